This design comes from an exercise in tuning for small area on the open sky130 flow, not from production work.
In this exercise RTL edits were held to simulation tests only and were not proved equivalent to the original.
Runs are listed by start time; runs that overlapped did not see each other's results, and the first one shown may already differ from the original design.
Some runs may be left out. An edit can pass the tests and still lose a function that they never use.
Power is estimated from default activity; no workload was simulated.

===== flow/config.mk =====
export PLATFORM = sky130hd
export DESIGN_NAME = spell
export DESIGN_NICKNAME = spell
export VERILOG_FILES = /design/flow/design.v
export SDC_FILE = /design/flow/constraint.sdc
export NUM_CORES = 4
export LEC_CHECK = 0
export CAP_MARGIN = 20
export CORE_MARGIN = 2
export CORE_UTILIZATION = 40
export SLEW_MARGIN = 20

===== flow/constraint.sdc =====
create_clock -name core_clock -period 10.0 [get_ports {clock}]
set_input_delay 2.0000 -clock core_clock [delete_from_list [all_inputs] [get_ports {clock}]]
set_output_delay 2.0000 -clock core_clock [all_outputs]
set_load 0.01 [all_outputs]

===== flow/design.v =====
`default_nettype none
`timescale 1ns / 1ps
module spell_execute (
    input wire [7:0] opcode,
    input wire [7:0] pc,
    input wire [4:0] sp,
    input wire [7:0] stack_top,
    input wire [7:0] stack_belowtop,
    input wire [7:0] memory_input,
    input wire out_of_order_exec,
    output reg [7:0] next_pc,
    output reg [4:0] next_sp,
    output reg [1:0] stack_write_count,
    output reg [7:0] set_stack_top,
    output reg [7:0] set_stack_belowtop,
    output reg memory_write_en,
    output reg memory_write_type_data,
    output reg [7:0] memory_write_data,
    output reg [7:0] memory_write_addr,
    output reg [7:0] delay_amount,
    output reg sleep,
    output reg stop
);
  always @(*) begin
    next_pc = out_of_order_exec ? pc : pc + 8'd1;
    next_sp = sp;
    stack_write_count = 2'd0;
    set_stack_top = 8'd0;
    set_stack_belowtop = 8'd0;
    memory_write_en = 1'b0;
    memory_write_type_data = 1'b0;
    memory_write_addr = 8'd0;
    memory_write_data = 8'd0;
    sleep = 0;
    stop = 0;
    delay_amount = 0;
    case (opcode)
      "+": begin
        set_stack_top = stack_belowtop + stack_top;
        stack_write_count = 1;
        next_sp = sp - 1;
      end
      "-": begin
        set_stack_top = stack_belowtop - stack_top;
        stack_write_count = 1;
        next_sp = sp - 1;
      end
      "&": begin
        set_stack_top = stack_belowtop & stack_top;
        stack_write_count = 1;
        next_sp = sp - 1;
      end
      "^": begin
        set_stack_top = stack_belowtop ^ stack_top;
        stack_write_count = 1;
        next_sp = sp - 1;
      end
      "|": begin
        set_stack_top = stack_belowtop | stack_top;
        stack_write_count = 1;
        next_sp = sp - 1;
      end
      ">": begin
        set_stack_top = {1'b0, stack_top[7:1]};
        stack_write_count = 1;
      end
      "<": begin
        set_stack_top = {stack_top[6:0], 1'b0};
        stack_write_count = 1;
      end
      "=": begin
        next_pc = stack_top;
        next_sp = sp - 1;
      end
      "@": begin
        if (stack_belowtop != 8'd0) begin
          next_pc = stack_top;
          next_sp = sp - 1;
          set_stack_top = stack_belowtop - 1;
          stack_write_count = 1;
        end else begin
          next_sp = sp - 2;
        end
      end
      ",": begin
        delay_amount = stack_top;
        next_sp = sp - 1;
      end
      "2": begin
        set_stack_top = stack_top;
        stack_write_count = 1;
        next_sp = sp + 1;
      end
      "!": begin
        memory_write_en = 1'b1;
        memory_write_type_data = 1'b0;
        memory_write_addr = stack_top;
        memory_write_data = stack_belowtop;
        next_sp = sp - 2;
      end
      "?", "r": begin
        set_stack_top = memory_input;
        stack_write_count = 1;
      end
      "w": begin
        memory_write_en = 1'b1;
        memory_write_type_data = 1'b1;
        memory_write_addr = stack_top;
        memory_write_data = stack_belowtop;
        next_sp = sp - 2;
      end
      "x": begin
        set_stack_top = stack_belowtop;
        set_stack_belowtop = stack_top;
        stack_write_count = 2;
      end
      "z":   sleep = 1'b1;
      8'hff: stop = 1'b1;
      default: begin
        set_stack_top = opcode;
        stack_write_count = 1;
        next_sp = sp + 1;
      end
    endcase
  end
endmodule
`default_nettype none
`timescale 1ns / 1ps
module spell_mem_io (
    input wire reset,
    input wire clock,
    input wire select,
    input wire [7:0] addr,
    input wire [7:0] data_in,
    input wire write,
    output reg [7:0] data_out,
    output reg data_ready,
    input  wire [7:0] io_in,
    output reg  [7:0] io_out,
    output reg  [7:0] io_oeb    
);
  localparam REG_PIN = 8'h36;
  localparam REG_DDR = 8'h37;
  localparam REG_PORT = 8'h38;
  reg past_write;
  always @(posedge clock) begin
    if (reset) begin
      io_out <= 8'b00000000;
      io_oeb <= 8'b11111111;
      data_out <= 8'b0;
      data_ready <= 1'b0;
      past_write <= 1'b0;
    end else begin
      past_write <= select & write;
      if (select) begin
        data_out   <= 8'b0;
        data_ready <= 1'b1;
        case (addr)
          REG_PIN: begin
            if (write) begin
              if (!past_write) io_out <= io_out ^ data_in;
            end else begin
              data_out <= io_in;
            end
          end
          REG_DDR: begin
            if (write) begin
              io_oeb <= ~data_in;
            end else begin
              data_out <= ~io_oeb;
            end
          end
          REG_PORT: begin
            if (write) begin
              io_out <= data_in;
            end else begin
              data_out <= io_out;
            end
          end
        endcase
      end else data_ready <= 1'b0;
    end
  end
endmodule
`default_nettype none
`timescale 1ns / 1ps
module spell_mem_dff (
    input wire reset,
    input wire clock,
    input wire select,
    input wire [7:0] addr,
    input wire [7:0] data_in,
    input wire memory_type_data,
    input wire write,
    output reg [7:0] data_out,
    output reg data_ready
);
  localparam code_size = 32;
  localparam data_size = 8;
  reg [7:0] code_mem[code_size-1:0];
  reg [7:0] data_mem[data_size-1:0];
  reg [1:0] cycles;
  integer i;
  always @(posedge clock) begin
    if (reset) begin
      cycles <= 0;
      data_ready <= 0;
      for (i = 0; i < code_size; i++) code_mem[i] = 0;
      for (i = 0; i < data_size; i++) data_mem[i] = 0;
    end else begin
      if (!select) begin
        data_ready <= 1'b0;
      end else if (cycles > 0) begin
        cycles <= cycles - 1;
      end else begin
        data_ready <= 1'b1;
        if (write) begin
          if (memory_type_data && addr < data_size) begin
            data_mem[addr] <= data_in;
          end else if (!memory_type_data && addr < code_size) begin
            code_mem[addr] <= data_in;
          end
        end else begin
          data_out <= 8'b0;
          if (memory_type_data && addr < data_size) begin
            data_out <= data_mem[addr];
          end else if (!memory_type_data && addr < code_size) begin
            data_out <= code_mem[addr];
          end
        end
      end
    end
  end
endmodule
`default_nettype none
`timescale 1ns / 1ps
module spell_mem (
    input wire reset,
    input wire clock,
    input wire sram_enable,
    input wire select,
    input wire [7:0] addr,
    input wire [7:0] data_in,
    input wire memory_type_data,
    input wire write,
    output reg [7:0] data_out,
    output wire data_ready,
    input  wire [7:0] io_in,
    output wire [7:0] io_out,
    output wire [7:0] io_oeb,   
    input wire [31:0] sram_dat_i,
    input wire sram_ack_i,
    output wire sram_cyc_o,
    output wire sram_stb_o,
    output wire sram_we_o,
    output wire [3:0] sram_sel_o,
    output wire [9:0] sram_addr_o,
    output wire [31:0] sram_dat_o
);
  wire code_select = select && !memory_type_data;
  wire data_select = select && memory_type_data;
  wire data_mem_select = data_select && (addr < 8'h20 || addr >= 8'h60);
  wire data_io_select = data_select && (addr >= 8'h20 && addr < 8'h60);
  wire mem_select = code_select || data_mem_select;
  wire sram_select = mem_select && sram_enable;
  wire [1:0] sram_byte_index = addr[1:0];
  assign sram_cyc_o  = sram_select;
  assign sram_stb_o  = sram_select;
  assign sram_we_o   = write;
  assign sram_sel_o  = 1 << sram_byte_index;
  assign sram_addr_o = {1'b0, data_select, addr[7:2], 2'b00};
  assign sram_dat_o  = {data_in, data_in, data_in, data_in};
  wire io_data_ready;
  wire dff_data_ready;
  assign data_ready = io_data_ready | dff_data_ready | (sram_select && sram_ack_i);
  wire [7:0] io_data_out;
  wire [7:0] dff_data_out;
  wire [7:0] sram_data_out;
  spell_mem_io mem_io (
      .reset(reset),
      .clock(clock),
      .select(data_io_select),
      .addr(addr),
      .data_in(data_in),
      .write(write),
      .data_out(io_data_out),
      .data_ready(io_data_ready),
      .io_in (io_in),
      .io_out(io_out),
      .io_oeb(io_oeb)
  );
  spell_mem_dff mem_dff (
      .reset(reset),
      .clock(clock),
      .select(!sram_select && mem_select),
      .addr(addr),
      .data_in(data_in),
      .memory_type_data(memory_type_data),
      .write(write),
      .data_out(dff_data_out),
      .data_ready(dff_data_ready)
  );
  always @(*) begin
    if (data_io_select) begin
      data_out = io_data_out;
    end else if (sram_enable) begin
      case (sram_byte_index)
        0: data_out = sram_dat_i[7:0];
        1: data_out = sram_dat_i[15:8];
        2: data_out = sram_dat_i[23:16];
        3: data_out = sram_dat_i[31:24];
      endcase
    end else begin
      data_out = dff_data_out;
    end
  end
endmodule
`default_nettype none
`timescale 1ns / 1ps
module spell (
    input wire reset,
    input wire clock,
    input wire i_la_write,
    input wire [6:0] i_la_addr,
    input wire [7:0] i_la_data,
    input wire i_la_wb_disable,
    output wire [31:0] la_data_out,
    input  wire        i_wb_cyc,    
    input  wire        i_wb_stb,    
    input  wire        i_wb_we,     
    input  wire [31:0] i_wb_addr,   
    input  wire [31:0] i_wb_data,   
    output wire        o_wb_ack,    
    output reg  [31:0] o_wb_data,   
    input  wire [7:0] io_in,
    output wire [7:0] io_out,
    output wire [7:0] io_oeb,   
    output wire        rambus_wb_rst_o,    
    output wire        rambus_wb_stb_o,    
    output wire        rambus_wb_cyc_o,    
    output wire        rambus_wb_we_o,     
    output wire [ 3:0] rambus_wb_sel_o,    
    output wire [31:0] rambus_wb_dat_o,    
    output wire [ 9:0] rambus_wb_addr_o,   
    input  wire        rambus_wb_ack_i,    
    input  wire [31:0] rambus_wb_dat_i,    
    output wire interrupt
);
  localparam StateFetch = 3'd0;
  localparam StateFetchData = 3'd1;
  localparam StateExecute = 3'd2;
  localparam StateStore = 3'd3;
  localparam StateDelay = 3'd4;
  localparam StateSleep = 3'd5;
  localparam REG_PC = 24'h000;
  localparam REG_SP = 24'h004;
  localparam REG_EXEC = 24'h008;
  localparam REG_CTRL = 24'h00c;
  localparam REG_CYCLES_PER_MS = 24'h010;
  localparam REG_STACK_TOP = 24'h014;
  localparam REG_STACK_PUSH = 24'h018;
  localparam REG_INT_ENABLE = 24'h20;
  localparam REG_INT = 24'h24;
  localparam INTR_SLEEP = 0;
  localparam INTR_STOP = 1;
  localparam INTR_COUNT = 2;
  reg [2:0] state;
  reg [7:0] pc;
  reg [4:0] sp;
  reg [7:0] opcode;
  reg [7:0] memory_input;
  reg [7:0] stack[31:0];
  wire [7:0] next_pc;
  wire [4:0] next_sp;
  wire [1:0] stack_write_count;
  wire [7:0] set_stack_top;
  wire [7:0] set_stack_belowtop;
  wire memory_write_en;
  wire memory_write_type_data;
  wire [7:0] memory_write_addr;
  wire [7:0] memory_write_data;
  wire [7:0] delay_amount;
  wire sleep;
  wire stop;
  reg [INTR_COUNT-1:0] intr;
  reg [INTR_COUNT-1:0] intr_enable;
  reg edge_interrupts;
  wire level_interrupt = |(intr & intr_enable);
  reg prev_level_interrupt;
  assign interrupt = edge_interrupts ? (!prev_level_interrupt && level_interrupt) : level_interrupt;
  reg single_step;
  reg out_of_order_exec;
  wire [4:0] stack_top_index = sp - 1;
  wire [4:0] stack_belowtop_index = sp - 2;
  wire [4:0] next_stack_top_index = next_sp - 1;
  wire [4:0] next_stack_belowtop_index = next_sp - 2;
  wire [7:0] stack_top = stack[stack_top_index];
  reg sram_enable;
  reg mem_select;
  reg mem_type_data;
  reg [7:0] mem_addr;
  reg [7:0] mem_write_value;
  reg mem_write_en;
  wire [7:0] mem_read_value;
  wire mem_data_ready;
  reg [23:0] cycles_per_ms;
  reg [23:0] delay_cycles;
  reg [7:0] delay_counter;
  reg wb_read_ack;
  reg wb_write_ack;
  assign o_wb_ack = wb_read_ack | wb_write_ack;
  wire wb_read = i_wb_stb && i_wb_cyc && !i_wb_we;
  wire wb_write = i_wb_stb && i_wb_cyc && i_wb_we && !i_la_wb_disable;
  wire [23:0] wb_addr = i_wb_addr[23:0];
  reg prev_reg_write;
  wire reg_write = wb_write | i_la_write;
  wire [6:0] reg_write_addr = i_la_write ? i_la_addr : i_wb_addr[6:0];
  wire [31:0] reg_write_data = i_la_write ? {24'b0, i_la_data} : i_wb_data;
  assign rambus_wb_rst_o = reset;
  assign la_data_out = {stack_top, state, sp, opcode, pc};
  reg [63:0] state_name;
  always @(*) begin
    case (state)
      StateFetch: state_name <= "Fetch";
      StateFetchData: state_name <= "FetchDat";
      StateExecute: state_name <= "Execute";
      StateStore: state_name <= "Store";
      StateDelay: state_name <= "Delay";
      StateSleep: state_name <= "Sleep";
      default: state_name <= "Invalid";
    endcase
  end
  spell_execute exec (
      .opcode(opcode),
      .pc(pc),
      .sp(sp),
      .stack_top(stack_top),
      .stack_belowtop(stack[stack_belowtop_index]),
      .memory_input(memory_input),
      .next_pc(next_pc),
      .next_sp(next_sp),
      .out_of_order_exec(out_of_order_exec),
      .stack_write_count(stack_write_count),
      .set_stack_top(set_stack_top),
      .set_stack_belowtop(set_stack_belowtop),
      .memory_write_en(memory_write_en),
      .memory_write_type_data(memory_write_type_data),
      .memory_write_addr(memory_write_addr),
      .memory_write_data(memory_write_data),
      .delay_amount(delay_amount),
      .sleep(sleep),
      .stop(stop)
  );
  spell_mem mem (
      .reset(reset),
      .clock(clock),
      .sram_enable(sram_enable),
      .select(mem_select),
      .addr(mem_addr),
      .data_in(mem_write_value),
      .memory_type_data(mem_type_data),
      .write(mem_write_en),
      .data_out(mem_read_value),
      .data_ready(mem_data_ready),
      .io_in(io_in),
      .io_out(io_out),
      .io_oeb(io_oeb),
      .sram_stb_o(rambus_wb_stb_o),
      .sram_cyc_o(rambus_wb_cyc_o),
      .sram_we_o(rambus_wb_we_o),
      .sram_sel_o(rambus_wb_sel_o),
      .sram_dat_o(rambus_wb_dat_o),
      .sram_addr_o(rambus_wb_addr_o),
      .sram_ack_i(rambus_wb_ack_i),
      .sram_dat_i(rambus_wb_dat_i)
  );
  function is_data_opcode(input [7:0] opcode);
    is_data_opcode = (opcode == "?" || opcode == "r");
  endfunction
  always @(posedge clock) begin
    if (reset) begin
      o_wb_data   <= 0;
      wb_read_ack <= 0;
    end else if (wb_read) begin
      o_wb_data <= 0;
      case (wb_addr)
        REG_PC: o_wb_data <= {24'b0, pc};
        REG_SP: o_wb_data <= {27'b0, sp};
        REG_EXEC: o_wb_data <= {24'b0, opcode};
        REG_CTRL: begin
          o_wb_data <= {28'b0, edge_interrupts, sram_enable, single_step, state != StateSleep};
        end
        REG_CYCLES_PER_MS: o_wb_data <= {8'b0, cycles_per_ms};
        REG_STACK_TOP: o_wb_data <= {24'b0, stack_top};
        REG_INT_ENABLE: o_wb_data[INTR_COUNT-1:0] <= intr_enable;
        REG_INT: o_wb_data[INTR_COUNT-1:0] <= intr;
        default: begin
          o_wb_data <= 32'b0;
        end
      endcase
      wb_read_ack <= 1;
    end else begin
      wb_read_ack <= 0;
    end
  end
  integer j;
  always @(posedge clock) begin
    if (reset) begin
      state <= StateSleep;
      pc    <= 0;
      sp    <= 0;
      for (j = 0; j < 32; j++) stack[j] = 0;
      opcode <= 0;
      mem_select <= 0;
      mem_write_en <= 0;
      single_step <= 0;
      out_of_order_exec <= 0;
      wb_write_ack <= 0;
      prev_reg_write <= 0;
      sram_enable <= 0;
      intr <= 0;
      intr_enable <= 0;
      edge_interrupts <= 0;
      prev_level_interrupt <= 0;
      cycles_per_ms <= 24'd10000;   
      delay_cycles <= 0;
    end else begin
      prev_reg_write <= reg_write;
      prev_level_interrupt <= level_interrupt;
      if (reg_write) begin
        case (reg_write_addr)
          REG_PC: pc <= reg_write_data[7:0];
          REG_SP: sp <= reg_write_data[4:0];
          REG_EXEC: begin
            if (state == StateSleep) begin
              opcode = reg_write_data[7:0];
              state <= is_data_opcode(opcode) ? StateFetchData : StateExecute;
              single_step <= 1;
              out_of_order_exec <= 1;
            end
          end
          REG_CTRL: begin
            if (reg_write_data[0] && state == StateSleep) begin
              out_of_order_exec <= 0;
              state <= StateFetch;
            end
            single_step <= reg_write_data[1];
            sram_enable <= reg_write_data[2];
            edge_interrupts <= reg_write_data[3];
          end
          REG_CYCLES_PER_MS: cycles_per_ms <= reg_write_data[23:0];
          REG_STACK_TOP: stack[stack_top_index] <= reg_write_data[7:0];
          REG_STACK_PUSH:
          if (!prev_reg_write) begin
            stack[sp] <= reg_write_data[7:0];
            sp <= sp + 1;
          end
          REG_INT_ENABLE: intr_enable <= reg_write_data[INTR_COUNT-1:0];
          REG_INT: intr <= intr & ~reg_write_data[INTR_COUNT-1:0];
        endcase
        if (wb_write) wb_write_ack <= 1;
      end else begin
        wb_write_ack <= 0;
        case (state)
          StateFetch: begin
            mem_select <= 1;
            mem_type_data <= 0;
            mem_addr <= pc;
            mem_write_en <= 0;
            if (mem_select && mem_data_ready) begin
              mem_select <= 0;
              opcode = mem_read_value;
              state <= is_data_opcode(opcode) ? StateFetchData : StateExecute;
            end
          end
          StateFetchData: begin
            mem_select <= 1;
            mem_type_data <= (opcode == "r") ? 1'b1 : 1'b0;
            mem_addr <= stack_top;
            mem_write_en <= 0;
            if (mem_select && mem_data_ready) begin
              mem_select <= 0;
              memory_input <= mem_read_value;
              state <= StateExecute;
            end
          end
          StateExecute: begin
            pc <= next_pc;
            sp <= next_sp;
            mem_type_data <= memory_write_type_data;
            mem_addr <= memory_write_addr;
            mem_write_value <= memory_write_data;
            if (sleep) intr[INTR_SLEEP] = 1'b1;
            if (stop) intr[INTR_STOP] = 1'b1;
            if (stack_write_count == 1 || stack_write_count == 2) begin
              stack[next_stack_top_index] = set_stack_top;
            end
            if (stack_write_count == 2) begin
              stack[next_stack_belowtop_index] = set_stack_belowtop;
            end
            if (memory_write_en) begin
              state <= StateStore;
            end else if (sleep || stop || single_step) begin
              state <= StateSleep;
            end else if (delay_amount != 8'b0 && cycles_per_ms != 24'b0) begin
              delay_counter <= delay_amount - 1;
              delay_cycles <= 0;
              state <= StateDelay;
            end else begin
              state <= StateFetch;
            end
          end
          StateStore: begin
            mem_select   <= 1;
            mem_write_en <= 1;
            if (mem_data_ready) begin
              mem_select <= 0;
              mem_write_en <= 0;
              state <= single_step ? StateSleep : StateFetch;
            end
          end
          StateSleep: begin
          end
          StateDelay: begin
            if (delay_cycles + 1 >= cycles_per_ms) begin
              delay_counter <= delay_counter - 1;
              delay_cycles  <= 0;
              if (delay_counter == 0) begin
                state <= single_step ? StateSleep : StateFetch;
              end
            end else begin
              delay_cycles = delay_cycles + 1;
            end
          end
          default: state <= StateSleep;
        endcase
      end
    end
  end
endmodule

===== flow/run.sh =====
#!/bin/bash
# synth_recipe.tcl (not shown) runs the flow's synth.tcl, then flattens the netlist and writes it again
# the make line also repeats each setting of config.mk as NAME=value (left out here)
make -C /OpenROAD-flow-scripts/flow DESIGN_CONFIG=/design/flow/config.mk WORK_HOME=/design/flow/orfs CLKGATE_MAP_FILE= SYNTH_SCRIPT=/design/flow/synth_recipe.tcl finish

==> impl_metrics.env, run 1 <==
export IMPL_synth_cell_area_mm2=0.0436
export IMPL_powerDensity_mw_per_mm2=141
export IMPL_coreArea_mm2=0.108
export IMPL_period_needed_ns=8.20
export IMPL_dp_hpwl_um=113000
export IMPL_ys_top_cells_by_count="nand2_1, dfxtp_1, a21oi_1"
export IMPL_grt_pass1_wl_um=250000
export IMPL_drtAntennaViolNets=0
export IMPL_worstMarginPinSlew_ns=1.17
export IMPL_fmax_mhz=122
export IMPL_p_leak_nw=16.7
export IMPL_gp_congestion=0.962
export IMPL_post_route_period_util_pct=82.0
export IMPL_drtPass1Iterations=8
export IMPL_diodes=0
export IMPL_clock_skew_ns=0.0472
export IMPL_synth_seq_area_share_pct=41.6
export IMPL_p_total_mw=7.04
export IMPL_startpoint_type="flip-flop"
export IMPL_antenna_found_initial=4
export IMPL_worst_path_largest_cell_delay_ns=0.79
export IMPL_clk_transition_reported_paths_ns=0.06
export IMPL_viasPerCell=6.49
export IMPL_ys_ff_latch=756
export IMPL_ys_flop_type="dfxtp_1"
export IMPL_cts_hold_buf=0
export IMPL_wl_per_cell_um=27.3
export IMPL_cts_sinks=756
export IMPL_slowest_stage="ha_1"
export IMPL_relSlewSlack_pct=21.8
export IMPL_area_growth_pct=14.5
export IMPL_layout_drive_gt1_share_pct=12.1
export IMPL_final_hold_viol_count=0
export IMPL_drtIter0Drc=5569
export IMPL_die_area_mm2=0.112
export IMPL_port_buffers=231
export IMPL_cp_end_kind="flip-flop"
export IMPL_ys_warnings_count=7
export IMPL_rsz0062_at_grt="no"
export IMPL_synth_edff_count=297
export IMPL_die_width_um=334
export IMPL_hold_path_class="reg -> reg"
export IMPL_cp_common_cell="nor2_1"
export IMPL_post_cts_buffers=0
export IMPL_synth_largest_area_cell="dfxtp_1"
export IMPL_numCtsBuffers=88
export IMPL_fill_cells=10400
export IMPL_vias=40800
export IMPL_path_max_fanout=28
export IMPL_core_rowCount=121
export IMPL_critPathKind="reg -> reg"
export IMPL_post_route_drc_count=0
export IMPL_grt_remaining_overflow=0
export IMPL_clk_latency_ns=0.70
export IMPL_worstPathArrival_ns=8.69
export IMPL_layout_nets=4997
export IMPL_setup_viol_count_final=0
export IMPL_cp_required_ns=10.49
export IMPL_path_cells="inv_1 -> ha_1 -> nor2b_2 -> a22oi_1 -> o221ai_1 -> a22oi_1 -> nand2_1 -> and3_1 -> a21oi_2 -> nor2_1 -> ha_1 -> or3_1 -> a211oi_1 -> nor2_1 -> nor2_1 -> buf_4 -> nand2_1 -> o31ai_1"
export IMPL_cts_root_buf="clkbuf_16"
export IMPL_avgSynthCellArea_um2=9.07
export IMPL_start_util_pct=40.2
export IMPL_fp_dieH_um=334
export IMPL_cts_resized=0
export IMPL_slew_violations=0
export IMPL_netlist_instances=4806
export IMPL_synth_area_leaders="dfxtp_1, edfxtp_1, mux4_2"
export IMPL_ctsLongestPathBuffers=3
export IMPL_routed_wl_um=171000
export IMPL_ioPinCount=259
export IMPL_fin_tns_setup_ns=0
export IMPL_ys_types=95
export IMPL_synthMostInstantiatedCell="nand2_1"
export IMPL_grtUsageTotal_pct=29.5
export IMPL_ir_drop_mv=0.114
export IMPL_grt_pass1_vias=37500
export IMPL_grt_max_degree=164
export IMPL_htree_levels=3
export IMPL_cap_violations=0
export IMPL_synth_top_area_share_pct=21.1
export IMPL_cts_tree="yes"
export IMPL_status="no timing/DRC/antenna violations"
export IMPL_synth_async_reset_ratio_pct=0
## final cells by class
cell class	count	area, um2	share of cell area [%]
Multi-Input combinational cell	3464	23100	46.3
Sequential cell	756	18100	36.3
Timing Repair Buffer	409	3710	7.44
Clock buffer	119	2530	5.07
Tap cell	1414	1770	3.55
Clock inverter	41	372	0.745
Inverter	84	315	0.632
## placed cells by master (no fill, tap or decap), types with 40 or more instances in the layout
cell	netlist	routed
edfxtp_1	297	297
nand4_1	181	181
inv_1	82	82
ha_1	66	64
mux4_2	125	125
clkbuf_16	0	92
dfxtp_1	459	457
buf_4	54	172
xnor2_1	51	48
mux2i_1	123	121
clkdlybuf4s50_1	0	229
nand3_1	346	346
a22oi_1	125	125
mux2_2	40	40
a221oi_1	43	43
o31ai_1	224	224
a21oi_1	418	417
nand2_1	649	649
nor3_1	50	43
nor2_1	273	257
o21ai_0	119	119
## flip-flops by register name, summed over array words and instances (netlist names), 2 cells and up
register / count
intr: 2
sp: 5
mem.mem_dff.cycles: 2
intr_enable: 2
mem.mem_io.io_out: 8
opcode: 8
mem.mem_dff.data_mem: 64
mem.mem_dff.data_out: 8
cycles_per_ms: 24
delay_cycles: 24
mem.mem_dff.code_mem: 256
mem_addr: 8
stack: 256
o_wb_data: 24
state: 3
memory_input: 8
mem.mem_io.io_oeb: 8
mem.mem_io.data_out: 8
delay_counter: 8
mem_write_value: 8
pc: 8
## final timing paths
path	startpoint	endpoint	slack, ns	cells past startpoint
hold / removal	mem.mem_dff.code_mem[0][6]	mem.mem_dff.code_mem[0][6]	0.45	2
setup reg to reg	sp[1]	stack[1][2]	1.80	18
setup / recovery	sp[1]	stack[1][2]	1.80	18
hold reg to reg	mem.mem_dff.code_mem[0][6]	mem.mem_dff.code_mem[0][6]	0.45	2
## stage by stage
step	setup slack, ns	instance area [um2]	hold slack, ns	instances	util (%)
2_1_floorplan	2.83	43600	0.433	4816	-
3_3_place_gp	2.02	47000	0.439	6127	43.3
3_5_place_dp	1.87	47000	0.445	6127	43.3
4_1_cts	1.82	49900	0.453	6287	46.0
5_1_grt	1.48	49900	0.469	6287	46.0
6_report	1.80	49900	0.452	6287	46.0
## cell families after synthesis
| logic type | Yosys count | synth area share, % |
|---|---|---|
| AND/OR/NAND/NOR | 1740 | 18.9 |
| AO/OA/AOI/OAI | 1286 | 19.9 |
| flip-flops | 756 | 41.6 |
| buffers and inverters | 596 | 5.97 |
| multiplexers | 288 | 10.3 |
| XOR/XNOR | 72 | 1.45 |
| adder cells (fa/ha/maj) | 67 | 1.94 |
| other | 1 | 0.00861 |
## per-layer routing
metal	part of all wire (%)	global-route usage (%)	wire (um)
met1	39	39.2	67600
met2	43	44.3	74300
met4	4.9	13.5	8350
met5	0.0058	0	10
met3	12	8.36	21200
## report_power, final
part	total (mW)	internal (mW)	leakage (nW)	switching, mW
Combinational	0.505	0.185	8.57	0.320
Sequential	3.27	3.23	6.69	0.0326
Clock	3.27	1.88	1.43	1.38
## worst max-delay path: cells and delay by family (launching register included)
family / cells / cell delay, ns
buffers and inverters: 2 / 0.63
adders and majority gates: 2 / 1.13
and+or+nand+nor: 8 / 2.84
DFF: 1 / 0.66
AOI/OAI and AO/OA: 6 / 2.72
==> run 2: changes to the inputs <==
--- a/flow/design.v
+++ b/flow/design.v
@@ -12,9 +12,8 @@
     output reg [4:0] next_sp,
-    output reg [1:0] stack_write_count,
-    output reg [7:0] set_stack_top,
-    output reg [7:0] set_stack_belowtop,
+    output reg wr_sp,
+    output reg wr_sp1,
+    output reg wr_sp2,
+    output reg swap,
+    output reg [7:0] value,
     output reg memory_write_en,
-    output reg memory_write_type_data,
-    output reg [7:0] memory_write_data,
-    output reg [7:0] memory_write_addr,
     output reg [7:0] delay_amount,
@@ -23,2 +22,8 @@
 );
+  wire op_add = opcode == "+";
+  wire op_sub = opcode == "-";
+  wire op_loop = opcode == "@";
+  wire below_nz = stack_belowtop != 8'd0;
+  wire [7:0] add_b = op_sub ? ~stack_top : (op_loop ? 8'hff : stack_top);
+  wire [7:0] sum = stack_belowtop + add_b + {7'd0, op_sub};
   always @(*) begin
@@ -26,9 +31,8 @@
     next_sp = sp;
-    stack_write_count = 2'd0;
-    set_stack_top = 8'd0;
-    set_stack_belowtop = 8'd0;
+    wr_sp = 1'b0;
+    wr_sp1 = 1'b0;
+    wr_sp2 = 1'b0;
+    swap = 1'b0;
+    value = opcode;
     memory_write_en = 1'b0;
-    memory_write_type_data = 1'b0;
-    memory_write_addr = 8'd0;
-    memory_write_data = 8'd0;
     sleep = 0;
@@ -37,10 +41,5 @@
     case (opcode)
-      "+": begin
-        set_stack_top = stack_belowtop + stack_top;
-        stack_write_count = 1;
-        next_sp = sp - 1;
-      end
-      "-": begin
-        set_stack_top = stack_belowtop - stack_top;
-        stack_write_count = 1;
+      "+", "-": begin
+        value = sum;
+        wr_sp2 = 1'b1;
         next_sp = sp - 1;
@@ -48,4 +47,4 @@
       "&": begin
-        set_stack_top = stack_belowtop & stack_top;
-        stack_write_count = 1;
+        value = stack_belowtop & stack_top;
+        wr_sp2 = 1'b1;
         next_sp = sp - 1;
@@ -53,4 +52,4 @@
       "^": begin
-        set_stack_top = stack_belowtop ^ stack_top;
-        stack_write_count = 1;
+        value = stack_belowtop ^ stack_top;
+        wr_sp2 = 1'b1;
         next_sp = sp - 1;
@@ -58,4 +57,4 @@
       "|": begin
-        set_stack_top = stack_belowtop | stack_top;
-        stack_write_count = 1;
+        value = stack_belowtop | stack_top;
+        wr_sp2 = 1'b1;
         next_sp = sp - 1;
@@ -63,8 +62,8 @@
       ">": begin
-        set_stack_top = {1'b0, stack_top[7:1]};
-        stack_write_count = 1;
+        value = {1'b0, stack_top[7:1]};
+        wr_sp1 = 1'b1;
       end
       "<": begin
-        set_stack_top = {stack_top[6:0], 1'b0};
-        stack_write_count = 1;
+        value = {stack_top[6:0], 1'b0};
+        wr_sp1 = 1'b1;
       end
@@ -75,7 +74,7 @@
       "@": begin
-        if (stack_belowtop != 8'd0) begin
+        value = sum;
+        if (below_nz) begin
           next_pc = stack_top;
           next_sp = sp - 1;
-          set_stack_top = stack_belowtop - 1;
-          stack_write_count = 1;
+          wr_sp2 = 1'b1;
         end else begin
@@ -89,11 +88,8 @@
       "2": begin
-        set_stack_top = stack_top;
-        stack_write_count = 1;
+        value = stack_top;
+        wr_sp = 1'b1;
         next_sp = sp + 1;
       end
-      "!": begin
+      "!", "w": begin
         memory_write_en = 1'b1;
-        memory_write_type_data = 1'b0;
-        memory_write_addr = stack_top;
-        memory_write_data = stack_belowtop;
         next_sp = sp - 2;
@@ -101,16 +97,10 @@
       "?", "r": begin
-        set_stack_top = memory_input;
-        stack_write_count = 1;
-      end
-      "w": begin
-        memory_write_en = 1'b1;
-        memory_write_type_data = 1'b1;
-        memory_write_addr = stack_top;
-        memory_write_data = stack_belowtop;
-        next_sp = sp - 2;
+        value = memory_input;
+        wr_sp1 = 1'b1;
       end
       "x": begin
-        set_stack_top = stack_belowtop;
-        set_stack_belowtop = stack_top;
-        stack_write_count = 2;
+        value = stack_belowtop;
+        wr_sp1 = 1'b1;
+        wr_sp2 = 1'b1;
+        swap = 1'b1;
       end
@@ -119,4 +109,4 @@
       default: begin
-        set_stack_top = opcode;
-        stack_write_count = 1;
+        value = opcode;
+        wr_sp = 1'b1;
         next_sp = sp + 1;
@@ -197,36 +187,41 @@
 );
-  localparam code_size = 32;
-  localparam data_size = 8;
-  reg [7:0] code_mem[code_size-1:0];
-  reg [7:0] data_mem[data_size-1:0];
-  reg [1:0] cycles;
+  wire code_hit = !memory_type_data && addr[7:5] == 3'd0;
+  wire data_hit = memory_type_data && addr[7:3] == 5'd0;
+  wire do_write = select && write;
+  wire [31:0] dec = 32'd1 << addr[4:0];
+  wire [7:0] wd = reset ? 8'd0 : data_in;
+  reg [7:0] rd;
   integer i;
+  reg [255:0] code_q;
+  reg [63:0] data_q;
+  genvar g;
+  generate
+    for (g = 0; g < 32; g = g + 1) begin : code
+      always @(posedge clock) if (reset || (do_write && code_hit && dec[g])) code_q[g*8+:8] <= wd;
+    end
+    for (g = 0; g < 8; g = g + 1) begin : data
+      always @(posedge clock) if (reset || (do_write && data_hit && dec[g])) data_q[g*8+:8] <= wd;
+    end
+  endgenerate
+  wire [7:0] code_rd[0:31];
+  wire [7:0] data_rd[0:7];
+  generate
+    for (g = 0; g < 32; g = g + 1) begin : crd
+      assign code_rd[g] = (code_hit && dec[g]) ? code_q[g*8+:8] : 8'd0;
+    end
+    for (g = 0; g < 8; g = g + 1) begin : drd
+      assign data_rd[g] = (data_hit && dec[g]) ? data_q[g*8+:8] : 8'd0;
+    end
+  endgenerate
+  always @(*) begin
+    rd = 8'd0;
+    for (i = 0; i < 32; i = i + 1) rd = rd | code_rd[i];
+    for (i = 0; i < 8; i = i + 1) rd = rd | data_rd[i];
+  end
   always @(posedge clock) begin
     if (reset) begin
-      cycles <= 0;
       data_ready <= 0;
-      for (i = 0; i < code_size; i++) code_mem[i] = 0;
-      for (i = 0; i < data_size; i++) data_mem[i] = 0;
     end else begin
-      if (!select) begin
-        data_ready <= 1'b0;
-      end else if (cycles > 0) begin
-        cycles <= cycles - 1;
-      end else begin
-        data_ready <= 1'b1;
-        if (write) begin
-          if (memory_type_data && addr < data_size) begin
-            data_mem[addr] <= data_in;
-          end else if (!memory_type_data && addr < code_size) begin
-            code_mem[addr] <= data_in;
-          end
-        end else begin
-          data_out <= 8'b0;
-          if (memory_type_data && addr < data_size) begin
-            data_out <= data_mem[addr];
-          end else if (!memory_type_data && addr < code_size) begin
-            data_out <= code_mem[addr];
-          end
-        end
-      end
+      data_ready <= select;
+      if (select && !write) data_out <= rd;
     end
@@ -371,12 +366,7 @@
   reg [7:0] memory_input;
-  reg [7:0] stack[31:0];
   wire [7:0] next_pc;
   wire [4:0] next_sp;
-  wire [1:0] stack_write_count;
-  wire [7:0] set_stack_top;
-  wire [7:0] set_stack_belowtop;
+  wire ex_wr_sp, ex_wr_sp1, ex_wr_sp2, ex_swap;
+  wire [7:0] ex_value;
   wire memory_write_en;
-  wire memory_write_type_data;
-  wire [7:0] memory_write_addr;
-  wire [7:0] memory_write_data;
   wire [7:0] delay_amount;
@@ -392,7 +382,2 @@
   reg out_of_order_exec;
-  wire [4:0] stack_top_index = sp - 1;
-  wire [4:0] stack_belowtop_index = sp - 2;
-  wire [4:0] next_stack_top_index = next_sp - 1;
-  wire [4:0] next_stack_belowtop_index = next_sp - 2;
-  wire [7:0] stack_top = stack[stack_top_index];
   reg sram_enable;
@@ -418,16 +403,61 @@
   wire [31:0] reg_write_data = i_la_write ? {24'b0, i_la_data} : i_wb_data;
+  wire wa_pc = reg_write_addr == REG_PC[6:0];
+  wire wa_sp = reg_write_addr == REG_SP[6:0];
+  wire wa_exec = reg_write_addr == REG_EXEC[6:0];
+  wire wa_ctrl = reg_write_addr == REG_CTRL[6:0];
+  wire wa_cpm = reg_write_addr == REG_CYCLES_PER_MS[6:0];
+  wire wa_top = reg_write_addr == REG_STACK_TOP[6:0];
+  wire wa_push = reg_write_addr == REG_STACK_PUSH[6:0];
+  wire wa_ien = reg_write_addr == REG_INT_ENABLE[6:0];
+  wire wa_int = reg_write_addr == REG_INT[6:0];
   assign rambus_wb_rst_o = reset;
-  assign la_data_out = {stack_top, state, sp, opcode, pc};
-  reg [63:0] state_name;
+  wire [3:0] h = sp[4:1];
+  wire [15:0] dh = 16'd1 << h;
+  wire [15:0] dm = {dh[0], dh[15:1]};   
+  wire [15:0] de = sp[0] ? dh : dm;
+  reg [7:0] even_out, odd_out;
+  wire [7:0] stack_top = sp[0] ? even_out : odd_out;
+  wire [7:0] stack_belowtop = sp[0] ? odd_out : even_out;
+  wire exec_cycle = !reset && !reg_write && state == StateExecute;
+  wire host_top = !reset && reg_write && wa_top;
+  wire host_push = !reset && reg_write && wa_push && !prev_reg_write;
+  wire wr_sp = host_push || (exec_cycle && ex_wr_sp);
+  wire wr_sp1 = host_top || (exec_cycle && ex_wr_sp1);
+  wire wr_sp2 = exec_cycle && ex_wr_sp2;
+  wire [7:0] dd = reg_write ? reg_write_data[7:0] : ex_value;
+  wire [7:0] d2 = ex_swap ? stack_top : ex_value;
+  wire even_en_h = sp[0] ? wr_sp1 : wr_sp;
+  wire even_en_m = !sp[0] && wr_sp2;
+  wire odd_en_h = sp[0] && wr_sp;
+  wire odd_en_m = sp[0] ? wr_sp2 : wr_sp1;
+  wire [7:0] even_wd = reset ? 8'd0 : ((sp[0] || wr_sp) ? dd : d2);
+  wire [7:0] odd_wd = reset ? 8'd0 : ((!sp[0] || wr_sp) ? dd : d2);
+  reg [127:0] stk_e, stk_o;
+  genvar g;
+  generate
+    for (g = 0; g < 16; g = g + 1) begin : stk
+      always @(posedge clock) begin
+        if (reset || (even_en_h && dh[g]) || (even_en_m && dm[g])) stk_e[g*8+:8] <= even_wd;
+        if (reset || (odd_en_h && dh[g]) || (odd_en_m && dm[g])) stk_o[g*8+:8] <= odd_wd;
+      end
+    end
+  endgenerate
+  wire [7:0] e_rd[0:15];
+  wire [7:0] o_rd[0:15];
+  generate
+    for (g = 0; g < 16; g = g + 1) begin : srd
+      assign e_rd[g] = de[g] ? stk_e[g*8+:8] : 8'd0;
+      assign o_rd[g] = dm[g] ? stk_o[g*8+:8] : 8'd0;
+    end
+  endgenerate
+  integer i;
   always @(*) begin
-    case (state)
-      StateFetch: state_name <= "Fetch";
-      StateFetchData: state_name <= "FetchDat";
-      StateExecute: state_name <= "Execute";
-      StateStore: state_name <= "Store";
-      StateDelay: state_name <= "Delay";
-      StateSleep: state_name <= "Sleep";
-      default: state_name <= "Invalid";
-    endcase
+    even_out = 8'd0;
+    odd_out = 8'd0;
+    for (i = 0; i < 16; i = i + 1) begin
+      even_out = even_out | e_rd[i];
+      odd_out = odd_out | o_rd[i];
+    end
   end
+  assign la_data_out = {stack_top, state, sp, opcode, pc};
   spell_execute exec (
@@ -437,14 +467,13 @@
       .stack_top(stack_top),
-      .stack_belowtop(stack[stack_belowtop_index]),
+      .stack_belowtop(stack_belowtop),
       .memory_input(memory_input),
+      .out_of_order_exec(out_of_order_exec),
       .next_pc(next_pc),
       .next_sp(next_sp),
-      .out_of_order_exec(out_of_order_exec),
-      .stack_write_count(stack_write_count),
-      .set_stack_top(set_stack_top),
-      .set_stack_belowtop(set_stack_belowtop),
+      .wr_sp(ex_wr_sp),
+      .wr_sp1(ex_wr_sp1),
+      .wr_sp2(ex_wr_sp2),
+      .swap(ex_swap),
+      .value(ex_value),
       .memory_write_en(memory_write_en),
-      .memory_write_type_data(memory_write_type_data),
-      .memory_write_addr(memory_write_addr),
-      .memory_write_data(memory_write_data),
       .delay_amount(delay_amount),
@@ -505,3 +534,2 @@
   end
-  integer j;
   always @(posedge clock) begin
@@ -511,3 +539,2 @@
       sp    <= 0;
-      for (j = 0; j < 32; j++) stack[j] = 0;
       opcode <= 0;
@@ -525,3 +552,2 @@
       cycles_per_ms <= 24'd10000;   
-      delay_cycles <= 0;
     end else begin
@@ -530,32 +556,23 @@
       if (reg_write) begin
-        case (reg_write_addr)
-          REG_PC: pc <= reg_write_data[7:0];
-          REG_SP: sp <= reg_write_data[4:0];
-          REG_EXEC: begin
-            if (state == StateSleep) begin
-              opcode = reg_write_data[7:0];
-              state <= is_data_opcode(opcode) ? StateFetchData : StateExecute;
-              single_step <= 1;
-              out_of_order_exec <= 1;
-            end
-          end
-          REG_CTRL: begin
-            if (reg_write_data[0] && state == StateSleep) begin
-              out_of_order_exec <= 0;
-              state <= StateFetch;
-            end
-            single_step <= reg_write_data[1];
-            sram_enable <= reg_write_data[2];
-            edge_interrupts <= reg_write_data[3];
-          end
-          REG_CYCLES_PER_MS: cycles_per_ms <= reg_write_data[23:0];
-          REG_STACK_TOP: stack[stack_top_index] <= reg_write_data[7:0];
-          REG_STACK_PUSH:
-          if (!prev_reg_write) begin
-            stack[sp] <= reg_write_data[7:0];
-            sp <= sp + 1;
-          end
-          REG_INT_ENABLE: intr_enable <= reg_write_data[INTR_COUNT-1:0];
-          REG_INT: intr <= intr & ~reg_write_data[INTR_COUNT-1:0];
-        endcase
+        if (wa_pc) pc <= reg_write_data[7:0];
+        if (wa_sp) sp <= reg_write_data[4:0];
+        if (wa_exec && state == StateSleep) begin
+          opcode <= reg_write_data[7:0];
+          state <= is_data_opcode(reg_write_data[7:0]) ? StateFetchData : StateExecute;
+          single_step <= 1;
+          out_of_order_exec <= 1;
+        end
+        if (wa_ctrl) begin
+          if (reg_write_data[0] && state == StateSleep) begin
+            out_of_order_exec <= 0;
+            state <= StateFetch;
+          end
+          single_step <= reg_write_data[1];
+          sram_enable <= reg_write_data[2];
+          edge_interrupts <= reg_write_data[3];
+        end
+        if (wa_cpm) cycles_per_ms <= reg_write_data[23:0];
+        if (wa_push && !prev_reg_write) sp <= sp + 1;
+        if (wa_ien) intr_enable <= reg_write_data[INTR_COUNT-1:0];
+        if (wa_int) intr <= intr & ~reg_write_data[INTR_COUNT-1:0];
         if (wb_write) wb_write_ack <= 1;
@@ -571,4 +588,4 @@
               mem_select <= 0;
-              opcode = mem_read_value;
-              state <= is_data_opcode(opcode) ? StateFetchData : StateExecute;
+              opcode <= mem_read_value;
+              state <= is_data_opcode(mem_read_value) ? StateFetchData : StateExecute;
             end
@@ -589,13 +606,7 @@
             sp <= next_sp;
-            mem_type_data <= memory_write_type_data;
-            mem_addr <= memory_write_addr;
-            mem_write_value <= memory_write_data;
-            if (sleep) intr[INTR_SLEEP] = 1'b1;
-            if (stop) intr[INTR_STOP] = 1'b1;
-            if (stack_write_count == 1 || stack_write_count == 2) begin
-              stack[next_stack_top_index] = set_stack_top;
-            end
-            if (stack_write_count == 2) begin
-              stack[next_stack_belowtop_index] = set_stack_belowtop;
-            end
+            mem_type_data <= opcode[6];
+            mem_addr <= stack_top;
+            mem_write_value <= stack_belowtop;
+            if (sleep) intr[INTR_SLEEP] <= 1'b1;
+            if (stop) intr[INTR_STOP] <= 1'b1;
             if (memory_write_en) begin
@@ -631,3 +642,3 @@
             end else begin
-              delay_cycles = delay_cycles + 1;
+              delay_cycles <= delay_cycles + 1;
             end
==> impl_metrics.env, run 2 <==
export IMPL_synth_top_area_share_pct=55.3
export IMPL_cts_sinks=754
export IMPL_htree_levels=3
export IMPL_setup_viol_count_final=0
export IMPL_ys_types=88
export IMPL_port_buffers=231
export IMPL_synth_area_leaders="edfxtp_1, dfxtp_1, nand2_1"
export IMPL_ctsLongestPathBuffers=3
export IMPL_final_hold_viol_count=0
export IMPL_wl_met3_um=11100
export IMPL_layout_commonest_cell="edfxtp_1"
export IMPL_status="no timing/DRC/antenna violations"
export IMPL_critPathLaunch="sp[1]"
export IMPL_path_cells="inv_1 -> ha_1 -> buf_4 -> mux2i_1 -> o32ai_1 -> a22oi_1 -> nand4_1 -> mux2_2 -> inv_1 -> nand2_1 -> and2_1 -> ha_1 -> a21o_1 -> a21oi_1 -> o21bai_1 -> a2111oi_0 -> nor3_1 -> xnor2_1 -> o21bai_1 -> a211oi_1 -> o221ai_1 -> a21oi_2"
export IMPL_min_path_cells=2
export IMPL_die_width_um=299
export IMPL_synth_seq_area_share_pct=61.8
export IMPL_wl_met2_um=55200
export IMPL_synth_compound_area_share_pct=14.7
export IMPL_largest_reg_flops=256
export IMPL_cp_end_kind="flip-flop"
export IMPL_ys_warnings_count=5
export IMPL_synth_xor_area_share_pct=1.33
export IMPL_grt_pass1_wl_um=172000
export IMPL_slew_violations=0
export IMPL_ff2ff_path_depth=22
export IMPL_synth_top_family_by_area="compound AO/OA/AOI/OAI gates"
export IMPL_die_area_mm2=0.0893
export IMPL_fill_cells=7699
export IMPL_seqCellArea_mm2=0.0215
export IMPL_post_place_ws_ns=2.24
export IMPL_coreArea_mm2=0.0865
export IMPL_cts_tree="yes"
export IMPL_p_clk_share_pct=43.6
export IMPL_period_needed_ns=7.54
export IMPL_numCtsBuffers=81
export IMPL_antenna_found_initial=4
export IMPL_hold_ws_ns=0.453
export IMPL_min_from="o_wb_data[18]"
export IMPL_post_cts_buffers=0
export IMPL_synthMostInstantiatedCell="edfxtp_1"
export IMPL_combPwrFrac_pct=5.5
export IMPL_ys_flop_type="edfxtp_1"
export IMPL_clk_transition_reported_paths_ns=0.07
export IMPL_synthMuxAreaShare_pct=4.09
export IMPL_drtAntennaViolNets=0
export IMPL_drtPass1Iterations=8
export IMPL_ys_ff_latch=754
export IMPL_layout_nets=3236
export IMPL_cts_hold_buf=0
export IMPL_wl_per_cell_um=27.8
export IMPL_path_max_fanout=37
export IMPL_cap_violations=0
export IMPL_cts_resized=0
export IMPL_fin_tns_setup_ns=0
export IMPL_top_layer="met4"
export IMPL_synth_edff_count=641
export IMPL_wirelength_met1_um=48900
export IMPL_slowest_stage="mux2i_1"
export IMPL_worstMarginPinSlew_ns=1.15
export IMPL_rsz0062_at_grt="no"
export IMPL_gp_congestion=0.921
export IMPL_layout_drive_gt1_share_pct=9.74
export IMPL_cp_required_ns=10.32
export IMPL_grt_remaining_overflow=0
export IMPL_cts_root_buf="clkbuf_16"
export IMPL_powerDensity_mw_per_mm2=170
export IMPL_worst_path_largest_cell_delay_ns=0.90
export IMPL_hold_path_class="reg -> reg"
export IMPL_fp_dieH_um=299
export IMPL_multi_input_area_mm2=0.0122
export IMPL_ys_top_cells_by_count="edfxtp_1, nand2_1, nor2_1"
export IMPL_r2r_start="sp[1]"
export IMPL_p_sw_mw=1.62
export IMPL_p_int_mw=5.37
export IMPL_viasPerCell=6.10
export IMPL_p_seq_share_pct=50.9
export IMPL_p_leak_nw=14.2
export IMPL_grtUsageTotal_pct=25.9
export IMPL_drtIter0Drc=3555
export IMPL_final_cell_mix="edfxtp_1, nand2_1, clkdlybuf4s50_1"
export IMPL_utilization_pct=47.5
export IMPL_top_register="mem.mem_dff.code_q"
export IMPL_r2r_end="stk_o[103]"
export IMPL_avgSynthCellArea_um2=12.2
export IMPL_synth_cell_area_mm2=0.0348
export IMPL_synthSimpleGateAreaFrac_pct=12.3
export IMPL_synth_largest_area_cell="edfxtp_1"
export IMPL_worstPathArrival_ns=7.86
export IMPL_routed_wl_um=119000
export IMPL_startpoint_type="flip-flop"
export IMPL_post_route_drc_count=0
export IMPL_netlist_instances=2848
export IMPL_clock_skew_ns=0.0497
export IMPL_vias=26100
export IMPL_relSlewSlack_pct=22.7
export IMPL_fin_ws_ns=2.46
export IMPL_fmax_mhz=133
export IMPL_dp_hpwl_um=81100
export IMPL_start_util_pct=40.2
export IMPL_grt_pass1_vias=25300
export IMPL_largestRegisters="mem.mem_dff.code_q (256), stk_e (128), stk_o (128)"
export IMPL_sw_frac_of_total_pct=23.1
export IMPL_ir_drop_mv=0.111
export IMPL_whs_endpoint="o_wb_data[18]"
export IMPL_ioPinCount=259
export IMPL_rrSetupSlack_ns=2.46
export IMPL_synth_async_reset_ratio_pct=0
export IMPL_area_growth_pct=18.2
export IMPL_synth_fa_ha_area_share_pct=2.13
export IMPL_critPathKind="reg -> reg"
export IMPL_post_route_period_util_pct=75.4
export IMPL_clk_latency_ns=0.66
export IMPL_core_rowCount=108
export IMPL_grt_max_degree=87
-- run 2: kinds of logic after synthesis --
group,after synthesis
compound gates,705
xor+xnor,53
fa+ha+maj,58
buf+inv,285
flops,754
mux,122
other cells,1
simple gates,870
-- run 2: per-stage QoR --
step | power, mW | cells | cell area [um2]
after global placement | 3.99 | 4122 | 38300
after detailed placement | 4.00 | 4122 | 38300
final | 6.99 | 4278 | 41100
after global routing | 7.17 | 4277 | 41100
after CTS | 7.02 | 4274 | 41100
after floorplan | 3.81 | 2858 | 34800
-- run 2: power groups by stage --
stage / Sequential [mW] / Clock [mW] / Combinational [mW]
after global placement: 3.62 / 0 / 0.375
final: 3.55 / 3.05 / 0.387
after global routing: 3.56 / 3.20 / 0.409
after floorplan: 3.61 / 0 / 0.198
after detailed placement: 3.62 / 0 / 0.381
after CTS: 3.55 / 3.08 / 0.383
-- run 2: critical path, delay by kind of cell (launching register included) --
family,cells,cell delay [ns]
AO/OA/AOI/OAI,10,2.77
XOR/XNOR,1,0.31
adder cells (fa/ha/maj),2,0.55
buffers and inverters,3,0.81
flip-flops,1,0.61
multiplexers,2,1.45
AND/OR/NAND/NOR,4,0.68
-- run 2: worst max path at each step --
stage | depth (start not counted) | to | slack [ns]
6_report | 22 | stk_o[103] | 2.46
3_5_place_dp | 22 | stk_o[103] | 2.24
5_1_grt | 22 | stk_o[119] | 2.10
4_1_cts | 22 | stk_o[103] | 2.19
3_3_place_gp | 22 | stk_o[103] | 2.40
2_1_floorplan | 24 | stk_e[101] | 3.59
-- run 2: cell type report --
cell class	count	area share, %
antenna	3	0.0183
clock buffer	100	5.18
clock inverter	52	1.41
inverter	82	0.749
multi-input combinational	1819	29.7
sequential	754	52.4
tap	1155	3.52
timing repair buffer	313	7.11
-- run 2: metal layers --
layer	GRT usage, %	up-vias
li1	-	11400
met1	36.1	13000
met2	41.2	1457
met3	4.32	224
met4	8.79	0
met5	0	-
==> run 3: changes to the inputs <==
--- a/flow/config.mk
+++ b/flow/config.mk
@@ -10,2 +10,3 @@
 export CORE_UTILIZATION = 40
+export CTS_BUF_LIST = sky130_fd_sc_hd__clkbuf_4
 export SLEW_MARGIN = 20
==> impl_metrics.env, run 3 <==
export IMPL_grtUsageTotal_pct=26.3
export IMPL_area_growth_pct=17.7
export IMPL_coreArea_mm2=0.0865
export IMPL_clk_transition_reported_paths_ns=0.06
export IMPL_synth_edff_count=641
export IMPL_ff2ff_path_depth=22
export IMPL_vias=26800
export IMPL_antenna_found_initial=6
export IMPL_die_area_mm2=0.0893
export IMPL_drtPass1Iterations=8
export IMPL_ys_flop_type="edfxtp_1"
export IMPL_post_route_period_util_pct=76.5
export IMPL_viasPerCell=5.99
export IMPL_relSlewSlack_pct=18.8
export IMPL_port_buffers=231
export IMPL_cts_tree="yes"
export IMPL_sw_frac_of_total_pct=23.8
export IMPL_r2r_start="sp[1]"
export IMPL_synth_area_leaders="edfxtp_1, dfxtp_1, nand2_1"
export IMPL_slew_violations=0
export IMPL_ir_drop_mv=0.0998
export IMPL_rrSetupSlack_ns=2.57
export IMPL_drtAntennaViolNets=0
export IMPL_post_cts_buffers=0
export IMPL_ys_warnings_count=5
export IMPL_wl_met3_um=11600
export IMPL_cts_resized=0
export IMPL_cts_root_buf="clkbuf_4"
export IMPL_final_cell_mix="edfxtp_1, clkbuf_4, nand2_1"
export IMPL_p_leak_nw=14.4
export IMPL_routed_wl_um=120000
export IMPL_startpoint_type="flip-flop"
export IMPL_clock_skew_ns=0.0789
export IMPL_netlist_instances=2848
export IMPL_ys_types=88
export IMPL_worst_path_largest_cell_delay_ns=0.86
export IMPL_p_seq_share_pct=53.4
export IMPL_largestRegisters="mem.mem_dff.code_q (256), stk_e (128), stk_o (128)"
export IMPL_p_clk_share_pct=40.8
export IMPL_worstPathArrival_ns=5.65
export IMPL_setup_viol_count_final=0
export IMPL_fin_tns_setup_ns=0
export IMPL_cap_violations=0
export IMPL_grt_remaining_overflow=0
export IMPL_min_from="o_wb_data[12]"
export IMPL_avgSynthCellArea_um2=12.2
export IMPL_critPathKind="reg -> out"
export IMPL_p_sw_mw=1.58
export IMPL_gp_congestion=0.921
export IMPL_top_register="mem.mem_dff.code_q"
export IMPL_wirelength_met1_um=49000
export IMPL_min_path_cells=2
export IMPL_whs_endpoint="o_wb_data[12]"
export IMPL_top_layer="met4"
export IMPL_critPathLaunch="sp[1]"
export IMPL_htree_levels=4
export IMPL_numCtsBuffers=194
export IMPL_wl_per_cell_um=26.8
export IMPL_worstMarginPinSlew_ns=1.21
export IMPL_fin_area_mm2=0.0409
export IMPL_r2r_end="stk_o[71]"
export IMPL_drtIter0Drc=3549
export IMPL_synth_seq_area_share_pct=61.8
export IMPL_synth_async_reset_ratio_pct=0
export IMPL_ioPinCount=259
export IMPL_layout_drive_gt1_share_pct=14.7
export IMPL_die_width_um=299
export IMPL_rsz0062_at_grt="no"
export IMPL_post_route_drc_count=0
export IMPL_cts_hold_buf=0
export IMPL_ys_ff_latch=754
export IMPL_synth_largest_area_cell="edfxtp_1"
export IMPL_path_cells="inv_1 -> ha_1 -> buf_4 -> mux2i_1 -> nor2_1 -> a221o_1 -> a2111oi_1 -> mux2i_1 -> buf_4 -> clkdlybuf4s50_1"
export IMPL_synth_cell_area_mm2=0.0348
export IMPL_clk_latency_ns=1.09
export IMPL_fill_cells=7832
export IMPL_grt_max_degree=87
export IMPL_largest_reg_flops=256
export IMPL_slowest_stage="mux2i_1"
export IMPL_cp_required_ns=8.00
export IMPL_wl_met2_um=55100
export IMPL_synthMostInstantiatedCell="edfxtp_1"
export IMPL_dp_hpwl_um=81100
export IMPL_p_int_mw=5.07
export IMPL_cp_end_kind="output pin"
export IMPL_path_max_fanout=37
export IMPL_fmax_mhz=131
export IMPL_final_hold_viol_count=0
export IMPL_grt_pass1_wl_um=174000
export IMPL_ctsLongestPathBuffers=3
export IMPL_combPwrFrac_pct=5.8
export IMPL_core_rowCount=108
export IMPL_hold_path_class="reg -> reg"
export IMPL_fp_dieH_um=299
export IMPL_synth_top_area_share_pct=55.3
export IMPL_layout_nets=3348
export IMPL_cts_sinks=754
export IMPL_ys_top_cells_by_count="edfxtp_1, nand2_1, nor2_1"
export IMPL_dpl_cell_area_mm2=0.0383
export IMPL_period_needed_ns=7.65
export IMPL_layout_commonest_cell="edfxtp_1"
export IMPL_powerDensity_mw_per_mm2=163
export IMPL_grt_pass1_vias=26100
export IMPL_status="no timing/DRC/antenna violations"
export IMPL_start_util_pct=40.2
run 3: critical path: cells and delay by family (launching register included):
family	cells	cell delay, ns
AOI/OAI and AO/OA	2	1.17
adders and majority gates	1	0.26
buffers and inverters	4	1.30
DFF	1	0.61
muxes	2	1.02
and+or+nand+nor	1	0.19
run 3: final cells by class:
cell class                      instances  area (um2)  area share (%)
Sequential cell                       754       21500            52.6
Multi-Input combinational cell       1819       12200            29.8
Timing Repair Buffer                  312        2920            7.12
Clock buffer                          289        2170            5.30
Tap cell                             1155        1450            3.53
Clock inverter                         58         370           0.905
Inverter                               82         308           0.752
Antenna cell                            8        20.0          0.0489
run 3: per-layer routing:
metal	GRT usage, %	vias up
li1	-	11800
met1	35.5	13300
met2	41.0	1538
met3	6.28	249
met4	10.4	0
met5	0	-
run 3: how the worst max path moves through the flow:
stage / endpoint / slack [ns] / depth (start not counted)
detailed placement: stk_o[103] / 2.24 / 22
CTS: stk_o[95] / 2.17 / 22
global route: stk_o[95] / 2.12 / 22
floorplan: stk_e[101] / 3.59 / 24
global placement: stk_o[103] / 2.40 / 22
finish: la_data_out[28] / 2.35 / 10
run 3: cell families after synthesis:
| kind of cell | share of synthesized area, % |
|---|---|
| mux | 4.09 |
| buf+inv | 3.61 |
| fa+ha+maj | 2.13 |
| xor+xnor | 1.33 |
| other cells | 0.0108 |
| simple gates | 12.3 |
| compound gates | 14.7 |
| flops | 61.8 |
run 3: through the flow:
step	hold WS [ns]	worst slack, ns	cells	total power, mW	util [%]
floorplan	0.433	3.59	2858	3.81	-
global placement	0.442	2.40	4122	3.99	44.3
detailed placement	0.449	2.24	4122	4.00	44.3
CTS	0.457	2.17	4469	6.70	47.3
global route	0.472	2.12	4476	6.91	47.3
finish	0.454	2.35	4477	6.66	47.3
run 3: power groups by stage:
stage	Sequential, mW	Clock (mW)	Combinational [mW]
3_5_place_dp	3.62	0	0.381
3_3_place_gp	3.62	0	0.375
6_report	3.55	2.72	0.388
4_1_cts	3.55	2.77	0.383
5_1_grt	3.56	2.94	0.409
2_1_floorplan	3.61	0	0.198
==> run 4: changes to the inputs <==
--- a/flow/config.mk
+++ b/flow/config.mk
@@ -10,3 +10,3 @@
 export CORE_UTILIZATION = 40
-export CTS_BUF_LIST = sky130_fd_sc_hd__clkbuf_4
+export CTS_BUF_LIST = sky130_fd_sc_hd__clkbuf_8
 export SLEW_MARGIN = 20
==> impl_metrics.env, run 4 <==
export IMPL_path_max_fanout=37
export IMPL_critPathLaunch="sp[1]"
export IMPL_rsz0062_at_grt="no"
export IMPL_synth_edff_count=641
export IMPL_hold_path_class="reg -> reg"
export IMPL_startpoint_type="flip-flop"
export IMPL_grt_max_degree=87
export IMPL_grt_pass1_vias=25700
export IMPL_cp_endpoint="stk_o[103]"
export IMPL_synthSimpleGateAreaFrac_pct=12.3
export IMPL_critPathKind="reg -> reg"
export IMPL_crit_buf_inv=3
export IMPL_avgSynthCellArea_um2=12.2
export IMPL_period_needed_ns=7.48
export IMPL_cp_required_ns=10.47
export IMPL_numCtsBuffers=131
export IMPL_cts_resized=0
export IMPL_drtPass1Iterations=6
export IMPL_synthMuxAreaShare_pct=4.09
export IMPL_synth_seq_area_share_pct=61.8
export IMPL_worstPathArrival_ns=7.95
export IMPL_grt_pass1_wl_um=173000
export IMPL_ys_types=88
export IMPL_netlist_instances=2848
export IMPL_synthMostInstantiatedCell="edfxtp_1"
export IMPL_worstMarginPinSlew_ns=1.18
export IMPL_dp_hpwl_um=81100
export IMPL_routed_wl_um=119000
export IMPL_ys_ff_latch=754
export IMPL_fin_tns_setup_ns=0
export IMPL_grtUsageTotal_pct=26.1
export IMPL_coreArea_mm2=0.0865
export IMPL_start_util_pct=40.2
export IMPL_post_route_drc_count=0
export IMPL_cp_num_cells=22
export IMPL_min_from="o_wb_data[12]"
export IMPL_ys_flop_type="edfxtp_1"
export IMPL_largest_reg_flops=256
export IMPL_synth_cell_area_mm2=0.0348
export IMPL_synth_compound_area_share_pct=14.7
export IMPL_clk_latency_ns=0.83
export IMPL_slowest_stage="mux2i_1"
export IMPL_synth_fa_ha_area_share_pct=2.13
export IMPL_antenna_found_initial=5
export IMPL_synth_largest_area_cell="edfxtp_1"
export IMPL_grt_remaining_overflow=0
export IMPL_utilization_pct=47.3
export IMPL_hold_ws_ns=0.453
export IMPL_min_path_cells=2
export IMPL_ctsLongestPathBuffers=3
export IMPL_slew_violations=0
export IMPL_area_growth_pct=17.6
export IMPL_htree_levels=4
export IMPL_setup_viol_count_final=0
export IMPL_final_hold_viol_count=0
export IMPL_layout_nets=3285
export IMPL_largestRegisters="mem.mem_dff.code_q (256), stk_e (128), stk_o (128)"
export IMPL_layout_commonest_cell="edfxtp_1"
export IMPL_viasPerCell=6.05
export IMPL_fmax_mhz=134
export IMPL_relSlewSlack_pct=21.2
export IMPL_synth_top_family_by_area="compound AO/OA/AOI/OAI gates"
export IMPL_die_width_um=299
export IMPL_ys_top_cells_by_count="edfxtp_1, nand2_1, nor2_1"
export IMPL_fp_dieH_um=299
export IMPL_clk_transition_reported_paths_ns=0.06
export IMPL_synth_async_reset_ratio_pct=0
export IMPL_cp_end_kind="flip-flop"
export IMPL_post_route_period_util_pct=74.8
export IMPL_final_cell_mix="edfxtp_1, nand2_1, clkdlybuf4s50_1"
export IMPL_rrSetupSlack_ns=2.52
export IMPL_r2r_end="stk_o[103]"
export IMPL_ioPinCount=259
export IMPL_status="no timing/DRC/antenna violations"
export IMPL_vias=26300
export IMPL_dpl_cell_area_mm2=0.0383
export IMPL_powerDensity_mw_per_mm2=164
export IMPL_cap_violations=0
export IMPL_drtIter0Drc=3307
export IMPL_clock_skew_ns=0.0778
export IMPL_worst_path_largest_cell_delay_ns=0.90
export IMPL_path_cells="inv_1 -> ha_1 -> buf_4 -> mux2i_1 -> o32ai_1 -> a22oi_1 -> nand4_1 -> mux2_2 -> inv_1 -> nand2_1 -> and2_1 -> ha_1 -> a21o_1 -> a21oi_1 -> o21bai_1 -> a2111oi_0 -> nor3_1 -> xnor2_1 -> o21bai_1 -> a211oi_1 -> o221ai_1 -> a21oi_2"
export IMPL_gp_congestion=0.921
export IMPL_r2r_start="sp[1]"
export IMPL_p_leak_nw=14.3
export IMPL_ir_drop_mv=0.102
export IMPL_ff2ff_path_depth=22
export IMPL_port_buffers=231
export IMPL_wl_per_cell_um=27.4
export IMPL_layout_drive_gt1_share_pct=10.9
export IMPL_cts_sinks=754
export IMPL_synth_area_leaders="edfxtp_1, dfxtp_1, nand2_1"
export IMPL_die_area_mm2=0.0893
export IMPL_post_cts_buffers=0
export IMPL_top_register="mem.mem_dff.code_q"
export IMPL_cp_top_family="compound AO/OA/AOI/OAI gates"
export IMPL_ys_warnings_count=5
export IMPL_core_rowCount=108
export IMPL_p_total_mw=6.70
export IMPL_synth_xor_area_share_pct=1.33
export IMPL_drtAntennaViolNets=0
export IMPL_cts_hold_buf=0
export IMPL_cts_tree="yes"
export IMPL_synth_top_area_share_pct=55.3
export IMPL_fin_area_mm2=0.0409
export IMPL_cts_root_buf="clkbuf_8"
## run 4: cell counts after synthesis
No cell type changed its count.
## run 4: worst min-delay path by stage
| stage | slack, ns | endpoint |
|---|---|---|
| after floorplan | 0.43 | wb_write_ack |
| after global placement | 0.44 | o_wb_data[18] |
| after detailed placement | 0.45 | o_wb_data[14] |
| after CTS | 0.46 | o_wb_data[18] |
| final | 0.45 | o_wb_data[12] |
| after global routing | 0.47 | o_wb_data[22] |
## run 4: cells by family after synthesis
family,after synthesis
simple gates,870
xor+xnor,53
buf+inv,285
compound gates,705
other cells,1
mux,122
flops,754
fa+ha+maj,58
## run 4: cell type report
| cell class | instances | area [um2] |
|---|---|---|
| fill | 7744 | 45600 |
| sequential | 754 | 21500 |
| multi-input combinational | 1819 | 12200 |
| timing repair buffer | 312 | 2920 |
| clock buffer | 139 | 1910 |
| tap | 1155 | 1450 |
| clock inverter | 88 | 614 |
| inverter | 82 | 308 |
| antenna | 4 | 10.0 |
## run 4: report_power, final
part	total [mW]	switching, mW	internal [mW]	leakage [nW]
Combinational	0.387	0.261	0.126	5.55
Sequential	3.56	0.0331	3.52	7.33
Clock	2.75	1.35	1.40	1.44
## run 4: tightest hold or removal path, delay by kind of cell (launching register included)
| kind | cells | cell delay (ns) |
|---|---|---|
| AND/OR/NAND/NOR | 1 | 0.05 |
| AO/OA/AOI/OAI | 1 | 0.05 |
| flip-flops | 1 | 0.31 |
## run 4: metal layers
| metal | track usage (%) | wire length [um] |
|---|---|---|
| met1 | 35.6 | 48800 |
| met2 | 40.6 | 54500 |
| met3 | 5.55 | 11300 |
| met4 | 10.6 | 4660 |
| met5 | 0 | 0 |
## run 4: through the flow
stage / instances / setup WS (ns)
6_report: 4353 / 2.52
3_3_place_gp: 4122 / 2.40
5_1_grt: 4352 / 2.09
3_5_place_dp: 4122 / 2.24
4_1_cts: 4349 / 2.18
2_1_floorplan: 2858 / 3.59
==> run 5: changes to the inputs <==
--- a/flow/design.v
+++ b/flow/design.v
@@ -125,4 +125,3 @@
     input wire write,
-    output reg [7:0] data_out,
-    output reg data_ready,
+    output reg [7:0] rd,
     input  wire [7:0] io_in,
@@ -135,3 +134,15 @@
   reg past_write;
+  always @(*) begin
+    rd = 8'b0;
+    if (!write) begin
+      case (addr)
+        REG_PIN: rd = io_in;
+        REG_DDR: rd = ~io_oeb;
+        REG_PORT: rd = io_out;
+        default: rd = 8'b0;
+      endcase
+    end
+  end
   always @(posedge clock) begin
+    past_write <= select & write;
     if (reset) begin
@@ -139,34 +150,8 @@
       io_oeb <= 8'b11111111;
-      data_out <= 8'b0;
-      data_ready <= 1'b0;
-      past_write <= 1'b0;
-    end else begin
-      past_write <= select & write;
-      if (select) begin
-        data_out   <= 8'b0;
-        data_ready <= 1'b1;
-        case (addr)
-          REG_PIN: begin
-            if (write) begin
-              if (!past_write) io_out <= io_out ^ data_in;
-            end else begin
-              data_out <= io_in;
-            end
-          end
-          REG_DDR: begin
-            if (write) begin
-              io_oeb <= ~data_in;
-            end else begin
-              data_out <= ~io_oeb;
-            end
-          end
-          REG_PORT: begin
-            if (write) begin
-              io_out <= data_in;
-            end else begin
-              data_out <= io_out;
-            end
-          end
-        endcase
-      end else data_ready <= 1'b0;
+    end else if (select && write) begin
+      case (addr)
+        REG_PIN: if (!past_write) io_out <= io_out ^ data_in;
+        REG_DDR: io_oeb <= ~data_in;
+        REG_PORT: io_out <= data_in;
+      endcase
     end
@@ -179,3 +164,2 @@
     input wire clock,
-    input wire select,
     input wire [7:0] addr,
@@ -183,5 +167,4 @@
     input wire memory_type_data,
-    input wire write,
-    output reg [7:0] data_out,
-    output reg data_ready
+    input wire write_en,
+    output reg [7:0] rd
 );
@@ -189,9 +172,7 @@
   wire data_hit = memory_type_data && addr[7:3] == 5'd0;
-  wire do_write = select && write;
   wire [31:0] dec = 32'd1 << addr[4:0];
   wire [7:0] wd = reset ? 8'd0 : data_in;
-  reg [7:0] rd;
-  integer i;
   reg [255:0] code_q;
   reg [63:0] data_q;
+  integer i;
   genvar g;
@@ -199,6 +180,6 @@
     for (g = 0; g < 32; g = g + 1) begin : code
-      always @(posedge clock) if (reset || (do_write && code_hit && dec[g])) code_q[g*8+:8] <= wd;
+      always @(posedge clock) if (reset || (write_en && code_hit && dec[g])) code_q[g*8+:8] <= wd;
     end
     for (g = 0; g < 8; g = g + 1) begin : data
-      always @(posedge clock) if (reset || (do_write && data_hit && dec[g])) data_q[g*8+:8] <= wd;
+      always @(posedge clock) if (reset || (write_en && data_hit && dec[g])) data_q[g*8+:8] <= wd;
     end
@@ -220,10 +201,2 @@
   end
-  always @(posedge clock) begin
-    if (reset) begin
-      data_ready <= 0;
-    end else begin
-      data_ready <= select;
-      if (select && !write) data_out <= rd;
-    end
-  end
 endmodule
@@ -240,4 +213,6 @@
     input wire write,
-    output reg [7:0] data_out,
+    input wire capture,
+    output wire [7:0] data_out,
     output wire data_ready,
+    output reg [7:0] rdata,
     input  wire [7:0] io_in,
@@ -254,8 +229,7 @@
 );
-  wire code_select = select && !memory_type_data;
-  wire data_select = select && memory_type_data;
-  wire data_mem_select = data_select && (addr < 8'h20 || addr >= 8'h60);
-  wire data_io_select = data_select && (addr >= 8'h20 && addr < 8'h60);
-  wire mem_select = code_select || data_mem_select;
-  wire sram_select = mem_select && sram_enable;
+  wire io_range = addr >= 8'h20 && addr < 8'h60;
+  wire io_hit = memory_type_data && io_range;
+  wire data_io_select = select && io_hit;
+  wire sram_select = select && !io_hit && sram_enable;
+  wire dff_select = select && !io_hit && !sram_enable;
   wire [1:0] sram_byte_index = addr[1:0];
@@ -265,10 +239,9 @@
   assign sram_sel_o  = 1 << sram_byte_index;
-  assign sram_addr_o = {1'b0, data_select, addr[7:2], 2'b00};
+  assign sram_addr_o = {1'b0, memory_type_data, addr[7:2], 2'b00};
   assign sram_dat_o  = {data_in, data_in, data_in, data_in};
-  wire io_data_ready;
-  wire dff_data_ready;
-  assign data_ready = io_data_ready | dff_data_ready | (sram_select && sram_ack_i);
-  wire [7:0] io_data_out;
-  wire [7:0] dff_data_out;
-  wire [7:0] sram_data_out;
+  reg ready_r;
+  assign data_ready = ready_r | (sram_select && sram_ack_i);
+  wire [7:0] io_rd;
+  wire [7:0] dff_rd;
+  reg [7:0] sram_byte;
   spell_mem_io mem_io (
@@ -280,4 +253,3 @@
       .write(write),
-      .data_out(io_data_out),
-      .data_ready(io_data_ready),
+      .rd(io_rd),
       .io_in (io_in),
@@ -289,3 +261,2 @@
       .clock(clock),
-      .select(!sram_select && mem_select),
       .addr(addr),
@@ -293,19 +264,19 @@
       .memory_type_data(memory_type_data),
-      .write(write),
-      .data_out(dff_data_out),
-      .data_ready(dff_data_ready)
+      .write_en(dff_select && write),
+      .rd(dff_rd)
   );
   always @(*) begin
-    if (data_io_select) begin
-      data_out = io_data_out;
-    end else if (sram_enable) begin
-      case (sram_byte_index)
-        0: data_out = sram_dat_i[7:0];
-        1: data_out = sram_dat_i[15:8];
-        2: data_out = sram_dat_i[23:16];
-        3: data_out = sram_dat_i[31:24];
-      endcase
-    end else begin
-      data_out = dff_data_out;
-    end
+    case (sram_byte_index)
+      0: sram_byte = sram_dat_i[7:0];
+      1: sram_byte = sram_dat_i[15:8];
+      2: sram_byte = sram_dat_i[23:16];
+      3: sram_byte = sram_dat_i[31:24];
+    endcase
+  end
+  assign data_out = (!data_io_select && sram_enable) ? sram_byte : rdata;
+  always @(posedge clock) begin
+    ready_r <= data_io_select || dff_select;
+    if (capture) rdata <= data_out;
+    else if (data_io_select) rdata <= io_rd;
+    else if (dff_select && !write) rdata <= dff_rd;
   end
@@ -365,3 +336,3 @@
   reg [7:0] opcode;
-  reg [7:0] memory_input;
+  wire [7:0] memory_input;
   wire [7:0] next_pc;
@@ -384,6 +355,6 @@
   reg mem_select;
-  reg mem_type_data;
   reg [7:0] mem_addr;
   reg [7:0] mem_write_value;
-  reg mem_write_en;
+  wire mem_type_data = opcode[6] && state[0];
+  wire mem_write_en = state == StateStore;
   wire [7:0] mem_read_value;
@@ -403,2 +374,4 @@
   wire [31:0] reg_write_data = i_la_write ? {24'b0, i_la_data} : i_wb_data;
+  wire mem_capture = !reg_write && mem_select && mem_data_ready &&
+                     (state == StateFetch || state == StateFetchData);
   wire wa_pc = reg_write_addr == REG_PC[6:0];
@@ -491,4 +464,6 @@
       .write(mem_write_en),
+      .capture(mem_capture),
       .data_out(mem_read_value),
       .data_ready(mem_data_ready),
+      .rdata(memory_input),
       .io_in(io_in),
@@ -541,3 +516,2 @@
       mem_select <= 0;
-      mem_write_en <= 0;
       single_step <= 0;
@@ -583,5 +557,3 @@
             mem_select <= 1;
-            mem_type_data <= 0;
             mem_addr <= pc;
-            mem_write_en <= 0;
             if (mem_select && mem_data_ready) begin
@@ -594,8 +566,5 @@
             mem_select <= 1;
-            mem_type_data <= (opcode == "r") ? 1'b1 : 1'b0;
             mem_addr <= stack_top;
-            mem_write_en <= 0;
             if (mem_select && mem_data_ready) begin
               mem_select <= 0;
-              memory_input <= mem_read_value;
               state <= StateExecute;
@@ -606,3 +575,2 @@
             sp <= next_sp;
-            mem_type_data <= opcode[6];
             mem_addr <= stack_top;
@@ -625,6 +593,4 @@
             mem_select   <= 1;
-            mem_write_en <= 1;
             if (mem_data_ready) begin
               mem_select <= 0;
-              mem_write_en <= 0;
               state <= single_step ? StateSleep : StateFetch;
==> flow/flow/run.sh (new file) <==
#!/bin/bash
# Own layout flow: the standard ORFS flow, with two changes to how cells are chosen:
#  - port buffers use the smallest buffer (buf_1) instead of ORFS's default choice;
#  - clock tree synthesis uses clkbuf_8 and inserts no dummy loads.
# Everything else (synthesis, floorplan, power grid, tap cells, placement, routing) is the
# standard flow, run through standard.sh. Its full output goes to standard.log here, and
# ORFS's own per-step logs stay under orfs/logs/.
set -euo pipefail
export BUFFER_PORTS_ARGS="-buffer_cell sky130_fd_sc_hd__buf_1"
export CTS_ARGS="-sink_clustering_enable -repair_clock_nets -dont_use_dummy_load -buf_list sky130_fd_sc_hd__clkbuf_8"
bash standard.sh > standard.log 2>&1
==> flow/standard.sh (new file) <==
#!/bin/bash
# synth_recipe.tcl (not shown) runs the flow's synth.tcl, then flattens the netlist and writes it again
# the make line also repeats each setting of config.mk as NAME=value (left out here)
make -C /OpenROAD-flow-scripts/flow DESIGN_CONFIG=/design/flow/config.mk WORK_HOME=/design/flow/orfs CLKGATE_MAP_FILE= SYNTH_SCRIPT=/design/flow/synth_recipe.tcl "${@:-finish}"
--- a/flow/config.mk
+++ b/flow/config.mk
@@ -10,3 +10,2 @@
 export CORE_UTILIZATION = 40
-export CTS_BUF_LIST = sky130_fd_sc_hd__clkbuf_8
 export SLEW_MARGIN = 20
removed: flow/run.sh
==> impl_metrics.env, run 5 <==
export IMPL_hold_path_class="reg -> reg"
export IMPL_path_max_fanout=42
export IMPL_cp_common_cell="inv_1"
export IMPL_drtIter0Drc=3456
export IMPL_p_int_mw=4.60
export IMPL_synth_top_area_share_pct=55.4
export IMPL_setup_viol_count_final=0
export IMPL_ys_types=101
export IMPL_ctsLongestPathBuffers=3
export IMPL_synth_largest_area_cell="edfxtp_1"
export IMPL_cp_required_ns=10.39
export IMPL_cts_resized=0
export IMPL_combPwrFrac_pct=6.4
export IMPL_layout_nets=3184
export IMPL_ys_ff_latch=735
export IMPL_layout_commonest_cell="edfxtp_1"
export IMPL_cp_end_kind="flip-flop"
export IMPL_grt_pass1_vias=24500
export IMPL_drtPass1Iterations=6
export IMPL_worstPathArrival_ns=7.14
export IMPL_post_cts_buffers=0
export IMPL_vias=25600
export IMPL_clk_transition_reported_paths_ns=0.06
export IMPL_utilization_pct=44.6
export IMPL_routed_wl_um=113000
export IMPL_netlist_instances=2763
export IMPL_ioPinCount=259
export IMPL_dp_hpwl_um=77300
export IMPL_synth_seq_area_share_pct=61.4
export IMPL_relSlewSlack_pct=23.1
export IMPL_grt_max_degree=75
export IMPL_critPathLaunch="sp[2]"
export IMPL_viasPerCell=6.19
export IMPL_die_area_mm2=0.0880
export IMPL_cap_violations=0
export IMPL_worstMarginPinSlew_ns=1.15
export IMPL_wl_per_cell_um=27.2
export IMPL_p_sw_mw=1.39
export IMPL_layout_drive_gt1_share_pct=10.2
export IMPL_clk_latency_ns=0.78
export IMPL_antenna_found_initial=2
export IMPL_top_register="mem.mem_dff.code_q"
export IMPL_period_needed_ns=6.76
export IMPL_synth_edff_count=632
export IMPL_r2r_start="sp[2]"
export IMPL_cts_sinks=735
export IMPL_sw_frac_of_total_pct=23.2
export IMPL_slew_violations=0
export IMPL_fin_ws_ns=3.24
export IMPL_avgSynthCellArea_um2=12.4
export IMPL_fmax_mhz=148
export IMPL_critPathKind="reg -> reg"
export IMPL_cts_tree="yes"
export IMPL_crit_buf_inv=6
export IMPL_core_rowCount=107
export IMPL_ys_warnings_count=5
export IMPL_die_width_um=297
export IMPL_coreArea_mm2=0.0850
export IMPL_p_total_mw=5.99
export IMPL_synth_area_leaders="edfxtp_1, dfxtp_1, a22oi_1"
export IMPL_synth_cell_area_mm2=0.0343
export IMPL_clock_skew_ns=0.118
export IMPL_fp_dieH_um=297
export IMPL_drtAntennaViolNets=0
export IMPL_post_route_drc_count=0
export IMPL_area_growth_pct=10.6
export IMPL_cp_top_family="compound AO/OA/AOI/OAI gates"
export IMPL_rsz0062_at_grt="no"
export IMPL_powerDensity_mw_per_mm2=158
export IMPL_grtUsageTotal_pct=25.0
export IMPL_ir_drop_mv=0.124
export IMPL_synth_async_reset_ratio_pct=0
export IMPL_port_buffers=231
export IMPL_fin_area_mm2=0.0379
export IMPL_numCtsBuffers=118
export IMPL_grt_pass1_wl_um=163000
export IMPL_post_place_ws_ns=2.92
export IMPL_largestRegisters="mem.mem_dff.code_q (256), stk_e (128), stk_o (128)"
export IMPL_slowest_stage="o32ai_2"
export IMPL_cts_hold_buf=0
export IMPL_largest_reg_flops=256
export IMPL_grt_remaining_overflow=0
export IMPL_min_from="o_wb_data[19]"
export IMPL_final_cell_mix="edfxtp_1, buf_1, nand2_1"
export IMPL_start_util_pct=40.3
export IMPL_worst_path_largest_cell_delay_ns=0.73
export IMPL_p_clk_share_pct=35.0
export IMPL_status="no timing/DRC/antenna violations"
export IMPL_post_route_period_util_pct=67.6
export IMPL_startpoint_type="flip-flop"
export IMPL_p_seq_share_pct=58.6
export IMPL_fin_tns_setup_ns=0
export IMPL_p_leak_nw=12.9
export IMPL_dpl_cell_area_mm2=0.0362
export IMPL_gp_congestion=0.912
export IMPL_final_hold_viol_count=0
export IMPL_ys_flop_type="edfxtp_1"
export IMPL_synthMostInstantiatedCell="edfxtp_1"
export IMPL_htree_levels=3
export IMPL_cts_root_buf="clkbuf_8"
export IMPL_ys_top_cells_by_count="edfxtp_1, nand2_1, nor2_1"
[run 5: cell count changes after synthesis, moves of 17 or more]
cell | before | now
o21ai_0 | 86 | 121
a221o_1 | 7 | 32
clkbuf_1 | 129 | 98
a22o_1 | 59 | 30
nand2_1 | 234 | 193
a221oi_1 | 55 | 38
nor3_1 | 57 | 39
mux2i_1 | 82 | 63
a22oi_1 | 116 | 171
[run 5: power groups by stage]
stage                     combinational, mW  sequential (mW)  clock, mW
after floorplan                       0.225             3.55          0
after global placement                0.368             3.56          0
after detailed placement              0.378             3.57          0
after CTS                             0.379             3.51       2.13
after global routing                  0.409             3.52       2.25
final                                 0.384             3.51       2.09
[run 5: cell type report]
| class | instances | area, um2 |
|---|---|---|
| Fill cell | 7777 | 47100 |
| Sequential cell | 735 | 21000 |
| Multi-Input combinational cell | 1769 | 12100 |
| Clock buffer | 118 | 1620 |
| Tap cell | 1144 | 1430 |
| Timing Repair Buffer | 301 | 1400 |
| Inverter | 74 | 278 |
| Antenna cell | 2 | 5.00 |
[run 5: metal layers]
metal / track usage (%) / routed length (um)
met5: 0 / 16
met4: 9.67 / 4640
met3: 5.01 / 11000
met2: 40.2 / 52800
met1: 33.3 / 44400
[run 5: tightest hold or removal path, cell delays in order (launching register included)]
cell	delay [ns]
dfxtp_1	0.31
nand2_1	0.05
a21oi_1	0.05
[run 5: kinds of logic (layout without fill, tap and decap cells)]
kind of cell    count (synthesis)  in the layout  synth area share (%)
mux                           110            110                  3.90
flops                         735            735                  61.4
other cells                     1             13                0.0109
fa+ha+maj                      58             58                  2.16
xor+xnor                       46             46                  1.18
simple gates                  778            778                  11.3
buf+inv                       269            493                  3.70
compound gates                766            766                  16.3
[run 5: stage by stage]
stage | hold WS (ns) | std cells
6_report | 0.453 | 4143
5_1_grt | 0.464 | 4142
4_1_cts | 0.451 | 4141
3_5_place_dp | 0.445 | 4023
3_3_place_gp | 0.442 | 4022
2_1_floorplan | 0.433 | 2773
[run 5: worst paths after layout]
kind	slack [ns]	to	cells after the start
max	3.24	stk_o[62]	25
min	0.45	o_wb_data[19]	2
max reg2reg	3.24	stk_o[62]	25
min reg2reg	0.45	o_wb_data[19]	2
==> run 6: changes to the inputs <==
==> flow/run.sh (new file) <==
#!/bin/bash
# synth_recipe.tcl (not shown) runs the flow's synth.tcl, then flattens the netlist and writes it again
# the make line also repeats each setting of config.mk as NAME=value (left out here)
make -C /OpenROAD-flow-scripts/flow DESIGN_CONFIG=/design/flow/config.mk WORK_HOME=/design/flow/orfs CLKGATE_MAP_FILE= SYNTH_SCRIPT=/design/flow/synth_recipe.tcl finish
removed: flow/flow/run.sh
removed: flow/standard.sh
==> impl_metrics.env, run 6 <==
export IMPL_ctsLongestPathBuffers=3
export IMPL_cp_required_ns=8.00
export IMPL_grt_remaining_overflow=0
export IMPL_clock_skew_ns=0.0482
export IMPL_ys_ff_latch=735
export IMPL_viasPerCell=6.10
export IMPL_die_width_um=297
export IMPL_layout_drive_gt1_share_pct=10.3
export IMPL_grt_pass1_wl_um=164000
export IMPL_synth_top_area_share_pct=55.4
export IMPL_p_seq_share_pct=50.5
export IMPL_numCtsBuffers=79
export IMPL_largestRegisters="mem.mem_dff.code_q (256), stk_e (128), stk_o (128)"
export IMPL_layout_commonest_cell="edfxtp_1"
export IMPL_fmax_mhz=143
export IMPL_hold_ws_ns=0.454
export IMPL_cp_endpoint="la_data_out[28]"
export IMPL_vias=25500
export IMPL_clk_transition_reported_paths_ns=0.06
export IMPL_critPathLaunch="sp[2]"
export IMPL_combPwrFrac_pct=6.0
export IMPL_synth_async_reset_ratio_pct=0
export IMPL_worstPathArrival_ns=4.99
export IMPL_antenna_found_initial=0
export IMPL_htree_levels=3
export IMPL_cts_resized=0
export IMPL_period_needed_ns=6.99
export IMPL_critPathKind="reg -> out"
export IMPL_path_max_fanout=29
export IMPL_r2r_end="stk_o[42]"
export IMPL_ys_types=101
export IMPL_hold_path_class="reg -> reg"
export IMPL_cts_tree="yes"
export IMPL_grtUsageMet1_pct=33.8
export IMPL_synth_area_leaders="edfxtp_1, dfxtp_1, a22oi_1"
export IMPL_grtUsageTotal_pct=25.1
export IMPL_synth_seq_area_share_pct=61.4
export IMPL_cp_end_kind="output pin"
export IMPL_grt_max_degree=82
export IMPL_dp_hpwl_um=77500
export IMPL_core_rowCount=107
export IMPL_area_growth_pct=17.9
export IMPL_p_int_mw=5.34
export IMPL_gr_usage_met2_pct=40.7
export IMPL_powerDensity_mw_per_mm2=172
export IMPL_grt_pass1_vias=24500
export IMPL_synth_cell_area_mm2=0.0343
export IMPL_synth_largest_area_cell="edfxtp_1"
export IMPL_synth_edff_count=632
export IMPL_layout_nets=3146
export IMPL_cts_sinks=735
export IMPL_final_hold_viol_count=0
export IMPL_p_sw_mw=1.60
export IMPL_netlist_instances=2763
export IMPL_relSlewSlack_pct=21.1
export IMPL_final_cell_mix="edfxtp_1, clkdlybuf4s50_1, nand2_1"
export IMPL_post_cts_buffers=0
export IMPL_cap_violations=0
export IMPL_rsz0062_at_grt="no"
export IMPL_synthMostInstantiatedCell="edfxtp_1"
export IMPL_worstMarginPinSlew_ns=1.18
export IMPL_start_util_pct=40.3
export IMPL_ir_drop_mv=0.130
export IMPL_ys_top_cells_by_count="edfxtp_1, nand2_1, nor2_1"
export IMPL_startpoint_type="flip-flop"
export IMPL_cts_root_buf="clkbuf_16"
export IMPL_drtPass1Iterations=7
export IMPL_clk_latency_ns=0.66
export IMPL_port_buffers=231
export IMPL_fin_tns_setup_ns=0
export IMPL_r2r_start="sp[2]"
export IMPL_status="no timing/DRC/antenna violations"
export IMPL_rrSetupSlack_ns=3.22
export IMPL_slew_violations=0
export IMPL_dpl_cell_area_mm2=0.0377
export IMPL_top_register="mem.mem_dff.code_q"
export IMPL_cts_hold_buf=0
export IMPL_largest_reg_flops=256
export IMPL_ff2ff_path_depth=21
export IMPL_p_clk_share_pct=43.5
export IMPL_die_area_mm2=0.0880
export IMPL_routed_wl_um=113000
export IMPL_wl_per_cell_um=27.0
export IMPL_grt_use_met3_pct=4.74
export IMPL_ioPinCount=259
export IMPL_drtIter0Drc=3011
export IMPL_p_leak_nw=13.9
export IMPL_post_route_drc_count=0
export IMPL_avgSynthCellArea_um2=12.4
export IMPL_busiest_layer="met2"
export IMPL_sw_frac_of_total_pct=23.0
export IMPL_drtAntennaViolNets=0
export IMPL_fp_dieH_um=297
export IMPL_gp_congestion=0.912
export IMPL_ys_warnings_count=5
export IMPL_coreArea_mm2=0.0850
export IMPL_setup_viol_count_final=0
export IMPL_post_route_period_util_pct=69.9
export IMPL_ys_flop_type="edfxtp_1"
export IMPL_fin_area_mm2=0.0404
run 6: cell counts after synthesis:
No cell type changed its count.
run 6: layout make-up:
type | count | area, um2
clock buffers | 94 | 2070
fillers | 7564 | 44600
repair buffers | 302 | 2840
multi-input cells | 1769 | 12100
clock inverters | 53 | 613
well taps | 1144 | 1430
diodes | 1 | 2.50
flip-flops and latches | 735 | 21000
inverters | 74 | 278
run 6: cells by family after synthesis:
family | after synthesis | synth area share [%]
xor gates and xnor gates | 46 | 1.18
and+or+nand+nor | 778 | 11.3
other | 1 | 0.0109
AOI/OAI and AO/OA | 766 | 16.3
adders and majority gates | 58 | 2.16
muxes | 110 | 3.90
buffers and inverters | 269 | 3.70
DFF | 735 | 61.4
run 6: routing by layer:
layer	part of all wire [%]	wire (um)	up-vias
met3	9.1	10200	213
li1	-	-	11200
met4	3.5	3940	0
met5	0	0	-
met1	40	45300	12600
met2	47	53100	1365
run 6: power by group through the flow:
stage	clock, mW	combinational (mW)	sequential [mW]
5_1_grt	3.16	0.443	3.51
2_1_floorplan	0	0.225	3.55
3_3_place_gp	0	0.402	3.56
4_1_cts	3.04	0.413	3.50
3_5_place_dp	0	0.411	3.57
6_report	3.01	0.418	3.50
run 6: metrics by stage:
step	std cells	utilization [%]	power [mW]	setup WS [ns]
3_5_place_dp	4023	44.3	3.98	3.08
6_report	4172	47.5	6.94	3.01
4_1_cts	4170	47.5	6.96	3.15
3_3_place_gp	4022	44.3	3.96	3.08
5_1_grt	4171	47.5	7.11	2.88
2_1_floorplan	2773	-	3.77	3.29
run 6: worst min-delay path by stage:
stage / end / from / slack (ns) / cells past startpoint
2_1_floorplan: wb_write_ack / wb_write_ack / 0.43 / 2
3_3_place_gp: o_wb_data[11] / o_wb_data[11] / 0.44 / 2
3_5_place_dp: o_wb_data[10] / o_wb_data[10] / 0.45 / 2
4_1_cts: o_wb_data[10] / o_wb_data[10] / 0.46 / 2
5_1_grt: o_wb_data[8] / o_wb_data[8] / 0.48 / 2
6_report: o_wb_data[2] / o_wb_data[2] / 0.45 / 2
run 6: critical path, cell delays in order (launching register included):
cell,delay (ns)
dfxtp_1,0.64
inv_1,0.18
ha_1,0.48
buf_4,0.38
a221oi_1,0.30
a21oi_1,0.06
a2111oi_0,0.91
nor2_1,0.30
mux2_2,0.53
clkdlybuf4s50_1,0.56
==> run 7: changes to the inputs <==
--- a/flow/design.v
+++ b/flow/design.v
@@ -18,3 +18,3 @@
     output reg memory_write_en,
-    output reg [7:0] delay_amount,
+    output reg is_delay,
     output reg sleep,
@@ -28,5 +28,11 @@
   wire [7:0] sum = stack_belowtop + add_b + {7'd0, op_sub};
+  reg sp_inc, sp_dec1, sp_dec2;
+  always @(*) begin
+    next_sp = sp + (sp_inc ? 5'd1 : sp_dec1 ? 5'd31 : sp_dec2 ? 5'd30 : 5'd0);
+  end
   always @(*) begin
     next_pc = out_of_order_exec ? pc : pc + 8'd1;
-    next_sp = sp;
+    sp_inc = 1'b0;
+    sp_dec1 = 1'b0;
+    sp_dec2 = 1'b0;
     wr_sp = 1'b0;
@@ -39,3 +45,3 @@
     stop = 0;
-    delay_amount = 0;
+    is_delay = 1'b0;
     case (opcode)
@@ -44,3 +50,3 @@
         wr_sp2 = 1'b1;
-        next_sp = sp - 1;
+        sp_dec1 = 1'b1;
       end
@@ -49,3 +55,3 @@
         wr_sp2 = 1'b1;
-        next_sp = sp - 1;
+        sp_dec1 = 1'b1;
       end
@@ -54,3 +60,3 @@
         wr_sp2 = 1'b1;
-        next_sp = sp - 1;
+        sp_dec1 = 1'b1;
       end
@@ -59,3 +65,3 @@
         wr_sp2 = 1'b1;
-        next_sp = sp - 1;
+        sp_dec1 = 1'b1;
       end
@@ -71,3 +77,3 @@
         next_pc = stack_top;
-        next_sp = sp - 1;
+        sp_dec1 = 1'b1;
       end
@@ -77,6 +83,6 @@
           next_pc = stack_top;
-          next_sp = sp - 1;
+          sp_dec1 = 1'b1;
           wr_sp2 = 1'b1;
         end else begin
-          next_sp = sp - 2;
+          sp_dec2 = 1'b1;
         end
@@ -84,4 +90,4 @@
       ",": begin
-        delay_amount = stack_top;
-        next_sp = sp - 1;
+        is_delay = 1'b1;
+        sp_dec1 = 1'b1;
       end
@@ -90,3 +96,3 @@
         wr_sp = 1'b1;
-        next_sp = sp + 1;
+        sp_inc = 1'b1;
       end
@@ -94,3 +100,3 @@
         memory_write_en = 1'b1;
-        next_sp = sp - 2;
+        sp_dec2 = 1'b1;
       end
@@ -101,3 +107,2 @@
       "x": begin
-        value = stack_belowtop;
         wr_sp1 = 1'b1;
@@ -111,3 +116,3 @@
         wr_sp = 1'b1;
-        next_sp = sp + 1;
+        sp_inc = 1'b1;
       end
@@ -342,3 +347,3 @@
   wire memory_write_en;
-  wire [7:0] delay_amount;
+  wire is_delay;
   wire sleep;
@@ -400,3 +405,3 @@
   wire [7:0] dd = reg_write ? reg_write_data[7:0] : ex_value;
-  wire [7:0] d2 = ex_swap ? stack_top : ex_value;
+  wire xswap = exec_cycle && ex_swap;
   wire even_en_h = sp[0] ? wr_sp1 : wr_sp;
@@ -405,4 +410,4 @@
   wire odd_en_m = sp[0] ? wr_sp2 : wr_sp1;
-  wire [7:0] even_wd = reset ? 8'd0 : ((sp[0] || wr_sp) ? dd : d2);
-  wire [7:0] odd_wd = reset ? 8'd0 : ((!sp[0] || wr_sp) ? dd : d2);
+  wire [7:0] even_wd = reset ? 8'd0 : (xswap ? odd_out : dd);
+  wire [7:0] odd_wd = reset ? 8'd0 : (xswap ? even_out : dd);
   reg [127:0] stk_e, stk_o;
@@ -451,3 +456,3 @@
       .memory_write_en(memory_write_en),
-      .delay_amount(delay_amount),
+      .is_delay(is_delay),
       .sleep(sleep),
@@ -510,2 +515,6 @@
   always @(posedge clock) begin
+    if (state != StateDelay) delay_cycles <= 0;
+    else if (!reg_write) delay_cycles <= (delay_cycles + 1 >= cycles_per_ms) ? 24'd0 : delay_cycles + 1;
+  end
+  always @(posedge clock) begin
     if (reset) begin
@@ -577,2 +586,3 @@
             mem_write_value <= stack_belowtop;
+            delay_counter <= stack_top;
             if (sleep) intr[INTR_SLEEP] <= 1'b1;
@@ -583,5 +593,3 @@
               state <= StateSleep;
-            end else if (delay_amount != 8'b0 && cycles_per_ms != 24'b0) begin
-              delay_counter <= delay_amount - 1;
-              delay_cycles <= 0;
+            end else if (is_delay && stack_top != 8'b0 && cycles_per_ms != 24'b0) begin
               state <= StateDelay;
@@ -603,8 +611,5 @@
               delay_counter <= delay_counter - 1;
-              delay_cycles  <= 0;
-              if (delay_counter == 0) begin
+              if (delay_counter == 8'd1) begin
                 state <= single_step ? StateSleep : StateFetch;
               end
-            end else begin
-              delay_cycles <= delay_cycles + 1;
             end
==> flow/flow/run.sh (new file) <==
#!/bin/bash
# Own layout flow: the standard ORFS flow (standard.sh), with three changes to how cells
# are chosen; the floorplan, power grid, tap cells, placement and routing are the standard ones.
#  - synthesis: the same synthesis script, but ABC maps the combinational logic for area
#    (no delay-driven mapping, buffering or gate upsizing; timing has ample slack at 10 ns),
#    and adders are left to ABC instead of being mapped to half/full-adder cells first.
#    Registers are mapped before ABC runs, so they are exactly the standard synthesis's.
#  - port buffers use the smallest buffer (buf_1) instead of ORFS's default choice;
#  - clock tree synthesis uses larger sink clusters and inserts no dummy loads.
# Each tool's full output goes to a log file here (synth.log, standard.log), and ORFS's
# per-step logs stay under orfs/logs/.
set -euo pipefail
rm -rf scripts_area
cp -r "$FLOW_HOME/scripts" scripts_area
printf '&get -n\n&st\n&dc2\n&dch\n&nf -R 1000 -p\n&put\n' > scripts_area/abc_speed.script
bash standard.sh SCRIPTS_DIR="$PWD/scripts_area" ADDER_MAP_FILE= synth > synth.log 2>&1
export BUFFER_PORTS_ARGS="-buffer_cell sky130_fd_sc_hd__buf_1"
export CTS_ARGS="-sink_clustering_enable -repair_clock_nets -dont_use_dummy_load -buf_list sky130_fd_sc_hd__clkbuf_16 -sink_clustering_size 30 -sink_clustering_max_diameter 100"
bash standard.sh > standard.log 2>&1
==> flow/standard.sh (new file) <==
#!/bin/bash
# synth_recipe.tcl (not shown) runs the flow's synth.tcl, then flattens the netlist and writes it again
# the make line also repeats each setting of config.mk as NAME=value (left out here)
make -C /OpenROAD-flow-scripts/flow DESIGN_CONFIG=/design/flow/config.mk WORK_HOME=/design/flow/orfs CLKGATE_MAP_FILE= SYNTH_SCRIPT=/design/flow/synth_recipe.tcl "${@:-finish}"
removed: flow/run.sh
==> impl_metrics.env, run 7 <==
export IMPL_crit_buf_inv=1
export IMPL_clk_latency_ns=0.64
export IMPL_wl_per_cell_um=26.5
export IMPL_utilization_pct=45.0
export IMPL_largestRegisters="mem.mem_dff.code_q (256), stk_e (128), stk_o (128)"
export IMPL_worstMarginPinSlew_ns=1.17
export IMPL_cp_end_kind="flip-flop"
export IMPL_cap_violations=0
export IMPL_post_place_ws_ns=2.46
export IMPL_worst_path_largest_cell_delay_ns=0.89
export IMPL_layout_nets=2917
export IMPL_cts_sinks=735
export IMPL_die_area_mm2=0.0807
export IMPL_synth_seq_area_share_pct=66.3
export IMPL_fin_tns_setup_ns=0
export IMPL_diodes=0
export IMPL_synth_edff_count=608
export IMPL_layout_commonest_cell="edfxtp_1"
export IMPL_synth_largest_area_cell="edfxtp_1"
export IMPL_post_cts_buffers=0
export IMPL_post_route_drc_count=0
export IMPL_ctsLongestPathBuffers=3
export IMPL_synth_area_leaders="edfxtp_1, dfxtp_1, a222oi_1"
export IMPL_drtAntennaViolNets=0
export IMPL_sw_frac_of_total_pct=25.3
export IMPL_relSlewSlack_pct=22.0
export IMPL_gp_congestion=0.903
export IMPL_path_cells="nor3_1 -> and2_0 -> a21o_1 -> a222oi_1 -> nand3_1 -> nor2_1 -> mux2i_1 -> or4_1 -> nor4_1 -> or2_0 -> nand2_1 -> nor3_1 -> clkinv_1 -> maj3_1 -> maj3_1 -> o21ai_0 -> o21ai_0 -> a21oi_1 -> o21ai_0 -> a311oi_1"
export IMPL_grt_remaining_overflow=0
export IMPL_final_cell_mix="edfxtp_1, nor2_1, buf_1"
export IMPL_routed_wl_um=102000
export IMPL_ys_types=60
export IMPL_fill_cells=7176
export IMPL_path_max_fanout=19
export IMPL_p_seq_share_pct=63.2
export IMPL_antenna_found_initial=2
export IMPL_cts_resized=0
export IMPL_start_util_pct=40.4
export IMPL_ioPinCount=259
export IMPL_cts_hold_buf=0
export IMPL_grtUsageTotal_pct=24.1
export IMPL_coreArea_mm2=0.0776
export IMPL_avgSynthCellArea_um2=12.7
export IMPL_hold_ws_ns=0.475
export IMPL_cts_root_buf="clkbuf_16"
export IMPL_powerDensity_mw_per_mm2=160
export IMPL_p_int_mw=4.18
export IMPL_clock_skew_ns=0.0569
export IMPL_netlist_instances=2460
export IMPL_viasPerCell=6.28
export IMPL_drtPass1Iterations=8
export IMPL_area_growth_pct=11.4
export IMPL_port_buffers=231
export IMPL_htree_levels=1
export IMPL_fp_dieH_um=284
export IMPL_setup_viol_count_final=0
export IMPL_cts_tree="yes"
export IMPL_cp_required_ns=10.53
export IMPL_slew_violations=0
export IMPL_period_needed_ns=7.66
export IMPL_die_width_um=284
export IMPL_grt_pass1_vias=22800
export IMPL_numCtsBuffers=30
export IMPL_dp_hpwl_um=70900
export IMPL_top_register="mem.mem_dff.code_q"
export IMPL_fmax_mhz=131
export IMPL_cp_top_family="simple AND/OR/NAND/NOR gates"
export IMPL_ir_drop_mv=0.117
export IMPL_ys_top_cells_by_count="edfxtp_1, nor2_1, nand2_1"
export IMPL_ys_warnings_count=5
export IMPL_vias=24000
export IMPL_synth_cell_area_mm2=0.0314
export IMPL_status="no timing/DRC/antenna violations"
export IMPL_seqCellArea_mm2=0.0208
export IMPL_p_leak_nw=11.6
export IMPL_grt_pass1_wl_um=149000
export IMPL_combPwrFrac_pct=11.4
export IMPL_layout_drive_gt1_share_pct=6.21
export IMPL_ys_ff_latch=735
export IMPL_fin_ws_ns=2.34
export IMPL_p_clk_share_pct=25.4
export IMPL_critPathKind="reg -> reg"
export IMPL_startpoint_type="flip-flop"
export IMPL_largest_reg_flops=256
export IMPL_core_rowCount=102
export IMPL_grt_max_degree=76
export IMPL_cp_common_cell="o21ai_0"
export IMPL_ys_flop_type="edfxtp_1"
export IMPL_synthMostInstantiatedCell="edfxtp_1"
export IMPL_synth_async_reset_ratio_pct=0
export IMPL_clk_transition_reported_paths_ns=0.11
export IMPL_slowest_stage="dfxtp_1"
export IMPL_worstPathArrival_ns=8.19
export IMPL_rsz0062_at_grt="no"
export IMPL_drtIter0Drc=3963
export IMPL_multi_input_area_mm2=0.0104
export IMPL_post_route_period_util_pct=76.6
export IMPL_p_sw_mw=1.41
export IMPL_final_hold_viol_count=0
export IMPL_hold_path_class="reg -> reg"
export IMPL_synth_top_area_share_pct=58.2
## run 7: worst min-delay path: stages, from the launching register on
cell and delay [ns]:
dfxtp_1 0.33, nand2_1 0.05, a21oi_1 0.05
## run 7: final cells by class
type                       instances  share of cell area, %
clock buffer                      30                   2.15
sequential                       735                   59.6
inverter                          15                  0.161
timing repair buffer             332                   4.66
multi-input combinational       1676                   29.7
tap                             1040                   3.73
## run 7: worst paths after layout
kind	start	endpoint	slack, ns	cells past startpoint
min reg2reg	o_wb_data[7]	o_wb_data[7]	0.47	2
max	sp[1]	sp[4]	2.34	20
max reg2reg	sp[1]	sp[4]	2.34	20
min	o_wb_data[7]	o_wb_data[7]	0.47	2
## run 7: metrics by stage
step | instances | instance area, um2 | power, mW
final | 3828 | 34900 | 5.59
after floorplan | 2470 | 31400 | 3.93
after CTS | 3827 | 34800 | 5.60
after global placement | 3797 | 34100 | 4.21
after detailed placement | 3797 | 34100 | 4.23
after global routing | 3828 | 34900 | 5.77
## run 7: cell families after synthesis
group | synth area share, %
other | 0.0120
xor gates and xnor gates | 1.33
AOI/OAI and AO/OA | 17.3
buffers and inverters | 1.23
and+or+nand+nor | 12.5
DFF | 66.3
adders and majority gates | 0.160
muxes | 1.14
## run 7: power groups by stage
stage               registers [mW]  clock network (mW)  logic, mW
finish                        3.54                1.42      0.640
global route                  3.55                1.53      0.685
detailed placement            3.60                   0      0.628
global placement              3.60                   0      0.615
CTS                           3.53                1.44      0.629
floorplan                     3.59                   0      0.344
## run 7: metal layers
metal,track usage (%),routed length (um),vias to the layer above
met5,0,13,-
li1,-,-,10600
met2,39.8,48600,1231
met4,7.26,3230,2
met3,3.91,8970,178
met1,32.8,40700,12000
==> run 8: changes to the inputs <==
--- a/flow/flow/run.sh
+++ b/flow/flow/run.sh
@@ -17,3 +17,3 @@
 export BUFFER_PORTS_ARGS="-buffer_cell sky130_fd_sc_hd__buf_1"
-export CTS_ARGS="-sink_clustering_enable -repair_clock_nets -dont_use_dummy_load -buf_list sky130_fd_sc_hd__clkbuf_16 -sink_clustering_size 30 -sink_clustering_max_diameter 100"
+export CTS_ARGS="-sink_clustering_enable -repair_clock_nets -dont_use_dummy_load -buf_list sky130_fd_sc_hd__clkbuf_8 -sink_clustering_size 16 -sink_clustering_max_diameter 60"
 bash standard.sh > standard.log 2>&1
==> impl_metrics.env, run 8 <==
export IMPL_die_area_mm2=0.0807
export IMPL_port_buffers=231
export IMPL_grt_remaining_overflow=0
export IMPL_cap_violations=0
export IMPL_htree_levels=2
export IMPL_dp_hpwl_um=70900
export IMPL_avgSynthCellArea_um2=12.7
export IMPL_slowest_stage="nor3_1"
export IMPL_grt_pass1_wl_um=150000
export IMPL_ioPinCount=259
export IMPL_grt_max_degree=76
export IMPL_synth_top_area_share_pct=58.2
export IMPL_path_cells="nor3_1 -> and2_0 -> a21o_1 -> a222oi_1 -> nand3_1 -> nor2_1 -> mux2i_1 -> or4_1 -> nor4_1 -> or2_0 -> nand2_1 -> nor3_1 -> clkinv_1 -> maj3_1 -> maj3_1 -> o21ai_0 -> o21ai_0 -> a21oi_1 -> o21ai_0 -> a311oi_1"
export IMPL_fin_ws_ns=2.36
export IMPL_netlist_instances=2460
export IMPL_fill_cells=7172
export IMPL_cp_required_ns=10.62
export IMPL_min_path_cells=2
export IMPL_ff2ff_path_depth=20
export IMPL_die_width_um=284
export IMPL_grt_pass1_vias=23000
export IMPL_worstPathArrival_ns=8.25
export IMPL_cts_hold_buf=0
export IMPL_fp_dieH_um=284
export IMPL_min_from="o_wb_data[7]"
export IMPL_worst_path_largest_cell_delay_ns=0.90
export IMPL_cp_end_kind="flip-flop"
export IMPL_drtPass1Iterations=12
export IMPL_ir_drop_mv=0.0964
export IMPL_clk_transition_reported_paths_ns=0.10
export IMPL_gp_congestion=0.903
export IMPL_r2r_end="sp[4]"
export IMPL_synth_seq_area_share_pct=66.3
export IMPL_viasPerCell=6.27
export IMPL_post_route_drc_count=0
export IMPL_wl_per_cell_um=26.5
export IMPL_largestRegisters="mem.mem_dff.code_q (256), stk_e (128), stk_o (128)"
export IMPL_startpoint_type="flip-flop"
export IMPL_rsz0062_at_grt="no"
export IMPL_whs_endpoint="o_wb_data[7]"
export IMPL_hold_path_class="reg -> reg"
export IMPL_layout_drive_gt1_share_pct=7.07
export IMPL_coreArea_mm2=0.0776
export IMPL_grtUsageTotal_pct=24.4
export IMPL_fin_tns_setup_ns=0
export IMPL_cts_tree="yes"
export IMPL_clk_latency_ns=0.74
export IMPL_synth_cell_area_mm2=0.0314
export IMPL_clock_skew_ns=0.122
export IMPL_synth_area_leaders="edfxtp_1, dfxtp_1, a222oi_1"
export IMPL_vias=24200
export IMPL_synth_edff_count=608
export IMPL_ys_top_cells_by_count="edfxtp_1, nor2_1, nand2_1"
export IMPL_synthMostInstantiatedCell="edfxtp_1"
export IMPL_ys_types=60
export IMPL_setup_viol_count_final=0
export IMPL_rrSetupSlack_ns=2.36
export IMPL_layout_nets=2943
export IMPL_layout_commonest_cell="edfxtp_1"
export IMPL_ys_flop_type="edfxtp_1"
export IMPL_cts_root_buf="clkbuf_8"
export IMPL_routed_wl_um=102000
export IMPL_post_cts_buffers=0
export IMPL_final_hold_viol_count=0
export IMPL_largest_reg_flops=256
export IMPL_ys_ff_latch=735
export IMPL_ctsLongestPathBuffers=3
export IMPL_cts_sinks=735
export IMPL_worstMarginPinSlew_ns=1.19
export IMPL_p_leak_nw=11.6
export IMPL_cp_num_cells=20
export IMPL_cts_resized=0
export IMPL_drtAntennaViolNets=0
export IMPL_relSlewSlack_pct=20.3
export IMPL_cp_common_cell="o21ai_0"
export IMPL_cp_top_family="simple AND/OR/NAND/NOR gates"
export IMPL_post_route_period_util_pct=76.4
export IMPL_path_max_fanout=18
export IMPL_status="no timing/DRC/antenna violations"
export IMPL_top_register="mem.mem_dff.code_q"
export IMPL_post_place_ws_ns=2.46
export IMPL_synth_async_reset_ratio_pct=0
export IMPL_r2r_start="sp[2]"
export IMPL_antenna_found_initial=3
export IMPL_multi_input_area_mm2=0.0104
export IMPL_core_rowCount=102
export IMPL_drtIter0Drc=3816
export IMPL_critPathKind="reg -> reg"
export IMPL_slew_violations=0
export IMPL_area_growth_pct=11.5
export IMPL_final_cell_mix="edfxtp_1, nor2_1, buf_1"
export IMPL_start_util_pct=40.4
export IMPL_numCtsBuffers=56
export IMPL_seqCellArea_mm2=0.0208
export IMPL_fmax_mhz=131
export IMPL_ys_warnings_count=5
export IMPL_utilization_pct=45.0
export IMPL_period_needed_ns=7.64
export IMPL_synth_largest_area_cell="edfxtp_1"
export IMPL_crit_buf_inv=1
export IMPL_powerDensity_mw_per_mm2=160
[run 8: changes by cell type in the layout (fill, tap and decap cells not counted), sizes merged]
| cell | change |
|---|---|
| diode | +3 |
| clkbuf | +26 |
[run 8: kinds of logic after synthesis]
family	after synthesis	synth area share, %
DFF	735	66.3
and+or+nand+nor	845	12.5
buffers and inverters	59	1.23
muxes	34	1.14
adders and majority gates	5	0.160
AOI/OAI and AO/OA	735	17.3
xor gates and xnor gates	46	1.33
other	1	0.0120
[run 8: cell type report]
type / count / share of cell area (%)
sequential: 735 / 59.5
inverter: 15 / 0.161
clock buffer: 56 / 2.21
timing repair buffer: 332 / 4.66
tap: 1040 / 3.72
antenna: 3 / 0.0215
multi-input combinational: 1676 / 29.7
[run 8: worst max-delay path by stage]
stage             to  slack [ns]   from
3_3_place_gp   sp[4]        2.64  sp[1]
5_1_grt        sp[4]        1.81  sp[2]
2_1_floorplan  sp[4]        3.51  sp[0]
3_5_place_dp   sp[4]        2.46  sp[1]
4_1_cts        sp[4]        2.49  sp[2]
6_report       sp[4]        2.36  sp[2]
[run 8: metrics by stage]
stage,total power [mW],area (um2),std cells,hold WS [ns]
4_1_cts,5.60,34900,3853,0.473
3_3_place_gp,4.21,34100,3797,0.445
5_1_grt,5.77,35000,3856,0.507
2_1_floorplan,3.93,31400,2470,0.434
6_report,5.59,35000,3857,0.473
3_5_place_dp,4.23,34100,3797,0.459
[run 8: worst register-to-register path, stage by stage (launching register included)]
cell	delay [ns]
dfxtp_1	0.85
nor3_1	0.18
and2_0	0.57
a21o_1	0.47
a222oi_1	0.29
nand3_1	0.22
nor2_1	0.36
mux2i_1	0.23
or4_1	0.52
nor4_1	0.57
or2_0	0.22
nand2_1	0.37
nor3_1	0.90
clkinv_1	0.26
maj3_1	0.43
maj3_1	0.40
o21ai_0	0.10
o21ai_0	0.14
a21oi_1	0.18
o21ai_0	0.11
a311oi_1	0.21
[run 8: routing by layer]
metal	wire [um]	global-route usage [%]	up-vias	part of all wire [%]
li1	-	-	10600	-
met1	40900	32.8	12000	40
met2	48700	40.0	1335	48
met3	9200	4.14	211	9.0
met4	3500	8.00	2	3.4
met5	13	0	-	0.013
[run 8: where the power goes]
group	switching (mW)	internal, mW
registers	0.0688	3.47
clock network	0.916	0.499
logic	0.465	0.177
==> run 9: changes to the inputs <==
--- a/flow/config.mk
+++ b/flow/config.mk
@@ -7,5 +7,6 @@
 export LEC_CHECK = 0
-export CAP_MARGIN = 20
+export CAP_MARGIN = 0
 export CORE_MARGIN = 2
-export CORE_UTILIZATION = 40
-export SLEW_MARGIN = 20
+export CORE_UTILIZATION = 60
+export PLACE_DENSITY = 0.7
+export SLEW_MARGIN = 0
==> impl_metrics.env, run 9 <==
export IMPL_cts_root_buf="clkbuf_8"
export IMPL_startpoint_type="flip-flop"
export IMPL_path_cells="nand3_1 -> nor2_1 -> nand2_1 -> o21ai_1 -> buf_4 -> a22o_1 -> a221oi_1 -> nand3_1 -> nor2_1 -> a21oi_1 -> buf_4 -> mux2i_1 -> xnor2_1 -> nor2_1 -> o21bai_1 -> maj3_1 -> a311oi_1 -> o21ai_0 -> xnor2_1 -> a221oi_1 -> nor2_1 -> nor2_1 -> a21oi_1"
export IMPL_clk_latency_ns=0.70
export IMPL_ioPinCount=259
export IMPL_p_leak_nw=11.7
export IMPL_whs_endpoint="wb_write_ack"
export IMPL_diodes=0
export IMPL_post_route_drc_count=0
export IMPL_area_growth_pct=9.85
export IMPL_post_route_period_util_pct=75.0
export IMPL_fp_dieH_um=233
export IMPL_cp_end_kind="flip-flop"
export IMPL_status="no timing/DRC/antenna violations"
export IMPL_die_width_um=233
export IMPL_grt_max_degree=74
export IMPL_relSlewSlack_pct=7.69
export IMPL_ctsLongestPathBuffers=3
export IMPL_clk_transition_reported_paths_ns=0.08
export IMPL_worstMarginPinSlew_ns=1.38
export IMPL_combPwrFrac_pct=11.4
export IMPL_slew_violations=0
export IMPL_cp_required_ns=10.29
export IMPL_htree_levels=2
export IMPL_vias=24400
export IMPL_synth_async_reset_ratio_pct=0
export IMPL_ys_warnings_count=5
export IMPL_min_from="wb_write_ack"
export IMPL_ys_ff_latch=735
export IMPL_cts_tree="yes"
export IMPL_cap_violations=0
export IMPL_p_clk_share_pct=25.4
export IMPL_routed_wl_um=97400
export IMPL_synth_largest_area_cell="edfxtp_1"
export IMPL_synth_top_area_share_pct=58.2
export IMPL_cp_common_cell="nor2_1"
export IMPL_cts_resized=0
export IMPL_crit_buf_inv=2
export IMPL_antenna_found_initial=0
export IMPL_synth_cell_area_mm2=0.0314
export IMPL_hold_path_class="reg -> reg"
export IMPL_netlist_instances=2460
export IMPL_ff2ff_path_depth=23
export IMPL_synth_area_leaders="edfxtp_1, dfxtp_1, a222oi_1"
export IMPL_top_register="mem.mem_dff.code_q"
export IMPL_drtPass1Iterations=7
export IMPL_cts_sinks=735
export IMPL_start_util_pct=60.9
export IMPL_worstPathArrival_ns=7.79
export IMPL_worst_path_largest_cell_delay_ns=1.01
export IMPL_synth_edff_count=608
export IMPL_r2r_start="sp[2]"
export IMPL_ir_drop_mv=0.164
export IMPL_p_sw_mw=1.43
export IMPL_clock_skew_ns=0.0801
export IMPL_synth_seq_area_share_pct=66.3
export IMPL_core_rowCount=83
export IMPL_final_cell_mix="edfxtp_1, nor2_1, buf_1"
export IMPL_cts_hold_buf=0
export IMPL_setup_viol_count_final=0
export IMPL_coreArea_mm2=0.0515
export IMPL_drtIter0Drc=4117
export IMPL_layout_drive_gt1_share_pct=6.52
export IMPL_fin_tns_setup_ns=0
export IMPL_synthMostInstantiatedCell="edfxtp_1"
export IMPL_sw_frac_of_total_pct=25.6
export IMPL_rsz0062_at_grt="no"
export IMPL_largestRegisters="mem.mem_dff.code_q (256), stk_e (128), stk_o (128)"
export IMPL_p_seq_share_pct=63.3
export IMPL_dp_cells=3445
export IMPL_die_area_mm2=0.0541
export IMPL_grt_remaining_overflow=0
export IMPL_drtAntennaViolNets=0
export IMPL_post_cts_buffers=0
export IMPL_cp_top_family="compound AO/OA/AOI/OAI gates"
export IMPL_layout_commonest_cell="edfxtp_1"
export IMPL_r2r_end="stk_o[55]"
export IMPL_slowest_stage="a21oi_1"
export IMPL_period_needed_ns=7.50
export IMPL_ys_flop_type="edfxtp_1"
export IMPL_powerDensity_mw_per_mm2=162
export IMPL_dp_hpwl_um=67100
export IMPL_grt_pass1_vias=22600
export IMPL_rrSetupSlack_ns=2.50
export IMPL_fin_cells=3502
export IMPL_avgSynthCellArea_um2=12.7
export IMPL_ys_top_cells_by_count="edfxtp_1, nor2_1, nand2_1"
export IMPL_largest_reg_flops=256
export IMPL_wl_per_cell_um=27.8
export IMPL_grt_pass1_wl_um=142000
export IMPL_fmax_mhz=133
export IMPL_viasPerCell=6.98
export IMPL_layout_nets=2951
export IMPL_min_path_cells=1
export IMPL_grtUsageTotal_pct=35.4
export IMPL_final_hold_viol_count=0
export IMPL_numCtsBuffers=57
export IMPL_p_int_mw=4.15
export IMPL_critPathKind="reg -> reg"
export IMPL_path_max_fanout=18
export IMPL_ys_types=60
export IMPL_port_buffers=231
export IMPL_gp_congestion=0.914
## run 9: cell counts after synthesis
Identical to the previous run, type by type.
## run 9: how the worst max path moves through the flow
stage | depth (start not counted) | endpoint | start | slack [ns]
floorplan | 18 | sp[4] | sp[0] | 3.51
global placement | 20 | sp[4] | sp[2] | 2.88
detailed placement | 20 | sp[4] | sp[2] | 2.71
CTS | 23 | stk_o[55] | sp[2] | 2.67
global route | 23 | stk_o[55] | sp[2] | 2.00
finish | 23 | stk_o[55] | sp[2] | 2.50
## run 9: metrics by stage
step | power, mW | area (um2) | worst slack (ns) | utilization (%) | hold WS [ns]
after floorplan | 3.93 | 31400 | 3.51 | - | 0.434
after global placement | 4.20 | 33700 | 2.88 | 65.4 | 0.446
final | 5.58 | 34400 | 2.50 | 66.9 | 0.470
after detailed placement | 4.22 | 33700 | 2.71 | 65.4 | 0.451
after global routing | 5.75 | 34400 | 2.00 | 66.9 | 0.479
after CTS | 5.57 | 34400 | 2.67 | 66.9 | 0.470
## run 9: power by group through the flow
stage | Sequential, mW | Combinational [mW] | Clock, mW
global route | 3.54 | 0.675 | 1.53
global placement | 3.59 | 0.605 | 0
detailed placement | 3.60 | 0.616 | 0
CTS | 3.53 | 0.619 | 1.43
finish | 3.53 | 0.634 | 1.42
floorplan | 3.59 | 0.344 | 0
## run 9: layer usage
metal	track usage [%]	wire length (um)	up-vias
li1	-	-	10700
met1	50.2	36900	11900
met2	54.7	44700	1646
met3	7.46	12400	227
met4	12.3	3360	0
met5	0	0	-
## run 9: cell families (layout without fill, tap and decap cells)
| family | after synthesis | in the layout | synth area share [%] |
|---|---|---|---|
| compound gates | 735 | 735 | 17.3 |
| xor+xnor | 46 | 46 | 1.33 |
| fa+ha+maj | 5 | 5 | 0.160 |
| buf+inv | 59 | 411 | 1.23 |
| flops | 735 | 735 | 66.3 |
| mux | 34 | 34 | 1.14 |
| other cells | 1 | 11 | 0.0120 |
| simple gates | 845 | 845 | 12.5 |
## run 9: final cells by class
type	count	area (um2)
inverter	15	56.3
sequential	735	20800
tap	680	851
multi-input combinational	1676	10300
fill	3965	17100
clock buffer	57	785
timing repair buffer	339	1680
==> run 10: changes to the inputs <==
--- a/flow/flow/run.sh
+++ b/flow/flow/run.sh
@@ -5,3 +5,4 @@
 #    (no delay-driven mapping, buffering or gate upsizing; timing has ample slack at 10 ns),
-#    and adders are left to ABC instead of being mapped to half/full-adder cells first.
+#    adders are left to ABC instead of being mapped to half/full-adder cells first, and
+#    no buffers are added for pass-through wires (every port gets its buffer later anyway).
 #    Registers are mapped before ABC runs, so they are exactly the standard synthesis's.
@@ -15,3 +16,3 @@
 printf '&get -n\n&st\n&dc2\n&dch\n&nf -R 1000 -p\n&put\n' > scripts_area/abc_speed.script
-bash standard.sh SCRIPTS_DIR="$PWD/scripts_area" ADDER_MAP_FILE= synth > synth.log 2>&1
+bash standard.sh SCRIPTS_DIR="$PWD/scripts_area" ADDER_MAP_FILE= SYNTH_INSBUF=0 synth > synth.log 2>&1
 export BUFFER_PORTS_ARGS="-buffer_cell sky130_fd_sc_hd__buf_1"
--- a/flow/config.mk
+++ b/flow/config.mk
@@ -7,6 +7,6 @@
 export LEC_CHECK = 0
-export CAP_MARGIN = 0
+export CAP_MARGIN = 20
 export CORE_MARGIN = 2
-export CORE_UTILIZATION = 60
-export PLACE_DENSITY = 0.7
-export SLEW_MARGIN = 0
+export CORE_UTILIZATION = 40
+export GPL_TIMING_DRIVEN = 0
+export SLEW_MARGIN = 20
==> impl_metrics.env, run 10 <==
export IMPL_cts_sinks=735
export IMPL_p_total_mw=5.63
export IMPL_synth_xor_area_share_pct=1.35
export IMPL_cts_root_buf="clkbuf_8"
export IMPL_clk_transition_reported_paths_ns=0.09
export IMPL_ys_flop_type="edfxtp_1"
export IMPL_routed_wl_um=102000
export IMPL_slew_violations=0
export IMPL_synth_top_family_by_area="compound AO/OA/AOI/OAI gates"
export IMPL_ctsLongestPathBuffers=3
export IMPL_netlist_instances=2416
export IMPL_synthSimpleGateAreaFrac_pct=12.7
export IMPL_critPathKind="reg -> reg"
export IMPL_ys_ff_latch=735
export IMPL_p_leak_nw=11.6
export IMPL_synth_compound_area_share_pct=17.4
export IMPL_cts_tree="yes"
export IMPL_avgSynthCellArea_um2=12.8
export IMPL_dp_hpwl_um=72600
export IMPL_r2r_start="sp[3]"
export IMPL_layout_nets=2916
export IMPL_min_path_cells=1
export IMPL_start_util_pct=40.3
export IMPL_post_route_period_util_pct=86.7
export IMPL_area_growth_pct=13.7
export IMPL_synth_largest_area_cell="edfxtp_1"
export IMPL_synth_fa_ha_area_share_pct=0.161
export IMPL_grt_pass1_wl_um=147000
export IMPL_die_width_um=283
export IMPL_grt_pass1_vias=22400
export IMPL_synth_seq_area_share_pct=67.0
export IMPL_ff2ff_path_depth=20
export IMPL_drtPass1Iterations=8
export IMPL_grt_max_degree=70
export IMPL_post_cts_buffers=0
export IMPL_startpoint_type="flip-flop"
export IMPL_core_rowCount=102
export IMPL_vias=24000
export IMPL_ys_types=59
export IMPL_layout_commonest_cell="edfxtp_1"
export IMPL_fin_ws_ns=1.33
export IMPL_synth_async_reset_ratio_pct=0
export IMPL_cp_required_ns=10.53
export IMPL_viasPerCell=6.28
export IMPL_rrSetupSlack_ns=1.33
export IMPL_final_cell_mix="edfxtp_1, nor2_1, buf_1"
export IMPL_largestRegisters="mem.mem_dff.code_q (256), stk_e (128), stk_o (128)"
export IMPL_period_needed_ns=8.67
export IMPL_setup_viol_count_final=0
export IMPL_min_from="wb_write_ack"
export IMPL_numCtsBuffers=57
export IMPL_cp_end_kind="flip-flop"
export IMPL_fin_area_mm2=0.0353
export IMPL_post_route_drc_count=0
export IMPL_synthMostInstantiatedCell="edfxtp_1"
export IMPL_dp_cells=3770
export IMPL_ir_drop_mv=0.122
export IMPL_antenna_found_initial=2
export IMPL_synthMuxAreaShare_pct=1.15
export IMPL_hold_path_class="reg -> reg"
export IMPL_clock_skew_ns=0.171
export IMPL_post_place_ws_ns=1.52
export IMPL_synth_edff_count=608
export IMPL_cts_resized=0
export IMPL_htree_levels=2
export IMPL_synth_cell_area_mm2=0.0310
export IMPL_grt_remaining_overflow=0
export IMPL_cap_violations=0
export IMPL_clk_latency_ns=0.77
export IMPL_worstPathArrival_ns=9.20
export IMPL_coreArea_mm2=0.0771
export IMPL_final_hold_viol_count=0
export IMPL_ys_top_cells_by_count="edfxtp_1, nor2_1, nand2_1"
export IMPL_synth_top_area_share_pct=58.8
export IMPL_fmax_mhz=115
export IMPL_dpl_cell_area_mm2=0.0344
export IMPL_drtIter0Drc=3332
export IMPL_whs_endpoint="wb_write_ack"
export IMPL_cts_hold_buf=0
export IMPL_rsz0062_at_grt="no"
export IMPL_relSlewSlack_pct=22.4
export IMPL_die_area_mm2=0.0798
export IMPL_wl_per_cell_um=26.6
export IMPL_fp_dieH_um=283
export IMPL_r2r_end="sp[4]"
export IMPL_port_buffers=231
export IMPL_layout_drive_gt1_share_pct=7.68
export IMPL_drtAntennaViolNets=0
export IMPL_ys_warnings_count=5
export IMPL_path_max_fanout=25
export IMPL_synth_area_leaders="edfxtp_1, dfxtp_1, a222oi_1"
export IMPL_ioPinCount=259
export IMPL_largest_reg_flops=256
export IMPL_top_register="mem.mem_dff.code_q"
export IMPL_worstMarginPinSlew_ns=1.16
export IMPL_utilization_pct=45.8
export IMPL_fill_cells=7035
export IMPL_fin_cells=3828
export IMPL_grtUsageTotal_pct=24.7
export IMPL_status="no timing/DRC/antenna violations"
export IMPL_gp_congestion=0.893
export IMPL_powerDensity_mw_per_mm2=160
==> run 10: cell count changes in the layout (fill, tap and decap cells not counted), moves of 9 or more <==
cell / change
o21ai_0: -24
a21oi_2: +20
nor3_1: -13
buf_12: +9
buf_4: -68
nor3_2: +13
a21oi_1: -20
buf_6: +11
o21ai_1: +16
==> run 10: layer usage <==
layer	vias up	wire length, um	part of all wire, %	track usage (%)
li1	10600	-	-	-
met1	12000	39500	39	32.5
met2	1253	50000	49	41.7
met3	164	9800	9.6	4.74
met4	0	2690	2.6	6.54
met5	-	0	0	0
==> run 10: how the worst max path moves through the flow <==
stage | to | cells after the start | startpoint
3_5_place_dp | sp[4] | 20 | sp[3]
5_1_grt | sp[4] | 20 | sp[3]
4_1_cts | sp[4] | 20 | sp[3]
3_3_place_gp | stk_o[13] | 7 | reset
6_report | sp[4] | 20 | sp[3]
2_1_floorplan | sp[4] | 18 | sp[0]
==> run 10: kinds of logic (layout without fill, tap and decap cells) <==
kind of cell	Yosys count	after routing
compound gates	735	735
xor+xnor	46	46
fa+ha+maj	5	5
buf+inv	15	376
flops	735	735
mux	34	34
other cells	1	12
simple gates	845	845
==> run 10: area by class of cell <==
class | instances | area (um2) | area share, %
Antenna cell | 1 | 2.50 | 0.00709
Clock buffer | 57 | 785 | 2.22
Multi-Input combinational cell | 1676 | 10600 | 30.1
Sequential cell | 735 | 20800 | 59.0
Tap cell | 1040 | 1300 | 3.69
Timing Repair Buffer | 304 | 1720 | 4.87
Inverter | 15 | 57.6 | 0.163
==> run 10: where the power goes <==
group	internal (mW)	total (mW)	switching (mW)	leakage, nW
logic	0.191	0.653	0.463	4.01
clock network	0.507	1.44	0.929	0.410
registers	3.47	3.54	0.0737	7.23
==> run 10: through the flow <==
stage	hold slack (ns)	setup TNS, ns
2_1_floorplan	0.434	0
3_3_place_gp	0.448	-3125.14
3_5_place_dp	0.459	0
4_1_cts	0.476	0
5_1_grt	0.494	0
6_report	0.470	0
==> run 10: critical path, stage by stage (launching register included) <==
cell and delay, ns:
dfxtp_1 1.05, clkinv_1 0.69, and3_1 0.56, a21o_1 0.41
a222oi_1 0.54, nand3_1 0.21, nor2_1 0.45, mux2i_1 0.28
or4_1 0.60, nor4_1 0.44, or2_0 0.23, nand2_1 0.39
nor3_1 0.88, clkinv_1 0.25, maj3_1 0.42, maj3_1 0.40
o21ai_0 0.09, o21ai_0 0.13, a21oi_1 0.15, o21ai_0 0.10
a311oi_1 0.24
==> run 11: changes to the inputs <==
--- a/flow/design.v
+++ b/flow/design.v
@@ -215,3 +215,4 @@
     input wire [7:0] addr,
-    input wire [7:0] data_in,
+    input wire load,
+    input wire [7:0] load_value,
     input wire memory_type_data,
@@ -234,2 +235,3 @@
 );
+  wire [7:0] data_in = rdata;
   wire io_range = addr >= 8'h20 && addr < 8'h60;
@@ -284,3 +286,4 @@
     if (capture) rdata <= data_out;
-    else if (data_io_select) rdata <= io_rd;
+    else if (load) rdata <= load_value;
+    else if (data_io_select && !write) rdata <= io_rd;
     else if (dff_select && !write) rdata <= dff_rd;
@@ -361,3 +364,2 @@
   reg [7:0] mem_addr;
-  reg [7:0] mem_write_value;
   wire mem_type_data = opcode[6] && state[0];
@@ -368,3 +370,2 @@
   reg [23:0] delay_cycles;
-  reg [7:0] delay_counter;
   reg wb_read_ack;
@@ -466,3 +467,4 @@
       .addr(mem_addr),
-      .data_in(mem_write_value),
+      .load(exec_cycle),
+      .load_value(stack_belowtop),
       .memory_type_data(mem_type_data),
@@ -585,4 +587,2 @@
             mem_addr <= stack_top;
-            mem_write_value <= stack_belowtop;
-            delay_counter <= stack_top;
             if (sleep) intr[INTR_SLEEP] <= 1'b1;
@@ -610,4 +610,4 @@
             if (delay_cycles + 1 >= cycles_per_ms) begin
-              delay_counter <= delay_counter - 1;
-              if (delay_counter == 8'd1) begin
+              mem_addr <= mem_addr - 1;
+              if (mem_addr == 8'd1) begin
                 state <= single_step ? StateSleep : StateFetch;
--- a/flow/flow/run.sh
+++ b/flow/flow/run.sh
@@ -5,4 +5,3 @@
 #    (no delay-driven mapping, buffering or gate upsizing; timing has ample slack at 10 ns),
-#    adders are left to ABC instead of being mapped to half/full-adder cells first, and
-#    no buffers are added for pass-through wires (every port gets its buffer later anyway).
+#    and adders are left to ABC instead of being mapped to half/full-adder cells first.
 #    Registers are mapped before ABC runs, so they are exactly the standard synthesis's.
@@ -16,3 +15,3 @@
 printf '&get -n\n&st\n&dc2\n&dch\n&nf -R 1000 -p\n&put\n' > scripts_area/abc_speed.script
-bash standard.sh SCRIPTS_DIR="$PWD/scripts_area" ADDER_MAP_FILE= SYNTH_INSBUF=0 synth > synth.log 2>&1
+bash standard.sh SCRIPTS_DIR="$PWD/scripts_area" ADDER_MAP_FILE= synth > synth.log 2>&1
 export BUFFER_PORTS_ARGS="-buffer_cell sky130_fd_sc_hd__buf_1"
--- a/flow/config.mk
+++ b/flow/config.mk
@@ -10,3 +10,2 @@
 export CORE_UTILIZATION = 40
-export GPL_TIMING_DRIVEN = 0
 export SLEW_MARGIN = 20
==> impl_metrics.env, run 11 <==
export IMPL_synth_seq_area_share_pct=65.8
export IMPL_drtIter0Drc=3903
export IMPL_p_leak_nw=11.6
export IMPL_final_hold_viol_count=0
export IMPL_synth_top_area_share_pct=57.5
export IMPL_netlist_instances=2448
export IMPL_critPathKind="reg -> reg"
export IMPL_routed_wl_um=108000
export IMPL_synthMostInstantiatedCell="edfxtp_1"
export IMPL_ir_drop_mv=0.0855
export IMPL_synth_area_leaders="edfxtp_1, dfxtp_1, a222oi_1"
export IMPL_start_util_pct=40.5
export IMPL_synth_async_reset_ratio_pct=0
export IMPL_fp_dieH_um=282
export IMPL_worstMarginPinSlew_ns=1.16
export IMPL_largest_reg_flops=256
export IMPL_cp_required_ns=10.63
export IMPL_final_cell_mix="edfxtp_1, nor2_1, buf_1"
export IMPL_relSlewSlack_pct=22.2
export IMPL_powerDensity_mw_per_mm2=159
export IMPL_ys_top_cells_by_count="edfxtp_1, nor2_1, nand2_1"
export IMPL_port_buffers=231
export IMPL_fin_cells=3846
export IMPL_ys_ff_latch=719
export IMPL_clock_skew_ns=0.130
export IMPL_post_cts_buffers=0
export IMPL_cts_hold_buf=0
export IMPL_ys_types=60
export IMPL_die_area_mm2=0.0795
export IMPL_wl_per_cell_um=28.0
export IMPL_slew_violations=0
export IMPL_coreArea_mm2=0.0762
export IMPL_utilization_pct=45.4
export IMPL_drtAntennaViolNets=0
export IMPL_hold_path_class="reg -> reg"
export IMPL_core_rowCount=101
export IMPL_grt_max_degree=79
export IMPL_antenna_found_initial=3
export IMPL_synth_largest_area_cell="edfxtp_1"
export IMPL_worstPathArrival_ns=8.29
export IMPL_synth_cell_area_mm2=0.0309
export IMPL_layout_commonest_cell="edfxtp_1"
export IMPL_fmax_mhz=131
export IMPL_numCtsBuffers=59
export IMPL_avgSynthCellArea_um2=12.6
export IMPL_setup_viol_count_final=0
export IMPL_post_route_period_util_pct=76.6
export IMPL_largestRegisters="mem.mem_dff.code_q (256), stk_e (128), stk_o (128)"
export IMPL_cap_violations=0
export IMPL_fin_tns_setup_ns=0
export IMPL_die_width_um=282
export IMPL_cts_sinks=719
export IMPL_area_growth_pct=11.9
export IMPL_clk_transition_reported_paths_ns=0.09
export IMPL_rsz0062_at_grt="no"
export IMPL_fin_area_mm2=0.0346
export IMPL_vias=24500
export IMPL_grt_pass1_wl_um=154000
export IMPL_dp_hpwl_um=74300
export IMPL_hold_ws_ns=0.487
export IMPL_layout_drive_gt1_share_pct=7.50
export IMPL_dp_cells=3785
export IMPL_layout_nets=2943
export IMPL_cts_resized=0
export IMPL_ys_warnings_count=5
export IMPL_htree_levels=2
export IMPL_top_register="mem.mem_dff.code_q"
export IMPL_status="no timing/DRC/antenna violations"
export IMPL_grt_remaining_overflow=0
export IMPL_path_max_fanout=18
export IMPL_synth_edff_count=592
export IMPL_dpl_cell_area_mm2=0.0337
export IMPL_gp_congestion=0.909
export IMPL_cp_end_kind="flip-flop"
export IMPL_startpoint_type="flip-flop"
export IMPL_cts_root_buf="clkbuf_8"
export IMPL_drtPass1Iterations=9
export IMPL_grtUsageTotal_pct=26.3
export IMPL_post_route_drc_count=0
export IMPL_ys_flop_type="edfxtp_1"
export IMPL_viasPerCell=6.36
export IMPL_ctsLongestPathBuffers=3
export IMPL_ioPinCount=259
export IMPL_cts_tree="yes"
export IMPL_period_needed_ns=7.66
export IMPL_clk_latency_ns=0.73
export IMPL_grt_pass1_vias=22600
run 11: cell types whose count changed after synthesis, sizes merged, moves of 16 or more:
cell,delta
a221oi,+17
o21ai,+23
a211oi,-21
buf,+44
edfxtp,-16
run 11: area by class of cell:
cell class / count / area (um2)
fill: 6988 / 41600
sequential: 719 / 20300
multi-input combinational: 1676 / 10400
timing repair buffer: 341 / 1700
tap: 1030 / 1290
clock buffer: 59 / 812
inverter: 19 / 71.3
antenna: 2 / 5.00
run 11: critical path: stages (launching register included):
cell and delay (ns):
dfxtp_1 0.58, nand2_1 0.21, nor2_1 0.07, and2_0 0.51, a21o_1 0.45, a22o_1 0.29, a221oi_1 0.34, nand4_1 0.25
o31ai_1 0.86, nand3b_1 0.23, nor4_1 0.53, nor2_1 0.43, or2_0 0.35, nor3_1 0.74, xnor2_1 0.23, nand2_1 0.08
o21ai_0 0.13, clkinv_1 0.11, maj3_1 0.40, maj3_1 0.38, a21oi_1 0.12, o21ai_0 0.10, a31oi_1 0.16
run 11: worst paths after layout:
check | startpoint | cells past startpoint | end | slack, ns
max | sp[1] | 22 | sp[4] | 2.34
min | wb_write_ack | 1 | wb_write_ack | 0.49
max reg2reg | sp[1] | 22 | sp[4] | 2.34
min reg2reg | wb_write_ack | 1 | wb_write_ack | 0.49
run 11: per-stage QoR:
| step | setup slack (ns) | power (mW) |
|---|---|---|
| 2_1_floorplan | 3.67 | 3.84 |
| 3_3_place_gp | 2.59 | 4.09 |
| 3_5_place_dp | 2.53 | 4.11 |
| 4_1_cts | 2.51 | 5.50 |
| 5_1_grt | 1.80 | 5.67 |
| 6_report | 2.34 | 5.49 |
run 11: logic make-up after synthesis:
kind of cell,Yosys count,synth area share [%]
flops,719,65.8
buf+inv,63,1.30
compound gates,755,17.9
other cells,1,0.0121
xor+xnor,42,1.19
simple gates,834,12.7
fa+ha+maj,6,0.194
mux,28,0.919
run 11: routing by layer:
layer / wire length [um] / part of all wire, % / vias up / GRT usage, %
met4: 3340 / 3.1 / 2 / 8.22
li1: - / - / 10700 / -
met3: 10300 / 9.6 / 214 / 5.25
met2: 49700 / 46 / 1367 / 41.7
met5: 13 / 0.012 / - / 0
met1: 44200 / 41 / 12200 / 36.4
run 11: report_power, final:
| group | internal [mW] | leakage (nW) | switching [mW] |
|---|---|---|---|
| combinational | 0.140 | 4.04 | 0.397 |
| sequential | 3.43 | 7.09 | 0.0871 |
| clock | 0.523 | 0.424 | 0.920 |
| total | 4.09 | 11.6 | 1.40 |
==> run 12: changes to the inputs <==
--- a/flow/flow/run.sh
+++ b/flow/flow/run.sh
@@ -3,4 +3,6 @@
 # are chosen; the floorplan, power grid, tap cells, placement and routing are the standard ones.
-#  - synthesis: the same synthesis script, but ABC maps the combinational logic for area
-#    (no delay-driven mapping, buffering or gate upsizing; timing has ample slack at 10 ns),
+#  - synthesis: the same synthesis script, but ABC restructures the combinational logic for
+#    area (&deepsyn, bounded by steps without improvement, so the result is deterministic)
+#    and maps it for area (no delay-driven mapping, buffering or gate upsizing; timing has
+#    ample slack at 10 ns),
 #    and adders are left to ABC instead of being mapped to half/full-adder cells first.
@@ -14,3 +16,3 @@
 cp -r "$FLOW_HOME/scripts" scripts_area
-printf '&get -n\n&st\n&dc2\n&dch\n&nf -R 1000 -p\n&put\n' > scripts_area/abc_speed.script
+printf '&get -n\n&st\n&deepsyn -J 50\n&dch\n&nf -R 1000 -p\n&put\n' > scripts_area/abc_speed.script
 bash standard.sh SCRIPTS_DIR="$PWD/scripts_area" ADDER_MAP_FILE= synth > synth.log 2>&1
==> impl_metrics.env, run 12 <==
export IMPL_worstPathArrival_ns=8.67
export IMPL_fin_tns_setup_ns=0
export IMPL_ys_warnings_count=5
export IMPL_r2r_start="sp[3]"
export IMPL_ys_flop_type="edfxtp_1"
export IMPL_viasPerCell=6.27
export IMPL_coreArea_mm2=0.0742
export IMPL_relSlewSlack_pct=23.5
export IMPL_post_cts_buffers=0
export IMPL_wl_per_cell_um=28.1
export IMPL_status="no timing/DRC/antenna violations"
export IMPL_die_width_um=278
export IMPL_ir_drop_mv=0.0888
export IMPL_synth_seq_area_share_pct=67.9
export IMPL_drtIter0Drc=3691
export IMPL_start_util_pct=40.3
export IMPL_largestRegisters="mem.mem_dff.code_q (256), stk_e (128), stk_o (128)"
export IMPL_vias=22700
export IMPL_top_register="mem.mem_dff.code_q"
export IMPL_fin_ws_ns=1.59
export IMPL_layout_drive_gt1_share_pct=6.76
export IMPL_synth_edff_count=592
export IMPL_fp_dieH_um=278
export IMPL_synth_area_leaders="edfxtp_1, dfxtp_1, nand2_1"
export IMPL_layout_nets=2776
export IMPL_clk_latency_ns=0.73
export IMPL_grt_max_degree=59
export IMPL_cp_required_ns=10.27
export IMPL_antenna_found_initial=3
export IMPL_cts_hold_buf=0
export IMPL_grt_pass1_vias=21300
export IMPL_drtAntennaViolNets=0
export IMPL_fill_cells=6777
export IMPL_cp_endpoint="stk_o[43]"
export IMPL_critPathKind="reg -> reg"
export IMPL_cts_resized=0
export IMPL_dp_cells=3557
export IMPL_synth_largest_area_cell="edfxtp_1"
export IMPL_ys_top_cells_by_count="edfxtp_1, nand2_1, nor2_1"
export IMPL_post_route_drc_count=0
export IMPL_synth_top_area_share_pct=59.4
export IMPL_p_leak_nw=11.2
export IMPL_die_area_mm2=0.0770
export IMPL_dp_hpwl_um=70700
export IMPL_grt_remaining_overflow=0
export IMPL_path_max_fanout=16
export IMPL_numCtsBuffers=59
export IMPL_fmax_mhz=119
export IMPL_period_needed_ns=8.41
export IMPL_ys_types=63
export IMPL_synth_async_reset_ratio_pct=0
export IMPL_routed_wl_um=102000
export IMPL_startpoint_type="flip-flop"
export IMPL_drtPass1Iterations=9
export IMPL_setup_viol_count_final=0
export IMPL_p_sw_mw=1.49
export IMPL_avgSynthCellArea_um2=13.0
export IMPL_slew_violations=0
export IMPL_grtUsageTotal_pct=25.7
export IMPL_core_rowCount=100
export IMPL_ff2ff_path_depth=24
export IMPL_layout_commonest_cell="edfxtp_1"
export IMPL_post_place_ws_ns=1.85
export IMPL_area_growth_pct=11.4
export IMPL_rsz0062_at_grt="no"
export IMPL_ctsLongestPathBuffers=3
export IMPL_critPathLaunch="sp[3]"
export IMPL_worstMarginPinSlew_ns=1.14
export IMPL_netlist_instances=2296
export IMPL_p_seq_share_pct=62.8
export IMPL_cap_violations=0
export IMPL_cts_tree="yes"
export IMPL_ys_ff_latch=719
export IMPL_sw_frac_of_total_pct=26.4
export IMPL_synth_cell_area_mm2=0.0299
export IMPL_htree_levels=2
export IMPL_final_hold_viol_count=0
export IMPL_final_cell_mix="edfxtp_1, nand2_1, buf_1"
export IMPL_p_clk_share_pct=25.5
export IMPL_cp_end_kind="flip-flop"
export IMPL_r2r_end="stk_o[43]"
export IMPL_combPwrFrac_pct=11.7
export IMPL_gp_congestion=0.915
export IMPL_ioPinCount=259
export IMPL_powerDensity_mw_per_mm2=170
export IMPL_clock_skew_ns=0.128
export IMPL_largest_reg_flops=256
export IMPL_clk_transition_reported_paths_ns=0.09
export IMPL_hold_path_class="reg -> reg"
export IMPL_fin_cells=3622
export IMPL_rrSetupSlack_ns=1.59
export IMPL_cts_root_buf="clkbuf_8"
export IMPL_synthMostInstantiatedCell="edfxtp_1"
export IMPL_post_route_period_util_pct=84.1
export IMPL_p_int_mw=4.16
export IMPL_port_buffers=231
export IMPL_grt_pass1_wl_um=148000
export IMPL_cts_sinks=719
## run 12: how the worst min path moves through the flow
stage / startpoint / endpoint / slack [ns] / depth (start not counted)
3_3_place_gp: wb_write_ack / wb_write_ack / 0.45 / 1
3_5_place_dp: o_wb_data[17] / o_wb_data[17] / 0.45 / 1
2_1_floorplan: wb_write_ack / wb_write_ack / 0.43 / 1
4_1_cts: wb_write_ack / wb_write_ack / 0.48 / 1
6_report: wb_write_ack / wb_write_ack / 0.48 / 1
5_1_grt: wb_write_ack / wb_write_ack / 0.50 / 1
## run 12: cell families (layout without fill, tap and decap cells)
group	count (synthesis)	count (layout)	synth area share (%)
compound gates	637	637	15.9
fa+ha+maj	7	7	0.234
other cells	1	17	0.0125
flops	719	719	67.9
xor+xnor	52	52	1.52
mux	24	24	0.878
buf+inv	63	404	1.34
simple gates	793	793	12.2
## run 12: final cells by class
type / count / area (um2) / area share [%]
repair buffers: 326 / 1580 / 4.75
inverters: 19 / 71.3 / 0.214
diodes: 6 / 15.0 / 0.0450
clock buffers: 59 / 812 / 2.44
well taps: 969 / 1210 / 3.64
multi-input cells: 1524 / 9330 / 28.0
flip-flops and latches: 719 / 20300 / 60.9
## run 12: routing by layer
metal  wire (um)  track usage (%)  vias up
met5           0                0        -
met4        2930             7.17        0
met3       11400             4.58      153
met2       46200             40.3     1452
met1       41300             36.8    11200
li1            -                -     9882
## run 12: through the flow
step | utilization, % | power, mW | hold WS [ns] | cell area, um2
floorplan | - | 3.95 | 0.434 | 30000
global placement | 43.8 | 4.25 | 0.449 | 32500
detailed placement | 43.8 | 4.27 | 0.455 | 32500
CTS | 44.9 | 5.66 | 0.478 | 33300
global route | 44.9 | 5.83 | 0.497 | 33300
finish | 44.9 | 5.66 | 0.479 | 33300
## run 12: critical path, cell delays in order, from the launching register on
cell and delay [ns]:
dfxtp_1 0.60, or2_0 0.64, nor3_1 0.13, nor2_1 0.16, nor2_1 0.05, buf_4 0.18
a22oi_1 0.28, nand4_1 0.15, nand4b_1 0.47, mux2_1 0.49, buf_4 0.21, a21oi_1 0.22
clkinv_1 0.09, maj3_1 0.37, maj3_1 0.40, maj3_1 0.41, maj3_1 0.41, maj3_1 0.40
maj3_1 0.40, o21bai_1 0.33, nand2_1 0.13, o21ai_0 0.40, a21oi_1 0.16, buf_4 0.24
a221o_1 0.60
## run 12: power by group through the flow
stage / Combinational (mW) / Sequential (mW) / Clock, mW
after detailed placement: 0.652 / 3.62 / 0
final: 0.662 / 3.55 / 1.44
after CTS: 0.656 / 3.55 / 1.46
after floorplan: 0.370 / 3.58 / 0
after global routing: 0.707 / 3.57 / 1.55
after global placement: 0.645 / 3.61 / 0
==> run 13: changes to the inputs <==
--- a/flow/flow/run.sh
+++ b/flow/flow/run.sh
@@ -19,3 +19,3 @@
 export BUFFER_PORTS_ARGS="-buffer_cell sky130_fd_sc_hd__buf_1"
-export CTS_ARGS="-sink_clustering_enable -repair_clock_nets -dont_use_dummy_load -buf_list sky130_fd_sc_hd__clkbuf_8 -sink_clustering_size 16 -sink_clustering_max_diameter 60"
+export CTS_ARGS="-sink_clustering_enable -repair_clock_nets -dont_use_dummy_load -buf_list sky130_fd_sc_hd__clkbuf_4 -sink_clustering_size 10 -sink_clustering_max_diameter 50"
 bash standard.sh > standard.log 2>&1
==> impl_metrics.env, run 13 <==
export IMPL_drtPass1Iterations=6
export IMPL_status="no timing/DRC/antenna violations"
export IMPL_rrSetupSlack_ns=1.59
export IMPL_netlist_instances=2296
export IMPL_worstMarginPinSlew_ns=1.14
export IMPL_clk_transition_reported_paths_ns=0.10
export IMPL_grt_pass1_wl_um=148000
export IMPL_relSlewSlack_pct=23.8
export IMPL_setup_viol_count_final=0
export IMPL_fill_cells=6811
export IMPL_fp_dieH_um=278
export IMPL_ioPinCount=259
export IMPL_worst_path_largest_cell_delay_ns=0.70
export IMPL_drtAntennaViolNets=0
export IMPL_path_cells="or2_0 -> nor3_1 -> nor2_1 -> nor2_1 -> buf_4 -> a22oi_1 -> nand4_1 -> nand4b_1 -> mux2_1 -> buf_4 -> a21oi_1 -> clkinv_1 -> maj3_1 -> maj3_1 -> maj3_1 -> maj3_1 -> maj3_1 -> maj3_1 -> o21bai_1 -> nand2_1 -> o21ai_0 -> a21oi_1 -> buf_4 -> a221o_1"
export IMPL_period_needed_ns=8.41
export IMPL_synth_edff_count=592
export IMPL_dp_hpwl_um=70700
export IMPL_wl_per_cell_um=27.9
export IMPL_cp_end_kind="flip-flop"
export IMPL_rsz0062_at_grt="no"
export IMPL_path_max_fanout=16
export IMPL_grtUsageTotal_pct=25.9
export IMPL_slowest_stage="or2_0"
export IMPL_ir_drop_mv=0.0862
export IMPL_cts_root_buf="clkbuf_4"
export IMPL_die_width_um=278
export IMPL_critPathKind="reg -> reg"
export IMPL_grt_pass1_vias=21600
export IMPL_die_area_mm2=0.0770
export IMPL_cp_required_ns=10.42
export IMPL_grt_max_degree=59
export IMPL_cts_hold_buf=0
export IMPL_worstPathArrival_ns=8.83
export IMPL_ys_types=63
export IMPL_slew_violations=0
export IMPL_cts_tree="yes"
export IMPL_layout_commonest_cell="edfxtp_1"
export IMPL_port_buffers=231
export IMPL_drtIter0Drc=3453
export IMPL_area_growth_pct=11.0
export IMPL_numCtsBuffers=91
export IMPL_vias=23000
export IMPL_synth_area_leaders="edfxtp_1, dfxtp_1, nand2_1"
export IMPL_cap_violations=0
export IMPL_clock_skew_ns=0.160
export IMPL_largestRegisters="mem.mem_dff.code_q (256), stk_e (128), stk_o (128)"
export IMPL_synth_seq_area_share_pct=67.9
export IMPL_hold_path_class="reg -> reg"
export IMPL_post_route_drc_count=0
export IMPL_viasPerCell=6.30
export IMPL_p_leak_nw=11.2
export IMPL_startpoint_type="flip-flop"
export IMPL_ys_top_cells_by_count="edfxtp_1, nand2_1, nor2_1"
export IMPL_fmax_mhz=119
export IMPL_ctsLongestPathBuffers=3
export IMPL_post_route_period_util_pct=84.1
export IMPL_powerDensity_mw_per_mm2=167
export IMPL_layout_drive_gt1_share_pct=7.88
export IMPL_top_register="mem.mem_dff.code_q"
export IMPL_final_hold_viol_count=0
export IMPL_grt_remaining_overflow=0
export IMPL_cts_sinks=719
export IMPL_post_cts_buffers=0
export IMPL_synth_async_reset_ratio_pct=0
export IMPL_start_util_pct=40.3
export IMPL_ys_ff_latch=719
export IMPL_coreArea_mm2=0.0742
export IMPL_avgSynthCellArea_um2=13.0
export IMPL_ys_warnings_count=5
export IMPL_antenna_found_initial=2
export IMPL_largest_reg_flops=256
export IMPL_synth_cell_area_mm2=0.0299
export IMPL_ys_flop_type="edfxtp_1"
export IMPL_clk_latency_ns=0.90
export IMPL_cts_resized=0
export IMPL_core_rowCount=100
export IMPL_synth_largest_area_cell="edfxtp_1"
export IMPL_synth_top_area_share_pct=59.4
export IMPL_htree_levels=3
export IMPL_final_cell_mix="edfxtp_1, nand2_1, buf_1"
export IMPL_fin_area_mm2=0.0332
export IMPL_layout_nets=2808
export IMPL_gp_congestion=0.915
export IMPL_cp_common_cell="maj3_1"
export IMPL_fin_tns_setup_ns=0
export IMPL_synthMostInstantiatedCell="edfxtp_1"
export IMPL_routed_wl_um=102000
export IMPL_dpl_cell_area_mm2=0.0325
## run 13: cell counts after synthesis
No cell type changed its count.
## run 13: critical path: cells and delay by family (launching register included)
family                     cells  cell delay [ns]
muxes                          1             0.49
AOI/OAI and AO/OA              6             1.94
and+or+nand+nor                7             1.78
buffers and inverters          4             0.74
adders and majority gates      6             2.41
DFF                            1             0.61
## run 13: path summary, 6_finish.rpt
kind	from	end	cells past startpoint
setup / recovery	sp[3]	stk_o[61]	24
hold / removal	o_wb_data[14]	o_wb_data[14]	1
setup reg to reg	sp[3]	stk_o[61]	24
hold reg to reg	o_wb_data[14]	o_wb_data[14]	1
## run 13: report_power, final
group | switching, mW | internal, mW | total (mW)
registers | 0.0987 | 3.45 | 3.55
logic | 0.474 | 0.188 | 0.662
clock network | 0.930 | 0.417 | 1.35
## run 13: final cells by class
cell class / count / area, um2 / area share, %
multi-input cells: 1524 / 9330 / 28.1
diodes: 5 / 12.5 / 0.0377
well taps: 969 / 1210 / 3.65
clock buffers: 91 / 683 / 2.06
repair buffers: 326 / 1580 / 4.77
flip-flops and latches: 719 / 20300 / 61.2
inverters: 19 / 71.3 / 0.215
## run 13: through the flow
stage                     worst slack [ns]  cells  hold slack [ns]  util (%)  power (mW)
after floorplan                       2.79   2306            0.434         -        3.95
after global placement                1.79   3556            0.449      43.8        4.25
after detailed placement              1.85   3557            0.455      43.8        4.27
after CTS                             1.76   3648            0.477      44.7        5.57
after global routing                  1.36   3653            0.500      44.8        5.75
final                                 1.59   3653            0.480      44.8        5.56
## run 13: layer usage
| layer | global-route usage (%) | up-vias | wire (um) |
|---|---|---|---|
| met5 | 0 | - | 0 |
| met4 | 7.83 | 0 | 2790 |
| met3 | 5.63 | 147 | 11700 |
| met2 | 40.4 | 1478 | 46300 |
| met1 | 36.3 | 11400 | 41100 |
| li1 | - | 9992 | - |
## run 13: kinds of logic (layout without fill, tap and decap cells)
logic type                 after synthesis  in the layout  share of synthesized area (%)
muxes                                   24             24                          0.878
other                                    1             16                         0.0125
buffers and inverters                   63            436                           1.34
DFF                                    719            719                           67.9
and+or+nand+nor                        793            793                           12.2
AOI/OAI and AO/OA                      637            637                           15.9
xor gates and xnor gates                52             52                           1.52
adders and majority gates                7              7                          0.234
==> run 14: changes to the inputs <==
--- a/flow/flow/run.sh
+++ b/flow/flow/run.sh
@@ -19,3 +19,3 @@
 export BUFFER_PORTS_ARGS="-buffer_cell sky130_fd_sc_hd__buf_1"
-export CTS_ARGS="-sink_clustering_enable -repair_clock_nets -dont_use_dummy_load -buf_list sky130_fd_sc_hd__clkbuf_4 -sink_clustering_size 10 -sink_clustering_max_diameter 50"
+export CTS_ARGS="-sink_clustering_enable -repair_clock_nets -dont_use_dummy_load -buf_list sky130_fd_sc_hd__clkbuf_8 -sink_clustering_size 18 -sink_clustering_max_diameter 60"
 bash standard.sh > standard.log 2>&1
==> impl_metrics.env, run 14 <==
export IMPL_die_area_mm2=0.0770
export IMPL_cts_hold_buf=0
export IMPL_cts_resized=0
export IMPL_coreArea_mm2=0.0742
export IMPL_port_buffers=231
export IMPL_synth_area_leaders="edfxtp_1, dfxtp_1, nand2_1"
export IMPL_worstMarginPinSlew_ns=1.17
export IMPL_sw_frac_of_total_pct=26.4
export IMPL_powerDensity_mw_per_mm2=169
export IMPL_top_register="mem.mem_dff.code_q"
export IMPL_p_seq_share_pct=63.1
export IMPL_fin_ws_ns=1.64
export IMPL_fill_cells=6775
export IMPL_ctsLongestPathBuffers=3
export IMPL_viasPerCell=6.31
export IMPL_grt_pass1_vias=21300
export IMPL_p_int_mw=4.14
export IMPL_htree_levels=2
export IMPL_synthMostInstantiatedCell="edfxtp_1"
export IMPL_layout_nets=2773
export IMPL_layout_commonest_cell="edfxtp_1"
export IMPL_final_hold_viol_count=0
export IMPL_dp_hpwl_um=70700
export IMPL_cts_tree="yes"
export IMPL_vias=22800
export IMPL_wl_per_cell_um=28.2
export IMPL_netlist_instances=2296
export IMPL_area_growth_pct=11.2
export IMPL_fp_dieH_um=278
export IMPL_synth_cell_area_mm2=0.0299
export IMPL_dpl_cell_area_mm2=0.0325
export IMPL_gr_usage_met2_pct=40.5
export IMPL_worstPathArrival_ns=8.64
export IMPL_grt_remaining_overflow=0
export IMPL_antenna_found_initial=3
export IMPL_fmax_mhz=120
export IMPL_post_route_drc_count=0
export IMPL_post_cts_buffers=0
export IMPL_cts_sinks=719
export IMPL_drtPass1Iterations=10
export IMPL_hold_path_class="reg -> reg"
export IMPL_period_needed_ns=8.36
export IMPL_synth_async_reset_ratio_pct=0
export IMPL_slew_violations=0
export IMPL_ioPinCount=259
export IMPL_final_cell_mix="edfxtp_1, nand2_1, buf_1"
export IMPL_p_leak_nw=11.2
export IMPL_synth_largest_area_cell="edfxtp_1"
export IMPL_p_clk_share_pct=25.1
export IMPL_critPathKind="reg -> reg"
export IMPL_post_route_period_util_pct=83.6
export IMPL_p_sw_mw=1.49
export IMPL_setup_viol_count_final=0
export IMPL_drtIter0Drc=3575
export IMPL_grt_max_degree=59
export IMPL_synth_top_area_share_pct=59.4
export IMPL_grtUsageMet1_pct=36.4
export IMPL_ys_ff_latch=719
export IMPL_largest_reg_flops=256
export IMPL_layout_drive_gt1_share_pct=6.66
export IMPL_fin_area_mm2=0.0333
export IMPL_relSlewSlack_pct=21.7
export IMPL_drtAntennaViolNets=0
export IMPL_grt_use_met3_pct=4.91
export IMPL_cts_root_buf="clkbuf_8"
export IMPL_start_util_pct=40.3
export IMPL_grt_pass1_wl_um=147000
export IMPL_ir_drop_mv=0.0837
export IMPL_synth_edff_count=592
export IMPL_path_max_fanout=16
export IMPL_startpoint_type="flip-flop"
export IMPL_core_rowCount=100
export IMPL_gp_congestion=0.915
export IMPL_cp_required_ns=10.28
export IMPL_die_width_um=278
export IMPL_cp_end_kind="flip-flop"
export IMPL_busiest_layer="met2"
export IMPL_numCtsBuffers=56
export IMPL_ys_warnings_count=5
export IMPL_clk_transition_reported_paths_ns=0.08
export IMPL_cap_violations=0
export IMPL_combPwrFrac_pct=11.8
export IMPL_largestRegisters="mem.mem_dff.code_q (256), stk_e (128), stk_o (128)"
export IMPL_ys_types=63
export IMPL_fin_tns_setup_ns=0
export IMPL_grtUsageTotal_pct=25.7
export IMPL_ys_flop_type="edfxtp_1"
export IMPL_clock_skew_ns=0.113
export IMPL_clk_latency_ns=0.71
export IMPL_status="no timing/DRC/antenna violations"
export IMPL_ys_top_cells_by_count="edfxtp_1, nand2_1, nor2_1"
export IMPL_avgSynthCellArea_um2=13.0
export IMPL_rsz0062_at_grt="no"
export IMPL_post_place_ws_ns=1.85
export IMPL_synth_seq_area_share_pct=67.9
export IMPL_routed_wl_um=102000
==> run 14: worst paths after layout <==
| path | startpoint | end | slack (ns) | depth (start not counted) |
|---|---|---|---|---|
| setup / recovery | sp[4] | stk_o[61] | 1.64 | 23 |
| hold / removal | o_wb_data[14] | o_wb_data[14] | 0.48 | 1 |
| setup reg to reg | sp[4] | stk_o[61] | 1.64 | 23 |
| hold reg to reg | o_wb_data[14] | o_wb_data[14] | 0.48 | 1 |
==> run 14: per-layer routing <==
metal | part of all wire [%] | vias up | wire [um]
li1 | - | 9879 | -
met1 | 41 | 11300 | 41600
met2 | 45 | 1450 | 46300
met3 | 11 | 143 | 11300
met4 | 2.6 | 0 | 2690
met5 | 0 | - | 0
==> run 14: cell type report <==
| class | instances | area, um2 | area share (%) |
|---|---|---|---|
| Sequential cell | 719 | 20300 | 61.0 |
| Tap cell | 969 | 1210 | 3.64 |
| Multi-Input combinational cell | 1524 | 9330 | 28.0 |
| Timing Repair Buffer | 326 | 1580 | 4.76 |
| Clock buffer | 56 | 771 | 2.32 |
| Inverter | 19 | 71.3 | 0.214 |
| Antenna cell | 1 | 2.50 | 0.00752 |
==> run 14: power groups by stage <==
stage	Sequential, mW	Combinational, mW	Clock, mW
final	3.55	0.663	1.41
after global routing	3.57	0.707	1.52
after CTS	3.55	0.656	1.43
after detailed placement	3.62	0.652	0
after global placement	3.61	0.645	0
after floorplan	3.58	0.370	0
==> run 14: critical path: stages (launching register included) <==
cell	delay [ns]
dfxtp_1	0.59
or2_0	0.68
nor2_1	0.11
buf_4	0.23
nor2_1	0.13
nor2_1	0.19
a222oi_1	0.66
nand4_1	0.49
nor2_1	0.20
a21oi_1	0.12
a21oi_1	0.20
nor2_1	0.10
maj3_1	0.40
maj3_1	0.41
maj3_1	0.41
maj3_1	0.41
maj3_1	0.40
maj3_1	0.40
o21bai_1	0.34
nand2_1	0.13
o21ai_0	0.38
a21oi_1	0.15
buf_4	0.23
a221o_1	0.58
==> run 14: metrics by stage <==
| step | power, mW | cells | hold slack, ns | utilization (%) |
|---|---|---|---|---|
| floorplan | 3.95 | 2306 | 0.434 | - |
| global placement | 4.25 | 3556 | 0.449 | 43.8 |
| detailed placement | 4.27 | 3557 | 0.455 | 43.8 |
| CTS | 5.63 | 3613 | 0.476 | 44.9 |
| global route | 5.79 | 3614 | 0.499 | 44.9 |
| finish | 5.63 | 3614 | 0.475 | 44.9 |
==> run 14: cell families after synthesis <==
| kind of cell | after synthesis | synth area share [%] |
|---|---|---|
| multiplexers | 24 | 0.878 |
| AND/OR/NAND/NOR | 793 | 12.2 |
| adder cells (fa/ha/maj) | 7 | 0.234 |
| AO/OA/AOI/OAI | 637 | 15.9 |
| buffers and inverters | 63 | 1.34 |
| flip-flops | 719 | 67.9 |
| other | 1 | 0.0125 |
| XOR/XNOR | 52 | 1.52 |
==> run 15: changes to the inputs <==
--- a/flow/flow/run.sh
+++ b/flow/flow/run.sh
@@ -19,3 +19,3 @@
 export BUFFER_PORTS_ARGS="-buffer_cell sky130_fd_sc_hd__buf_1"
-export CTS_ARGS="-sink_clustering_enable -repair_clock_nets -dont_use_dummy_load -buf_list sky130_fd_sc_hd__clkbuf_8 -sink_clustering_size 18 -sink_clustering_max_diameter 60"
+export CTS_ARGS="-sink_clustering_enable -repair_clock_nets -dont_use_dummy_load -buf_list sky130_fd_sc_hd__clkbuf_4 -sink_clustering_size 8 -sink_clustering_max_diameter 50"
 bash standard.sh > standard.log 2>&1
==> impl_metrics.env, run 15 <==
export IMPL_drtPass1Iterations=8
export IMPL_final_hold_viol_count=0
export IMPL_dp_hpwl_um=70700
export IMPL_path_max_fanout=16
export IMPL_r2r_start="sp[2]"
export IMPL_synth_largest_area_cell="edfxtp_1"
export IMPL_fmax_mhz=120
export IMPL_whs_endpoint="o_wb_data[12]"
export IMPL_cp_end_kind="flip-flop"
export IMPL_largest_reg_flops=256
export IMPL_min_path_cells=1
export IMPL_grt_max_degree=59
export IMPL_die_width_um=278
export IMPL_core_rowCount=100
export IMPL_wl_per_cell_um=27.9
export IMPL_ys_types=63
export IMPL_routed_wl_um=102000
export IMPL_setup_viol_count_final=0
export IMPL_avgSynthCellArea_um2=13.0
export IMPL_ys_flop_type="edfxtp_1"
export IMPL_status="no timing/DRC/antenna violations"
export IMPL_dpl_cell_area_mm2=0.0325
export IMPL_p_total_mw=5.64
export IMPL_area_growth_pct=11.3
export IMPL_synth_cell_area_mm2=0.0299
export IMPL_grt_pass1_wl_um=149000
export IMPL_cts_hold_buf=0
export IMPL_die_area_mm2=0.0770
export IMPL_hold_path_class="reg -> reg"
export IMPL_synth_seq_area_share_pct=67.9
export IMPL_synth_edff_count=592
export IMPL_coreArea_mm2=0.0742
export IMPL_synth_top_area_share_pct=59.4
export IMPL_ys_warnings_count=5
export IMPL_p_leak_nw=11.3
export IMPL_netlist_instances=2296
export IMPL_critPathKind="reg -> reg"
export IMPL_rsz0062_at_grt="no"
export IMPL_drtAntennaViolNets=0
export IMPL_post_route_drc_count=0
export IMPL_drtIter0Drc=3618
export IMPL_fp_dieH_um=278
export IMPL_relSlewSlack_pct=22.7
export IMPL_htree_levels=3
export IMPL_antenna_found_initial=3
export IMPL_ys_ff_latch=719
export IMPL_cts_sinks=719
export IMPL_start_util_pct=40.3
export IMPL_numCtsBuffers=106
export IMPL_viasPerCell=6.29
export IMPL_top_register="mem.mem_dff.code_q"
export IMPL_clock_skew_ns=0.208
export IMPL_gp_congestion=0.915
export IMPL_synthMostInstantiatedCell="edfxtp_1"
export IMPL_fin_cells=3665
export IMPL_rrSetupSlack_ns=1.67
export IMPL_synth_async_reset_ratio_pct=0
export IMPL_grt_pass1_vias=21700
export IMPL_grt_remaining_overflow=0
export IMPL_r2r_end="stk_o[46]"
export IMPL_ys_top_cells_by_count="edfxtp_1, nand2_1, nor2_1"
export IMPL_layout_nets=2823
export IMPL_min_from="o_wb_data[12]"
export IMPL_largestRegisters="mem.mem_dff.code_q (256), stk_e (128), stk_o (128)"
export IMPL_startpoint_type="flip-flop"
export IMPL_cts_root_buf="clkbuf_4"
export IMPL_worstPathArrival_ns=8.77
export IMPL_post_route_period_util_pct=83.3
export IMPL_post_cts_buffers=0
export IMPL_powerDensity_mw_per_mm2=169
export IMPL_slew_violations=0
export IMPL_synth_area_leaders="edfxtp_1, dfxtp_1, nand2_1"
export IMPL_dp_cells=3557
export IMPL_vias=23100
export IMPL_fin_area_mm2=0.0333
export IMPL_worstMarginPinSlew_ns=1.15
export IMPL_ff2ff_path_depth=22
export IMPL_final_cell_mix="edfxtp_1, nand2_1, buf_1"
export IMPL_port_buffers=231
export IMPL_ioPinCount=259
export IMPL_ctsLongestPathBuffers=3
export IMPL_cts_tree="yes"
export IMPL_cp_required_ns=10.44
export IMPL_grtUsageTotal_pct=25.9
export IMPL_clk_transition_reported_paths_ns=0.09
export IMPL_ir_drop_mv=0.0745
export IMPL_cap_violations=0
export IMPL_cts_resized=0
export IMPL_layout_drive_gt1_share_pct=8.39
export IMPL_period_needed_ns=8.33
export IMPL_fin_tns_setup_ns=0
export IMPL_clk_latency_ns=0.94
export IMPL_layout_commonest_cell="edfxtp_1"
[run 15: cell counts after synthesis]
Identical to the previous run, type by type.
[run 15: worst max-delay path, cell delays in order (launching register included)]
cell,delay (ns)
dfxtp_1,0.85
xnor2_1,0.21
or2_0,0.35
nor2_1,0.29
a22o_1,0.35
a221oi_1,0.25
nand4b_1,0.41
mux2_1,0.49
buf_4,0.21
a21oi_1,0.22
clkinv_1,0.09
maj3_1,0.38
maj3_1,0.40
maj3_1,0.41
maj3_1,0.41
maj3_1,0.40
maj3_1,0.40
o21bai_1,0.32
nand2_1,0.12
o21ai_0,0.37
a21oi_1,0.14
buf_4,0.23
a221o_1,0.60
[run 15: power breakdown]
group | internal, mW | switching, mW | total [mW]
combinational | 0.188 | 0.474 | 0.662
sequential | 3.45 | 0.0990 | 3.55
clock | 0.482 | 0.945 | 1.43
total | 4.12 | 1.52 | 5.64
[run 15: kinds of logic (layout without fill, tap and decap cells)]
logic type | Yosys count | after routing | share of synthesized area (%)
simple gates | 793 | 793 | 12.2
flops | 719 | 719 | 67.9
compound gates | 637 | 637 | 15.9
buf+inv | 63 | 451 | 1.34
xor+xnor | 52 | 52 | 1.52
mux | 24 | 24 | 0.878
fa+ha+maj | 7 | 7 | 0.234
other cells | 1 | 13 | 0.0125
[run 15: through the flow]
stage	hold WS [ns]	worst slack (ns)	util, %
after floorplan	0.434	2.79	-
after global placement	0.449	1.79	43.8
after detailed placement	0.455	1.85	43.8
after CTS	0.478	1.76	44.9
after global routing	0.499	1.33	44.9
final	0.479	1.67	44.9
[run 15: worst max-delay path by stage]
stage                             to  start  depth (start not counted)  slack, ns
after global routing       stk_o[46]  sp[3]                         23       1.33
after global placement     stk_o[44]  sp[3]                         24       1.79
after detailed placement   stk_o[45]  sp[2]                         22       1.85
final                      stk_o[46]  sp[2]                         22       1.67
after floorplan           stk_e[120]  sp[0]                         20       2.79
after CTS                  stk_o[43]  sp[2]                         22       1.76
[run 15: layer usage]
metal	wire, um	GRT usage [%]	share of wire, %	vias to the layer above
li1	-	-	-	10000
met1	41400	36.4	41	11400
met2	46500	40.4	45	1471
met3	11500	5.49	11	156
met4	2770	8.14	2.7	0
met5	0	0	0	-
[run 15: cell type report]
| type | count | area (um2) |
|---|---|---|
| antenna | 2 | 5.00 |
| clock buffer | 106 | 796 |
| fill | 6806 | 40900 |
| inverter | 19 | 71.3 |
| multi-input combinational | 1524 | 9330 |
| sequential | 719 | 20300 |
| tap | 969 | 1210 |
| timing repair buffer | 326 | 1580 |
==> run 16: changes to the inputs <==
--- a/flow/design.v
+++ b/flow/design.v
@@ -130,2 +130,3 @@
     input wire write,
+    input wire past_write,
     output reg [7:0] rd,
@@ -138,3 +139,2 @@
   localparam REG_PORT = 8'h38;
-  reg past_write;
   always @(*) begin
@@ -151,3 +151,2 @@
   always @(posedge clock) begin
-    past_write <= select & write;
     if (reset) begin
@@ -217,2 +216,4 @@
     input wire [7:0] load_value,
+    input wire step,
+    input wire [7:0] step_value,
     input wire memory_type_data,
@@ -260,2 +261,3 @@
       .write(write),
+      .past_write(ready_r),
       .rd(io_rd),
@@ -287,2 +289,3 @@
     else if (load) rdata <= load_value;
+    else if (step) rdata <= step_value;
     else if (data_io_select && !write) rdata <= io_rd;
@@ -369,3 +372,7 @@
   reg [23:0] cycles_per_ms;
-  reg [23:0] delay_cycles;
+  reg [15:0] delay_hi;
+  wire [23:0] delay_cycles = {delay_hi, memory_input};
+  wire [24:0] delay_next = delay_cycles + 25'd1;
+  wire delay_tick = delay_next >= {1'b0, cycles_per_ms};
+  wire delay_step = !reset && !reg_write && state == StateDelay;
   reg wb_read_ack;
@@ -468,3 +475,5 @@
       .load(exec_cycle),
-      .load_value(stack_belowtop),
+      .load_value(is_delay ? 8'd0 : stack_belowtop),
+      .step(delay_step),
+      .step_value(delay_tick ? 8'd0 : delay_next[7:0]),
       .memory_type_data(mem_type_data),
@@ -517,4 +526,4 @@
   always @(posedge clock) begin
-    if (state != StateDelay) delay_cycles <= 0;
-    else if (!reg_write) delay_cycles <= (delay_cycles + 1 >= cycles_per_ms) ? 24'd0 : delay_cycles + 1;
+    if (state != StateDelay) delay_hi <= 0;
+    else if (!reg_write) delay_hi <= delay_tick ? 16'd0 : delay_next[23:8];
   end
@@ -609,3 +618,3 @@
           StateDelay: begin
-            if (delay_cycles + 1 >= cycles_per_ms) begin
+            if (delay_tick) begin
               mem_addr <= mem_addr - 1;
@@ -616,3 +625,2 @@
           end
-          default: state <= StateSleep;
         endcase
--- a/flow/flow/run.sh
+++ b/flow/flow/run.sh
@@ -19,3 +19,3 @@
 export BUFFER_PORTS_ARGS="-buffer_cell sky130_fd_sc_hd__buf_1"
-export CTS_ARGS="-sink_clustering_enable -repair_clock_nets -dont_use_dummy_load -buf_list sky130_fd_sc_hd__clkbuf_4 -sink_clustering_size 8 -sink_clustering_max_diameter 50"
+export CTS_ARGS="-sink_clustering_enable -repair_clock_nets -dont_use_dummy_load -buf_list sky130_fd_sc_hd__clkbuf_8 -sink_clustering_size 16 -sink_clustering_max_diameter 60"
 bash standard.sh > standard.log 2>&1
==> impl_metrics.env, run 16 <==
export IMPL_synth_cell_area_mm2=0.0300
export IMPL_cp_required_ns=10.22
export IMPL_drtPass1Iterations=7
export IMPL_clock_skew_ns=0.132
export IMPL_min_path_cells=1
export IMPL_critPathLaunch="sp[1]"
export IMPL_powerDensity_mw_per_mm2=155
export IMPL_grt_remaining_overflow=0
export IMPL_cp_end_kind="flip-flop"
export IMPL_dp_cells=3558
export IMPL_slew_violations=0
export IMPL_layout_drive_gt1_share_pct=6.31
export IMPL_fp_dieH_um=278
export IMPL_synth_async_reset_ratio_pct=0
export IMPL_drtAntennaViolNets=0
export IMPL_period_needed_ns=7.92
export IMPL_cts_tree="yes"
export IMPL_multi_input_area_mm2=0.00950
export IMPL_fin_cells=3620
export IMPL_ys_flop_type="edfxtp_1"
export IMPL_largestRegisters="mem.mem_dff.code_q (256), stk_e (128), stk_o (128)"
export IMPL_core_rowCount=100
export IMPL_dp_hpwl_um=71700
export IMPL_grt_pass1_wl_um=150000
export IMPL_clk_latency_ns=0.75
export IMPL_die_width_um=278
export IMPL_dpl_cell_area_mm2=0.0324
export IMPL_gp_congestion=0.941
export IMPL_rrSetupSlack_ns=2.08
export IMPL_final_cell_mix="edfxtp_1, buf_1, nand2_1"
export IMPL_path_cells="xor2_1 -> nand2b_1 -> nor2_1 -> a222oi_1 -> nand3_1 -> a2111oi_0 -> nand3_1 -> nand2_1 -> o21ai_1 -> buf_4 -> mux2i_1 -> xnor2_1 -> or3_1 -> o21ai_0 -> nand2b_1 -> o21ai_0 -> maj3_1 -> maj3_1 -> o21bai_1 -> a41oi_1 -> a21oi_2 -> o21ai_1"
export IMPL_grtUsageTotal_pct=26.1
export IMPL_post_cts_buffers=0
export IMPL_post_route_period_util_pct=79.2
export IMPL_hold_path_class="reg -> reg"
export IMPL_critPathKind="reg -> reg"
export IMPL_fill_cells=6831
export IMPL_numCtsBuffers=58
export IMPL_r2r_start="sp[1]"
export IMPL_grt_pass1_vias=21900
export IMPL_clk_transition_reported_paths_ns=0.06
export IMPL_ctsLongestPathBuffers=3
export IMPL_area_growth_pct=10.9
export IMPL_synth_edff_count=592
export IMPL_worst_path_largest_cell_delay_ns=0.75
export IMPL_layout_nets=2777
export IMPL_final_hold_viol_count=0
export IMPL_drtIter0Drc=3451
export IMPL_r2r_end="stk_o[4]"
export IMPL_path_max_fanout=16
export IMPL_cts_root_buf="clkbuf_8"
export IMPL_status="no timing/DRC/antenna violations"
export IMPL_synth_seq_area_share_pct=67.2
export IMPL_routed_wl_um=104000
export IMPL_synthMostInstantiatedCell="edfxtp_1"
export IMPL_start_util_pct=40.3
export IMPL_cp_top_family="compound AO/OA/AOI/OAI gates"
export IMPL_whs_endpoint="wb_write_ack"
export IMPL_min_from="wb_write_ack"
export IMPL_ff2ff_path_depth=22
export IMPL_layout_commonest_cell="edfxtp_1"
export IMPL_fin_ws_ns=2.08
export IMPL_p_leak_nw=11.1
export IMPL_crit_buf_inv=1
export IMPL_netlist_instances=2315
export IMPL_ioPinCount=259
export IMPL_avgSynthCellArea_um2=12.9
export IMPL_worstPathArrival_ns=8.14
export IMPL_htree_levels=2
export IMPL_die_area_mm2=0.0771
export IMPL_top_register="mem.mem_dff.code_q"
export IMPL_cts_resized=0
export IMPL_viasPerCell=6.34
export IMPL_rsz0062_at_grt="no"
export IMPL_worstMarginPinSlew_ns=1.14
export IMPL_ys_warnings_count=5
export IMPL_fin_tns_setup_ns=0
export IMPL_post_place_ws_ns=1.87
export IMPL_wl_per_cell_um=28.6
export IMPL_synth_largest_area_cell="edfxtp_1"
export IMPL_ys_ff_latch=710
export IMPL_largest_reg_flops=256
export IMPL_setup_viol_count_final=0
export IMPL_cts_hold_buf=0
export IMPL_grt_max_degree=60
export IMPL_relSlewSlack_pct=24.1
export IMPL_slowest_stage="dfxtp_1"
export IMPL_port_buffers=231
export IMPL_coreArea_mm2=0.0743
export IMPL_startpoint_type="flip-flop"
export IMPL_post_route_drc_count=0
export IMPL_ys_types=58
export IMPL_ys_top_cells_by_count="edfxtp_1, nor2_1, nand2_1"
export IMPL_antenna_found_initial=6
export IMPL_cap_violations=0
export IMPL_seqCellArea_mm2=0.0201
export IMPL_ir_drop_mv=0.126
export IMPL_hold_ws_ns=0.474
export IMPL_synth_top_area_share_pct=59.3
export IMPL_fin_area_mm2=0.0332
export IMPL_fmax_mhz=126
export IMPL_synth_area_leaders="edfxtp_1, dfxtp_1, a222oi_1"
export IMPL_vias=23000
export IMPL_cts_sinks=710
[run 16: changes by cell type after synthesis, sizes merged, moves of 18 or more]
cell   delta
nand2    -85
a21o     +27
nand3    +29
a221o    -23
o21ai    +36
a22o     +18
[run 16: layer usage]
layer	routed length (um)	GRT usage, %
met1	43500	37.3
met2	46600	40.3
met3	10600	5.31
met4	2940	7.65
met5	30	0
[run 16: report_power, final]
part           switching, mW  total (mW)  internal [mW]  leakage (nW)
Sequential            0.0417        3.39           3.35          7.00
Clock                  0.904        1.42          0.514         0.417
Combinational          0.253       0.341         0.0883          3.72
Total                   1.20        5.15           3.95          11.1
[run 16: worst max-delay path by stage]
stage / to / slack (ns) / cells after the start
6_report: stk_o[4] / 2.08 / 22
4_1_cts: stk_o[68] / 1.83 / 22
3_5_place_dp: stk_o[68] / 1.87 / 22
3_3_place_gp: stk_o[2] / 1.90 / 22
5_1_grt: stk_o[68] / 1.66 / 23
2_1_floorplan: stk_o[0] / 3.55 / 22
[run 16: per-stage QoR]
step                      util, %  power, mW
after floorplan                 -       3.62
after CTS                    44.6       5.17
after global routing         44.7       5.31
final                        44.7       5.15
after global placement       43.6       3.78
after detailed placement     43.6       3.79
[run 16: cell families after synthesis]
| group | share of synthesized area [%] |
|---|---|
| and+or+nand+nor | 11.7 |
| AOI/OAI and AO/OA | 17.2 |
| DFF | 67.2 |
| buffers and inverters | 1.48 |
| xor gates and xnor gates | 1.40 |
| muxes | 0.936 |
| adders and majority gates | 0.0668 |
| other | 0.0125 |
[run 16: area by class of cell]
cell class | instances | area share (%)
Multi-Input combinational cell | 1549 | 28.6
Clock buffer | 58 | 2.40
Antenna cell | 3 | 0.0226
Sequential cell | 710 | 60.6
Tap cell | 969 | 3.65
Inverter | 14 | 0.158
Timing Repair Buffer | 317 | 4.56
[run 16: worst register-to-register path, delay by kind of cell, from the launching register on]
family | cells | cell delay (ns)
AOI/OAI and AO/OA | 9 | 3.16
and+or+nand+nor | 7 | 1.69
adders and majority gates | 2 | 0.86
DFF | 1 | 0.75
xor gates and xnor gates | 2 | 0.59
muxes | 1 | 0.24
buffers and inverters | 1 | 0.23
==> run 17: changes to the inputs <==
--- a/flow/config.mk
+++ b/flow/config.mk
@@ -7,5 +7,5 @@
 export LEC_CHECK = 0
-export CAP_MARGIN = 20
+export CAP_MARGIN = 0
 export CORE_MARGIN = 2
 export CORE_UTILIZATION = 40
-export SLEW_MARGIN = 20
+export SLEW_MARGIN = 0
==> impl_metrics.env, run 17 <==
export IMPL_r2r_start="sp[1]"
export IMPL_synth_seq_area_share_pct=67.2
export IMPL_worst_path_largest_cell_delay_ns=0.95
export IMPL_grt_remaining_overflow=0
export IMPL_period_needed_ns=8.46
export IMPL_htree_levels=2
export IMPL_worstPathArrival_ns=8.67
export IMPL_fin_cells=3618
export IMPL_cap_violations=0
export IMPL_ys_ff_latch=710
export IMPL_cts_root_buf="clkbuf_8"
export IMPL_synth_area_leaders="edfxtp_1, dfxtp_1, a222oi_1"
export IMPL_grt_use_met3_pct=4.44
export IMPL_utilization_pct=44.6
export IMPL_synth_cell_area_mm2=0.0300
export IMPL_cp_end_kind="flip-flop"
export IMPL_coreArea_mm2=0.0743
export IMPL_dp_cells=3557
export IMPL_ioPinCount=259
export IMPL_vias=23000
export IMPL_final_cell_mix="edfxtp_1, buf_1, nand2_1, nor2_1, a21oi_1"
export IMPL_largestRegisters="mem.mem_dff.code_q (256), stk_e (128), stk_o (128)"
export IMPL_cp_required_ns=10.21
export IMPL_busiest_layer="met2"
export IMPL_clk_transition_reported_paths_ns=0.06
export IMPL_synthMostInstantiatedCell="edfxtp_1"
export IMPL_gp_congestion=0.941
export IMPL_cts_hold_buf=0
export IMPL_area_growth_pct=10.7
export IMPL_drtIter0Drc=3391
export IMPL_startpoint_type="flip-flop"
export IMPL_whs_endpoint="wb_write_ack"
export IMPL_hold_ws_ns=0.474
export IMPL_p_leak_nw=11.1
export IMPL_core_rowCount=100
export IMPL_antenna_found_initial=4
export IMPL_cts_tree="yes"
export IMPL_ys_warnings_count=5
export IMPL_grt_pass1_wl_um=150000
export IMPL_clk_latency_ns=0.74
export IMPL_worstMarginPinSlew_ns=1.25
export IMPL_ir_drop_mv=0.111
export IMPL_layout_nets=2774
export IMPL_relSlewSlack_pct=16.0
export IMPL_post_route_drc_count=0
export IMPL_die_width_um=278
export IMPL_ys_types=58
export IMPL_layout_drive_gt1_share_pct=5.86
export IMPL_min_path_cells=1
export IMPL_slew_violations=0
export IMPL_post_cts_buffers=0
export IMPL_clock_skew_ns=0.118
export IMPL_hold_path_class="reg -> reg"
export IMPL_netlist_instances=2315
export IMPL_wl_per_cell_um=28.6
export IMPL_start_util_pct=40.3
export IMPL_cts_resized=0
export IMPL_synth_top_area_share_pct=59.3
export IMPL_largest_reg_flops=256
export IMPL_layout_commonest_cell="edfxtp_1"
export IMPL_top_register="mem.mem_dff.code_q"
export IMPL_synth_edff_count=592
export IMPL_grtUsageMet1_pct=37.4
export IMPL_grt_pass1_vias=21800
export IMPL_powerDensity_mw_per_mm2=155
export IMPL_slowest_stage="a21oi_1"
export IMPL_path_max_fanout=16
export IMPL_final_hold_viol_count=0
export IMPL_avgSynthCellArea_um2=12.9
export IMPL_grt_max_degree=60
export IMPL_routed_wl_um=103000
export IMPL_grtUsageTotal_pct=26.1
export IMPL_post_route_period_util_pct=84.6
export IMPL_r2r_end="stk_o[78]"
export IMPL_rrSetupSlack_ns=1.54
export IMPL_fin_tns_setup_ns=0
export IMPL_min_from="wb_write_ack"
export IMPL_p_total_mw=5.14
export IMPL_rsz0062_at_grt="no"
export IMPL_drtAntennaViolNets=0
export IMPL_status="no timing/DRC/antenna violations"
export IMPL_gr_usage_met2_pct=41.0
export IMPL_drtPass1Iterations=7
export IMPL_setup_viol_count_final=0
export IMPL_port_buffers=231
export IMPL_fp_dieH_um=278
export IMPL_viasPerCell=6.36
export IMPL_path_cells="xor2_1 -> nand2b_1 -> nor2_1 -> a222oi_1 -> nand3_1 -> a2111oi_0 -> nand3_1 -> nand2_1 -> o21ai_1 -> buf_4 -> mux2i_1 -> xnor2_1 -> or3_1 -> o21ai_0 -> nand2b_1 -> o21ai_0 -> maj3_1 -> maj3_1 -> o21bai_1 -> a41oi_1 -> a21oi_1 -> o21ai_1"
export IMPL_die_area_mm2=0.0771
export IMPL_ctsLongestPathBuffers=3
export IMPL_dp_hpwl_um=71600
export IMPL_ys_top_cells_by_count="edfxtp_1, nor2_1, nand2_1"
export IMPL_synth_async_reset_ratio_pct=0
export IMPL_synth_largest_area_cell="edfxtp_1"
export IMPL_critPathKind="reg -> reg"
export IMPL_numCtsBuffers=57
export IMPL_fmax_mhz=118
export IMPL_ys_flop_type="edfxtp_1"
export IMPL_ff2ff_path_depth=22
export IMPL_cts_sinks=710
[run 17: worst max path at each step]
| stage | from | to | slack, ns | cells past startpoint |
|---|---|---|---|---|
| after floorplan | sp[0] | stk_o[0] | 3.55 | 22 |
| after global placement | sp[1] | stk_o[2] | 1.90 | 22 |
| after detailed placement | sp[1] | stk_o[68] | 1.81 | 22 |
| after CTS | sp[1] | stk_o[78] | 1.77 | 22 |
| after global routing | sp[1] | stk_o[78] | 1.25 | 23 |
| final | sp[1] | stk_o[78] | 1.54 | 22 |
[run 17: logic make-up after synthesis]
family                     after synthesis  synth area share, %
and+or+nand+nor                        746                 11.7
other                                    1               0.0125
AOI/OAI and AO/OA                      715                 17.2
DFF                                    710                 67.2
buffers and inverters                   66                 1.48
xor gates and xnor gates                48                 1.40
muxes                                   27                0.936
adders and majority gates                2               0.0668
[run 17: final cells by class]
| class | count | area, um2 |
|---|---|---|
| diodes | 4 | 10.0 |
| clock buffers | 57 | 785 |
| fillers | 6764 | 41200 |
| inverters | 14 | 52.6 |
| multi-input cells | 1549 | 9470 |
| flip-flops and latches | 710 | 20100 |
| well taps | 969 | 1210 |
| repair buffers | 315 | 1500 |
[run 17: power by group]
part	total, mW	switching, mW	internal (mW)
clock	1.41	0.905	0.506
sequential	3.39	0.0417	3.35
combinational	0.339	0.252	0.0874
total	5.14	1.20	3.94
[run 17: metrics by stage]
step / setup slack (ns) / instance area [um2]
2_1_floorplan: 3.55 / 30000
3_3_place_gp: 1.90 / 32400
3_5_place_dp: 1.81 / 32400
4_1_cts: 1.77 / 33200
5_1_grt: 1.25 / 33200
6_report: 1.54 / 33200
[run 17: worst max-delay path, delay by kind of cell (launching register included)]
family,cells,cell delay [ns]
compound gates,9,3.66
xor+xnor,2,0.59
fa+ha+maj,2,0.87
buf+inv,1,0.22
flops,1,0.76
mux,1,0.23
simple gates,7,1.65
[run 17: per-layer routing]
layer / part of all wire (%) / vias to the layer above
met3: 10 / 165
met1: 42 / 11500
met2: 46 / 1422
li1: - / 9909
met5: 0.013 / -
met4: 2.6 / 2
==> run 18: changes to the inputs <==
--- a/flow/design.v
+++ b/flow/design.v
@@ -344,2 +344,6 @@
   reg [2:0] state;
+  wire st_execute = state[1] && !state[0];
+  wire st_store = state[1] && state[0];
+  wire st_delay = state[2] && !state[0];
+  wire st_sleep = state[2] && state[0];
   reg [7:0] pc;
@@ -368,3 +372,3 @@
   wire mem_type_data = opcode[6] && state[0];
-  wire mem_write_en = state == StateStore;
+  wire mem_write_en = st_store;
   wire [7:0] mem_read_value;
@@ -376,3 +380,3 @@
   wire delay_tick = delay_next >= {1'b0, cycles_per_ms};
-  wire delay_step = !reset && !reg_write && state == StateDelay;
+  wire delay_step = !reset && !reg_write && st_delay;
   reg wb_read_ack;
@@ -388,3 +392,3 @@
   wire mem_capture = !reg_write && mem_select && mem_data_ready &&
-                     (state == StateFetch || state == StateFetchData);
+                     !state[1];   
   wire wa_pc = reg_write_addr == REG_PC[6:0];
@@ -406,3 +410,3 @@
   wire [7:0] stack_belowtop = sp[0] ? odd_out : even_out;
-  wire exec_cycle = !reset && !reg_write && state == StateExecute;
+  wire exec_cycle = !reset && !reg_write && st_execute;
   wire host_top = !reset && reg_write && wa_top;
@@ -510,3 +514,3 @@
         REG_CTRL: begin
-          o_wb_data <= {28'b0, edge_interrupts, sram_enable, single_step, state != StateSleep};
+          o_wb_data <= {28'b0, edge_interrupts, sram_enable, single_step, !st_sleep};
         end
@@ -526,3 +530,3 @@
   always @(posedge clock) begin
-    if (state != StateDelay) delay_hi <= 0;
+    if (!st_delay) delay_hi <= 0;
     else if (!reg_write) delay_hi <= delay_tick ? 16'd0 : delay_next[23:8];
@@ -552,3 +556,3 @@
         if (wa_sp) sp <= reg_write_data[4:0];
-        if (wa_exec && state == StateSleep) begin
+        if (wa_exec && st_sleep) begin
           opcode <= reg_write_data[7:0];
@@ -559,3 +563,3 @@
         if (wa_ctrl) begin
-          if (reg_write_data[0] && state == StateSleep) begin
+          if (reg_write_data[0] && st_sleep) begin
             out_of_order_exec <= 0;
--- a/flow/config.mk
+++ b/flow/config.mk
@@ -7,5 +7,5 @@
 export LEC_CHECK = 0
-export CAP_MARGIN = 0
+export CAP_MARGIN = 20
 export CORE_MARGIN = 2
 export CORE_UTILIZATION = 40
-export SLEW_MARGIN = 0
+export SLEW_MARGIN = 20
==> impl_metrics.env, run 18 <==
export IMPL_status="no timing/DRC/antenna violations"
export IMPL_die_width_um=278
export IMPL_seqCellArea_mm2=0.0201
export IMPL_cts_resized=0
export IMPL_numCtsBuffers=57
export IMPL_ir_drop_mv=0.111
export IMPL_r2r_start="sp[3]"
export IMPL_viasPerCell=6.34
export IMPL_min_path_cells=1
export IMPL_layout_drive_gt1_share_pct=6.02
export IMPL_rrSetupSlack_ns=1.79
export IMPL_cts_sinks=710
export IMPL_post_place_ws_ns=2.13
export IMPL_start_util_pct=40.3
export IMPL_ys_top_cells_by_count="edfxtp_1, nand2_1, nor2_1"
export IMPL_antenna_found_initial=6
export IMPL_layout_commonest_cell="edfxtp_1"
export IMPL_synth_top_area_share_pct=59.3
export IMPL_multi_input_area_mm2=0.00944
export IMPL_area_growth_pct=10.8
export IMPL_drtAntennaViolNets=0
export IMPL_post_route_period_util_pct=82.1
export IMPL_synth_largest_area_cell="edfxtp_1"
export IMPL_ys_types=63
export IMPL_grtUsageTotal_pct=25.1
export IMPL_path_max_fanout=19
export IMPL_synth_async_reset_ratio_pct=0
export IMPL_worstPathArrival_ns=8.46
export IMPL_relSlewSlack_pct=20.6
export IMPL_ff2ff_path_depth=21
export IMPL_top_register="mem.mem_dff.code_q"
export IMPL_slowest_stage="o21bai_1"
export IMPL_grt_pass1_vias=21700
export IMPL_worst_path_largest_cell_delay_ns=0.90
export IMPL_drtPass1Iterations=8
export IMPL_slew_violations=0
export IMPL_r2r_end="stk_e[35]"
export IMPL_critPathKind="reg -> reg"
export IMPL_die_area_mm2=0.0772
export IMPL_ys_flop_type="edfxtp_1"
export IMPL_grt_remaining_overflow=0
export IMPL_largest_reg_flops=256
export IMPL_p_seq_share_pct=64.1
export IMPL_coreArea_mm2=0.0743
export IMPL_post_cts_buffers=0
export IMPL_grt_pass1_wl_um=145000
export IMPL_htree_levels=2
export IMPL_dpl_cell_area_mm2=0.0324
export IMPL_synthMostInstantiatedCell="edfxtp_1"
export IMPL_cp_common_cell="nor2_1"
export IMPL_worstMarginPinSlew_ns=1.18
export IMPL_powerDensity_mw_per_mm2=163
export IMPL_synth_seq_area_share_pct=67.2
export IMPL_clk_transition_reported_paths_ns=0.09
export IMPL_setup_viol_count_final=0
export IMPL_whs_endpoint="wb_write_ack"
export IMPL_cp_top_family="compound AO/OA/AOI/OAI gates"
export IMPL_gp_congestion=0.933
export IMPL_p_int_mw=4.05
export IMPL_p_clk_share_pct=26.1
export IMPL_dp_hpwl_um=69200
export IMPL_hold_path_class="reg -> reg"
export IMPL_core_rowCount=100
export IMPL_final_cell_mix="edfxtp_1, buf_1, nand2_1"
export IMPL_fin_ws_ns=1.79
export IMPL_min_from="wb_write_ack"
export IMPL_port_buffers=231
export IMPL_netlist_instances=2293
export IMPL_rsz0062_at_grt="no"
export IMPL_ys_warnings_count=5
export IMPL_layout_nets=2753
export IMPL_grt_max_degree=120
export IMPL_fp_dieH_um=278
export IMPL_p_leak_nw=11.3
export IMPL_sw_frac_of_total_pct=25.3
export IMPL_hold_ws_ns=0.476
export IMPL_cp_required_ns=10.25
export IMPL_clk_latency_ns=0.74
export IMPL_startpoint_type="flip-flop"
export IMPL_vias=22800
export IMPL_synth_edff_count=592
export IMPL_ioPinCount=259
export IMPL_fmax_mhz=122
export IMPL_ctsLongestPathBuffers=3
export IMPL_p_sw_mw=1.37
export IMPL_path_cells="nand2b_1 -> nor2_1 -> a21oi_1 -> nor2_1 -> a222oi_1 -> nand3_1 -> nor2_1 -> mux2i_1 -> nor2_1 -> o31ai_1 -> maj3_1 -> o21bai_1 -> a21o_1 -> nor2_1 -> o21ai_0 -> a21oi_1 -> o31ai_1 -> a31o_1 -> nor2_1 -> a22oi_1 -> o21bai_1"
export IMPL_cts_root_buf="clkbuf_8"
export IMPL_post_route_drc_count=0
export IMPL_routed_wl_um=100000
export IMPL_fill_cells=6731
export IMPL_final_hold_viol_count=0
export IMPL_cts_hold_buf=0
export IMPL_combPwrFrac_pct=9.8
export IMPL_clock_skew_ns=0.125
export IMPL_ys_ff_latch=710
export IMPL_cap_violations=0
export IMPL_synth_area_leaders="edfxtp_1, dfxtp_1, nand2_1"
export IMPL_fin_tns_setup_ns=0
export IMPL_synth_cell_area_mm2=0.0300
export IMPL_period_needed_ns=8.21
export IMPL_drtIter0Drc=3412
export IMPL_fin_area_mm2=0.0332
export IMPL_cp_end_kind="flip-flop"
export IMPL_crit_buf_inv=0
export IMPL_largestRegisters="mem.mem_dff.code_q (256), stk_e (128), stk_o (128)"
export IMPL_wl_per_cell_um=27.8
export IMPL_cts_tree="yes"
export IMPL_avgSynthCellArea_um2=13.1
run 18: metal layers:
layer  track usage [%]  part of all wire [%]  vias up
met1              35.0                    41    11400
met4              8.54                   3.4        0
li1                  -                     -     9888
met3              4.00                   9.6      191
met5                 0                     0        -
met2              40.0                    46     1332
run 18: cell families (layout without fill, tap and decap cells):
| logic type | after synthesis | after routing | synth area share, % |
|---|---|---|---|
| AOI/OAI and AO/OA | 722 | 722 | 18.0 |
| and+or+nand+nor | 711 | 711 | 10.9 |
| DFF | 710 | 710 | 67.2 |
| buffers and inverters | 78 | 399 | 1.63 |
| xor gates and xnor gates | 42 | 42 | 1.23 |
| muxes | 27 | 27 | 0.918 |
| adders and majority gates | 2 | 2 | 0.0668 |
| other | 1 | 13 | 0.0125 |
run 18: power groups by stage:
stage / Sequential, mW / Clock [mW] / Combinational (mW)
finish: 3.47 / 1.41 / 0.533
floorplan: 3.52 / 0 / 0.282
global placement: 3.53 / 0 / 0.513
CTS: 3.47 / 1.43 / 0.522
global route: 3.48 / 1.52 / 0.564
detailed placement: 3.54 / 0 / 0.521
run 18: cell type report:
cell class,count,share of cell area [%]
Timing Repair Buffer,316,4.58
Antenna cell,2,0.0151
Sequential cell,710,60.7
Inverter,26,0.294
Tap cell,969,3.65
Clock buffer,57,2.36
Multi-Input combinational cell,1515,28.4
run 18: worst register-to-register path: stages (launching register included):
cell and delay (ns):
dfxtp_1 0.85, nand2b_1 0.50, nor2_1 0.66, a21oi_1 0.23, nor2_1 0.70, a222oi_1 0.25
nand3_1 0.15, nor2_1 0.14, mux2i_1 0.36, nor2_1 0.12, o31ai_1 0.40, maj3_1 0.27
o21bai_1 0.12, a21o_1 0.20, nor2_1 0.18, o21ai_0 0.21, a21oi_1 0.35, o31ai_1 0.22
a31o_1 0.31, nor2_1 0.35, a22oi_1 0.25, o21bai_1 0.90
run 18: worst max path at each step:
stage / from / to / slack (ns) / cells after the start
2_1_floorplan: sp[3] / stk_e[100] / 4.08 / 21
3_3_place_gp: sp[3] / stk_e[38] / 2.35 / 21
3_5_place_dp: sp[3] / stk_e[38] / 2.13 / 21
4_1_cts: sp[3] / stk_e[35] / 2.01 / 21
5_1_grt: sp[3] / stk_e[38] / 1.35 / 21
6_report: sp[3] / stk_e[35] / 1.79 / 21
run 18: through the flow:
| stage | util [%] | cells | total power [mW] |
|---|---|---|---|
| floorplan | - | 2303 | 3.80 |
| global placement | 43.6 | 3535 | 4.04 |
| detailed placement | 43.6 | 3536 | 4.06 |
| CTS | 44.7 | 3593 | 5.42 |
| global route | 44.7 | 3594 | 5.57 |
| finish | 44.7 | 3595 | 5.41 |

==> port drivers added, routing unchanged <==
Ports are ideal in the flow. The routed layouts listed here were re-timed in OpenROAD. Step 1 sets driving cells, clkbuf_16 on the clock port and buf_2 on the other inputs (assumed; they add their load-dependent delay and slew). Step 2 moves the port delays by t, midway between the first and last clock arrival at a register: inputs arrive t later, outputs are due t later. That takes back most of the time a late clock gives input paths. Slacks: no drivers / after step 1 / after step 2; pairs: no drivers / after step 1.
| run | t (ns) | setup WS [ns] | latest minus earliest clock arrival (ns) |
|---|---|---|---|
| run 1 | 0.745 | 1.797 / 1.797 / 1.797 | 0.051 / 0.050 |
| run 2 | 0.714 | 2.459 / 2.459 / 2.459 | 0.063 / 0.064 |
| run 3 | 1.123 | 2.351 / 2.281 / 2.570 | 0.085 / 0.085 |
| run 4 | 0.862 | 2.519 / 2.519 / 2.519 | 0.078 / 0.078 |
| run 5 | 0.779 | 3.241 / 3.241 / 2.752 | 0.131 / 0.131 |
| run 6 | 0.706 | 3.010 / 2.941 / 2.995 | 0.050 / 0.049 |
| run 7 | 0.683 | 2.342 / 2.342 / 2.342 | 0.066 / 0.067 |
| run 8 | 0.734 | 2.363 / 2.363 / 2.363 | 0.122 / 0.122 |
| run 9 | 0.719 | 2.500 / 2.500 / 2.500 | 0.083 / 0.083 |
| run 10 | 0.750 | 1.325 / 1.325 / 1.325 | 0.173 / 0.173 |
| run 11 | 0.748 | 2.338 / 2.338 / 2.338 | 0.166 / 0.167 |
| run 12 | 0.739 | 1.594 / 1.594 / 1.594 | 0.143 / 0.144 |
| run 13 | 0.903 | 1.589 / 1.589 / 1.589 | 0.189 / 0.189 |
| run 14 | 0.732 | 1.640 / 1.640 / 1.640 | 0.134 / 0.134 |
| run 15 | 0.899 | 1.669 / 1.669 / 1.669 | 0.213 / 0.213 |
| run 16 | 0.744 | 2.085 / 2.085 / 2.085 | 0.149 / 0.150 |
| run 17 | 0.741 | 1.544 / 1.544 / 1.544 | 0.118 / 0.118 |
| run 18 | 0.735 | 1.791 / 1.791 / 1.791 | 0.126 / 0.125 |
After both steps setup and hold are still met in every run listed. For run 5, which loses most, drivers alone change the setup slack by 0.000 ns; drivers and shift together by -0.489 ns.
